Source: an optimization exercise on an open RTL-to-GDS flow (aim: small area and a short achievable clock period). Production flows keep margins and buffers that such runs may drop.
RTL that was checked went through simulation tests only; none was proved equivalent to the original.
Order is by start time. A run may have started before the one above it ended, and the first run may already hold edits.
Some runs may be left out. An edit can pass the tests and still lose a function that they never use.
No functional check of the RTL was part of runs 2 to 5, 8, 10 to 15 and 21.
No activity file was given, so power comes from the tool's default toggle rates.

### design/flow/run.sh
#!/bin/bash
# synth_recipe.tcl (not shown) runs the flow's synth.tcl, then flattens the netlist and writes it again
# the make line also repeats each setting of config.mk as NAME=value (left out here)
make -C /OpenROAD-flow-scripts/flow DESIGN_CONFIG=/design/flow/config.mk WORK_HOME=/design/flow/orfs CLKGATE_MAP_FILE= SYNTH_SCRIPT=/design/flow/synth_recipe.tcl finish
### design/flow/config.mk
export PLATFORM = sky130hd
export DESIGN_NAME = fifo_generic
export DESIGN_NICKNAME = fifo_generic
export VERILOG_FILES = /design/flow/design.v
export SDC_FILE = /design/flow/constraint.sdc
export NUM_CORES = 4
export LEC_CHECK = 0
export CAP_MARGIN = 20
export CORE_MARGIN = 2
export CORE_UTILIZATION = 40
export PLACE_DENSITY = 0.6
export SETUP_SLACK_MARGIN = 1.0
export SLEW_MARGIN = 20
### design/flow/constraint.sdc
create_clock -name core_clock -period 2.8 [get_ports {clk}]
set_input_delay 0.5600 -clock core_clock [delete_from_list [all_inputs] [get_ports {clk}]]
set_output_delay 0.5600 -clock core_clock [all_outputs]
set_load 0.01 [all_outputs]
### design/flow/design.v
`timescale 1ns / 1ps
module fifo_generic #(
    parameter DataWidth = 32, 
    parameter int unsigned FifoDepth = 32  
    ) (
    input logic                    clk,
    input logic                    i_rst,
    input logic                    i_read,
    input logic                    i_write,
    input logic  [DataWidth - 1:0] i_write_data,
    output logic [DataWidth - 1:0] o_read_data,
    output logic                   o_full,
    output logic                   o_empty
    );
    localparam mem_addr_width = $clog2(FifoDepth);
    logic [DataWidth - 1:0] fifo_mem[0: FifoDepth - 1];  
    logic [mem_addr_width:0] write_ptr;
    logic [mem_addr_width:0] read_ptr;
    wire logic [mem_addr_width - 1:0] write_addr;  
    wire logic [mem_addr_width - 1:0] read_addr;  
    assign write_addr = write_ptr[mem_addr_width - 1:0];
    assign read_addr = read_ptr[mem_addr_width - 1:0];
    logic read_en;
    logic write_en;
    wire logic addr_equal;
    wire logic ptr_msb_equal;
    assign read_en = (i_read && !o_empty) ? 1'b1 : 1'b0;
    assign write_en = (i_write && !o_full) ? 1'b1 : 1'b0;
    always_ff @(posedge clk) begin
        if (i_rst == 1'b1) begin 
            read_ptr <= 0;  
        end else if (read_en) begin
            read_ptr <= read_ptr + 1'b1;
        end
    end
    always_ff @(posedge clk) begin
        if (read_en && !o_empty) begin
            o_read_data <= fifo_mem[read_addr];
        end
    end
    always_ff @(posedge clk) begin
        if (i_rst == 1'b1) begin
            write_ptr <= 0;  
        end else if (i_write && !o_full) begin
            write_ptr <= write_ptr + 1;
        end   
    end  
    always_ff @(posedge clk) begin
        if (write_en && !o_full) begin
            fifo_mem[write_addr] <= i_write_data;
        end 
    end 
    assign addr_equal = (write_addr == read_addr) ? 1'b1 : 1'b0;
    assign ptr_msb_equal = (write_ptr[mem_addr_width] == read_ptr[mem_addr_width]) ? 1'b1 : 1'b0;
    assign o_empty = (addr_equal && ptr_msb_equal) ? 1'b1 : 1'b0;  
    assign o_full = (addr_equal && !ptr_msb_equal) ? 1'b1 : 1'b0;  
endmodule
==> out/qor.csv, run 1 <==
stage,metric,value,unit
clock_network,Clock Tree Buf Depth,3,
final_layout,filler instances,7888,
clock_network,Skew-Pair Late Insertion Delay,670,ps
run,Max-Cap Viols,0,
yosys,library cells used by synthesis,41,
final_layout,register area,0.03199,sq mm
timing,Rel. slew slack,42.10,%
timing,Fmax,0.4231,GHz
timing,Final Hold Viols,0,
timing,RSZ-0062 raised after global routing,true,
timing,Least-Margin Pin Slew,868.5,ps
yosys,syn_nets,1960,
grt,Congestion Overflow GR,0,
floorplan,I/O pins,70,
worst_setup_path,Reg2Reg Depth,6,
clock_network,root buf cell,clkbuf_16,
detailed_routing,DR pass1 iterations,6,
detailed_routing,DR WL/cell,30.70,um
yosys,Post-synth EDFFs,1056,
yosys,largest cells by area after synthesis,"edfxtp_1 (77%), mux4_2 (8.8%), mux2i_1 (4.7%)",
timing,fin worst setup slack,436.7,ps
yosys,Yosys top cell area share,77.42,%
timing,post-route clock period utilization,84.40,%
placement,Buffers on Ports,69,
detailed_routing,Vias,21571,
clock_network,# hold bufs at CTS,0,
floorplan,chip height,324.0,um
detailed_routing,DRC,0,
timing,Setup Skew,22.55,ps
timing,worst hold slack,635.3,ps
power_and_ir_drop,Sequential Power Share,48.8,%
power_and_ir_drop,Pwr Density,705.8,mW/mm^2
grt,GRT Util Overall,20.98,%
yosys,number of synthesized register bits,1068,
clock_network,H-Tree Depth,3,
worst_setup_path,CP max FO,32,
yosys,largest area contributor in the netlist,edfxtp_1,
grt,vias in the first global route,21074,
placement,routability congestion estimate,0.7999,
placement,Final HPWL DP,63900,um
worst_setup_path,Crit. End Element,register,
power_and_ir_drop,Int Pwr,28240,uW
yosys,Avg Inst Size Synth,21.34,sq um
floorplan,FP Rows,117,
timing,Finish-stage setup viols,0,
floorplan,die area,0.1050,sq mm
grt,global-route wire length before repair,155100,um
detailed_routing,Post-DRT Antenna Nets,0,
power_and_ir_drop,sw frac,23.30,%
final_layout,Multi-input gate area,0.009648,sq mm
yosys,Post-Syn Area,0.04096,sq mm
detailed_routing,post-DR vias/cell,5.743,
worst_setup_path,WP data required,3300,ps
timing,post-layout min period,2363,ps
power_and_ir_drop,clock share of power,37.9,%
yosys,post-synthesis sequential area ratio,78.01,%
grt,initial antenna violation count,4,
detailed_routing,DRT iter0 DRCs,2684,
hold_path,Worst Hold Depth,2,
final_layout,n_diodes,0,
worst_setup_path,kind of critical path,reg2reg,
clock_network,TritonCTS clock tree,yes,
power_and_ir_drop,Leakage,0.01629,uW
power_and_ir_drop,combinational share of power,13.3,%
power_and_ir_drop,Sw Pwr,8581,uW
worst_setup_path,Startpoint Class,register,
clock_network,number of clock sinks,1068,
clock_network,Clock Pin Slew Worst Setup and Hold Paths,70,ps
grt,largest net degree at the start of global routing,44,
final_layout,Layout area overhead,27.38,%
yosys,Synth async-reset ratio,0,%
yosys,Main synth FF type,edfxtp_1,
floorplan,DIE WIDTH,324.0,um
floorplan,initial core utilization,40.31,%
yosys,warnings from Yosys,1,
detailed_routing,DRT Wirelength,115300,um
floorplan,core footprint,0.1016,sq mm
final_layout,fraction of layout cells with a size suffix above 1,37.06,%
power_and_ir_drop,VDD IR max,0.5372,mV
timing,"Slew Viols, Final",0,
hold_path,Hold Path Class,reg2reg,
placement,"worst slack, placed",-0.8340,ps
final_layout,Final nets,2348,
outcome,status,timing/DRC/antenna clean,
worst_setup_path,Worst Path Arrival,2870,ps
clock_network,total CTS buffers,102,
yosys,Post-Syn Instances,1919,
==> path summary, 6_finish.rpt <==
kind / from / end / slack, ps
worst max register to register: read_ptr[4] / o_read_data[1] / 440
worst min-delay path: read_ptr[5] / read_ptr[5] / 640
worst max-delay path: read_ptr[4] / o_read_data[1] / 440
worst min register to register: read_ptr[5] / read_ptr[5] / 640
==> cell usage in the layout, fill, tap and decap left out, drive strengths merged, types with 7 or more instances in the layout <==
master	instances
clkdlybuf4s50	35
a221oi	62
nor3	30
o221ai	32
mux2i	194
nand2	12
mux4	160
xnor2	10
nor2	49
clkinv	40
buf	333
a22oi	32
edfxtp	1056
inv	7
dfxtp	12
a211oi	30
bufinv	14
mux2	35
bufbuf	7
clkinvlp	7
o22ai	32
clkbuf	150
==> worst max-delay path, cell delays in order (launching register included) <==
cell and delay, ps:
dfxtp_4 370, buf_4 220, or3_1 390, buf_12 210, o221ai_1 710, a221oi_4 80, nor3_1 180
==> power groups by stage <==
stage               logic (uW)  registers (uW)  clock network, uW
finish                    4890           18000              14000
CTS                       4570           18000              14200
global route              5110           18000              14800
detailed placement        3770           18300                  0
global placement          3720           18300                  0
floorplan                 2200           18300                  0
==> cell families (layout without fill, tap and decap cells) <==
family	after synthesis	count (layout)	synth area share [%]
flops	1068	1068	78.01
mux	389	389	14.50
compound gates	202	202	4.152
buf+inv	124	593	1.549
simple gates	118	118	1.356
xor+xnor	13	13	0.2780
fa+ha+maj	5	5	0.1527
==> state kept, by name, summed over array words and instances, names as in the netlist <==
signal       cells
fifo_mem      1024
o_read_data     32
read_ptr         6
write_ptr        6
==> layout make-up <==
class | count | share of cell area, %
Clock inverter | 63 | 1.322
Clock buffer | 122 | 5.118
Sequential cell | 1068 | 61.31
Multi-Input combinational cell | 727 | 18.49
Tap cell | 1368 | 3.281
Inverter | 5 | 0.04317
Timing Repair Buffer | 403 | 10.43
==> metal layers <==
| metal | global-route usage (%) | part of all wire (%) | vias to the layer above |
|---|---|---|---|
| met1 | 29.86 | 41 | 11420 |
| met3 | 5.170 | 9.7 | 145 |
| li1 | - | - | 8914 |
| met5 | 0 | 0.011 | - |
| met2 | 32.54 | 47 | 1090 |
| met4 | 5.257 | 2.0 | 2 |
==> synth_stat cells (all sizes together), types with 2 or more instances <==
cell type and count:
a211oi 30, a21oi 5, a221oi 62, a22oi 32, a2bb2oi 2, a31oi 2, and2 2, and2b 2
and3 2, buf 69, clkbuf 50, dfxtp 12, edfxtp 1056, ha 5, inv 5, mux2 35
mux2i 194, mux4 160, nand2 12, nand2b 2, nand3 3, nand3b 3, nand4 2, nor2 49
nor2b 4, nor3 30, o221ai 32, o22ai 32, or2 2, or3 3, or3b 2, xnor2 10
xor2 3
==> repair_timing <==
item,CTS,global route
pin swaps,20,34
resized for setup,307,171
setup endpoints to repair,1128,1131
buffers inserted,50,67
cloned,13,31
==> through the flow <==
stage                     instances  TNS (ps)  power (uW)  util (%)  instance area (sq um)
after floorplan                1919         0       20450         -                  41250
after global placement         3410    -23.26       22050     44.27                  44970
after detailed placement       3410   -0.8340       22090     44.27                  44970
after CTS                      3658         0       36710     49.31                  50100
after global routing           3756         0       37860     51.35                  52170
final                          3756         0       36820     51.35                  52170
==> run 2: changes to the inputs <==
==> design/flow/design.v (replaced) <==
module fifo_generic #(
    parameter DataWidth = 32,
    parameter int unsigned FifoDepth = 32  
    ) (
    input logic                    clk,
    input logic                    i_rst,
    input logic                    i_read,
    input logic                    i_write,
    input logic  [DataWidth - 1:0] i_write_data,
    output logic [DataWidth - 1:0] o_read_data,
    output logic                   o_full,
    output logic                   o_empty
    );
    localparam AW = $clog2(FifoDepth);
    logic [DataWidth - 1:0] fifo_mem [0:FifoDepth - 1];
    logic [AW:0]            write_ptr;
    logic [AW:0]            read_ptr;
    logic [FifoDepth - 1:0] read_sel;    
    logic read_en, write_en;
    assign read_en  = i_read  & ~o_empty;
    assign write_en = i_write & ~o_full;
    logic [AW:0] count;
    assign count = write_ptr - read_ptr;
    logic almost_full, almost_empty;
    assign almost_full  = (count == FifoDepth - 1);
    assign almost_empty = (count == 1);
    always_ff @(posedge clk) begin
        if (i_rst) begin
            write_ptr <= '0;
            read_ptr  <= '0;
            read_sel  <= {{(FifoDepth - 1){1'b0}}, 1'b1};
            o_empty   <= 1'b1;
            o_full    <= 1'b0;
        end else begin
            if (write_en) write_ptr <= write_ptr + 1'b1;
            if (read_en) begin
                read_ptr <= read_ptr + 1'b1;
                read_sel <= {read_sel[FifoDepth - 2:0], read_sel[FifoDepth - 1]};
            end
            if (write_en & ~read_en) begin
                o_empty <= 1'b0;
                o_full  <= almost_full;
            end else if (read_en & ~write_en) begin
                o_full  <= 1'b0;
                o_empty <= almost_empty;
            end
        end
    end
    always_ff @(posedge clk) begin
        for (int i = 0; i < FifoDepth; i++) begin
            if (write_en && write_ptr[AW - 1:0] == i) fifo_mem[i] <= i_write_data;
        end
    end
    logic [DataWidth - 1:0] head;
    always_comb begin
        head = '0;
        for (int i = 0; i < FifoDepth; i++) begin
            head = head | (fifo_mem[i] & {DataWidth{read_sel[i]}});
        end
    end
    always_ff @(posedge clk) begin
        if (read_en) o_read_data <= head;
    end
endmodule
==> run 2 against run 1 <==
Compared with the run above:
- still clean on timing, DRC and antenna
- maximum frequency increased by 9.5%
- worst hold slack got worse by 150 ps
- global-route usage increased by 6.2 points
- worst setup slack improved by 210 ps
- critical path depth decreased by 3
- clock power about the same
- synthesized cell count increased by 12%
- count of clock-buffer cells in the layout increased by 17
- combinational power decreased by 71%
- utilization increased by 1.0 points
- total power decreased by 8.0%
==> out/qor.csv, run 2 <==
stage,metric,value,unit,change
outcome,status,timing/DRC/antenna clean,,
floorplan,I/O pins,70,,unchanged
yosys,combinational family with the most area after synthesis,compound AO/OA/AOI/OAI gates,,
worst_setup_path,Worst Path Arrival,2580,ps,-290 ps
floorplan,core footprint,0.09871,sq mm,-2.8%
yosys,largest area contributor in the netlist,edfxtp_1,,
power_and_ir_drop,VDD IR max,0.4983,mV,-7.2%
yosys,warnings from Yosys,2,,+1
grt,initial antenna violation count,3,,-1
timing,setup TNS,0,ps,unchanged
grt,GRT Util Overall,27.18,%,+6.2 points
final_layout,final instance area,0.05170,sq mm,-0.91%
worst_setup_path,reg2reg end,o_read_data[13],,
worst_setup_path,Startpoint Class,register,,
floorplan,FP Rows,115,,-1.7%
final_layout,Largest register FFs,1024,,unchanged
floorplan,chip height,320.0,um,-1.2%
power_and_ir_drop,combinational share of power,4.1,%,-9.2 points
power_and_ir_drop,Sw Pwr,7101,uW,-17%
final_layout,Final nets,2620,,+12%
power_and_ir_drop,Leakage,0.01628,uW,about the same
clock_network,number of clock sinks,1102,,+3.2%
final_layout,"commonest non-fill, non-tap cells in the layout","edfxtp_1 (1,056), a22oi_1 (349), a22oi_2 (163), buf_4 (141)",,
detailed_routing,DR pass1 iterations,6,,unchanged
timing,post-route clock period utilization,77.05,%,-7.3 points
yosys,Synth async-reset ratio,0,%,unchanged
run,Max-Cap Viols,0,,unchanged
yosys,Compound-Gate Fraction of Synth Area,10.33,%,+6.2 points
hold_path,Worst Hold Depth,2,,unchanged
power_and_ir_drop,Sequential Power Share,53.9,%,+5.1 points
yosys,library cells used by synthesis,36,,-12%
grt,global-route wire length before repair,193300,um,+25%
grt,vias in the first global route,23671,,+12%
detailed_routing,Post-DRT Antenna Nets,0,,unchanged
clock_network,Skew-Pair Late Insertion Delay,710,ps,+40 ps
yosys,Avg Inst Size Synth,18.57,sq um,-13%
hold_path,Worst Min Path Start,o_empty,,
power_and_ir_drop,sw frac,20.96,%,-2.3 points
detailed_routing,DRC,0,,unchanged
worst_setup_path,Reg2Reg Setup Slack,640,ps,+210 ps
grt,Congestion Overflow GR,0,,unchanged
yosys,Post-synth EDFFs,1056,,unchanged
timing,Rel. slew slack,54.77,%,+13 points
worst_setup_path,FF-to-FF Start,fifo_mem[11][13],,
yosys,Yosys top cell area share,79.39,%,+2.0 points
floorplan,initial core utilization,40.46,%,+0.15 points
final_layout,Non-Filler Instances,3948,,+5.1%
clock_network,Clock Tree Buf Depth,3,,unchanged
placement,Buffers on Ports,69,,unchanged
yosys,Adder-Cell Fraction of Synth Area,0.4574,%,+0.30 points
hold_path,Hold Path Class,reg2reg,,
final_layout,Util after Layout,52.37,%,+1.0 points
clock_network,root buf cell,clkbuf_16,,
yosys,post-synthesis xor/xnor area fraction,0.2851,%,+0.0071 points
timing,RSZ-0062 raised after global routing,true,,
timing,Final Hold Viols,0,,unchanged
yosys,Main synth FF type,edfxtp_1,,
power_and_ir_drop,Pwr Density,655.3,mW/mm^2,-7.2%
yosys,most frequent cell after synthesis,edfxtp_1,,
detailed_routing,Vias,25396,,+18%
yosys,syn_nets,2201,,+12%
yosys,post-synthesis sequential area ratio,81.70,%,+3.7 points
power_and_ir_drop,Int Pwr,26770,uW,-5.2%
clock_network,Clock Pin Slew Worst Setup and Hold Paths,60,ps,about the same
worst_setup_path,Crit. End Element,register,,
worst_setup_path,CP max FO,1,,-97%
power_and_ir_drop,clock share of power,41.9,%,+4.0 points
placement,Final HPWL DP,78010,um,+22%
timing,post-layout min period,2158,ps,-205.8 ps
detailed_routing,DR WL/cell,37.17,um,+21%
timing,Least-Margin Pin Slew,673.6,ps,-194.9 ps
worst_setup_path,WP data required,3220,ps,-80 ps
yosys,number of synthesized register bits,1102,,+3.2%
final_layout,top flop regs,"fifo_mem: 1024 flops, o_read_data: 32 flops, read_sel: 32 flops",,
clock_network,total CTS buffers,105,,+2.9%
floorplan,DIE WIDTH,320.0,um,-1.2%
detailed_routing,post-DR vias/cell,6.433,,+12%
final_layout,"most common cell after layout, fill and taps aside",edfxtp_1,,
grt,largest net degree at the start of global routing,50,,+14%
yosys,Post-Syn Area,0.03994,sq mm,-2.5%
worst_setup_path,Reg2Reg Depth,3,,-3
final_layout,Largest Register,fifo_mem,,
floorplan,die area,0.1024,sq mm,-2.4%
detailed_routing,DRT iter0 DRCs,4574,,+70%
yosys,simple-gate share of the synthesized area,4.185,%,+2.8 points
clock_network,TritonCTS clock tree,yes,,
timing,Finish-stage setup viols,0,,unchanged
final_layout,Layout area overhead,29.43,%,
yosys,largest cells by area after synthesis,"edfxtp_1 (79%), a22oi_1 (9.4%), dfxtp_1 (2.3%)",,
worst_setup_path,kind of critical path,reg2reg,,
placement,routability congestion estimate,0.8767,,+9.6%
placement,placed insts,3547,,+4.0%
timing,"Slew Viols, Final",0,,unchanged
yosys,Post-Syn Instances,2151,,+12%
detailed_routing,DRT Wirelength,146800,um,+27%
yosys,synth cell count leaders,"edfxtp_1 (1,056), a22oi_1 (502), nand4_1 (133), nand2_1 (76), buf_6 (73)",,
timing,Fmax,0.4635,GHz,+9.5%
yosys,post-synthesis mux area share,0.02506,%,-14 points
final_layout,fraction of layout cells with a size suffix above 1,32.54,%,-4.5 points
timing,Setup Skew,39.44,ps,+16.89 ps
placement,Placed Area,0.04371,sq mm,-2.8%
hold_path,Hold Path Sink,o_empty,,
clock_network,H-Tree Depth,3,,unchanged
==> run 2: worst max path at each step <==
stage / endpoint / cells after the start / from / slack (ps)
floorplan: o_empty / 9 / i_write / 640
global placement: o_empty / 9 / i_write / -0.4
detailed placement: fifo_mem[17][7] / 7 / i_write / 120
CTS: o_read_data[13] / 3 / fifo_mem[11][13] / 720
global route: o_read_data[13] / 4 / read_sel[6] / 670
finish: o_read_data[13] / 3 / fifo_mem[11][13] / 640
==> run 2: through the flow <==
step                      total power [uW]  worst slack, ps  hold slack (ps)
final                                33870            642.5            486.7
after global routing                 34560            670.2            511.9
after CTS                            33760            716.7            487.9
after detailed placement             19710            122.1            476.8
after global placement               19690          -0.3735            473.9
after floorplan                      18990            637.3            466.4
==> run 2: cells by family after synthesis <==
family | after synthesis
AO/OA/AOI/OAI | 555
XOR/XNOR | 13
adder cells (fa/ha/maj) | 14
buffers and inverters | 155
multiplexers | 1
flip-flops | 1102
AND/OR/NAND/NOR | 311
==> run 2: critical path, cell delays in order, from the launching register on <==
cell and delay, ps:
edfxtp_1 380, a22oi_2 380, nand4_1 440, or4_4 670
==> run 2: power groups by stage <==
stage               combinational (uW)  sequential [uW]  clock, uW
global route                      1440            18300      14800
global placement                  1050            18600          0
floorplan                          357            18600          0
CTS                               1270            18300      14200
finish                            1400            18300      14200
detailed placement                1060            18600          0
==> run 2: what timing repair did <==
action,4_1_cts,5_1_grt
gates resized for setup,449,118
pin swaps,98,71
hold buffers,0,0
buffers inserted,122,32
gates cloned,21,28
endpoints found under the setup margin,1079,819
==> run 2: cell type report <==
class,instances,area [sq um]
clock buffer,139,2839
inverter,9,37.54
multi-input combinational,894,7477
antenna,6,15.01
tap,1287,1610
sequential,1102,32750
timing repair buffer,458,6410
clock inverter,53,553.0
fill,7617,47010
==> run 2: metal layers <==
metal	GRT usage (%)	part of all wire, %	up-vias	routed length, um
met5	0	0.0089	-	13
met3	7.998	15	352	22560
met4	9.254	4.1	2	6051
met1	38.22	37	12940	54440
met2	40.45	43	2283	63700
li1	-	-	9819	-
==> run 3: changes to the inputs <==
==> design/flow/design.v (replaced) <==
module fifo_generic #(
    parameter DataWidth = 32,
    parameter int unsigned FifoDepth = 32  
    ) (
    input logic                    clk,
    input logic                    i_rst,
    input logic                    i_read,
    input logic                    i_write,
    input logic  [DataWidth - 1:0] i_write_data,
    output logic [DataWidth - 1:0] o_read_data,
    output logic                   o_full,
    output logic                   o_empty
    );
    localparam AW = $clog2(FifoDepth);
    logic [DataWidth - 1:0] fifo_mem [0:FifoDepth - 1];
    logic [AW - 1:0]        write_addr;
    logic [FifoDepth - 1:0] read_sel;    
    logic [AW:0]            count;       
    logic read_en, write_en;
    assign read_en  = i_read  & ~o_empty;
    assign write_en = i_write & ~o_full;
    always_ff @(posedge clk) begin
        if (i_rst) begin
            write_addr <= '0;
            read_sel   <= {{(FifoDepth - 1){1'b0}}, 1'b1};
            count      <= '0;
            o_empty    <= 1'b1;
            o_full     <= 1'b0;
        end else begin
            if (write_en) write_addr <= write_addr + 1'b1;
            if (read_en) read_sel <= {read_sel[FifoDepth - 2:0], read_sel[FifoDepth - 1]};
            if (write_en & ~read_en) begin
                count   <= count + 1'b1;
                o_empty <= 1'b0;
                o_full  <= (count == FifoDepth - 1);
            end else if (read_en & ~write_en) begin
                count   <= count - 1'b1;
                o_full  <= 1'b0;
                o_empty <= (count == 1);
            end
        end
    end
    logic [FifoDepth - 1:0] wsel, wkeep;
    always_comb begin
        for (int i = 0; i < FifoDepth; i++) begin
            wsel[i]  = i_write & ~o_full & (write_addr == i);
            wkeep[i] = ~i_write | count[AW] | (write_addr != i);
        end
    end
    always_ff @(posedge clk) begin
        for (int i = 0; i < FifoDepth; i++) begin
            fifo_mem[i] <= (i_write_data & {DataWidth{wsel[i]}})
                         | (fifo_mem[i] & {DataWidth{wkeep[i]}});
        end
    end
    logic [DataWidth - 1:0] head;
    always_comb begin
        head = '0;
        for (int i = 0; i < FifoDepth; i++) begin
            head = head | (fifo_mem[i] & {DataWidth{read_sel[i]}});
        end
    end
    always_ff @(posedge clk) begin
        if (read_en) o_read_data <= head;
    end
endmodule
==> run 3 against run 2 <==
Compared with the run above:
- flip-flop and latch count decreased by 1
- highest routed layer unchanged
- non-clock buffer count decreased by 29
- total power is 7.1% higher
- critical path depth rose by 1
- synthesized area hardly changed
- maximum frequency is 9.5% higher
- first-iteration DRC count up 18%
- count of clock-buffer cells in the layout grew 21
- synthesized cell count increased by 62%
- utilization shrank 2.5 points
- die area hardly changed
- sequential share of layout area shrank 18 points
==> out/qor.csv, run 3 <==
stage,metric,value,unit,change
outcome,status,timing/DRC/antenna clean,,
grt,Congestion Overflow GR,0,,unchanged
floorplan,chip height,320.1,um,about the same
detailed_routing,DR WL/cell,36.95,um,-0.59%
timing,RSZ-0062 raised after global routing,true,,
yosys,Main synth FF type,dfxtp_1,,
timing,Least-Margin Pin Slew,728.3,ps,+54.67 ps
timing,worst hold slack,478.2,ps,-8.409 ps
timing,Rel. slew slack,51.29,%,-3.5 points
final_layout,Util after Layout,49.87,%,-2.5 points
yosys,largest cells by area after synthesis,"dfxtp_1 (54%), a22o_1 (22%), a22oi_1 (9.6%)",,
yosys,warnings from Yosys,2,,unchanged
final_layout,fraction of layout cells with a size suffix above 1,22.97,%,-9.6 points
floorplan,FP Rows,115,,unchanged
final_layout,Largest register FFs,1024,,unchanged
timing,Final Hold Viols,0,,unchanged
clock_network,root buf cell,clkbuf_16,,
yosys,library cells used by synthesis,46,,+28%
final_layout,Final nets,3631,,+39%
timing,post-layout min period,1971,ps,-186.3 ps
floorplan,initial core utilization,40.49,%,about the same
final_layout,Layout area overhead,23.18,%,
clock_network,Skew-Pair Late Insertion Delay,700,ps,about the same
worst_setup_path,Crit. End Element,register,,
clock_network,Clock Tree Buf Depth,3,,unchanged
yosys,syn_nets,3536,,+61%
detailed_routing,DRC,0,,unchanged
placement,placed insts,4650,,+31%
worst_setup_path,kind of critical path,reg2reg,,
yosys,Yosys top cell area share,53.55,%,-26 points
final_layout,"commonest non-fill, non-tap cells in the layout","dfxtp_1 (1,032), a22o_1 (1,024), a22oi_1 (406), buf_4 (184), nand4_1 (133)",,
worst_setup_path,WP data required,3220,ps,about the same
power_and_ir_drop,Pwr Density,737.1,mW/mm^2,+12%
clock_network,# hold bufs at CTS,0,,unchanged
clock_network,H-Tree Depth,3,,unchanged
clock_network,Clock Pin Slew Worst Setup and Hold Paths,70,ps,about the same
detailed_routing,DRT iter0 DRCs,5382,,+18%
grt,largest net degree at the start of global routing,63,,+26%
grt,GRT Util Overall,34.00,%,+6.8 points
final_layout,Largest Register,fifo_mem,,
final_layout,n_diodes,0,,-6
clock_network,total CTS buffers,111,,+5.7%
run,Max-Cap Viols,0,,unchanged
detailed_routing,DRT Wirelength,183400,um,+25%
yosys,post-synthesis sequential area ratio,55.95,%,-26 points
floorplan,DIE WIDTH,320.1,um,about the same
timing,Fmax,0.5073,GHz,+9.5%
placement,Buffers on Ports,69,,unchanged
worst_setup_path,Reg2Reg Setup Slack,830,ps,+190 ps
yosys,Post-Syn Area,0.03996,sq mm,about the same
timing,post-route clock period utilization,70.40,%,-6.7 points
yosys,Post-Syn Instances,3490,,+62%
clock_network,TritonCTS clock tree,yes,,
timing,setup TNS,0,ps,unchanged
grt,vias in the first global route,32271,,+36%
floorplan,I/O pins,70,,unchanged
floorplan,core footprint,0.09871,sq mm,unchanged
yosys,number of synthesized register bits,1101,,-0.091%
yosys,Synth async-reset ratio,0,%,unchanged
yosys,Post-synth EDFFs,32,,-97%
power_and_ir_drop,Power Total,36290,uW,+7.1%
placement,Final HPWL DP,99790,um,+28%
worst_setup_path,Startpoint Class,register,,
yosys,most frequent cell after synthesis,dfxtp_1,,
grt,initial antenna violation count,6,,+3
final_layout,"most common cell after layout, fill and taps aside",dfxtp_1,,
yosys,Avg Inst Size Synth,11.45,sq um,-38%
worst_setup_path,Worst Path Arrival,2390,ps,-190 ps
detailed_routing,Post-DRT Antenna Nets,0,,unchanged
detailed_routing,post-DR vias/cell,7.057,,+9.7%
detailed_routing,DR pass1 iterations,6,,unchanged
final_layout,top flop regs,"fifo_mem: 1024 flops, o_read_data: 32 flops, read_sel: 32 flops",,
clock_network,number of clock sinks,1101,,-0.091%
placement,routability congestion estimate,0.8622,,-1.7%
detailed_routing,Vias,35015,,+38%
power_and_ir_drop,VDD IR max,0.5153,mV,+3.4%
final_layout,filler instances,8760,,+15%
timing,Setup Skew,26.19,ps,-13.25 ps
hold_path,Hold Path Class,reg2reg,,
timing,"Slew Viols, Final",0,,unchanged
yosys,largest area contributor in the netlist,dfxtp_1,,
grt,global-route wire length before repair,250200,um,+29%
floorplan,die area,0.1025,sq mm,about the same
timing,Finish-stage setup viols,0,,unchanged
worst_setup_path,CP max FO,6,,+5
yosys,synth cell count leaders,"dfxtp_1 (1,069), a22o_1 (1,024), a22oi_1 (512), clkbuf_1 (233), buf_2 (154)",,
final_layout,Non-Filler Instances,4962,,+26%
power_and_ir_drop,Leakage,0.01848,uW,+14%
[run 3: cell count changes in the layout (fill, tap and decap cells not counted), moves of 20 or more]
cell and delta:
buf_16 -25, a22oi_2 -57, a22o_1 +1024, buf_4 +43, a22oi_1 +57, edfxtp_1 -1024
clkinv_1 -20, clkbuf_8 +29, dfxtp_1 +1026
[run 3: cell families (layout without fill, tap and decap cells)]
| logic type | count (synthesis) | in the layout | share of synthesized area, % |
|---|---|---|---|
| AND/OR/NAND/NOR | 340 | 340 | 5.291 |
| XOR/XNOR | 8 | 8 | 0.1753 |
| flip-flops | 1101 | 1101 | 55.95 |
| buffers and inverters | 453 | 638 | 5.623 |
| multiplexers | 1 | 1 | 0.02505 |
| adder cells (fa/ha/maj) | 10 | 10 | 0.3131 |
| AO/OA/AOI/OAI | 1577 | 1577 | 32.62 |
[run 3: worst max-delay path, cell delays in order, from the launching register on]
cell and delay, ps:
dfxtp_4 410, buf_4 200, a22oi_1 180, nand4_1 250, or4_4 640
[run 3: cell type report]
cell class / count / area (sq um) / share of cell area [%]
flip-flops and latches: 1101 / 22480 / 45.67
clock buffers: 160 / 3378 / 6.863
multi-input cells: 1936 / 16280 / 33.08
repair buffers: 429 / 5047 / 10.25
clock inverters: 43 / 401.6 / 0.8159
inverters: 6 / 23.77 / 0.04829
well taps: 1287 / 1610 / 3.271
[run 3: repair_timing]
item,in CTS,in global routing
gates resized for setup,318,109
pin swaps,35,64
endpoints found under the setup margin,953,679
buffers inserted,69,29
endpoints found under the hold margin,0,0
gates cloned,2,9
[run 3: routing by layer]
layer	GRT usage, %	share of wire [%]	vias up
li1	-	-	13948
met1	45.75	38	17460
met2	49.26	41	2890
met3	10.16	14	709
met4	17.12	6.6	8
met5	0	0.030	-
[run 3: final timing paths]
kind,from,endpoint,cells past startpoint
setup / recovery,read_sel[4],o_read_data[25],4
hold / removal,fifo_mem[22][26],fifo_mem[22][26],1
hold reg to reg,fifo_mem[22][26],fifo_mem[22][26],1
setup reg to reg,read_sel[4],o_read_data[25],4
[run 3: stage by stage]
stage               cell area (sq um)  setup slack [ps]
finish                          49230             828.8
global route                    49230             850.4
CTS                             48260             914.5
detailed placement              43170             182.7
global placement                43170             131.4
floorplan                       40020             656.9
[run 3: power breakdown]
part / total (uW) / leakage (uW) / switching (uW) / internal [uW]
Combinational: 2940 / 0.00758 / 1370 / 1570
Sequential: 17900 / 0.00901 / 791 / 17100
Clock: 15500 / 0.00189 / 6560 / 8910
Total: 36300 / 0.0185 / 8710 / 27600
==> run 4: changes to the inputs <==
--- a/design/flow/config.mk
+++ b/design/flow/config.mk
@@ -8,6 +8,7 @@
 export CAP_MARGIN = 20
 export CORE_MARGIN = 2
-export CORE_UTILIZATION = 40
-export PLACE_DENSITY = 0.6
-export SETUP_SLACK_MARGIN = 1.0
+export CORE_UTILIZATION = 60
+export PLACE_DENSITY = 0.7
+export SETUP_SLACK_MARGIN = 1.2
 export SLEW_MARGIN = 20
+export TNS_END_PERCENT = 5
==> run 4 against run 3 <==
Compared with the run above:
- critical path depth up 1
- critical path type unchanged
- worst setup slack worse by 16 ps
- die area down 33%
- total power down 0.52%
- synthesized area unchanged
- final cell count down 8.2%
- routed wire length up 2.8%
- count of clock-buffer cells in the layout down 4
- clock skew down 0.55 ps
- register-to-register slack worse by 20 ps
- worst hold slack better by 2.6 ps
==> out/qor.csv, run 4 <==
stage,metric,value,unit,change
final_layout,Final nets,3638,,+0.19%
clock_network,number of clock sinks,1101,,unchanged
detailed_routing,DR pass1 iterations,12,,+6
grt,global-route wire length before repair,250800,um,+0.23%
worst_setup_path,Crit. End Element,register,,
worst_setup_path,Reg2Reg Setup Slack,810,ps,-20 ps
worst_setup_path,Critical Path Sink,o_read_data[16],,
worst_setup_path,CP max-delay cell,or4_1,,
outcome,status,timing/DRC/antenna clean,,
timing,Finish-stage setup viols,0,,unchanged
yosys,most frequent cell after synthesis,dfxtp_1,,
hold_path,Worst Hold Depth,1,,unchanged
timing,Least-Margin Pin Slew,616.7,ps,-111.6 ps
clock_network,Skew-Pair Late Insertion Delay,730,ps,+30 ps
floorplan,initial core utilization,60.68,%,+20 points
floorplan,chip height,262.1,um,-18%
detailed_routing,Vias,37513,,+7.1%
clock_network,Clock Pin Slew Worst Setup and Hold Paths,60,ps,about the same
grt,initial antenna violation count,12,,+6
power_and_ir_drop,Sw Pwr,8920,uW,+2.4%
yosys,warnings from Yosys,2,,unchanged
worst_setup_path,Startpoint Class,register,,
yosys,Main synth FF type,dfxtp_1,,
final_layout,"most common cell after layout, fill and taps aside",dfxtp_1,,
timing,RSZ-0062 raised after global routing,true,,
yosys,synth cell count leaders,"dfxtp_1 (1,069), a22o_1 (1,024), a22oi_1 (512), clkbuf_1 (233), buf_2 (154)",,
detailed_routing,DR WL/cell,41.37,um,+12%
power_and_ir_drop,sw frac,24.71,%,+0.70 points
worst_setup_path,"CP delay by family, top",simple AND/OR/NAND/NOR gates,,
worst_setup_path,WP data required,3240,ps,+20 ps
final_layout,Layout area overhead,21.58,%,
floorplan,I/O pins,70,,unchanged
worst_setup_path,Crit path buffers/inverters,2,,+1
timing,Fmax,0.5032,GHz,-0.81%
power_and_ir_drop,Power Total,36100,uW,-0.52%
worst_setup_path,Worst Path Arrival,2420,ps,+30 ps
grt,met3 usage,22.03,%,+12 points
worst_setup_path,kind of critical path,reg2reg,,
yosys,Post-synth EDFFs,32,,unchanged
worst_setup_path,Stages on worst setup path,5,,+1
grt,largest net degree at the start of global routing,46,,-27%
clock_network,# hold bufs at CTS,0,,unchanged
timing,Rel. slew slack,58.89,%,+7.6 points
grt,met2 GRT Util,70.47,%,+21 points
power_and_ir_drop,Int Pwr,27180,uW,-1.4%
detailed_routing,Post-DRT Antenna Nets,0,,unchanged
placement,routability congestion estimate,0.9415,,+9.2%
timing,Final Hold Viols,0,,unchanged
yosys,post-synthesis sequential area ratio,55.95,%,unchanged
timing,post-route clock period utilization,70.97,%,+0.57 points
yosys,Yosys top cell area share,53.55,%,unchanged
final_layout,filler instances,4374,,-50%
detailed_routing,DRT iter0 DRCs,7444,,+38%
final_layout,top flop regs,"fifo_mem: 1024 flops, o_read_data: 32 flops, read_sel: 32 flops",,
yosys,largest area contributor in the netlist,dfxtp_1,,
worst_setup_path,CP max FO,4,,-2
worst_setup_path,Reg2Reg Depth,5,,+1
floorplan,DIE WIDTH,262.1,um,-18%
timing,"Slew Viols, Final",0,,unchanged
hold_path,Hold Path Class,reg2reg,,
yosys,largest cells by area after synthesis,"dfxtp_1 (54%), a22o_1 (22%), a22oi_1 (9.6%)",,
yosys,library cells used by synthesis,46,,unchanged
floorplan,FP Rows,94,,-18%
clock_network,H-Tree Depth,3,,unchanged
worst_setup_path,Setup crit start,read_sel[1],,
detailed_routing,DRT Wirelength,188500,um,+2.8%
power_and_ir_drop,Pwr Density,743.0,mW/mm^2,+0.79%
worst_setup_path,max incr delay on CP,600,ps,-40 ps
floorplan,die area,0.06869,sq mm,-33%
grt,vias in the first global route,34550,,+7.1%
grt,GRT busiest layer,met2,,
grt,Congestion Overflow GR,0,,unchanged
clock_network,TritonCTS clock tree,yes,,
yosys,Post-Syn Area,0.03996,sq mm,unchanged
detailed_routing,DRC,0,,unchanged
run,Max-Cap Viols,0,,unchanged
timing,Setup Skew,25.65,ps,-0.5454 ps
final_layout,"commonest non-fill, non-tap cells in the layout","dfxtp_1 (1,029), a22o_1 (1,024), a22oi_1 (452), buf_4 (193), nand4_1 (133)",,
final_layout,Largest register FFs,1024,,unchanged
clock_network,Clock Tree Buf Depth,3,,unchanged
placement,Buffers on Ports,69,,unchanged
yosys,syn_nets,3536,,unchanged
power_and_ir_drop,Leakage,0.01852,uW,+0.23%
worst_setup_path,FF-to-FF Start,read_sel[1],,
power_and_ir_drop,VDD IR max,0.6630,mV,+29%
final_layout,Largest Register,fifo_mem,,
yosys,number of synthesized register bits,1101,,unchanged
floorplan,core footprint,0.06586,sq mm,-33%
power_and_ir_drop,Sequential Power Share,49.8,%,+0.5 points
timing,post-layout min period,1987,ps,+16.05 ps
power_and_ir_drop,combinational share of power,8.6,%,+0.5 points
yosys,Avg Inst Size Synth,11.45,sq um,unchanged
power_and_ir_drop,clock share of power,41.6,%,-1.0 points
yosys,Post-Syn Instances,3490,,unchanged
timing,setup TNS,0,ps,unchanged
worst_setup_path,cells along the critical path,buf_12 > buf_4 > a22oi_2 > nand4_1 > or4_1,,
clock_network,root buf cell,clkbuf_16,,
clock_network,total CTS buffers,107,,-3.6%
grt,met1 Use GR,63.11,%,+17 points
yosys,Synth async-reset ratio,0,%,unchanged
worst_setup_path,reg2reg end,o_read_data[16],,
placement,Final HPWL DP,95670,um,-4.1%
final_layout,fraction of layout cells with a size suffix above 1,21.37,%,-1.6 points
grt,GRT Util Overall,51.20,%,+17 points
detailed_routing,post-DR vias/cell,8.234,,+17%
-- run 4: cell counts after synthesis --
No cell type changed its count.
-- run 4: worst register-to-register path, stage by stage (launching register included) --
cell,delay (ps)
dfxtp_4,370
buf_12,160
buf_4,150
a22oi_2,210
nand4_1,220
or4_1,600
-- run 4: cells by family (layout without fill, tap and decap cells) --
kind of cell / count (synthesis) / after routing / share of synthesized area [%]
compound gates: 1577 / 1577 / 32.62
flops: 1101 / 1101 / 55.95
buf+inv: 453 / 645 / 5.623
simple gates: 340 / 341 / 5.291
fa+ha+maj: 10 / 10 / 0.3131
xor+xnor: 8 / 8 / 0.1753
mux: 1 / 1 / 0.02505
other cells: 0 / 9 / 0
-- run 4: stage by stage --
| step | worst slack, ps | std cells | utilization (%) | cell area (sq um) | hold slack, ps |
|---|---|---|---|---|---|
| CTS | 906.6 | 4483 | 71.88 | 47340 | 482.6 |
| finish | 812.7 | 4556 | 73.77 | 48590 | 480.8 |
| floorplan | 656.9 | 3490 | - | 40030 | 449.9 |
| global route | 834.8 | 4547 | 73.73 | 48560 | 490.3 |
| detailed placement | 94.83 | 4199 | 64.01 | 42160 | 456.1 |
| global placement | 105.8 | 4199 | 64.01 | 42160 | 456.0 |
-- run 4: timing repair --
item | CTS | global route
setup buffers | 74 | 47
cloned | 10 | 17
endpoints found under the hold margin | 0 | 0
pin swaps | 39 | 37
resized for setup | 279 | 123
setup endpoints to repair | 1093 | 1115
-- run 4: power by group through the flow --
stage	clock [uW]	combinational (uW)	sequential (uW)
finish	15000	3100	18000
global route	15500	3190	18100
CTS	14800	2730	17900
detailed placement	0	2620	18200
global placement	0	2540	18200
floorplan	0	1830	18000
-- run 4: how the worst min path moves through the flow --
stage	from	end	slack, ps
floorplan	fifo_mem[18][10]	fifo_mem[18][10]	450
global placement	read_sel[2]	read_sel[3]	460
detailed placement	read_sel[2]	read_sel[2]	460
CTS	fifo_mem[17][31]	fifo_mem[17][31]	480
global route	fifo_mem[25][3]	fifo_mem[25][3]	490
finish	fifo_mem[26][14]	fifo_mem[26][14]	480
-- run 4: per-layer routing --
layer | vias up | share of wire [%]
met5 | - | 0.11
met4 | 20 | 10
met3 | 1408 | 19
met2 | 4112 | 38
met1 | 17984 | 33
li1 | 13989 | -
-- run 4: cell type report --
class / instances / area, sq um / area share [%]
sequential: 1101 / 22490 / 46.29
multi-input combinational: 1937 / 16060 / 33.04
timing repair buffer: 439 / 5266 / 10.84
clock buffer: 156 / 3143 / 6.469
tap: 864 / 1081 / 2.225
clock inverter: 44 / 506.7 / 1.043
inverter: 6 / 22.52 / 0.04635
antenna: 9 / 22.52 / 0.04635
==> run 5: changes to the inputs <==
--- a/design/flow/design.v
+++ b/design/flow/design.v
@@ -1,2 +1,26 @@
+module fifo_or8 (input logic [7:0] d, input logic [7:0] s, output logic y);
+    assign y = |(d & s);
+endmodule
+module fifo_nor2 (input logic a, b, output logic y);
+    assign y = ~(a | b);
+endmodule
+module fifo_nand2 (input logic a, b, output logic y);
+    assign y = ~(a & b);
+endmodule
+module fifo_rdbit (
+    input  logic [31:0] d,
+    input  logic [31:0] s,
+    output logic        y
+    );
+    logic [3:0]  l2;
+    logic [1:0]  l3;
+    for (genvar k = 0; k < 4; k++) begin : g_l2
+        fifo_or8 u (.d(d[8*k +: 8]), .s(s[8*k +: 8]), .y(l2[k]));
+    end
+    for (genvar k = 0; k < 2; k++) begin : g_l3
+        fifo_nor2 u (.a(l2[2*k]), .b(l2[2*k+1]), .y(l3[k]));
+    end
+    fifo_nand2 u_l4 (.a(l3[0]), .b(l3[1]), .y(y));
+endmodule
 module fifo_generic #(
     parameter DataWidth = 32,
@@ -55,9 +79,10 @@
     end
     logic [DataWidth - 1:0] head;
-    always_comb begin
-        head = '0;
-        for (int i = 0; i < FifoDepth; i++) begin
-            head = head | (fifo_mem[i] & {DataWidth{read_sel[i]}});
+    for (genvar b = 0; b < DataWidth; b++) begin : g_rd
+        logic [FifoDepth - 1:0] col;
+        for (genvar i = 0; i < FifoDepth; i++) begin : g_col
+            assign col[i] = fifo_mem[i][b];
         end
+        fifo_rdbit u_bit (.d(col), .s(read_sel), .y(head[b]));
     end
     always_ff @(posedge clk) begin
--- a/design/flow/config.mk
+++ b/design/flow/config.mk
@@ -8,7 +8,7 @@
 export CAP_MARGIN = 20
 export CORE_MARGIN = 2
-export CORE_UTILIZATION = 60
-export PLACE_DENSITY = 0.7
-export SETUP_SLACK_MARGIN = 1.2
+export CORE_UTILIZATION = 40
+export PLACE_DENSITY = 0.6
+export SETUP_SLACK_MARGIN = 1.0
 export SLEW_MARGIN = 20
-export TNS_END_PERCENT = 5
+export SYNTH_HIERARCHICAL = 1
==> run 5 against run 4 <==
Compared with the run above:
- total power down 0.25%
- still clean
- global-route usage is 27 points lower
- highest routed layer unchanged
- largest cell class unchanged
- sequential power about the same
- largest power group unchanged
==> out/qor.csv, run 5 <==
stage,metric,value,unit,change
outcome,status,timing/DRC/antenna clean,,
detailed_routing,Vias,30548,,-19%
grt,initial antenna violation count,1,,-11
final_layout,fraction of layout cells with a size suffix above 1,13.48,%,-7.9 points
yosys,syn_nets,3489,,-1.3%
final_layout,Final nets,3515,,-3.4%
yosys,synth cell count leaders,"dfxtp_1 (1,069), a22o_1 (1,024), a22oi_1 (512), clkbuf_1 (198)",,
clock_network,Clock Pin Slew Worst Setup and Hold Paths,60,ps,about the same
power_and_ir_drop,VDD IR max,0.4243,mV,-36%
final_layout,top flop regs,"fifo_mem: 1024 flops, o_read_data: 32 flops, read_sel: 32 flops",,
clock_network,Clock Tree Buf Depth,3,,unchanged
detailed_routing,post-DR vias/cell,6.317,,-23%
yosys,Yosys top cell area share,54.91,%,+1.4 points
worst_setup_path,Worst Path Arrival,2240,ps,-180 ps
grt,GRT Util Overall,24.48,%,-27 points
clock_network,total CTS buffers,109,,+1.9%
yosys,warnings from Yosys,8,,+6
clock_network,root buf cell,clkbuf_16,,
timing,worst hold slack,453.3,ps,-27.46 ps
worst_setup_path,kind of critical path,reg2reg,,
clock_network,TritonCTS clock tree,yes,,
yosys,Post-Syn Area,0.03897,sq mm,-2.5%
timing,Rel. slew slack,58.44,%,-0.45 points
clock_network,Skew-Pair Late Insertion Delay,690,ps,-40 ps
worst_setup_path,Startpoint Class,register,,
detailed_routing,DRT iter0 DRCs,2906,,-61%
final_layout,Layout area overhead,18.06,%,
timing,Finish-stage setup viols,0,,unchanged
clock_network,H-Tree Depth,3,,unchanged
detailed_routing,DR pass1 iterations,5,,-7
floorplan,core footprint,0.09657,sq mm,+47%
floorplan,chip height,316.2,um,+21%
worst_setup_path,Crit. End Element,register,,
yosys,post-synthesis sequential area ratio,57.37,%,+1.4 points
detailed_routing,DR WL/cell,26.06,um,-37%
timing,post-layout min period,1821,ps,-166.0 ps
final_layout,"commonest non-fill, non-tap cells in the layout","dfxtp_1 (1,052), a22o_1 (1,024), a22oi_1 (511), nand4_1 (134), nand2_1 (128)",,
yosys,library cells used by synthesis,35,,-24%
yosys,number of synthesized register bits,1101,,unchanged
final_layout,n_diodes,0,,-9
placement,routability congestion estimate,0.8316,,-12%
worst_setup_path,WP data required,3220,ps,-20 ps
power_and_ir_drop,Pwr Density,782.5,mW/mm^2,+5.3%
floorplan,initial core utilization,40.36,%,-20 points
clock_network,number of clock sinks,1101,,unchanged
yosys,Avg Inst Size Synth,11.32,sq um,-1.1%
yosys,largest cells by area after synthesis,"dfxtp_1 (55%), a22o_1 (23%), a22oi_1 (9.9%)",,
timing,Final Hold Viols,0,,unchanged
timing,Fmax,0.5491,GHz,+9.1%
hold_path,Hold Path Class,reg2reg,,
placement,Buffers on Ports,69,,unchanged
yosys,Main synth FF type,dfxtp_1,,
detailed_routing,Post-DRT Antenna Nets,0,,unchanged
grt,largest net degree at the start of global routing,46,,unchanged
floorplan,I/O pins,70,,unchanged
placement,Final HPWL DP,72810,um,-24%
timing,Setup Skew,29.30,ps,+3.651 ps
grt,global-route wire length before repair,189500,um,-24%
final_layout,Largest Register,fifo_mem,,
yosys,Synth async-reset ratio,0,%,unchanged
yosys,Post-synth EDFFs,32,,unchanged
final_layout,filler instances,8618,,+97%
worst_setup_path,CP max FO,11,,+7
timing,post-route clock period utilization,65.05,%,-5.9 points
detailed_routing,DRT Wirelength,126000,um,-33%
final_layout,Largest register FFs,1024,,unchanged
detailed_routing,DRC,0,,unchanged
yosys,largest area contributor in the netlist,dfxtp_1,,
yosys,Post-Syn Instances,3443,,-1.3%
grt,vias in the first global route,29715,,-14%
timing,setup TNS,0,ps,unchanged
floorplan,FP Rows,114,,+21%
final_layout,register area,0.02241,sq mm,-0.36%
floorplan,DIE WIDTH,316.2,um,+21%
timing,"Slew Viols, Final",0,,unchanged
yosys,most frequent cell after synthesis,dfxtp_1,,
final_layout,Multi-input gate area,0.01577,sq mm,-1.8%
run,Max-Cap Viols,0,,unchanged
timing,RSZ-0062 raised after global routing,true,,
grt,Congestion Overflow GR,0,,unchanged
floorplan,die area,0.09995,sq mm,+46%
power_and_ir_drop,Leakage,0.01720,uW,-7.1%
final_layout,"most common cell after layout, fill and taps aside",dfxtp_1,,
timing,Least-Margin Pin Slew,622.5,ps,+5.846 ps
## run 5: changes by cell type after synthesis, moves of 32 or more
cell,change
buf_2,-63
buf_6,-36
clkbuf_1,-35
nand2_1,+56
nor2_1,+91
or4_1,-32
## run 5: final timing paths
| kind | startpoint | end | slack [ps] | depth (start not counted) |
|---|---|---|---|---|
| worst max-delay path | read_sel[5] | o_read_data[9] | 980 | 5 |
| worst min-delay path | read_sel[8] | read_sel[8] | 450 | 2 |
| worst max register to register | read_sel[5] | o_read_data[9] | 980 | 5 |
| worst min register to register | read_sel[8] | read_sel[8] | 450 | 2 |
## run 5: through the flow
stage	cells	worst slack (ps)	instance area (sq um)	utilization [%]	total power, uW
2_1_floorplan	3443	656.9	39030	-	19780
6_report	4836	978.7	46020	47.65	36010
5_1_grt	4836	962.3	46020	47.65	37220
3_5_place_dp	4629	268.7	41810	43.29	20850
3_3_place_gp	4629	256.2	41810	43.29	20790
4_1_cts	4832	873.1	45660	47.28	36080
## run 5: per-module statistics from Yosys (local to each module, per instance), a selection
module | flip-flops and latches | cells | times used | cell area [sq um]
fifo_nand2 | 0 | 1 | 32 | 3.754
fifo_or8 | 0 | 5 | 128 | 36.28
fifo_generic | 1101 | 2707 | 1 | 33970
fifo_nor2 | 0 | 1 | 64 | 3.754
## run 5: critical path, stage by stage, from the launching register on
cell and delay [ps]:
dfxtp_4 400, buf_4 210, a22oi_1 190, nand4_1 290, nor2_4 290, nand2_1 150
## run 5: logic make-up after synthesis
| group | count (synthesis) | share of synthesized area, % |
|---|---|---|
| AOI/OAI and AO/OA | 1577 | 33.44 |
| DFF | 1101 | 57.37 |
| and+or+nand+nor | 426 | 5.252 |
| buffers and inverters | 320 | 3.403 |
| adders and majority gates | 10 | 0.3210 |
| xor gates and xnor gates | 8 | 0.1798 |
| muxes | 1 | 0.02568 |
## run 5: metal layers
layer	track usage [%]	vias to the layer above	share of wire, %
li1	-	13711	-
met1	33.33	15361	44
met2	40.10	1242	47
met3	3.231	232	6.7
met4	8.272	2	2.6
met5	0	-	0.0071
## run 5: power breakdown
group / leakage (uW) / internal [uW] / total, uW / switching [uW]
Combinational: 0.00632 / 1360 / 2820 / 1450
Clock: 0.00188 / 9000 / 15400 / 6350
Sequential: 0.00899 / 17100 / 17800 / 724
Total: 0.0172 / 27500 / 36000 / 8530
## run 5: repair_timing
item / in CTS / in global routing
endpoints found under the setup margin: 1050 / 975
resized for setup: 197 / 86
pin swaps: 3 / 17
gates cloned: 1 / 2
setup buffers: 0 / 2
hold buffers: 0 / 0
## run 5: area by class of cell
cell class                 instances  area share, %
inverter                           6        0.04894
multi-input combinational       2022          34.27
clock buffer                     156          6.972
timing repair buffer             229          5.261
tap                             1276          3.470
sequential                      1101          48.70
clock inverter                    46          1.281
==> run 6: changes to the inputs <==
--- a/design/flow/design.v
+++ b/design/flow/design.v
@@ -38,28 +38,42 @@
     localparam AW = $clog2(FifoDepth);
     logic [DataWidth - 1:0] fifo_mem [0:FifoDepth - 1];
-    logic [AW - 1:0]        write_addr;
+    localparam LoN = 4;
+    localparam HiN = FifoDepth / LoN;
+    logic [LoN - 1:0]       wr_lo;
+    logic [HiN - 1:0]       wr_hi;
     logic [FifoDepth - 1:0] read_sel;    
     logic [AW:0]            count;       
+    logic not_empty, not_full;
     logic read_en, write_en;
-    assign read_en  = i_read  & ~o_empty;
-    assign write_en = i_write & ~o_full;
+    assign read_en  = i_read  & not_empty;
+    assign write_en = i_write & ~count[AW];
     always_ff @(posedge clk) begin
         if (i_rst) begin
-            write_addr <= '0;
+            wr_lo      <= {{(LoN - 1){1'b0}}, 1'b1};
+            wr_hi      <= {{(HiN - 1){1'b0}}, 1'b1};
             read_sel   <= {{(FifoDepth - 1){1'b0}}, 1'b1};
             count      <= '0;
+            not_empty  <= 1'b0;
+            not_full   <= 1'b1;
             o_empty    <= 1'b1;
             o_full     <= 1'b0;
         end else begin
-            if (write_en) write_addr <= write_addr + 1'b1;
+            if (write_en) begin
+                wr_lo <= {wr_lo[LoN - 2:0], wr_lo[LoN - 1]};
+                if (wr_lo[LoN - 1]) wr_hi <= {wr_hi[HiN - 2:0], wr_hi[HiN - 1]};
+            end
             if (read_en) read_sel <= {read_sel[FifoDepth - 2:0], read_sel[FifoDepth - 1]};
             if (write_en & ~read_en) begin
                 count   <= count + 1'b1;
-                o_empty <= 1'b0;
-                o_full  <= (count == FifoDepth - 1);
+                not_empty <= 1'b1;
+                o_empty   <= 1'b0;
+                not_full  <= (count != FifoDepth - 1);
+                o_full    <= (count == FifoDepth - 1);
             end else if (read_en & ~write_en) begin
                 count   <= count - 1'b1;
-                o_full  <= 1'b0;
-                o_empty <= (count == 1);
+                not_full  <= 1'b1;
+                o_full    <= 1'b0;
+                not_empty <= (count != 1);
+                o_empty   <= (count == 1);
             end
         end
@@ -68,6 +82,6 @@
     always_comb begin
         for (int i = 0; i < FifoDepth; i++) begin
-            wsel[i]  = i_write & ~o_full & (write_addr == i);
-            wkeep[i] = ~i_write | count[AW] | (write_addr != i);
+            wsel[i]  = i_write & ~count[AW] & wr_lo[i % LoN] & wr_hi[i / LoN];
+            wkeep[i] = ~(i_write & not_full & wr_lo[i % LoN] & wr_hi[i / LoN]);
         end
     end
@@ -86,6 +100,9 @@
         fifo_rdbit u_bit (.d(col), .s(read_sel), .y(head[b]));
     end
+    logic read_keep;
+    assign read_keep = ~i_read | (count == 0);
     always_ff @(posedge clk) begin
-        if (read_en) o_read_data <= head;
+        o_read_data <= (head & {DataWidth{read_en}})
+                     | (o_read_data & {DataWidth{read_keep}});
     end
 endmodule
--- a/design/flow/config.mk
+++ b/design/flow/config.mk
@@ -8,7 +8,10 @@
 export CAP_MARGIN = 20
 export CORE_MARGIN = 2
-export CORE_UTILIZATION = 40
-export PLACE_DENSITY = 0.6
-export SETUP_SLACK_MARGIN = 1.0
+export CORE_UTILIZATION = 50
+export CTS_CLUSTER_DIAMETER = 80
+export CTS_CLUSTER_SIZE = 25
+export PLACE_DENSITY = 0.65
+export SETUP_SLACK_MARGIN = 1.25
 export SLEW_MARGIN = 20
 export SYNTH_HIERARCHICAL = 1
+export TNS_END_PERCENT = 10
==> run 6 against run 5 <==
Compared with the run above:
- still clean on timing, DRC and antenna
- clock power shrank 45%
- synthesized cell count grew 1.4%
- sequential power is essentially flat
- first-iteration DRC count grew 43%
- routed wire length grew 13%
- utilization grew 11 points
- non-clock buffer count grew 121
- critical path type unchanged
- largest cell class unchanged
==> out/qor.csv, run 6 <==
stage,metric,value,unit,change
yosys,Post-synth EDFFs,0,,-100%
floorplan,FP Rows,102,,-11%
power_and_ir_drop,Pwr Density,675.1,mW/mm^2,-14%
grt,global-route wire length before repair,209700,um,+11%
timing,fin worst setup slack,951.0,ps,-27.67 ps
yosys,Synth async-reset ratio,0,%,unchanged
yosys,warnings from Yosys,8,,unchanged
worst_setup_path,kind of critical path,reg2reg,,
timing,Final Hold Viols,0,,unchanged
final_layout,Multi-input gate area,0.01626,sq mm,+3.1%
clock_network,root buf cell,clkbuf_16,,
placement,routability congestion estimate,0.8353,,+0.44%
clock_network,TritonCTS clock tree,yes,,
yosys,Main synth FF type,dfxtp_1,,
worst_setup_path,Crit. End Element,register,,
floorplan,I/O pins,70,,unchanged
detailed_routing,DRT Wirelength,143000,um,+13%
timing,Rel. slew slack,49.43,%,-9.0 points
clock_network,# hold bufs at CTS,0,,unchanged
final_layout,register area,0.02239,sq mm,about the same
grt,GRT Util Overall,33.83,%,+9.3 points
clock_network,Clock Tree Buf Depth,3,,unchanged
detailed_routing,Vias,33183,,+8.6%
worst_setup_path,WP data required,3340,ps,+120 ps
grt,vias in the first global route,32298,,+8.7%
final_layout,Largest register FFs,1024,,unchanged
worst_setup_path,CP max FO,7,,-4
yosys,syn_nets,3531,,+1.2%
placement,Final HPWL DP,77660,um,+6.7%
final_layout,Util after Layout,58.78,%,+11 points
yosys,number of synthesized register bits,1110,,+0.82%
yosys,Yosys top cell area share,56.70,%,+1.8 points
grt,Congestion Overflow GR,0,,unchanged
floorplan,chip height,284.0,um,-10%
final_layout,n_diodes,0,,unchanged
placement,"worst slack, placed",210.2,ps,-58.49 ps
detailed_routing,DRT iter0 DRCs,4153,,+43%
yosys,Avg Inst Size Synth,11.23,sq um,-0.80%
final_layout,fraction of layout cells with a size suffix above 1,17.59,%,+4.1 points
yosys,Post-Syn Area,0.03919,sq mm,+0.56%
final_layout,Largest Register,fifo_mem,,
detailed_routing,DRC,0,,unchanged
timing,post-layout min period,1849,ps,+27.67 ps
run,Max-Cap Viols,0,,unchanged
yosys,most frequent cell after synthesis,dfxtp_1,,
clock_network,number of clock sinks,1110,,+0.82%
final_layout,top flop regs,"fifo_mem: 1024 flops, o_read_data: 32 flops, read_sel: 32 flops",,
clock_network,Skew-Pair Late Insertion Delay,660,ps,-30 ps
floorplan,core footprint,0.07747,sq mm,-20%
timing,Setup Skew,22.78,ps,-6.521 ps
power_and_ir_drop,Leakage,0.01696,uW,-1.4%
timing,RSZ-0062 raised after global routing,true,,
detailed_routing,Post-DRT Antenna Nets,0,,unchanged
timing,Fmax,0.5408,GHz,-1.5%
floorplan,initial core utilization,50.59,%,+10 points
worst_setup_path,Worst Path Arrival,2390,ps,+150 ps
yosys,largest area contributor in the netlist,dfxtp_1,,
placement,Buffers on Ports,69,,unchanged
yosys,library cells used by synthesis,39,,+11%
final_layout,filler instances,6244,,-28%
final_layout,Layout area overhead,16.19,%,
detailed_routing,DR WL/cell,31.02,um,+19%
timing,Least-Margin Pin Slew,758.6,ps,+136.1 ps
yosys,Post-Syn Instances,3490,,+1.4%
yosys,post-synthesis sequential area ratio,56.70,%,-0.67 points
hold_path,Hold Path Class,in2reg,,
detailed_routing,post-DR vias/cell,7.196,,+14%
yosys,synth cell count leaders,"dfxtp_1 (1,110), a22o_1 (1,056), a22oi_1 (512), clkbuf_1 (182), nand4_1 (134)",,
floorplan,DIE WIDTH,284.0,um,-10%
outcome,status,timing/DRC/antenna clean,,
final_layout,"most common cell after layout, fill and taps aside",a22o_1,,
final_layout,"commonest non-fill, non-tap cells in the layout","a22o_1 (1,056), dfxtp_1 (1,039), a22oi_1 (421), buf_4 (154), nand4_1 (134)",,
grt,initial antenna violation count,0,,-1
clock_network,Clock Pin Slew Worst Setup and Hold Paths,110,ps,+50 ps
worst_setup_path,Startpoint Class,register,,
floorplan,die area,0.08064,sq mm,-19%
timing,setup TNS,0,ps,unchanged
grt,largest net degree at the start of global routing,65,,+41%
power_and_ir_drop,VDD IR max,0.5427,mV,+28%
timing,"Slew Viols, Final",0,,unchanged
detailed_routing,DR pass1 iterations,6,,+1
clock_network,H-Tree Depth,2,,-1
timing,post-route clock period utilization,66.03,%,+0.99 points
yosys,largest cells by area after synthesis,"dfxtp_1 (57%), a22o_1 (24%), a22oi_1 (9.8%)",,
timing,Finish-stage setup viols,0,,unchanged
clock_network,total CTS buffers,51,,-53%
final_layout,Final nets,3601,,+2.4%
[run 6: cell types whose count changed after synthesis, moves of 11 or more]
cell	change
a22o_1	+32
nor2_2	-11
buf_2	+37
nor2_1	-13
clkbuf_1	-16
a21oi_1	+11
and3_1	+13
dfxtp_1	+41
edfxtp_1	-32
[run 6: cell type report]
class,count,area share [%]
Clock inverter,5,0.09617
Sequential cell,1110,49.17
Timing Repair Buffer,350,9.123
Multi-Input combinational cell,2042,35.70
Clock buffer,59,3.006
Inverter,5,0.04671
Tap cell,1040,2.858
[run 6: layer usage]
layer | vias up | track usage, % | wire [um]
li1 | 13888 | - | -
met1 | 16621 | 43.80 | 55810
met2 | 2161 | 52.19 | 62710
met3 | 513 | 7.564 | 15390
met4 | 0 | 19.22 | 9116
met5 | - | 0 | 0
[run 6: path summary, 6_finish.rpt]
check	start	endpoint	slack (ps)	cells past startpoint
setup / recovery	read_sel[3]	o_read_data[9]	950	7
hold / removal	i_rst	count[0]	460	2
setup reg to reg	read_sel[3]	o_read_data[9]	950	7
hold reg to reg	not_empty	not_empty	470	2
[run 6: Yosys stat by module, one instance, submodules excluded, a selection]
module,flops+latches,area [sq um],times used,cells inside
fifo_generic,1110,34190,1,2754
fifo_or8,0,36.28,128,5
fifo_nand2,0,3.754,32,1
fifo_nor2,0,3.754,64,1
[run 6: logic make-up (layout without fill, tap and decap cells)]
family | Yosys count | after routing | synth area share [%]
compound gates | 1621 | 1621 | 34.13
xor+xnor | 5 | 5 | 0.1118
fa+ha+maj | 5 | 5 | 0.1596
buf+inv | 338 | 419 | 3.774
flops | 1110 | 1110 | 56.70
mux | 1 | 1 | 0.02554
simple gates | 410 | 410 | 5.098
[run 6: timing repair]
action                                   CTS  global route
endpoints found under the setup margin  1132          1044
setup buffers                             95             1
pin swaps                                132            16
gates cloned                              11             5
resized for setup                        480            32
[run 6: stage by stage]
step                area, sq um  std cells  total power, uW  hold slack [ps]
floorplan                 39290       3490            20140            435.2
global placement          41590       4435            21680            447.1
detailed placement        41590       4435            21810            450.7
finish                    45530       4611            30740            455.5
global route              45530       4611            31690            460.4
CTS                       45290       4605            30620            428.2
[run 6: worst max-delay path, cell delays in order (launching register included)]
cell and delay, ps:
dfxtp_4 430, buf_12 170, buf_4 140, a22oi_2 140, nand4_1 300, nor2_4 270, nand2_2 90, a22o_1 200
[run 6: report_power, final]
group	internal, uW	switching [uW]
clock	3490	5040
combinational	2110	2200
sequential	17100	846
total	22700	8090
==> run 7: changes to the inputs <==
==> design/flow/flow/run.sh (new file) <==
#!/bin/bash
set -e
cp standard.sh standard.sh.txt
echo 'export BUFFER_PORTS_ARGS = -buffer_cell sky130_fd_sc_hd__buf_4' >> config.mk
bash standard.sh > standard.log 2>&1
==> design/flow/standard.sh (new file) <==
#!/bin/bash
# synth_recipe.tcl (not shown) runs the flow's synth.tcl, then flattens the netlist and writes it again
# the make line also repeats each setting of config.mk as NAME=value (left out here)
make -C /OpenROAD-flow-scripts/flow DESIGN_CONFIG=/design/flow/config.mk WORK_HOME=/design/flow/orfs CLKGATE_MAP_FILE= SYNTH_SCRIPT=/design/flow/synth_recipe.tcl "${@:-finish}"
--- a/design/flow/config.mk
+++ b/design/flow/config.mk
@@ -12,6 +12,6 @@
 export CTS_CLUSTER_SIZE = 25
 export PLACE_DENSITY = 0.65
-export SETUP_SLACK_MARGIN = 1.25
+export SETUP_SLACK_MARGIN = 1.0
 export SLEW_MARGIN = 20
 export SYNTH_HIERARCHICAL = 1
-export TNS_END_PERCENT = 10
+export BUFFER_PORTS_ARGS = -buffer_cell sky130_fd_sc_hd__buf_4
removed: design/flow/run.sh
==> run 7 against run 6 <==
Compared with the run above:
- clock skew up 3.2 ps
- die area unchanged
- critical endpoint is now o_read_data[0]
- largest power group unchanged
- total power down 0.54%
==> out/qor.csv, run 7 <==
stage,metric,value,unit,change
final_layout,Layout area overhead,10.21,%,
worst_setup_path,Crit. End Element,register,,
grt,global-route wire length before repair,199600,um,-4.8%
power_and_ir_drop,Pwr Density,707.9,mW/mm^2,+4.9%
clock_network,total CTS buffers,52,,+2.0%
timing,RSZ-0062 raised after global routing,true,,
placement,Final HPWL DP,75990,um,-2.1%
yosys,Post-synth EDFFs,0,,unchanged
detailed_routing,post-DR vias/cell,7.035,,-2.2%
grt,Congestion Overflow GR,0,,unchanged
worst_setup_path,cells along the critical path,buf_12 > buf_8 > a22oi_2 > nand4_1 > nor2_4 > nand2_1 > a22o_1,,
grt,largest net degree at the start of global routing,65,,unchanged
timing,Fmax,0.5301,GHz,-2.0%
floorplan,I/O pins,70,,unchanged
yosys,largest cells by area after synthesis,"dfxtp_1 (57%), a22o_1 (24%), a22oi_1 (9.8%)",,
hold_path,Worst Min Path Start,i_write,,
timing,post-route clock period utilization,67.37,%,+1.3 points
yosys,warnings from Yosys,8,,unchanged
timing,worst hold slack,427.0,ps,-28.51 ps
detailed_routing,met1 WL,54780,um,-1.8%
timing,"Slew Viols, Final",0,,unchanged
clock_network,Skew-Pair Late Insertion Delay,660,ps,about the same
yosys,Main synth FF type,dfxtp_1,,
power_and_ir_drop,VDD IR max,0.3685,mV,-32%
worst_setup_path,WP data required,3350,ps,about the same
clock_network,TritonCTS clock tree,yes,,
floorplan,initial core utilization,50.59,%,unchanged
yosys,most frequent cell after synthesis,dfxtp_1,,
detailed_routing,DR top layer,met4,,
yosys,syn_nets,3531,,unchanged
floorplan,FP Rows,102,,unchanged
floorplan,chip height,284.0,um,unchanged
grt,vias in the first global route,30939,,-4.2%
yosys,Yosys top cell area share,56.70,%,unchanged
final_layout,Util after Layout,55.75,%,-3.0 points
final_layout,Largest Register,fifo_mem,,
yosys,Avg Inst Size Synth,11.23,sq um,unchanged
detailed_routing,DR pass1 iterations,6,,unchanged
power_and_ir_drop,Power Total,30570,uW,-0.54%
clock_network,root buf cell,clkbuf_16,,
yosys,number of synthesized register bits,1110,,unchanged
placement,Buffers on Ports,69,,unchanged
timing,Final Hold Viols,0,,unchanged
final_layout,n_diodes,0,,unchanged
detailed_routing,Post-DRT Antenna Nets,0,,unchanged
detailed_routing,DRT Wirelength,135400,um,-5.3%
timing,post-layout min period,1886,ps,+37.49 ps
final_layout,"most common cell after layout, fill and taps aside",dfxtp_1,,
power_and_ir_drop,Leakage,0.01615,uW,-4.7%
final_layout,top flop regs,"fifo_mem: 1024 flops, o_read_data: 32 flops, read_sel: 32 flops",,
floorplan,core footprint,0.07747,sq mm,unchanged
worst_setup_path,kind of critical path,reg2reg,,
placement,routability congestion estimate,0.8420,,+0.80%
yosys,synth cell count leaders,"dfxtp_1 (1,110), a22o_1 (1,056), a22oi_1 (512), clkbuf_1 (182), nand4_1 (134)",,
yosys,Post-Syn Area,0.03919,sq mm,unchanged
final_layout,Largest register FFs,1024,,unchanged
yosys,Post-Syn Instances,3490,,unchanged
timing,Finish-stage setup viols,0,,unchanged
clock_network,H-Tree Depth,2,,unchanged
run,Max-Cap Viols,0,,unchanged
yosys,largest area contributor in the netlist,dfxtp_1,,
detailed_routing,met2 wire len,60500,um,-3.5%
final_layout,"commonest non-fill, non-tap cells in the layout","dfxtp_1 (1,082), a22o_1 (1,056), a22oi_1 (482), buf_4 (187), nand4_1 (134)",,
yosys,post-synthesis sequential area ratio,56.70,%,unchanged
worst_setup_path,Setup crit start,read_sel[0],,
detailed_routing,DRT iter0 DRCs,3804,,-8.4%
floorplan,die area,0.08064,sq mm,unchanged
grt,initial antenna violation count,0,,unchanged
floorplan,DIE WIDTH,284.0,um,unchanged
clock_network,Clock Pin Slew Worst Setup and Hold Paths,100,ps,about the same
hold_path,Hold Path Class,in2reg,,
timing,Least-Margin Pin Slew,960.3,ps,+201.7 ps
yosys,Synth async-reset ratio,0,%,unchanged
worst_setup_path,CP max-delay cell,dfxtp_2,,
detailed_routing,Vias,31678,,-4.5%
final_layout,fraction of layout cells with a size suffix above 1,12.56,%,-5.0 points
worst_setup_path,max incr delay on CP,340,ps,-90 ps
detailed_routing,DRC,0,,unchanged
final_layout,filler instances,6608,,+5.8%
timing,setup TNS,0,ps,unchanged
timing,Setup Skew,25.95,ps,+3.175 ps
final_layout,Final nets,3486,,-3.2%
worst_setup_path,Startpoint Class,register,,
worst_setup_path,FF-to-FF Start,read_sel[0],,
clock_network,# hold bufs at CTS,0,,unchanged
timing,Rel. slew slack,35.98,%,-13 points
detailed_routing,DR WL/cell,30.08,um,-3.0%
worst_setup_path,Worst Path Arrival,2430,ps,+40 ps
grt,GRT Util Overall,32.27,%,-1.6 points
clock_network,Clock Tree Buf Depth,3,,unchanged
yosys,library cells used by synthesis,39,,unchanged
worst_setup_path,CP max FO,24,,+17
detailed_routing,DR WL met3,11840,um,-23%
outcome,status,timing/DRC/antenna clean,,
clock_network,number of clock sinks,1110,,unchanged
run 7: cell counts after synthesis:
No cell type changed its count.
run 7: cells by family after synthesis:
| logic type | count (synthesis) | synth area share (%) |
|---|---|---|
| buf+inv | 338 | 3.774 |
| mux | 1 | 0.02554 |
| simple gates | 410 | 5.098 |
| xor+xnor | 5 | 0.1118 |
| flops | 1110 | 56.70 |
| fa+ha+maj | 5 | 0.1596 |
| compound gates | 1621 | 34.13 |
run 7: repair_timing:
action / in CTS / in global routing
setup buffers: 19 / 20
pin swaps: 34 / 44
endpoints found under the setup margin: 107 / 293
resized for setup: 112 / 68
run 7: final cells by class:
cell class	instances	area, sq um	share of cell area [%]
clock buffers	59	1349	3.123
clock inverters	13	198.9	0.4606
multi-input cells	2042	15920	36.86
inverters	5	28.78	0.06663
flip-flops and latches	1110	22300	51.64
well taps	1040	1301	3.013
repair buffers	234	2091	4.841
run 7: metal layers:
layer  vias up  track usage [%]
met5         -                0
met4         0            18.72
met3       300            5.265
met2      1673            50.43
met1     16060            42.32
li1      13645                -
run 7: report_power, final:
part           internal (uW)  switching (uW)
clock                   3850            5120
sequential             17000             750
combinational           1710            2130
run 7: through the flow:
step | cell area [sq um] | std cells | worst slack (ps)
finish | 43190 | 4503 | 913.6
detailed placement | 40650 | 4392 | 554.1
global placement | 40640 | 4392 | 511.8
floorplan | 39230 | 3490 | 639.0
CTS | 42710 | 4483 | 940.4
global route | 43190 | 4503 | 923.1
run 7: worst paths after layout:
check,to,slack (ps),cells past startpoint
worst min-delay path,wr_lo[2],430,5
worst min register to register,not_empty,470,2
worst max register to register,o_read_data[0],910,7
worst max-delay path,o_read_data[0],910,7
run 7: critical path, delay by kind of cell (launching register included):
kind | cells | cell delay [ps]
AO/OA/AOI/OAI | 2 | 380
buffers and inverters | 2 | 320
flip-flops | 1 | 340
AND/OR/NAND/NOR | 3 | 700
run 7: per-module statistics from Yosys (local to each module, per instance), a selection:
module,times used,cells inside
fifo_generic,1,2754
fifo_nand2,32,1
fifo_nor2,64,1
fifo_or8,128,5
==> run 8: changes to the inputs <==
--- a/design/flow/design.v
+++ b/design/flow/design.v
@@ -1,25 +1,29 @@
-module fifo_or8 (input logic [7:0] d, input logic [7:0] s, output logic y);
+module fifo_or4 (input logic [3:0] d, input logic [3:0] s, output logic y);
     assign y = |(d & s);
+endmodule
+module fifo_nand2 (input logic a, b, output logic y);
+    assign y = ~(a & b);
 endmodule
 module fifo_nor2 (input logic a, b, output logic y);
     assign y = ~(a | b);
 endmodule
-module fifo_nand2 (input logic a, b, output logic y);
-    assign y = ~(a & b);
-endmodule
 module fifo_rdbit (
     input  logic [31:0] d,
     input  logic [31:0] s,
-    output logic        y
+    output logic        y_n
     );
-    logic [3:0]  l2;
-    logic [1:0]  l3;
-    for (genvar k = 0; k < 4; k++) begin : g_l2
-        fifo_or8 u (.d(d[8*k +: 8]), .s(s[8*k +: 8]), .y(l2[k]));
+    logic [7:0]  l2;    
+    logic [3:0]  l3;    
+    logic [1:0]  l4;    
+    for (genvar k = 0; k < 8; k++) begin : g_l2
+        fifo_or4 u (.d(d[4*k +: 4]), .s(s[4*k +: 4]), .y(l2[k]));
     end
-    for (genvar k = 0; k < 2; k++) begin : g_l3
+    for (genvar k = 0; k < 4; k++) begin : g_l3
         fifo_nor2 u (.a(l2[2*k]), .b(l2[2*k+1]), .y(l3[k]));
     end
-    fifo_nand2 u_l4 (.a(l3[0]), .b(l3[1]), .y(y));
+    for (genvar k = 0; k < 2; k++) begin : g_l4
+        fifo_nand2 u (.a(l3[2*k]), .b(l3[2*k+1]), .y(l4[k]));
+    end
+    fifo_nor2 u_l5 (.a(l4[0]), .b(l4[1]), .y(y_n));
 endmodule
 module fifo_generic #(
@@ -92,5 +96,5 @@
         end
     end
-    logic [DataWidth - 1:0] head;
+    logic [DataWidth - 1:0] head_n;
     for (genvar b = 0; b < DataWidth; b++) begin : g_rd
         logic [FifoDepth - 1:0] col;
@@ -98,10 +102,10 @@
             assign col[i] = fifo_mem[i][b];
         end
-        fifo_rdbit u_bit (.d(col), .s(read_sel), .y(head[b]));
+        fifo_rdbit u_bit (.d(col), .s(read_sel), .y_n(head_n[b]));
     end
     logic read_keep;
     assign read_keep = ~i_read | (count == 0);
     always_ff @(posedge clk) begin
-        o_read_data <= (head & {DataWidth{read_en}})
+        o_read_data <= (~head_n & {DataWidth{read_en}})
                      | (o_read_data & {DataWidth{read_keep}});
     end
==> run 8 against run 7 <==
Compared with the run above:
- die area is 1.7% higher
- utilization decreased by 0.91 points
- synthesized area increased by 1.7%
- global-route usage shrank 1.1 points
- first-iteration DRC count shrank 6.2%
- total power down 1.6%
- worst hold slack got worse by 3.6 ps
- routed wire length decreased by 2.9%
==> out/qor.csv, run 8 <==
stage,metric,value,unit,change
detailed_routing,DRT iter0 DRCs,3569,,-6.2%
yosys,Main synth FF type,dfxtp_1,,
timing,Rel. slew slack,49.85,%,+14 points
yosys,warnings from Yosys,8,,unchanged
placement,Final HPWL DP,75250,um,-0.98%
detailed_routing,Vias,31611,,-0.21%
worst_setup_path,Worst Path Arrival,2380,ps,-50 ps
yosys,syn_nets,3820,,+8.2%
final_layout,Largest register FFs,1024,,unchanged
yosys,Synth async-reset ratio,0,%,unchanged
clock_network,TritonCTS clock tree,yes,,
hold_path,Hold Path Class,in2reg,,
clock_network,root buf cell,clkbuf_16,,
grt,largest net degree at the start of global routing,65,,unchanged
timing,fin worst setup slack,925.3,ps,+11.74 ps
detailed_routing,Post-DRT Antenna Nets,0,,unchanged
placement,"worst slack, placed",571.5,ps,+17.40 ps
detailed_routing,post-DR vias/cell,6.621,,-5.9%
yosys,largest cells by area after synthesis,"dfxtp_1 (56%), a22o_1 (23%), a22oi_1 (9.6%)",,
yosys,Post-Syn Area,0.03985,sq mm,+1.7%
timing,"Slew Viols, Final",0,,unchanged
final_layout,Layout area overhead,8.716,%,
floorplan,die area,0.08198,sq mm,+1.7%
yosys,Post-Syn Instances,3779,,+8.3%
worst_setup_path,Startpoint Class,register,,
timing,Finish-stage setup viols,0,,unchanged
worst_setup_path,kind of critical path,reg2reg,,
clock_network,Skew-Pair Late Insertion Delay,650,ps,about the same
outcome,status,timing/DRC/antenna clean,,
timing,post-route clock period utilization,66.95,%,-0.42 points
worst_setup_path,Crit. End Element,register,,
worst_setup_path,CP max FO,6,,-75%
clock_network,H-Tree Depth,2,,unchanged
placement,routability congestion estimate,0.8692,,+3.2%
final_layout,"most common cell after layout, fill and taps aside",dfxtp_1,,
timing,RSZ-0062 raised after global routing,true,,
power_and_ir_drop,Leakage,0.01746,uW,+8.1%
final_layout,final instance area,0.04333,sq mm,+0.31%
power_and_ir_drop,Pwr Density,694.1,mW/mm^2,-2.0%
power_and_ir_drop,VDD IR max,0.4662,mV,+27%
clock_network,# hold bufs at CTS,0,,unchanged
clock_network,total CTS buffers,51,,-1.9%
detailed_routing,DR pass1 iterations,6,,unchanged
floorplan,DIE WIDTH,286.3,um,+0.83%
timing,Final Hold Viols,0,,unchanged
grt,GRT Util Overall,31.14,%,-1.1 points
clock_network,number of clock sinks,1110,,unchanged
final_layout,Util after Layout,54.84,%,-0.91 points
detailed_routing,DRT Wirelength,131500,um,-2.9%
worst_setup_path,WP data required,3310,ps,-40 ps
final_layout,filler instances,6998,,+5.9%
floorplan,FP Rows,103,,+0.98%
yosys,library cells used by synthesis,37,,-5.1%
placement,Buffers on Ports,69,,unchanged
grt,initial antenna violation count,2,,+2
final_layout,Non-Filler Instances,4774,,+6.0%
final_layout,Largest Register,fifo_mem,,
clock_network,Clock Pin Slew Worst Setup and Hold Paths,100,ps,about the same
detailed_routing,DR WL/cell,27.55,um,-8.4%
yosys,most frequent cell after synthesis,dfxtp_1,,
final_layout,n_diodes,0,,unchanged
timing,setup TNS,0,ps,unchanged
yosys,post-synthesis sequential area ratio,55.76,%,-0.94 points
placement,placed insts,4703,,+7.1%
grt,global-route wire length before repair,195700,um,-2.0%
final_layout,fraction of layout cells with a size suffix above 1,10.74,%,-1.8 points
placement,Placed Area,0.04143,sq mm,+1.9%
yosys,Yosys top cell area share,55.76,%,-0.94 points
grt,vias in the first global route,29854,,-3.5%
timing,Fmax,0.5334,GHz,+0.63%
yosys,number of synthesized register bits,1110,,unchanged
floorplan,chip height,286.3,um,+0.83%
detailed_routing,DRC,0,,unchanged
yosys,Avg Inst Size Synth,10.55,sq um,-6.1%
floorplan,I/O pins,70,,unchanged
final_layout,top flop regs,"fifo_mem: 1024 flops, o_read_data: 32 flops, read_sel: 32 flops",,
yosys,largest area contributor in the netlist,dfxtp_1,,
timing,post-layout min period,1875,ps,-11.74 ps
timing,Least-Margin Pin Slew,752.2,ps,-208.1 ps
yosys,Post-synth EDFFs,0,,unchanged
floorplan,core footprint,0.07900,sq mm,+2.0%
run,Max-Cap Viols,0,,unchanged
final_layout,"commonest non-fill, non-tap cells in the layout","dfxtp_1 (1,092), a22o_1 (1,024), a22oi_1 (511), nand2_1 (440), buf_4 (199)",,
floorplan,initial core utilization,50.45,%,-0.15 points
worst_setup_path,Reg2Reg Setup Slack,930,ps,about the same
clock_network,Clock Tree Buf Depth,3,,unchanged
final_layout,Final nets,3755,,+7.7%
timing,Setup Skew,22.91,ps,-3.040 ps
yosys,synth cell count leaders,"dfxtp_1 (1,110), a22o_1 (1,024), a22oi_1 (512), nand2_1 (452), nor2_1 (193)",,
grt,Congestion Overflow GR,0,,unchanged
-- run 8: worst max-delay path, stage by stage (launching register included) --
cell      delay [ps]
dfxtp_4          400
nand2b_4         150
inv_4             50
ha_4             180
or4_4            420
a221oi_2         310
xnor2_1          160
nor2_1            60
-- run 8: cell families after synthesis --
kind of cell / count (synthesis) / synth area share (%)
XOR/XNOR: 5 / 0.1099
AO/OA/AOI/OAI: 1622 / 33.31
adder cells (fa/ha/maj): 5 / 0.1570
multiplexers: 1 / 0.02512
buffers and inverters: 339 / 3.733
AND/OR/NAND/NOR: 697 / 6.910
flip-flops: 1110 / 55.76
-- run 8: what timing repair did --
item,4_1_cts,5_1_grt
hold endpoints to repair,0,0
pin swaps,2,9
setup endpoints to repair,635,587
resized for setup,80,55
buffers inserted,3,5
-- run 8: area by class of cell --
class	instances	area, sq um	area share [%]
well taps	1050	1314	3.032
multi-input cells	2330	16540	38.18
inverters	5	21.27	0.04909
repair buffers	216	1755	4.052
clock inverters	6	71.32	0.1646
flip-flops and latches	1110	22260	51.38
clock buffers	57	1361	3.142
-- run 8: worst paths after layout --
path | from | end | cells after the start
max | count[5] | count[5] | 7
min | i_rst | count[1] | 2
max reg2reg | count[5] | count[5] | 7
min reg2reg | o_read_data[30] | o_read_data[30] | 2
-- run 8: through the flow --
| step | power (uW) | hold slack [ps] |
|---|---|---|
| after detailed placement | 21640 | 443.4 |
| after floorplan | 20090 | 435.2 |
| after CTS | 30090 | 409.2 |
| final | 30070 | 423.5 |
| after global routing | 31140 | 445.9 |
| after global placement | 21580 | 440.8 |
-- run 8: routing by layer --
| layer | track usage (%) | share of wire, % | up-vias |
|---|---|---|---|
| li1 | - | - | 14201 |
| met1 | 43.72 | 44 | 15874 |
| met2 | 47.96 | 44 | 1323 |
| met3 | 4.404 | 7.4 | 213 |
| met4 | 13.46 | 4.5 | 0 |
| met5 | 0 | 0 | - |
-- run 8: per-module statistics from Yosys (local to each module, per instance), a selection --
module	flops+latches	times used	area, sq um	cells inside
fifo_nand2	0	64	3.754	1
fifo_or4	0	256	18.77	3
fifo_nor2	0	160	3.754	1
fifo_generic	1110	1	34210	2787
-- run 8: report_power, final --
| group | internal [uW] | switching (uW) | total, uW |
|---|---|---|---|
| Clock | 3580 | 5030 | 8610 |
| Combinational | 1600 | 2090 | 3700 |
| Sequential | 17000 | 750 | 17800 |
| Total | 22200 | 7870 | 30100 |
==> run 9: changes to the inputs <==
--- a/design/flow/design.v
+++ b/design/flow/design.v
@@ -1,29 +1,25 @@
-module fifo_or4 (input logic [3:0] d, input logic [3:0] s, output logic y);
+module fifo_or8 (input logic [7:0] d, input logic [7:0] s, output logic y);
     assign y = |(d & s);
+endmodule
+module fifo_nor2 (input logic a, b, output logic y);
+    assign y = ~(a | b);
 endmodule
 module fifo_nand2 (input logic a, b, output logic y);
     assign y = ~(a & b);
 endmodule
-module fifo_nor2 (input logic a, b, output logic y);
-    assign y = ~(a | b);
-endmodule
 module fifo_rdbit (
     input  logic [31:0] d,
     input  logic [31:0] s,
-    output logic        y_n
+    output logic        y
     );
-    logic [7:0]  l2;    
-    logic [3:0]  l3;    
-    logic [1:0]  l4;    
-    for (genvar k = 0; k < 8; k++) begin : g_l2
-        fifo_or4 u (.d(d[4*k +: 4]), .s(s[4*k +: 4]), .y(l2[k]));
+    logic [3:0]  l2;
+    logic [1:0]  l3;
+    for (genvar k = 0; k < 4; k++) begin : g_l2
+        fifo_or8 u (.d(d[8*k +: 8]), .s(s[8*k +: 8]), .y(l2[k]));
     end
-    for (genvar k = 0; k < 4; k++) begin : g_l3
+    for (genvar k = 0; k < 2; k++) begin : g_l3
         fifo_nor2 u (.a(l2[2*k]), .b(l2[2*k+1]), .y(l3[k]));
     end
-    for (genvar k = 0; k < 2; k++) begin : g_l4
-        fifo_nand2 u (.a(l3[2*k]), .b(l3[2*k+1]), .y(l4[k]));
-    end
-    fifo_nor2 u_l5 (.a(l4[0]), .b(l4[1]), .y(y_n));
+    fifo_nand2 u_l4 (.a(l3[0]), .b(l3[1]), .y(y));
 endmodule
 module fifo_generic #(
@@ -96,5 +92,5 @@
         end
     end
-    logic [DataWidth - 1:0] head_n;
+    logic [DataWidth - 1:0] head;
     for (genvar b = 0; b < DataWidth; b++) begin : g_rd
         logic [FifoDepth - 1:0] col;
@@ -102,10 +98,10 @@
             assign col[i] = fifo_mem[i][b];
         end
-        fifo_rdbit u_bit (.d(col), .s(read_sel), .y_n(head_n[b]));
+        fifo_rdbit u_bit (.d(col), .s(read_sel), .y(head[b]));
     end
     logic read_keep;
     assign read_keep = ~i_read | (count == 0);
     always_ff @(posedge clk) begin
-        o_read_data <= (~head_n & {DataWidth{read_en}})
+        o_read_data <= (head & {DataWidth{read_en}})
                      | (o_read_data & {DataWidth{read_keep}});
     end
==> design/flow/run.sh (new file) <==
#!/bin/bash
# synth_recipe.tcl (not shown) runs the flow's synth.tcl, then flattens the netlist and writes it again
# the make line also repeats each setting of config.mk as NAME=value (left out here)
make -C /OpenROAD-flow-scripts/flow DESIGN_CONFIG=/design/flow/config.mk WORK_HOME=/design/flow/orfs CLKGATE_MAP_FILE= SYNTH_SCRIPT=/design/flow/synth_recipe.tcl finish
--- a/design/flow/config.mk
+++ b/design/flow/config.mk
@@ -15,3 +15,2 @@
 export SLEW_MARGIN = 20
 export SYNTH_HIERARCHICAL = 1
-export BUFFER_PORTS_ARGS = -buffer_cell sky130_fd_sc_hd__buf_4
removed: design/flow/flow/run.sh
removed: design/flow/standard.sh
==> run 9 against run 8 <==
Compared with the run above:
- still clean
- critical endpoint is now o_read_data[1]
- die area decreased by 1.6%
- highest routed layer is now met5
- worst hold slack got worse by 65 ps
- via count increased by 2.5%
- first-iteration DRC count grew 13%
- count of clock-buffer cells in the layout decreased by 3
- critical path type unchanged
==> out/qor.csv, run 9 <==
stage,metric,value,unit,change
run,Max-Cap Viols,0,,unchanged
power_and_ir_drop,Pwr Density,692.5,mW/mm^2,-0.23%
detailed_routing,DRT iter0 DRCs,4039,,+13%
clock_network,Clock Pin Slew Worst Setup and Hold Paths,100,ps,about the same
yosys,Synth async-reset ratio,0,%,unchanged
final_layout,Largest Register,fifo_mem,,
yosys,Post-synth EDFFs,0,,unchanged
yosys,post-synthesis sequential area ratio,56.70,%,+0.94 points
floorplan,initial core utilization,50.59,%,+0.15 points
grt,global-route wire length before repair,205500,um,+5.0%
clock_network,number of clock sinks,1110,,unchanged
detailed_routing,DR WL/cell,30.95,um,+12%
timing,Fmax,0.5307,GHz,-0.51%
timing,Final Hold Viols,0,,unchanged
clock_network,total CTS buffers,51,,unchanged
grt,largest net degree at the start of global routing,65,,unchanged
yosys,largest cells by area after synthesis,"dfxtp_1 (57%), a22o_1 (24%), a22oi_1 (9.8%)",,
worst_setup_path,Worst Path Arrival,2430,ps,+50 ps
final_layout,filler instances,6504,,-7.1%
worst_setup_path,max incr delay on CP,420,ps,about the same
floorplan,die area,0.08064,sq mm,-1.6%
power_and_ir_drop,Leakage,0.01626,uW,-6.9%
detailed_routing,Post-DRT Antenna Nets,0,,unchanged
placement,Buffers on Ports,69,,unchanged
final_layout,fraction of layout cells with a size suffix above 1,12.37,%,+1.6 points
timing,Finish-stage setup viols,0,,unchanged
worst_setup_path,CP max FO,8,,+2
yosys,Avg Inst Size Synth,11.23,sq um,+6.5%
clock_network,Skew-Pair Late Insertion Delay,660,ps,about the same
final_layout,Layout area overhead,11.26,%,
yosys,library cells used by synthesis,39,,+5.4%
timing,post-layout min period,1884,ps,+9.533 ps
placement,routability congestion estimate,0.8486,,-2.4%
yosys,largest area contributor in the netlist,dfxtp_1,,
worst_setup_path,Crit. End Element,register,,
timing,setup TNS,0,ps,unchanged
grt,initial antenna violation count,5,,+3
placement,Final HPWL DP,78610,um,+4.5%
clock_network,# hold bufs at CTS,0,,unchanged
worst_setup_path,Startpoint Class,register,,
power_and_ir_drop,VDD IR max,0.5055,mV,+8.4%
yosys,Post-Syn Area,0.03919,sq mm,-1.7%
final_layout,Non-Filler Instances,4524,,-5.2%
timing,RSZ-0062 raised after global routing,true,,
yosys,number of synthesized register bits,1110,,unchanged
detailed_routing,DRT Wirelength,140000,um,+6.4%
worst_setup_path,Reg2Reg Depth,6,,-1
clock_network,Clock Tree Buf Depth,3,,unchanged
grt,vias in the first global route,31679,,+6.1%
hold_path,Hold Path Class,in2reg,,
worst_setup_path,CP max-delay cell,dfxtp_4,,
detailed_routing,post-DR vias/cell,7.159,,+8.1%
worst_setup_path,Reg2Reg Setup Slack,920,ps,about the same
yosys,syn_nets,3531,,-7.6%
clock_network,TritonCTS clock tree,yes,,
clock_network,H-Tree Depth,2,,unchanged
detailed_routing,DR pass1 iterations,5,,-1
yosys,Main synth FF type,dfxtp_1,,
final_layout,Final nets,3515,,-6.4%
timing,post-route clock period utilization,67.29,%,+0.34 points
yosys,warnings from Yosys,8,,unchanged
detailed_routing,Vias,32388,,+2.5%
hold_path,Worst Hold Depth,2,,unchanged
final_layout,"most common cell after layout, fill and taps aside",a22o_1,,
final_layout,n_diodes,0,,unchanged
floorplan,core footprint,0.07747,sq mm,-1.9%
yosys,most frequent cell after synthesis,dfxtp_1,,
floorplan,DIE WIDTH,284.0,um,-0.82%
placement,placed insts,4426,,-5.9%
floorplan,I/O pins,70,,unchanged
yosys,Yosys top cell area share,56.70,%,+0.94 points
outcome,status,timing/DRC/antenna clean,,
final_layout,Largest register FFs,1024,,unchanged
final_layout,top flop regs,"fifo_mem: 1024 flops, o_read_data: 32 flops, read_sel: 32 flops",,
grt,GRT Util Overall,33.17,%,+2.0 points
final_layout,Multi-input gate area,0.01578,sq mm,-4.6%
grt,Congestion Overflow GR,0,,unchanged
floorplan,chip height,284.0,um,-0.82%
timing,Setup Skew,28.25,ps,+5.337 ps
final_layout,register area,0.02235,sq mm,+0.42%
worst_setup_path,WP data required,3350,ps,+40 ps
final_layout,"commonest non-fill, non-tap cells in the layout","a22o_1 (1,056), dfxtp_1 (1,050), a22oi_1 (503), nand4_1 (134), buf_4 (133)",,
timing,Rel. slew slack,39.31,%,-11 points
timing,"Slew Viols, Final",0,,unchanged
clock_network,root buf cell,clkbuf_16,,
timing,Least-Margin Pin Slew,910.4,ps,+158.2 ps
yosys,Post-Syn Instances,3490,,-7.6%
detailed_routing,DRC,0,,unchanged
worst_setup_path,cells along the critical path,buf_12 > a22oi_1 > nand4_1 > nor2_4 > nand2_1 > a22o_1,,
worst_setup_path,kind of critical path,reg2reg,,
yosys,synth cell count leaders,"dfxtp_1 (1,110), a22o_1 (1,056), a22oi_1 (512), clkbuf_1 (182), nand4_1 (134)",,
floorplan,FP Rows,102,,-0.97%
==> run 9: worst paths after layout <==
check | start | to
hold / removal | i_rst | read_sel[2]
setup reg to reg | read_sel[3] | o_read_data[1]
hold reg to reg | o_empty | o_empty
setup / recovery | read_sel[3] | o_read_data[1]
==> run 9: cells by family (layout without fill, tap and decap cells) <==
family          after synthesis  after routing  synth area share [%]
compound gates             1621           1621                 34.13
flops                      1110           1110                 56.70
simple gates                410            410                 5.098
buf+inv                     338            332                 3.774
fa+ha+maj                     5              5                0.1596
xor+xnor                      5              5                0.1118
mux                           1              1               0.02554
==> run 9: where the power goes <==
group | switching (uW) | internal [uW] | total, uW
sequential | 766 | 17000 | 17800
clock | 5070 | 3450 | 8520
combinational | 2140 | 1730 | 3870
==> run 9: through the flow <==
stage / worst slack [ps] / hold WS [ps] / utilization (%) / total power (uW) / area [sq um]
2_1_floorplan: 639.0 / 435.2 / - / 20130 / 39230
3_3_place_gp: 180.8 / 448.6 / 53.60 / 21700 / 41520
6_report: 915.8 / 358.9 / 56.29 / 30200 / 43600
5_1_grt: 945.2 / 336.9 / 56.29 / 31140 / 43600
4_1_cts: 983.6 / 328.6 / 55.76 / 30060 / 43200
3_5_place_dp: 182.4 / 462.8 / 53.60 / 21860 / 41520
==> run 9: layout make-up <==
class | instances | share of cell area, %
clock inverters | 9 | 0.2267
well taps | 1040 | 2.984
clock buffers | 54 | 2.976
repair buffers | 264 | 6.304
flip-flops and latches | 1110 | 51.27
multi-input cells | 2042 | 36.20
inverters | 5 | 0.04878
==> run 9: critical path: cells and delay by family (launching register included) <==
family          cells  cell delay, ps
simple gates        3             800
compound gates      2             400
buf+inv             1             160
flops               1             420
==> run 9: repair_timing <==
| action | in CTS | in global routing |
|---|---|---|
| endpoints found under the setup margin | 483 | 436 |
| cloned | 0 | 1 |
| pin swaps | 13 | 35 |
| buffers inserted | 6 | 28 |
| resized for setup | 203 | 76 |
==> run 9: layer usage <==
metal	track usage (%)	wire length [um]	part of all wire, %
met3	7.741	15400	11
met2	51.10	62390	45
met4	16.59	6989	5.0
met1	43.68	55210	39
met5	0	13	0.0093
==> run 9: per-module statistics from Yosys, one instance, submodules excluded, a selection <==
module | cells | flip-flops and latches
fifo_generic | 2754 | 1110
fifo_or8 | 5 | 0
fifo_nand2 | 1 | 0
fifo_nor2 | 1 | 0
==> run 10: changes to the inputs <==
--- a/design/flow/design.v
+++ b/design/flow/design.v
@@ -1,25 +1,29 @@
-module fifo_or8 (input logic [7:0] d, input logic [7:0] s, output logic y);
+module fifo_or4 (input logic [3:0] d, input logic [3:0] s, output logic y);
     assign y = |(d & s);
+endmodule
+module fifo_nand2 (input logic a, b, output logic y);
+    assign y = ~(a & b);
 endmodule
 module fifo_nor2 (input logic a, b, output logic y);
     assign y = ~(a | b);
 endmodule
-module fifo_nand2 (input logic a, b, output logic y);
-    assign y = ~(a & b);
-endmodule
 module fifo_rdbit (
     input  logic [31:0] d,
     input  logic [31:0] s,
-    output logic        y
+    output logic        y_n
     );
-    logic [3:0]  l2;
-    logic [1:0]  l3;
-    for (genvar k = 0; k < 4; k++) begin : g_l2
-        fifo_or8 u (.d(d[8*k +: 8]), .s(s[8*k +: 8]), .y(l2[k]));
+    logic [7:0]  l2;    
+    logic [3:0]  l3;    
+    logic [1:0]  l4;    
+    for (genvar k = 0; k < 8; k++) begin : g_l2
+        fifo_or4 u (.d(d[4*k +: 4]), .s(s[4*k +: 4]), .y(l2[k]));
     end
-    for (genvar k = 0; k < 2; k++) begin : g_l3
+    for (genvar k = 0; k < 4; k++) begin : g_l3
         fifo_nor2 u (.a(l2[2*k]), .b(l2[2*k+1]), .y(l3[k]));
     end
-    fifo_nand2 u_l4 (.a(l3[0]), .b(l3[1]), .y(y));
+    for (genvar k = 0; k < 2; k++) begin : g_l4
+        fifo_nand2 u (.a(l3[2*k]), .b(l3[2*k+1]), .y(l4[k]));
+    end
+    fifo_nor2 u_l5 (.a(l4[0]), .b(l4[1]), .y(y_n));
 endmodule
 module fifo_generic #(
@@ -42,9 +46,12 @@
     logic [LoN - 1:0]       wr_lo;
     logic [HiN - 1:0]       wr_hi;
-    logic [FifoDepth - 1:0] read_sel;    
+    logic [FifoDepth - 1:0] read_sel;
+    logic [FifoDepth - 1:0] read_sel_b;
     logic [AW:0]            count;       
     logic not_empty, not_full;
     logic read_en, write_en;
     assign read_en  = i_read  & not_empty;
+    logic read_en_b;
+    assign read_en_b = i_read & (count != 0);
     assign write_en = i_write & ~count[AW];
     always_ff @(posedge clk) begin
@@ -53,4 +60,5 @@
             wr_hi      <= {{(HiN - 1){1'b0}}, 1'b1};
             read_sel   <= {{(FifoDepth - 1){1'b0}}, 1'b1};
+            read_sel_b <= {{(FifoDepth - 1){1'b0}}, 1'b1};
             count      <= '0;
             not_empty  <= 1'b0;
@@ -64,4 +72,5 @@
             end
             if (read_en) read_sel <= {read_sel[FifoDepth - 2:0], read_sel[FifoDepth - 1]};
+            if (read_en_b) read_sel_b <= {read_sel_b[FifoDepth - 2:0], read_sel_b[FifoDepth - 1]};
             if (write_en & ~read_en) begin
                 count   <= count + 1'b1;
@@ -92,5 +101,5 @@
         end
     end
-    logic [DataWidth - 1:0] head;
+    logic [DataWidth - 1:0] head_n;
     for (genvar b = 0; b < DataWidth; b++) begin : g_rd
         logic [FifoDepth - 1:0] col;
@@ -98,10 +107,10 @@
             assign col[i] = fifo_mem[i][b];
         end
-        fifo_rdbit u_bit (.d(col), .s(read_sel), .y(head[b]));
+        fifo_rdbit u_bit (.d(col), .s(b < DataWidth / 2 ? read_sel : read_sel_b), .y_n(head_n[b]));
     end
     logic read_keep;
     assign read_keep = ~i_read | (count == 0);
     always_ff @(posedge clk) begin
-        o_read_data <= (head & {DataWidth{read_en}})
+        o_read_data <= (~head_n & {DataWidth{read_en}})
                      | (o_read_data & {DataWidth{read_keep}});
     end
==> design/flow/flow/run.sh (new file) <==
#!/bin/bash
set -e
cp standard.sh standard.sh.txt
echo 'export BUFFER_PORTS_ARGS = -buffer_cell sky130_fd_sc_hd__buf_4' >> config.mk
bash standard.sh > standard.log 2>&1
==> design/flow/standard.sh (new file) <==
#!/bin/bash
# synth_recipe.tcl (not shown) runs the flow's synth.tcl, then flattens the netlist and writes it again
# the make line also repeats each setting of config.mk as NAME=value (left out here)
make -C /OpenROAD-flow-scripts/flow DESIGN_CONFIG=/design/flow/config.mk WORK_HOME=/design/flow/orfs CLKGATE_MAP_FILE= SYNTH_SCRIPT=/design/flow/synth_recipe.tcl "${@:-finish}"
--- a/design/flow/config.mk
+++ b/design/flow/config.mk
@@ -15,2 +15,3 @@
 export SLEW_MARGIN = 20
 export SYNTH_HIERARCHICAL = 1
+export BUFFER_PORTS_ARGS = -buffer_cell sky130_fd_sc_hd__buf_4
removed: design/flow/run.sh
==> run 10 against run 9 <==
Compared with the run above:
- worst hold slack lost 31 ps
- maximum frequency increased by 4.1%
- total power rose by 4.4%
- global-route usage fell by 3.5 points
- synthesized cell count increased by 12%
- non-clock buffer count fell by 86
- clock power increased by 3.4%
- sequential share of layout area grew 1.0 points
==> out/qor.csv, run 10 <==
stage,metric,value,unit,change
worst_setup_path,Worst Path Arrival,2390,ps,-40 ps
floorplan,FP Rows,104,,+2.0%
placement,Buffers on Ports,69,,unchanged
final_layout,"most common cell after layout, fill and taps aside",dfxtp_1,,
yosys,warnings from Yosys,8,,unchanged
clock_network,root buf cell,clkbuf_16,,
floorplan,core footprint,0.08081,sq mm,+4.3%
detailed_routing,DR WL/cell,26.79,um,-13%
placement,Final HPWL DP,74280,um,-5.5%
yosys,synth cell count leaders,"dfxtp_1 (1,142), a22o_1 (1,024), nand2_1 (516), a22oi_1 (512), clkbuf_1 (243)",,
worst_setup_path,Reg2Reg Depth,6,,unchanged
worst_setup_path,"CP delay by family, top",flip-flops,,
detailed_routing,DR pass1 iterations,5,,unchanged
clock_network,total CTS buffers,52,,+2.0%
timing,setup TNS,0,ps,unchanged
final_layout,Multi-input gate area,0.01673,sq mm,+6.0%
yosys,most frequent cell after synthesis,dfxtp_1,,
clock_network,Clock Tree Buf Depth,3,,unchanged
worst_setup_path,FF-to-FF Start,read_sel[21],,
yosys,syn_nets,3961,,+12%
clock_network,Skew-Pair Late Insertion Delay,670,ps,about the same
timing,post-layout min period,1811,ps,-73.58 ps
worst_setup_path,Stages on worst setup path,6,,unchanged
worst_setup_path,Crit. End Element,register,,
final_layout,n_diodes,0,,unchanged
timing,Rel. slew slack,35.87,%,-3.4 points
floorplan,DIE WIDTH,290.0,um,+2.1%
timing,Least-Margin Pin Slew,962.0,ps,+51.60 ps
detailed_routing,DRT Wirelength,130600,um,-6.7%
grt,GRT Util Overall,29.68,%,-3.5 points
worst_setup_path,cells along the critical path,a22oi_1 > nand2_1 > nor2_1 > nand2_1 > nor2_1 > o21ai_0,,
floorplan,initial core utilization,50.63,%,about the same
floorplan,chip height,290.0,um,+2.1%
yosys,Post-synth EDFFs,0,,unchanged
worst_setup_path,Startpoint Class,register,,
yosys,Synth async-reset ratio,0,%,unchanged
worst_setup_path,Critical Path Sink,o_read_data[15],,
worst_setup_path,Setup crit start,read_sel[21],,
detailed_routing,Vias,32175,,-0.66%
grt,initial antenna violation count,0,,-5
worst_setup_path,reg2reg end,o_read_data[15],,
placement,placed insts,4796,,+8.4%
worst_setup_path,WP data required,3380,ps,+30 ps
final_layout,Layout area overhead,7.307,%,
worst_setup_path,kind of critical path,reg2reg,,
clock_network,number of clock sinks,1142,,+2.9%
worst_setup_path,Reg2Reg Setup Slack,990,ps,+70 ps
power_and_ir_drop,VDD IR max,0.4680,mV,-7.4%
final_layout,register area,0.02295,sq mm,+2.6%
timing,RSZ-0062 raised after global routing,true,,
power_and_ir_drop,Pwr Density,718.4,mW/mm^2,+3.7%
yosys,largest area contributor in the netlist,dfxtp_1,,
grt,vias in the first global route,30178,,-4.7%
yosys,number of synthesized register bits,1142,,+2.9%
final_layout,Final nets,3847,,+9.4%
floorplan,die area,0.08412,sq mm,+4.3%
final_layout,filler instances,7117,,+9.4%
yosys,post-synthesis sequential area ratio,55.88,%,-0.82 points
timing,"Slew Viols, Final",0,,unchanged
yosys,Post-Syn Instances,3920,,+12%
grt,largest net degree at the start of global routing,65,,unchanged
worst_setup_path,Crit path buffers/inverters,0,,-1
worst_setup_path,max incr delay on CP,820,ps,+400 ps
run,Max-Cap Viols,0,,unchanged
yosys,largest cells by area after synthesis,"dfxtp_1 (56%), a22o_1 (22%), a22oi_1 (9.4%)",,
worst_setup_path,CP max FO,18,,+10
clock_network,Clock Pin Slew Worst Setup and Hold Paths,90,ps,about the same
yosys,Main synth FF type,dfxtp_1,,
yosys,Avg Inst Size Synth,10.44,sq um,-7.1%
final_layout,Largest register FFs,1024,,unchanged
final_layout,Util after Layout,54.32,%,-2.0 points
detailed_routing,DRC,0,,unchanged
clock_network,TritonCTS clock tree,yes,,
timing,post-route clock period utilization,64.67,%,-2.6 points
final_layout,Non-Filler Instances,4875,,+7.8%
yosys,Yosys top cell area share,55.88,%,-0.82 points
power_and_ir_drop,Leakage,0.01751,uW,+7.7%
floorplan,I/O pins,70,,unchanged
final_layout,Largest Register,fifo_mem,,
timing,Final Hold Viols,0,,unchanged
grt,Congestion Overflow GR,0,,unchanged
detailed_routing,Post-DRT Antenna Nets,0,,unchanged
placement,routability congestion estimate,0.8103,,-4.5%
timing,Setup Skew,26.17,ps,-2.084 ps
final_layout,fraction of layout cells with a size suffix above 1,9.305,%,-3.1 points
hold_path,Hold Path Class,in2reg,,
grt,global-route wire length before repair,194400,um,-5.4%
final_layout,"commonest non-fill, non-tap cells in the layout","dfxtp_1 (1,077), a22o_1 (1,024), nand2_1 (509), a22oi_1 (509), nor2_1 (170)",,
timing,worst hold slack,328.0,ps,-30.86 ps
yosys,Post-Syn Area,0.04091,sq mm,+4.4%
yosys,library cells used by synthesis,38,,-2.6%
clock_network,H-Tree Depth,2,,unchanged
detailed_routing,DRT iter0 DRCs,3507,,-13%
worst_setup_path,CP max-delay cell,dfxtp_1,,
timing,Finish-stage setup viols,0,,unchanged
detailed_routing,post-DR vias/cell,6.600,,-7.8%
outcome,status,timing/DRC/antenna clean,,
timing,Fmax,0.5523,GHz,+4.1%
-- run 10: cell types whose count changed after synthesis, sizes merged, moves of 31 or more --
cell / change
a21oi: +31
a22o: -32
buf: -45
clkbuf: +59
dfxtp: +32
nand2: +383
nand4: -128
nor2: +96
o21ai: +32
-- run 10: how the worst min path moves through the flow --
stage | start | to | slack, ps | cells after the start
after floorplan | not_empty | not_empty | 440 | 2
after global placement | o_read_data[18] | o_read_data[18] | 440 | 2
after detailed placement | o_read_data[13] | o_read_data[13] | 440 | 2
after CTS | i_rst | count[0] | 310 | 2
after global routing | i_rst | count[0] | 330 | 2
final | i_rst | count[0] | 330 | 2
-- run 10: timing repair --
| action | 4_1_cts | 5_1_grt |
|---|---|---|
| endpoints found under the hold margin | 0 | 0 |
| gates cloned | 0 | 1 |
| gates resized for setup | 42 | 65 |
| pin swaps | 0 | 5 |
| hold buffers | 0 | 0 |
| setup buffers | 3 | 12 |
| endpoints found under the setup margin | 605 | 696 |
-- run 10: metrics by stage --
stage               area [sq um]  power [uW]  setup slack, ps
floorplan                  40970       20950            461.1
global route               43900       32620            898.4
CTS                        43650       31290             1003
global placement           42110       22610            566.4
finish                     43900       31540            989.3
detailed placement         42110       22680            557.0
-- run 10: power breakdown --
group / internal [uW] / switching, uW / total [uW]
registers: 17500 / 817 / 18300
clock network: 3620 / 5200 / 8810
logic: 1840 / 2570 / 4400
-- run 10: routing by layer --
metal	GRT usage (%)	routed length (um)	up-vias
li1	-	-	14541
met1	43.44	58960	16086
met2	45.66	58010	1362
met3	3.577	9758	186
met4	9.400	3895	0
met5	0	0	-
-- run 10: kinds of logic after synthesis --
kind of cell	share of synthesized area [%]
compound gates	32.88
xor+xnor	0.1071
simple gates	7.356
flops	55.88
fa+ha+maj	0.1529
mux	0.02447
buf+inv	3.597
-- run 10: Yosys stat by module, one instance, submodules excluded, excerpt --
module | flip-flops and latches | cell area [sq um]
fifo_nand2 | 0 | 3.754
fifo_generic | 1142 | 35260
fifo_nor2 | 0 | 3.754
fifo_or4 | 0 | 18.77
-- run 10: layout make-up --
| cell class | count | share of cell area, % |
|---|---|---|
| clock buffers | 54 | 3.030 |
| inverters | 5 | 0.04845 |
| well taps | 1060 | 3.021 |
| clock inverters | 9 | 0.2565 |
| flip-flops and latches | 1142 | 52.27 |
| repair buffers | 178 | 3.266 |
| multi-input cells | 2427 | 38.11 |
==> run 11: changes to the inputs <==
--- a/design/flow/design.v
+++ b/design/flow/design.v
@@ -40,5 +40,4 @@
     output logic                   o_empty
     );
-    localparam AW = $clog2(FifoDepth);
     logic [DataWidth - 1:0] fifo_mem [0:FifoDepth - 1];
     localparam LoN = 4;
@@ -46,13 +45,25 @@
     logic [LoN - 1:0]       wr_lo;
     logic [HiN - 1:0]       wr_hi;
+    logic [FifoDepth - 1:0] wr_sel;      
+    always_comb begin
+        for (int i = 0; i < FifoDepth; i++) wr_sel[i] = wr_lo[i % LoN] & wr_hi[i / LoN];
+    end
     logic [FifoDepth - 1:0] read_sel;
     logic [FifoDepth - 1:0] read_sel_b;
-    logic [AW:0]            count;       
-    logic not_empty, not_full;
-    logic read_en, write_en;
-    assign read_en  = i_read  & not_empty;
-    logic read_en_b;
-    assign read_en_b = i_read & (count != 0);
-    assign write_en = i_write & ~count[AW];
+    logic not_empty, not_full, empty_b, full_b;
+    logic read_en, write_en, read_en_b, write_en_b;
+    assign read_en    = i_read  & not_empty;
+    assign write_en   = i_write & not_full;
+    assign read_en_b  = i_read  & ~empty_b;
+    assign write_en_b = i_write & ~full_b;
+    logic one_left, one_free;
+    always_comb begin
+        one_left = 1'b0;
+        one_free = 1'b0;
+        for (int i = 0; i < FifoDepth; i++) begin
+            one_left = one_left | (read_sel[i] & wr_sel[(i + 1) % FifoDepth]);
+            one_free = one_free | (wr_sel[i] & read_sel[(i + 1) % FifoDepth]);
+        end
+    end
     always_ff @(posedge clk) begin
         if (i_rst) begin
@@ -61,9 +72,10 @@
             read_sel   <= {{(FifoDepth - 1){1'b0}}, 1'b1};
             read_sel_b <= {{(FifoDepth - 1){1'b0}}, 1'b1};
-            count      <= '0;
             not_empty  <= 1'b0;
             not_full   <= 1'b1;
             o_empty    <= 1'b1;
             o_full     <= 1'b0;
+            empty_b    <= 1'b1;
+            full_b     <= 1'b0;
         end else begin
             if (write_en) begin
@@ -74,15 +86,20 @@
             if (read_en_b) read_sel_b <= {read_sel_b[FifoDepth - 2:0], read_sel_b[FifoDepth - 1]};
             if (write_en & ~read_en) begin
-                count   <= count + 1'b1;
                 not_empty <= 1'b1;
                 o_empty   <= 1'b0;
-                not_full  <= (count != FifoDepth - 1);
-                o_full    <= (count == FifoDepth - 1);
+                not_full  <= ~one_free;
+                o_full    <= one_free;
             end else if (read_en & ~write_en) begin
-                count   <= count - 1'b1;
                 not_full  <= 1'b1;
                 o_full    <= 1'b0;
-                not_empty <= (count != 1);
-                o_empty   <= (count == 1);
+                not_empty <= ~one_left;
+                o_empty   <= one_left;
+            end
+            if (write_en_b & ~read_en_b) begin
+                empty_b <= 1'b0;
+                full_b  <= one_free;
+            end else if (read_en_b & ~write_en_b) begin
+                full_b  <= 1'b0;
+                empty_b <= one_left;
             end
         end
@@ -91,6 +108,6 @@
     always_comb begin
         for (int i = 0; i < FifoDepth; i++) begin
-            wsel[i]  = i_write & ~count[AW] & wr_lo[i % LoN] & wr_hi[i / LoN];
-            wkeep[i] = ~(i_write & not_full & wr_lo[i % LoN] & wr_hi[i / LoN]);
+            wsel[i]  = i_write & ~full_b & wr_sel[i];
+            wkeep[i] = ~(i_write & not_full & wr_sel[i]);
         end
     end
@@ -110,5 +127,5 @@
     end
     logic read_keep;
-    assign read_keep = ~i_read | (count == 0);
+    assign read_keep = ~i_read | empty_b;
     always_ff @(posedge clk) begin
         o_read_data <= (~head_n & {DataWidth{read_en}})
==> run 11 against run 10 <==
Compared with the run above:
- count of clock-buffer cells in the layout rose by 6
- worst hold slack got worse by 46 ps
- routed wire length rose by 0.80%
- total power fell by 10%
- flip-flop and latch count fell by 4
- register-to-register slack improved by 20 ps
- global-route usage rose by 0.49 points
- synthesized area rose by 0.33%
- via count rose by 0.80%
- first-iteration DRC count rose by 2.7%
- synthesized cell count rose by 0.89%
- critical path type unchanged
- critical endpoint is now o_read_data[6]
- largest power group unchanged
- highest routed layer unchanged
==> out/qor.csv, run 11 <==
stage,metric,value,unit,change
outcome,status,timing/DRC/antenna clean,,
clock_network,Clock Tree Buf Depth,3,,unchanged
grt,initial antenna violation count,0,,unchanged
yosys,Post-Syn Instances,3955,,+0.89%
hold_path,Hold Path Class,in2reg,,
detailed_routing,DR pass1 iterations,5,,unchanged
detailed_routing,DR WL/cell,26.76,um,-0.12%
timing,"Slew Viols, Final",0,,unchanged
floorplan,FP Rows,105,,+0.96%
clock_network,TritonCTS clock tree,yes,,
timing,Fmax,0.5583,GHz,+1.1%
yosys,largest cells by area after synthesis,"dfxtp_1 (56%), a22o_1 (22%), a22oi_1 (9.6%)",,
final_layout,n_diodes,0,,unchanged
final_layout,final instance area,0.04462,sq mm,+1.7%
timing,Least-Margin Pin Slew,787.5,ps,-174.5 ps
detailed_routing,Post-DRT Antenna Nets,0,,unchanged
run,Max-Cap Viols,0,,unchanged
floorplan,DIE WIDTH,290.5,um,+0.16%
clock_network,number of clock sinks,1138,,-0.35%
yosys,number of synthesized register bits,1138,,-0.35%
detailed_routing,Vias,32432,,+0.80%
yosys,Avg Inst Size Synth,10.38,sq um,-0.55%
worst_setup_path,Crit. End Element,register,,
worst_setup_path,WP data required,3350,ps,-30 ps
grt,Congestion Overflow GR,0,,unchanged
final_layout,filler instances,7211,,+1.3%
worst_setup_path,Startpoint Class,register,,
final_layout,"commonest non-fill, non-tap cells in the layout","dfxtp_1 (1,072), a22o_1 (1,038), a22oi_1 (522), nand2_1 (521), buf_4 (160)",,
timing,post-route clock period utilization,63.97,%,-0.70 points
power_and_ir_drop,Leakage,0.01792,uW,+2.3%
clock_network,Skew-Pair Late Insertion Delay,660,ps,about the same
worst_setup_path,kind of critical path,reg2reg,,
timing,setup TNS,0,ps,unchanged
timing,Setup Skew,25.42,ps,-0.7422 ps
final_layout,Layout area overhead,8.715,%,
placement,Final HPWL DP,76120,um,+2.5%
yosys,Post-synth EDFFs,0,,unchanged
yosys,syn_nets,3993,,+0.81%
detailed_routing,DRT Wirelength,131700,um,+0.80%
yosys,post-synthesis sequential area ratio,55.50,%,-0.38 points
yosys,largest area contributor in the netlist,dfxtp_1,,
placement,Placed Area,0.04263,sq mm,+1.2%
final_layout,Util after Layout,54.61,%,+0.28 points
grt,global-route wire length before repair,198000,um,+1.9%
floorplan,core footprint,0.08172,sq mm,+1.1%
yosys,library cells used by synthesis,34,,-11%
final_layout,fraction of layout cells with a size suffix above 1,9.377,%,+0.071 points
placement,Buffers on Ports,69,,unchanged
clock_network,H-Tree Depth,2,,unchanged
detailed_routing,DRC,0,,unchanged
timing,Finish-stage setup viols,0,,unchanged
clock_network,root buf cell,clkbuf_16,,
yosys,Main synth FF type,dfxtp_1,,
final_layout,Final nets,3872,,+0.65%
final_layout,"most common cell after layout, fill and taps aside",dfxtp_1,,
grt,GRT Util Overall,30.18,%,+0.49 points
detailed_routing,DRT iter0 DRCs,3602,,+2.7%
final_layout,Largest register FFs,1024,,unchanged
floorplan,initial core utilization,50.23,%,-0.40 points
yosys,Post-Syn Area,0.04105,sq mm,+0.33%
placement,routability congestion estimate,0.8546,,+5.5%
yosys,synth cell count leaders,"dfxtp_1 (1,138), a22o_1 (1,040), a22oi_1 (526), nand2_1 (526), clkbuf_1 (253)",,
yosys,Synth async-reset ratio,0,%,unchanged
clock_network,total CTS buffers,54,,+3.8%
power_and_ir_drop,VDD IR max,0.5342,mV,+14%
timing,post-layout min period,1791,ps,-19.53 ps
yosys,most frequent cell after synthesis,dfxtp_1,,
worst_setup_path,CP max FO,20,,+2
grt,vias in the first global route,30623,,+1.5%
floorplan,chip height,290.5,um,+0.16%
floorplan,die area,0.08440,sq mm,+0.33%
floorplan,I/O pins,70,,unchanged
timing,Rel. slew slack,47.43,%,+12 points
yosys,Yosys top cell area share,55.50,%,-0.38 points
timing,Final Hold Viols,0,,unchanged
yosys,warnings from Yosys,8,,unchanged
final_layout,Largest Register,fifo_mem,,
grt,largest net degree at the start of global routing,65,,unchanged
detailed_routing,post-DR vias/cell,6.592,,-0.12%
timing,RSZ-0062 raised after global routing,true,,
power_and_ir_drop,Power Total,28260,uW,-10%
clock_network,Clock Pin Slew Worst Setup and Hold Paths,100,ps,about the same
worst_setup_path,Worst Path Arrival,2340,ps,-50 ps
power_and_ir_drop,Pwr Density,633.3,mW/mm^2,-12%
-- run 11: changes by cell type in the layout (fill, tap and decap cells not counted), sizes merged, moves of 4 or more --
cell and change:
buf +19, and3 +23, clkinv +4, dfxtp -4
nand3 -5, a22oi +14, a22o +17, clkbuf +7
a221o +4, nand2b -5, nand2 +10, nor2 -30
nand4 -4
-- run 11: worst paths after layout --
| check | from | endpoint | slack (ps) | depth (start not counted) |
|---|---|---|---|---|
| worst max-delay path | read_sel[14] | o_read_data[6] | 1010 | 6 |
| worst min-delay path | i_rst | wr_lo[2] | 280 | 2 |
| worst max register to register | read_sel[14] | o_read_data[6] | 1010 | 6 |
| worst min register to register | o_read_data[29] | o_read_data[29] | 450 | 2 |
-- run 11: kinds of logic (layout without fill, tap and decap cells) --
| group | Yosys count | after routing | synth area share, % |
|---|---|---|---|
| AO/OA/AOI/OAI | 1688 | 1688 | 33.47 |
| flip-flops | 1138 | 1138 | 55.50 |
| AND/OR/NAND/NOR | 747 | 747 | 7.221 |
| buffers and inverters | 380 | 275 | 3.743 |
| adder cells (fa/ha/maj) | 2 | 2 | 0.06096 |
-- run 11: cell type report --
cell class	count	area [sq um]	area share, %
Clock buffer	60	1394	3.124
Clock inverter	12	187.7	0.4206
Inverter	5	18.77	0.04206
Multi-Input combinational cell	2437	16840	37.73
Sequential cell	1138	22920	51.36
Tap cell	1070	1339	3.000
Timing Repair Buffer	198	1929	4.324
-- run 11: worst max-delay path: stages (launching register included) --
cell and delay (ps):
dfxtp_2 480, a22oi_1 390, nand2_1 100, nor2_1 230, nand2_1 150, nor2_1 220, o21ai_1 100
-- run 11: per-stage QoR --
stage / std cells / hold slack [ps] / worst slack, ps
after floorplan: 3955 / 439.1 / 864.1
after global placement: 4827 / 442.7 / 773.0
after detailed placement: 4827 / 443.1 / 744.0
after CTS: 4905 / 248.4 / 1001
after global routing: 4920 / 266.9 / 924.9
final: 4920 / 282.5 / 1009
-- run 11: routing by layer --
layer  vias to the layer above  GRT usage (%)  routed length [um]
li1                      14704              -                   -
met1                     16242          44.03               59010
met2                      1294          46.58               59020
met3                       192          3.816                9604
met4                         0          9.289                4029
met5                         -              0                   0
-- run 11: what timing repair did --
action                                  in CTS  in global routing
gates resized for setup                     54                 60
endpoints found under the setup margin     541                356
setup buffers                                6                 14
pin swaps                                    5                  9
hold buffers                                 0                  0
cloned                                       0                  1
-- run 11: where the power goes --
group / switching [uW] / leakage [uW] / internal (uW)
Combinational: 1110 / 0.00789 / 794
Clock: 5330 / 0.000771 / 3810
Sequential: 398 / 0.00925 / 16800
-- run 11: modules after synthesis (local to each module, per instance), a selection --
| module | area (sq um) | flops+latches |
|---|---|---|
| fifo_nand2 | 3.754 | 0 |
| fifo_nor2 | 3.754 | 0 |
| fifo_or4 | 18.77 | 0 |
| fifo_generic | 35400 | 1138 |
==> run 12: changes to the inputs <==
--- a/design/flow/config.mk
+++ b/design/flow/config.mk
@@ -12,6 +12,7 @@
 export CTS_CLUSTER_SIZE = 25
 export PLACE_DENSITY = 0.65
-export SETUP_SLACK_MARGIN = 1.0
+export SETUP_SLACK_MARGIN = 1.2
 export SLEW_MARGIN = 20
 export SYNTH_HIERARCHICAL = 1
+export TNS_END_PERCENT = 20
 export BUFFER_PORTS_ARGS = -buffer_cell sky130_fd_sc_hd__buf_4
==> run 12 against run 11 <==
Compared with the run above:
- utilization rose by 0.77 points
- synthesized area did not move
- worst hold slack improved by 80 ps
- maximum frequency rose by 3.9%
- sequential power barely moved
- total power fell by 0.84%
- via count rose by 1.4%
- critical path type unchanged
- clock skew rose by 2.1 ps
- die area did not move
- non-clock buffer count rose by 52
- synthesized cell count did not move
- register-to-register slack improved by 70 ps
- still clean on timing, DRC and antenna
==> out/qor.csv, run 12 <==
stage,metric,value,unit,change
detailed_routing,post-DR vias/cell,6.621,,+0.44%
worst_setup_path,CP max FO,9,,-55%
yosys,Post-Syn Area,0.04105,sq mm,unchanged
power_and_ir_drop,VDD IR max,0.4055,mV,-24%
yosys,Avg Inst Size Synth,10.38,sq um,unchanged
yosys,warnings from Yosys,8,,unchanged
grt,vias in the first global route,31010,,+1.3%
timing,post-layout min period,1725,ps,-66.51 ps
clock_network,total CTS buffers,53,,-1.9%
grt,Congestion Overflow GR,0,,unchanged
yosys,post-synthesis sequential area ratio,55.50,%,unchanged
worst_setup_path,Crit. End Element,register,,
grt,met2 GRT Util,46.81,%,+0.23 points
hold_path,Worst Hold Depth,2,,unchanged
final_layout,Layout area overhead,10.25,%,
power_and_ir_drop,Power Total,28020,uW,-0.84%
clock_network,number of clock sinks,1138,,unchanged
floorplan,initial core utilization,50.23,%,unchanged
power_and_ir_drop,Leakage,0.01821,uW,+1.6%
yosys,Yosys top cell area share,55.50,%,unchanged
floorplan,FP Rows,105,,unchanged
hold_path,Hold Path Class,in2reg,,
timing,Setup Skew,27.57,ps,+2.147 ps
yosys,Synth async-reset ratio,0,%,unchanged
clock_network,Skew-Pair Late Insertion Delay,660,ps,about the same
worst_setup_path,FF-to-FF Start,wr_lo[2],,
clock_network,H-Tree Depth,2,,unchanged
final_layout,"commonest non-fill, non-tap cells in the layout","a22o_1 (1,039), dfxtp_1 (1,038), a22oi_1 (515), nand2_1 (505), buf_4 (172)",,
yosys,library cells used by synthesis,34,,unchanged
final_layout,Largest register FFs,1024,,unchanged
grt,met3 usage,3.870,%,+0.054 points
detailed_routing,Vias,32894,,+1.4%
floorplan,DIE WIDTH,290.5,um,unchanged
timing,RSZ-0062 raised after global routing,true,,
yosys,largest area contributor in the netlist,dfxtp_1,,
yosys,Main synth FF type,dfxtp_1,,
worst_setup_path,Reg2Reg Depth,6,,unchanged
final_layout,fraction of layout cells with a size suffix above 1,13.21,%,+3.8 points
grt,initial antenna violation count,1,,+1
worst_setup_path,Startpoint Class,register,,
clock_network,Clock Tree Buf Depth,3,,unchanged
floorplan,chip height,290.5,um,unchanged
worst_setup_path,Reg2Reg Setup Slack,1080,ps,+70 ps
grt,GRT busiest layer,met2,,
hold_path,Hold Path Sink,full_b,,
timing,Fmax,0.5798,GHz,+3.9%
yosys,Post-Syn Instances,3955,,unchanged
grt,GRT Util Overall,30.39,%,+0.21 points
final_layout,Largest Register,fifo_mem,,
final_layout,final instance area,0.04525,sq mm,+1.4%
final_layout,Non-Filler Instances,4968,,+0.98%
worst_setup_path,Worst Path Arrival,2270,ps,-70 ps
outcome,status,timing/DRC/antenna clean,,
yosys,syn_nets,3993,,unchanged
placement,Buffers on Ports,69,,unchanged
hold_path,Worst Min Path Start,i_rst,,
timing,Least-Margin Pin Slew,602.8,ps,-184.7 ps
clock_network,Clock Pin Slew Worst Setup and Hold Paths,100,ps,about the same
clock_network,TritonCTS clock tree,yes,,
yosys,number of synthesized register bits,1138,,unchanged
placement,Placed Area,0.04251,sq mm,-0.28%
timing,worst hold slack,362.5,ps,+80.01 ps
worst_setup_path,kind of critical path,reg2reg,,
grt,global-route wire length before repair,199900,um,+0.92%
placement,routability congestion estimate,0.8821,,+3.2%
timing,Final Hold Viols,0,,unchanged
grt,met1 Use GR,43.89,%,-0.13 points
clock_network,root buf cell,clkbuf_16,,
floorplan,die area,0.08440,sq mm,unchanged
final_layout,"most common cell after layout, fill and taps aside",a22o_1,,
detailed_routing,DRT iter0 DRCs,3463,,-3.9%
timing,post-route clock period utilization,61.59,%,-2.4 points
timing,"Slew Viols, Final",0,,unchanged
yosys,largest cells by area after synthesis,"dfxtp_1 (56%), a22o_1 (22%), a22oi_1 (9.6%)",,
yosys,most frequent cell after synthesis,dfxtp_1,,
detailed_routing,DR WL/cell,26.78,um,about the same
placement,Final HPWL DP,78000,um,+2.5%
grt,largest net degree at the start of global routing,52,,-20%
detailed_routing,DRT Wirelength,133100,um,+1.1%
floorplan,I/O pins,70,,unchanged
detailed_routing,Post-DRT Antenna Nets,0,,unchanged
final_layout,n_diodes,0,,unchanged
worst_setup_path,reg2reg end,o_empty,,
yosys,synth cell count leaders,"dfxtp_1 (1,138), a22o_1 (1,040), a22oi_1 (526), nand2_1 (526), clkbuf_1 (253)",,
worst_setup_path,WP data required,3340,ps,about the same
final_layout,Final nets,3925,,+1.4%
timing,Rel. slew slack,59.81,%,+12 points
timing,Finish-stage setup viols,0,,unchanged
final_layout,filler instances,7200,,-0.15%
power_and_ir_drop,Pwr Density,619.3,mW/mm^2,-2.2%
timing,setup TNS,0,ps,unchanged
detailed_routing,DR pass1 iterations,5,,unchanged
floorplan,core footprint,0.08172,sq mm,unchanged
detailed_routing,DRC,0,,unchanged
placement,placed insts,4852,,+0.52%
run,Max-Cap Viols,0,,unchanged
yosys,Post-synth EDFFs,0,,unchanged
## run 12: cell counts after synthesis
No cell type changed its count.
## run 12: Yosys stat by module (local to each module, per instance), excerpt
module        flip-flops and latches  cells inside  times used  cell area (sq um)
fifo_nand2                         0             1          64              3.754
fifo_or4                           0             3         256              18.77
fifo_generic                    1138          2963           1              35400
fifo_nor2                          0             1         160              3.754
## run 12: timing repair
item                       in CTS  in global routing
pin swaps                       9                 20
gates cloned                    1                  2
resized for setup             145                178
buffers inserted               32                 15
setup endpoints to repair    1090                996
hold buffers                    0                  0
hold endpoints to repair        0                  0
## run 12: report_power, final
group	leakage [uW]	total, uW	internal (uW)	switching (uW)
Combinational	0.00825	2090	925	1170
Clock	0.000694	8700	3480	5220
Sequential	0.00927	17200	16800	406
Total	0.0182	28000	21200	6790
## run 12: worst max path at each step
stage,startpoint,endpoint,slack [ps],cells after the start
floorplan,i_read,full_b,860,8
global placement,i_write,fifo_mem[8][31],680,5
detailed placement,i_write,fifo_mem[23][31],660,5
CTS,o_empty,o_empty,1070,1
global route,wr_lo[1],empty_b,1030,6
finish,wr_lo[2],o_empty,1080,6
## run 12: per-stage QoR
stage | utilization (%) | worst slack (ps)
6_report | 55.38 | 1075
4_1_cts | 54.50 | 1071
3_3_place_gp | 52.02 | 682.8
2_1_floorplan | - | 864.1
5_1_grt | 55.38 | 1028
3_5_place_dp | 52.02 | 659.7
## run 12: area by class of cell
cell class	count	area (sq um)	share of cell area [%]
sequential	1138	23000	50.84
clock inverter	8	72.57	0.1604
timing repair buffer	250	2300	5.082
inverter	5	18.77	0.04147
tap	1070	1339	2.958
multi-input combinational	2439	17170	37.95
clock buffer	58	1345	2.972
## run 12: per-layer routing
metal | vias up | wire (um)
li1 | 14795 | -
met1 | 16373 | 58740
met2 | 1470 | 59290
met3 | 254 | 10350
met4 | 2 | 4654
met5 | - | 13
## run 12: worst max-delay path, stage by stage, from the launching register on
cell	delay, ps
dfxtp_2	340
buf_12	130
a22o_1	210
a22oi_1	150
nand4_1	200
a2111oi_4	460
o31ai_1	120
## run 12: cells by family after synthesis
group                      share of synthesized area [%]
adders and majority gates                        0.06096
buffers and inverters                              3.743
DFF                                                55.50
AOI/OAI and AO/OA                                  33.47
and+or+nand+nor                                    7.221
==> run 13: changes to the inputs <==
--- a/design/flow/design.v
+++ b/design/flow/design.v
@@ -43,12 +43,13 @@
     localparam LoN = 4;
     localparam HiN = FifoDepth / LoN;
-    logic [LoN - 1:0]       wr_lo;
-    logic [HiN - 1:0]       wr_hi;
-    logic [FifoDepth - 1:0] wr_sel;      
+    logic [LoN - 1:0]       wr_lo, rd_lo;
+    logic [HiN - 1:0]       wr_hi, rd_hi;
+    logic [FifoDepth - 1:0] wr_sel, rd_sel;
     always_comb begin
-        for (int i = 0; i < FifoDepth; i++) wr_sel[i] = wr_lo[i % LoN] & wr_hi[i / LoN];
+        for (int i = 0; i < FifoDepth; i++) begin
+            wr_sel[i] = wr_lo[i % LoN] & wr_hi[i / LoN];
+            rd_sel[i] = rd_lo[i % LoN] & rd_hi[i / LoN];
+        end
     end
-    logic [FifoDepth - 1:0] read_sel;
-    logic [FifoDepth - 1:0] read_sel_b;
     logic not_empty, not_full, empty_b, full_b;
     logic read_en, write_en, read_en_b, write_en_b;
@@ -57,19 +58,32 @@
     assign read_en_b  = i_read  & ~empty_b;
     assign write_en_b = i_write & ~full_b;
+    logic rw_lo_next, rw_hi_same, rw_hi_next;    
+    logic wr_lo_next, wr_hi_same, wr_hi_next;    
+    always_comb begin
+        rw_lo_next = 1'b0;
+        wr_lo_next = 1'b0;
+        for (int k = 0; k < LoN; k++) begin
+            rw_lo_next = rw_lo_next | (rd_lo[k] & wr_lo[(k + 1) % LoN]);
+            wr_lo_next = wr_lo_next | (wr_lo[k] & rd_lo[(k + 1) % LoN]);
+        end
+        rw_hi_same = 1'b0;
+        rw_hi_next = 1'b0;
+        wr_hi_next = 1'b0;
+        for (int j = 0; j < HiN; j++) begin
+            rw_hi_same = rw_hi_same | (rd_hi[j] & wr_hi[j]);
+            rw_hi_next = rw_hi_next | (rd_hi[j] & wr_hi[(j + 1) % HiN]);
+            wr_hi_next = wr_hi_next | (wr_hi[j] & rd_hi[(j + 1) % HiN]);
+        end
+        wr_hi_same = rw_hi_same;
+    end
     logic one_left, one_free;
-    always_comb begin
-        one_left = 1'b0;
-        one_free = 1'b0;
-        for (int i = 0; i < FifoDepth; i++) begin
-            one_left = one_left | (read_sel[i] & wr_sel[(i + 1) % FifoDepth]);
-            one_free = one_free | (wr_sel[i] & read_sel[(i + 1) % FifoDepth]);
-        end
-    end
+    assign one_left = rw_lo_next & (rd_lo[LoN - 1] ? rw_hi_next : rw_hi_same);
+    assign one_free = wr_lo_next & (wr_lo[LoN - 1] ? wr_hi_next : wr_hi_same);
     always_ff @(posedge clk) begin
         if (i_rst) begin
             wr_lo      <= {{(LoN - 1){1'b0}}, 1'b1};
             wr_hi      <= {{(HiN - 1){1'b0}}, 1'b1};
-            read_sel   <= {{(FifoDepth - 1){1'b0}}, 1'b1};
-            read_sel_b <= {{(FifoDepth - 1){1'b0}}, 1'b1};
+            rd_lo      <= {{(LoN - 1){1'b0}}, 1'b1};
+            rd_hi      <= {{(HiN - 1){1'b0}}, 1'b1};
             not_empty  <= 1'b0;
             not_full   <= 1'b1;
@@ -83,6 +97,8 @@
                 if (wr_lo[LoN - 1]) wr_hi <= {wr_hi[HiN - 2:0], wr_hi[HiN - 1]};
             end
-            if (read_en) read_sel <= {read_sel[FifoDepth - 2:0], read_sel[FifoDepth - 1]};
-            if (read_en_b) read_sel_b <= {read_sel_b[FifoDepth - 2:0], read_sel_b[FifoDepth - 1]};
+            if (read_en) begin
+                rd_lo <= {rd_lo[LoN - 2:0], rd_lo[LoN - 1]};
+                if (rd_lo[LoN - 1]) rd_hi <= {rd_hi[HiN - 2:0], rd_hi[HiN - 1]};
+            end
             if (write_en & ~read_en) begin
                 not_empty <= 1'b1;
@@ -124,5 +140,5 @@
             assign col[i] = fifo_mem[i][b];
         end
-        fifo_rdbit u_bit (.d(col), .s(b < DataWidth / 2 ? read_sel : read_sel_b), .y_n(head_n[b]));
+        fifo_rdbit u_bit (.d(col), .s(rd_sel), .y_n(head_n[b]));
     end
     logic read_keep;
==> run 13 against run 12 <==
Compared with the run above:
- global-route usage up 6.2 points
- die area decreased by 3.1%
- non-clock buffer count is 23 higher
- maximum frequency is 7.8% lower
- worst setup slack lost 150 ps
- routed wire length is 19% higher
- still clean on timing, DRC and antenna
==> out/qor.csv, run 13 <==
stage,metric,value,unit,change
detailed_routing,DR WL/cell,32.68,um,+22%
yosys,library cells used by synthesis,34,,unchanged
detailed_routing,DRT iter0 DRCs,4444,,+28%
placement,placed insts,4580,,-5.6%
timing,Finish-stage setup viols,0,,unchanged
grt,Congestion Overflow GR,0,,unchanged
yosys,largest area contributor in the netlist,dfxtp_1,,
run,Max-Cap Viols,0,,unchanged
yosys,post-synthesis sequential area ratio,54.68,%,-0.83 points
yosys,Post-Syn Area,0.03976,sq mm,-3.1%
worst_setup_path,CP max FO,8,,-1
yosys,synth cell count leaders,"dfxtp_1 (1,086), a22o_1 (1,026), a22oi_1 (520), nand2_1 (417), nor2_1 (163)",,
clock_network,root buf cell,clkbuf_16,,
yosys,Synth async-reset ratio,0,%,unchanged
yosys,Post-synth EDFFs,0,,unchanged
grt,vias in the first global route,32490,,+4.8%
power_and_ir_drop,VDD IR max,0.4723,mV,+16%
timing,Least-Margin Pin Slew,674.6,ps,+71.75 ps
clock_network,total CTS buffers,50,,-5.7%
outcome,status,timing/DRC/antenna clean,,
hold_path,Hold Path Class,in2reg,,
power_and_ir_drop,Leakage,0.01831,uW,+0.56%
floorplan,I/O pins,70,,unchanged
timing,post-route clock period utilization,66.78,%,+5.2 points
timing,setup TNS,0,ps,unchanged
final_layout,"commonest non-fill, non-tap cells in the layout","dfxtp_1 (1,048), a22o_1 (1,026), a22oi_1 (408), nand2_1 (340), buf_4 (164)",,
final_layout,fraction of layout cells with a size suffix above 1,20.57,%,+7.4 points
yosys,Main synth FF type,dfxtp_1,,
detailed_routing,DR pass1 iterations,10,,+5
clock_network,H-Tree Depth,2,,unchanged
worst_setup_path,Startpoint Class,register,,
clock_network,Clock Pin Slew Worst Setup and Hold Paths,100,ps,about the same
yosys,largest cells by area after synthesis,"dfxtp_1 (55%), a22o_1 (23%), a22oi_1 (9.8%)",,
detailed_routing,DRC,0,,unchanged
timing,worst hold slack,277.3,ps,-85.18 ps
detailed_routing,Vias,34265,,+4.2%
worst_setup_path,kind of critical path,reg2reg,,
floorplan,chip height,286.0,um,-1.6%
clock_network,Skew-Pair Late Insertion Delay,660,ps,about the same
floorplan,DIE WIDTH,286.0,um,-1.6%
yosys,most frequent cell after synthesis,dfxtp_1,,
final_layout,"most common cell after layout, fill and taps aside",dfxtp_1,,
placement,"worst slack, placed",235.3,ps,-424.4 ps
final_layout,Layout area overhead,14.77,%,
timing,Rel. slew slack,55.03,%,-4.8 points
yosys,Yosys top cell area share,54.68,%,-0.83 points
clock_network,# hold bufs at CTS,0,,unchanged
final_layout,Largest Register,fifo_mem,,
worst_setup_path,Crit. End Element,register,,
timing,RSZ-0062 raised after global routing,true,,
grt,largest net degree at the start of global routing,34,,-35%
grt,global-route wire length before repair,224100,um,+12%
timing,Setup Skew,30.45,ps,+2.880 ps
grt,initial antenna violation count,4,,+3
yosys,warnings from Yosys,8,,unchanged
final_layout,Final nets,3801,,-3.2%
placement,routability congestion estimate,0.9064,,+2.8%
timing,post-layout min period,1870,ps,+145.2 ps
floorplan,die area,0.08180,sq mm,-3.1%
clock_network,TritonCTS clock tree,yes,,
detailed_routing,DRT Wirelength,157800,um,+19%
final_layout,top flop regs,"fifo_mem: 1024 flops, o_read_data: 32 flops",,
clock_network,number of clock sinks,1086,,-4.6%
timing,fin worst setup slack,930.2,ps,-145.2 ps
timing,"Slew Viols, Final",0,,unchanged
final_layout,Largest register FFs,1024,,unchanged
clock_network,Clock Tree Buf Depth,3,,unchanged
timing,Final Hold Viols,0,,unchanged
final_layout,filler instances,6599,,-8.3%
final_layout,Non-Filler Instances,4829,,-2.8%
floorplan,core footprint,0.07887,sq mm,-3.5%
placement,Buffers on Ports,69,,unchanged
timing,Fmax,0.5348,GHz,-7.8%
floorplan,FP Rows,103,,-1.9%
worst_setup_path,Worst Path Arrival,2390,ps,+120 ps
power_and_ir_drop,Power Total,27570,uW,-1.6%
grt,GRT Util Overall,36.56,%,+6.2 points
floorplan,initial core utilization,50.42,%,+0.19 points
worst_setup_path,WP data required,3320,ps,-20 ps
detailed_routing,post-DR vias/cell,7.096,,+7.2%
power_and_ir_drop,Pwr Density,604.2,mW/mm^2,-2.4%
detailed_routing,Post-DRT Antenna Nets,0,,unchanged
yosys,number of synthesized register bits,1086,,-4.6%
yosys,syn_nets,3772,,-5.5%
yosys,Post-Syn Instances,3734,,-5.6%
placement,Final HPWL DP,77660,um,-0.44%
yosys,Avg Inst Size Synth,10.65,sq um,+2.6%
run 13: changes by cell type after synthesis, moves of 31 or more:
cell and change:
dfxtp_1 -52, nand2_1 -109, clkbuf_1 -99, a21oi_1 -50
buf_6 +58, and2_1 +31
run 13: cell families (layout without fill, tap and decap cells):
family                     after synthesis  in the layout  synth area share (%)
AOI/OAI and AO/OA                     1618           1618                 33.45
adders and majority gates                2              2               0.06292
buffers and inverters                  366            344                 5.044
DFF                                   1086           1086                 54.68
other                                    0              1                     0
and+or+nand+nor                        662            728                 6.765
run 13: per-module statistics from Yosys (local to each module, per instance), excerpt:
module        cells inside  flops+latches
fifo_generic          2742           1086
fifo_nand2               1              0
fifo_nor2                1              0
fifo_or4                 3              0
run 13: path summary, 6_finish.rpt:
kind,start,to,slack (ps),depth (start not counted)
max,rd_lo[2],o_read_data[18],930,8
max reg2reg,rd_lo[2],o_read_data[18],930,8
min reg2reg,o_read_data[13],o_read_data[13],480,2
min,i_rst,wr_lo[3],280,2
run 13: power by group:
part	leakage (uW)	internal [uW]	switching (uW)
registers	0.00881	16100	568
clock network	0.000703	3600	5020
logic	0.00879	958	1290
run 13: metrics by stage:
step	util [%]	area, sq um
after floorplan	-	39890
after global placement	51.18	40370
after detailed placement	51.18	40370
after CTS	56.51	44570
after global routing	57.86	45640
final	57.86	45640
run 13: layout make-up:
type / count / area, sq um / area share, %
Clock inverter: 4 / 62.56 / 0.1371
Clock buffer: 63 / 1384 / 3.032
Timing Repair Buffer: 273 / 2793 / 6.119
Tap cell: 1050 / 1314 / 2.879
Multi-Input combinational cell: 2348 / 18220 / 39.91
Sequential cell: 1086 / 21850 / 47.88
Antenna cell: 1 / 2.502 / 0.005483
Inverter: 4 / 15.01 / 0.03290
run 13: repair_timing:
action | 4_1_cts | 5_1_grt
pin swaps | 132 | 114
setup endpoints to repair | 1094 | 1086
gates resized for setup | 467 | 203
cloned | 52 | 15
buffers inserted | 95 | 19
run 13: layer usage:
| layer | vias to the layer above | GRT usage, % | wire length [um] |
|---|---|---|---|
| met1 | 17086 | 47.38 | 59810 |
| met5 | - | 0 | 11 |
| met4 | 2 | 26.40 | 12980 |
| li1 | 14323 | - | - |
| met3 | 562 | 8.493 | 18330 |
| met2 | 2292 | 53.49 | 66700 |
run 13: critical path, cell delays in order (launching register included):
cell and delay [ps]:
dfxtp_4 410, buf_8 170, and2_2 310, a22oi_1 220, nand2_1 110, nor2_4 200, nand2_4 120, nor2_4 120
o21ai_0 90
==> run 14: changes to the inputs <==
--- a/design/flow/config.mk
+++ b/design/flow/config.mk
@@ -12,7 +12,6 @@
 export CTS_CLUSTER_SIZE = 25
 export PLACE_DENSITY = 0.65
-export SETUP_SLACK_MARGIN = 1.2
+export SETUP_SLACK_MARGIN = 1.0
 export SLEW_MARGIN = 20
 export SYNTH_HIERARCHICAL = 1
-export TNS_END_PERCENT = 20
 export BUFFER_PORTS_ARGS = -buffer_cell sky130_fd_sc_hd__buf_4
==> run 14 against run 13 <==
Compared with the run above:
- still clean
- worst hold slack worse by 42 ps
- synthesized cell count unchanged
- clock skew up 2.2 ps
- routed wire length down 10%
- register-to-register slack worse by 70 ps
- total power down 0.60%
- critical path type unchanged
- critical endpoint is now o_read_data[14]
- largest power group unchanged
==> out/qor.csv, run 14 <==
stage,metric,value,unit,change
grt,met2 GRT Util,51.25,%,-2.2 points
timing,Setup Skew,32.61,ps,+2.163 ps
timing,worst hold slack,235.3,ps,-42.01 ps
yosys,Post-Syn Instances,3734,,unchanged
run,Max-Cap Viols,0,,unchanged
timing,Fmax,0.5162,GHz,-3.5%
outcome,status,timing/DRC/antenna clean,,
clock_network,Clock Tree Buf Depth,3,,unchanged
power_and_ir_drop,VDD IR max,0.4710,mV,-0.27%
yosys,post-synthesis sequential area ratio,54.68,%,unchanged
grt,vias in the first global route,31505,,-3.0%
detailed_routing,DRC,0,,unchanged
floorplan,die area,0.08180,sq mm,unchanged
placement,Placed Area,0.04085,sq mm,+1.2%
detailed_routing,Vias,32562,,-5.0%
worst_setup_path,Crit. End Element,register,,
grt,met1 Use GR,42.87,%,-4.5 points
detailed_routing,post-DR vias/cell,6.928,,-2.4%
grt,met3 usage,5.989,%,-2.5 points
worst_setup_path,Worst path most repeated cell,nand2_1,,
worst_setup_path,"CP delay by family, top",simple AND/OR/NAND/NOR gates,,
grt,Congestion Overflow GR,0,,unchanged
clock_network,total CTS buffers,51,,+2.0%
worst_setup_path,cells along the critical path,buf_4 > and2_4 > clkbuf_16 > a22oi_1 > nand2_1 > nor2_2 > nand2_1 > nor2_4 > o21ai_0,,
clock_network,# hold bufs at CTS,0,,unchanged
floorplan,initial core utilization,50.42,%,unchanged
final_layout,filler instances,6750,,+2.3%
yosys,Avg Inst Size Synth,10.65,sq um,unchanged
yosys,Post-synth EDFFs,0,,unchanged
final_layout,"commonest non-fill, non-tap cells in the layout","dfxtp_1 (1,057), a22o_1 (1,026), a22oi_1 (453), nand2_1 (347), buf_4 (155)",,
yosys,library cells used by synthesis,34,,unchanged
power_and_ir_drop,Pwr Density,622.7,mW/mm^2,+3.1%
final_layout,Layout area overhead,10.68,%,
timing,post-layout min period,1937,ps,+67.28 ps
grt,GRT busiest layer,met2,,
yosys,largest cells by area after synthesis,"dfxtp_1 (55%), a22o_1 (23%), a22oi_1 (9.8%)",,
placement,routability congestion estimate,0.8902,,-1.8%
detailed_routing,DRT Wirelength,141900,um,-10%
final_layout,Final nets,3673,,-3.4%
placement,"worst slack, placed",215.4,ps,-19.91 ps
grt,largest net degree at the start of global routing,37,,+8.8%
yosys,syn_nets,3772,,unchanged
final_layout,register area,0.02182,sq mm,-0.13%
worst_setup_path,Startpoint Class,register,,
timing,Rel. slew slack,48.94,%,-6.1 points
worst_setup_path,kind of critical path,reg2reg,,
floorplan,DIE WIDTH,286.0,um,unchanged
final_layout,Largest register FFs,1024,,unchanged
clock_network,root buf cell,clkbuf_16,,
yosys,largest area contributor in the netlist,dfxtp_1,,
worst_setup_path,CP max-delay cell,dfxtp_4,,
detailed_routing,DR pass1 iterations,7,,-3
grt,global-route wire length before repair,206400,um,-7.9%
clock_network,TritonCTS clock tree,yes,,
final_layout,top flop regs,"fifo_mem: 1024 flops, o_read_data: 32 flops",,
clock_network,Clock Pin Slew Worst Setup and Hold Paths,100,ps,about the same
clock_network,number of clock sinks,1086,,unchanged
final_layout,Util after Layout,55.80,%,-2.1 points
worst_setup_path,Worst Path Arrival,2440,ps,+50 ps
hold_path,Hold Path Class,in2reg,,
floorplan,FP Rows,103,,unchanged
worst_setup_path,CP max FO,8,,unchanged
yosys,synth cell count leaders,"dfxtp_1 (1,086), a22o_1 (1,026), a22oi_1 (520), nand2_1 (417), nor2_1 (163)",,
detailed_routing,DR WL/cell,30.19,um,-7.6%
grt,initial antenna violation count,1,,-3
placement,Buffers on Ports,69,,unchanged
worst_setup_path,WP data required,3300,ps,-20 ps
timing,"Slew Viols, Final",0,,unchanged
yosys,most frequent cell after synthesis,dfxtp_1,,
clock_network,Skew-Pair Late Insertion Delay,660,ps,about the same
detailed_routing,DRT iter0 DRCs,3784,,-15%
final_layout,Largest Register,fifo_mem,,
yosys,warnings from Yosys,8,,unchanged
timing,setup TNS,0,ps,unchanged
placement,Final HPWL DP,79890,um,+2.9%
floorplan,chip height,286.0,um,unchanged
power_and_ir_drop,Leakage,0.01759,uW,-3.9%
yosys,Main synth FF type,dfxtp_1,,
final_layout,final instance area,0.04401,sq mm,-3.6%
yosys,Post-Syn Area,0.03976,sq mm,unchanged
yosys,Yosys top cell area share,54.68,%,unchanged
floorplan,core footprint,0.07887,sq mm,unchanged
timing,Least-Margin Pin Slew,765.9,ps,+91.28 ps
worst_setup_path,Crit path buffers/inverters,2,,+1
timing,Final Hold Viols,0,,unchanged
timing,Finish-stage setup viols,0,,unchanged
floorplan,I/O pins,70,,unchanged
detailed_routing,Post-DRT Antenna Nets,0,,unchanged
final_layout,fraction of layout cells with a size suffix above 1,14.99,%,-5.6 points
yosys,Synth async-reset ratio,0,%,unchanged
final_layout,Multi-input gate area,0.01719,sq mm,-5.6%
grt,GRT Util Overall,33.13,%,-3.4 points
clock_network,H-Tree Depth,2,,unchanged
timing,RSZ-0062 raised after global routing,true,,
timing,post-route clock period utilization,69.18,%,+2.4 points
final_layout,"most common cell after layout, fill and taps aside",dfxtp_1,,
worst_setup_path,max incr delay on CP,380,ps,-30 ps
yosys,number of synthesized register bits,1086,,unchanged
timing,fin worst setup slack,862.9,ps,-67.28 ps
run 14: power breakdown:
part	switching [uW]	leakage [uW]	internal, uW	total [uW]
clock	5010	0.000726	3620	8630
sequential	566	0.00881	16100	16700
combinational	1240	0.00805	855	2090
run 14: tightest hold or removal path, delay by kind of cell:
family / cells / cell delay (ps)
AO/OA/AOI/OAI: 1 / 50
AND/OR/NAND/NOR: 1 / 90
buffers and inverters: 1 / 150
run 14: kinds of logic after synthesis:
group | synth area share [%]
flops | 54.68
fa+ha+maj | 0.06292
compound gates | 33.45
buf+inv | 5.044
simple gates | 6.765
run 14: metal layers:
metal  vias up  part of all wire [%]
li1      13971                     -
met1     16469                    40
met2      1780                    44
met3       342                   8.9
met4         0                   6.8
met5         -                     0
run 14: worst paths after layout:
check | from | end | slack (ps) | cells past startpoint
min | i_read | rd_lo[1] | 240 | 3
max reg2reg | rd_lo[2] | o_read_data[14] | 860 | 9
min reg2reg | o_read_data[12] | o_read_data[12] | 480 | 2
max | rd_lo[2] | o_read_data[14] | 860 | 9
run 14: per-module statistics from Yosys, one instance, submodules excluded, a selection:
module        flip-flops and latches  cell area [sq um]  copies in the design
fifo_nor2                          0              3.754                   160
fifo_or4                           0              18.77                   256
fifo_nand2                         0              3.754                    64
fifo_generic                    1086              34120                     1
run 14: final cells by class:
class	count	area share [%]
Tap cell	1050	2.985
Clock inverter	9	0.2388
Clock buffer	57	3.116
Antenna cell	2	0.01137
Sequential cell	1086	49.59
Multi-Input combinational cell	2282	39.06
Timing Repair Buffer	210	4.970
Inverter	4	0.03412
run 14: repair_timing:
| item | 4_1_cts | 5_1_grt |
|---|---|---|
| pin swaps | 21 | 111 |
| gates resized for setup | 228 | 184 |
| cloned | 1 | 6 |
| endpoints found under the setup margin | 637 | 251 |
| buffers inserted | 5 | 10 |
run 14: metrics by stage:
stage                     total power (uW)  cells
after floorplan                      17780   3734
after global placement               18790   4610
after detailed placement             18860   4610
after CTS                            27350   4682
after global routing                 28190   4699
final                                27410   4700
==> run 15: changes to the inputs <==
--- a/design/flow/design.v
+++ b/design/flow/design.v
@@ -1,29 +1,28 @@
-module fifo_or4 (input logic [3:0] d, input logic [3:0] s, output logic y);
+module fifo_or8 (input logic [7:0] d, input logic [7:0] s, output logic y);
     assign y = |(d & s);
+endmodule
+module fifo_nor2 (input logic a, b, output logic y);
+    assign y = ~(a | b);
 endmodule
 module fifo_nand2 (input logic a, b, output logic y);
     assign y = ~(a & b);
 endmodule
-module fifo_nor2 (input logic a, b, output logic y);
-    assign y = ~(a | b);
-endmodule
 module fifo_rdbit (
     input  logic [31:0] d,
     input  logic [31:0] s,
-    output logic        y_n
+    output logic        y
     );
-    logic [7:0]  l2;    
-    logic [3:0]  l3;    
-    logic [1:0]  l4;    
-    for (genvar k = 0; k < 8; k++) begin : g_l2
-        fifo_or4 u (.d(d[4*k +: 4]), .s(s[4*k +: 4]), .y(l2[k]));
+    logic [3:0]  l2;
+    logic [1:0]  l3;
+    for (genvar k = 0; k < 4; k++) begin : g_l2
+        fifo_or8 u (.d(d[8*k +: 8]), .s(s[8*k +: 8]), .y(l2[k]));
     end
-    for (genvar k = 0; k < 4; k++) begin : g_l3
+    for (genvar k = 0; k < 2; k++) begin : g_l3
         fifo_nor2 u (.a(l2[2*k]), .b(l2[2*k+1]), .y(l3[k]));
     end
-    for (genvar k = 0; k < 2; k++) begin : g_l4
-        fifo_nand2 u (.a(l3[2*k]), .b(l3[2*k+1]), .y(l4[k]));
-    end
-    fifo_nor2 u_l5 (.a(l4[0]), .b(l4[1]), .y(y_n));
+    fifo_nand2 u_l4 (.a(l3[0]), .b(l3[1]), .y(y));
+endmodule
+module fifo_and2 (input logic a, b, output logic y);
+    assign y = a & b;
 endmodule
 module fifo_generic #(
@@ -43,13 +42,10 @@
     localparam LoN = 4;
     localparam HiN = FifoDepth / LoN;
-    logic [LoN - 1:0]       wr_lo, rd_lo;
-    logic [HiN - 1:0]       wr_hi, rd_hi;
-    logic [FifoDepth - 1:0] wr_sel, rd_sel;
-    always_comb begin
-        for (int i = 0; i < FifoDepth; i++) begin
-            wr_sel[i] = wr_lo[i % LoN] & wr_hi[i / LoN];
-            rd_sel[i] = rd_lo[i % LoN] & rd_hi[i / LoN];
-        end
-    end
+    logic [LoN - 1:0]       wr_lo;
+    logic [HiN - 1:0]       wr_hi;
+    logic [FifoDepth - 1:0] read_sel;
+    logic [FifoDepth - 1:0] read_sel_b;
+    logic [LoN - 1:0]       rd_lo;
+    logic [HiN - 1:0]       rd_hi;
     logic not_empty, not_full, empty_b, full_b;
     logic read_en, write_en, read_en_b, write_en_b;
@@ -86,4 +82,6 @@
             rd_lo      <= {{(LoN - 1){1'b0}}, 1'b1};
             rd_hi      <= {{(HiN - 1){1'b0}}, 1'b1};
+            read_sel   <= {{(FifoDepth - 1){1'b0}}, 1'b1};
+            read_sel_b <= {{(FifoDepth - 1){1'b0}}, 1'b1};
             not_empty  <= 1'b0;
             not_full   <= 1'b1;
@@ -100,5 +98,7 @@
                 rd_lo <= {rd_lo[LoN - 2:0], rd_lo[LoN - 1]};
                 if (rd_lo[LoN - 1]) rd_hi <= {rd_hi[HiN - 2:0], rd_hi[HiN - 1]};
+                read_sel <= {read_sel[FifoDepth - 2:0], read_sel[FifoDepth - 1]};
             end
+            if (read_en_b) read_sel_b <= {read_sel_b[FifoDepth - 2:0], read_sel_b[FifoDepth - 1]};
             if (write_en & ~read_en) begin
                 not_empty <= 1'b1;
@@ -121,10 +121,11 @@
         end
     end
+    logic [LoN - 1:0]       wlo_sel, wlo_hold_n;
     logic [FifoDepth - 1:0] wsel, wkeep;
-    always_comb begin
-        for (int i = 0; i < FifoDepth; i++) begin
-            wsel[i]  = i_write & ~full_b & wr_sel[i];
-            wkeep[i] = ~(i_write & not_full & wr_sel[i]);
-        end
+    assign wlo_sel    = {LoN{i_write & ~full_b}} & wr_lo;
+    assign wlo_hold_n = {LoN{i_write & not_full}} & wr_lo;
+    for (genvar i = 0; i < FifoDepth; i++) begin : g_we
+        fifo_and2  u_sel  (.a(wlo_sel[i % LoN]),    .b(wr_hi[i / LoN]), .y(wsel[i]));
+        fifo_nand2 u_keep (.a(wlo_hold_n[i % LoN]), .b(wr_hi[i / LoN]), .y(wkeep[i]));
     end
     always_ff @(posedge clk) begin
@@ -134,5 +135,5 @@
         end
     end
-    logic [DataWidth - 1:0] head_n;
+    logic [DataWidth - 1:0] head;
     for (genvar b = 0; b < DataWidth; b++) begin : g_rd
         logic [FifoDepth - 1:0] col;
@@ -140,10 +141,10 @@
             assign col[i] = fifo_mem[i][b];
         end
-        fifo_rdbit u_bit (.d(col), .s(rd_sel), .y_n(head_n[b]));
+        fifo_rdbit u_bit (.d(col), .s(b < DataWidth / 2 ? read_sel : read_sel_b), .y(head[b]));
     end
     logic read_keep;
     assign read_keep = ~i_read | empty_b;
     always_ff @(posedge clk) begin
-        o_read_data <= (~head_n & {DataWidth{read_en}})
+        o_read_data <= (head & {DataWidth{read_en}})
                      | (o_read_data & {DataWidth{read_keep}});
     end
--- a/design/flow/config.mk
+++ b/design/flow/config.mk
@@ -12,6 +12,7 @@
 export CTS_CLUSTER_SIZE = 25
 export PLACE_DENSITY = 0.65
-export SETUP_SLACK_MARGIN = 1.0
+export SETUP_SLACK_MARGIN = 1.2
 export SLEW_MARGIN = 20
 export SYNTH_HIERARCHICAL = 1
+export TNS_END_PERCENT = 20
 export BUFFER_PORTS_ARGS = -buffer_cell sky130_fd_sc_hd__buf_4
==> run 15 against run 14 <==
Compared with the run above:
- non-clock buffer count shrank 36
- global-route usage fell by 1.7 points
- clock power rose by 5.7%
- synthesized area rose by 1.4%
- utilization decreased by 0.86 points
==> out/qor.csv, run 15 <==
stage,metric,value,unit,change
worst_setup_path,CP max FO,18,,+10
power_and_ir_drop,Power Total,28550,uW,+4.2%
clock_network,Clock Pin Slew Worst Setup and Hold Paths,90,ps,about the same
yosys,post-synthesis sequential area ratio,57.11,%,+2.4 points
timing,post-route clock period utilization,62.78,%,-6.4 points
grt,GRT Util Overall,31.39,%,-1.7 points
floorplan,core footprint,0.08016,sq mm,+1.6%
timing,Least-Margin Pin Slew,829.2,ps,+63.36 ps
yosys,Synth async-reset ratio,0,%,unchanged
final_layout,fraction of layout cells with a size suffix above 1,11.41,%,-3.6 points
clock_network,TritonCTS clock tree,yes,,
floorplan,chip height,287.9,um,+0.67%
final_layout,register area,0.02320,sq mm,+6.3%
timing,RSZ-0062 raised after global routing,true,,
yosys,post-synthesis mux area share,0,%,unchanged
worst_setup_path,kind of critical path,reg2reg,,
power_and_ir_drop,Pwr Density,648.4,mW/mm^2,+4.1%
worst_setup_path,Worst Path Arrival,2300,ps,-140 ps
power_and_ir_drop,combinational share of power,7.0,%,-0.6 points
power_and_ir_drop,VDD IR max,0.4502,mV,-4.4%
timing,setup TNS,0,ps,unchanged
yosys,Post-Syn Area,0.04031,sq mm,+1.4%
yosys,synth cell count leaders,"dfxtp_1 (1,150), a22o_1 (1,058), a22oi_1 (520), clkbuf_1 (306), nand2_1 (235)",,
detailed_routing,DR top layer,met5,,
final_layout,Largest register FFs,1024,,unchanged
timing,"Slew Viols, Final",0,,unchanged
power_and_ir_drop,sw frac,24.04,%,-0.81 points
yosys,Post-synth EDFFs,0,,unchanged
power_and_ir_drop,Sequential Power Share,61.1,%,+0.2 points
clock_network,Clock Tree Buf Depth,3,,unchanged
final_layout,Multi-input gate area,0.01640,sq mm,-4.6%
grt,largest net degree at the start of global routing,66,,+78%
floorplan,die area,0.08291,sq mm,+1.4%
timing,Setup Skew,32.34,ps,-0.2787 ps
worst_setup_path,Crit. End Element,register,,
timing,Rel. slew slack,44.72,%,-4.2 points
yosys,simple-gate share of the synthesized area,5.649,%,-1.1 points
power_and_ir_drop,Sw Pwr,6864,uW,+0.81%
power_and_ir_drop,Leakage,0.01630,uW,-7.3%
power_and_ir_drop,clock share of power,31.9,%,+0.4 points
worst_setup_path,Startpoint Class,register,,
detailed_routing,DR pass1 iterations,8,,+1
yosys,largest area contributor in the netlist,dfxtp_1,,
floorplan,FP Rows,104,,+0.97%
detailed_routing,DR WL/cell,29.07,um,-3.7%
worst_setup_path,Reg2Reg Setup Slack,1040,ps,+180 ps
yosys,Post-Syn Instances,3643,,-2.4%
detailed_routing,DRC,0,,unchanged
final_layout,Final nets,3591,,-2.2%
worst_setup_path,reg2reg end,o_read_data[17],,
timing,Finish-stage setup viols,0,,unchanged
yosys,Adder-Cell Fraction of Synth Area,0.06208,%,-0.00085 points
detailed_routing,met1 WL,57400,um,+1.6%
floorplan,DIE WIDTH,287.9,um,+0.67%
worst_setup_path,Reg2Reg Depth,5,,-4
clock_network,Skew-Pair Late Insertion Delay,650,ps,about the same
final_layout,n_diodes,0,,-2
outcome,status,timing/DRC/antenna clean,,
final_layout,Largest Register,fifo_mem,,
yosys,Avg Inst Size Synth,11.07,sq um,+3.9%
hold_path,Hold Path Class,in2reg,,
yosys,syn_nets,3681,,-2.4%
grt,Congestion Overflow GR,0,,unchanged
final_layout,"commonest non-fill, non-tap cells in the layout","dfxtp_1 (1,069), a22o_1 (1,058), a22oi_1 (484), nand2_1 (235), buf_4 (133)",,
hold_path,Worst Min Path Start,i_write,,
placement,Final HPWL DP,79350,um,-0.67%
detailed_routing,Vias,32754,,+0.59%
detailed_routing,DR WL met3,13660,um,+7.9%
yosys,number of synthesized register bits,1150,,+5.9%
yosys,library cells used by synthesis,33,,-2.9%
timing,post-layout min period,1758,ps,-179.4 ps
floorplan,initial core utilization,50.29,%,-0.13 points
floorplan,I/O pins,70,,unchanged
yosys,largest cells by area after synthesis,"dfxtp_1 (57%), a22o_1 (23%), a22oi_1 (9.7%)",,
final_layout,Layout area overhead,9.244,%,
clock_network,H-Tree Depth,2,,unchanged
yosys,warnings from Yosys,8,,unchanged
power_and_ir_drop,Int Pwr,21690,uW,+5.3%
detailed_routing,DRT iter0 DRCs,3842,,+1.5%
worst_setup_path,FF-to-FF Start,read_sel_b[23],,
hold_path,Hold Path Sink,wr_lo[0],,
detailed_routing,met2 wire len,59050,um,-6.5%
worst_setup_path,WP data required,3340,ps,+40 ps
clock_network,total CTS buffers,54,,+5.9%
yosys,combinational family with the most area after synthesis,compound AO/OA/AOI/OAI gates,,
placement,Buffers on Ports,69,,unchanged
clock_network,number of clock sinks,1150,,+5.9%
timing,Fmax,0.5689,GHz,+10%
yosys,Yosys top cell area share,57.11,%,+2.4 points
final_layout,"most common cell after layout, fill and taps aside",dfxtp_1,,
final_layout,filler instances,6860,,+1.6%
timing,Final Hold Viols,0,,unchanged
yosys,Compound-Gate Fraction of Synth Area,34.07,%,+0.62 points
clock_network,root buf cell,clkbuf_16,,
hold_path,Worst Hold Depth,3,,unchanged
placement,routability congestion estimate,0.8467,,-4.9%
grt,vias in the first global route,31535,,+0.095%
detailed_routing,Post-DRT Antenna Nets,0,,unchanged
yosys,Main synth FF type,dfxtp_1,,
run,Max-Cap Viols,0,,unchanged
detailed_routing,post-DR vias/cell,7.079,,+2.2%
detailed_routing,DRT Wirelength,134500,um,-5.2%
yosys,post-synthesis xor/xnor area fraction,0,%,unchanged
grt,initial antenna violation count,3,,+2
yosys,most frequent cell after synthesis,dfxtp_1,,
clock_network,# hold bufs at CTS,0,,unchanged
grt,global-route wire length before repair,200900,um,-2.7%
[run 15: layout make-up]
| type | count | area share [%] |
|---|---|---|
| inverter | 7 | 0.07387 |
| multi-input combinational | 2166 | 37.24 |
| tap | 1060 | 3.012 |
| sequential | 1150 | 52.69 |
| clock inverter | 8 | 0.2444 |
| timing repair buffer | 174 | 3.444 |
| clock buffer | 62 | 3.304 |
[run 15: worst max-delay path by stage]
stage / slack (ps) / end / from / cells past startpoint
2_1_floorplan: 1070 / not_full / i_read / 7
3_3_place_gp: 620 / fifo_mem[30][31] / i_write / 6
3_5_place_dp: 560 / fifo_mem[30][26] / i_write / 6
4_1_cts: 1070 / o_read_data[14] / o_read_data[14] / 1
5_1_grt: 1040 / o_read_data[26] / read_sel_b[3] / 7
6_report: 1040 / o_read_data[17] / read_sel_b[23] / 5
[run 15: metrics by stage]
step / cell area (sq um) / hold WS (ps) / std cells / worst slack (ps) / utilization, %
after floorplan: 40540 / 439.1 / 3643 / 1066 / -
after CTS: 43860 / 283.5 / 4619 / 1070 / 54.72
after detailed placement: 41650 / 455.0 / 4536 / 556.1 / 51.96
after global routing: 44040 / 330.1 / 4627 / 1036 / 54.94
after global placement: 41650 / 452.9 / 4536 / 616.0 / 51.96
final: 44040 / 327.9 / 4627 / 1042 / 54.94
[run 15: logic make-up after synthesis]
kind of cell	count (synthesis)
fa+ha+maj	2
buf+inv	328
compound gates	1679
flops	1150
simple gates	484
[run 15: routing by layer]
layer / global-route usage (%) / up-vias
met3: 6.173 / 287
li1: - / 14103
met1: 44.38 / 16475
met4: 10.85 / 6
met5: 0 / -
met2: 47.88 / 1883
[run 15: modules after synthesis (local to each module, per instance), excerpt]
module / copies in the design / cell area (sq um)
fifo_and2: 32 / 6.256
fifo_generic: 1 / 34980
fifo_nand2: 64 / 3.754
fifo_nor2: 64 / 3.754
fifo_or8: 128 / 36.28
[run 15: worst max-delay path, cell delays in order (launching register included)]
cell     delay (ps)
dfxtp_2         470
a22oi_1         250
nand4_1         310
nor2_4          270
nand2_1         120
a22o_1          210
[run 15: timing repair]
action,CTS,global route
setup buffers,12,8
pin swaps,36,29
gates cloned,1,0
gates resized for setup,205,36
setup endpoints to repair,1065,1097
[run 15: power groups by stage]
| stage | Combinational [uW] | Clock, uW | Sequential (uW) |
|---|---|---|---|
| after floorplan | 1050 | 0 | 17700 |
| after global placement | 1830 | 0 | 17800 |
| after detailed placement | 1880 | 0 | 17800 |
| after CTS | 1940 | 9170 | 17400 |
| after global routing | 2110 | 9750 | 17500 |
| final | 1990 | 9120 | 17400 |
==> run 16: changes to the inputs <==
--- a/design/flow/design.v
+++ b/design/flow/design.v
@@ -1,28 +1,32 @@
-module fifo_or8 (input logic [7:0] d, input logic [7:0] s, output logic y);
+module fifo_or4 (input logic [3:0] d, input logic [3:0] s, output logic y);
     assign y = |(d & s);
+endmodule
+module fifo_nand2 (input logic a, b, output logic y);
+    assign y = ~(a & b);
+endmodule
+module fifo_and2 (input logic a, b, output logic y);
+    assign y = a & b;
 endmodule
 module fifo_nor2 (input logic a, b, output logic y);
     assign y = ~(a | b);
 endmodule
-module fifo_nand2 (input logic a, b, output logic y);
-    assign y = ~(a & b);
-endmodule
 module fifo_rdbit (
     input  logic [31:0] d,
     input  logic [31:0] s,
-    output logic        y
+    output logic        y_n
     );
-    logic [3:0]  l2;
-    logic [1:0]  l3;
-    for (genvar k = 0; k < 4; k++) begin : g_l2
-        fifo_or8 u (.d(d[8*k +: 8]), .s(s[8*k +: 8]), .y(l2[k]));
+    logic [7:0]  l2;    
+    logic [3:0]  l3;    
+    logic [1:0]  l4;    
+    for (genvar k = 0; k < 8; k++) begin : g_l2
+        fifo_or4 u (.d(d[4*k +: 4]), .s(s[4*k +: 4]), .y(l2[k]));
     end
-    for (genvar k = 0; k < 2; k++) begin : g_l3
+    for (genvar k = 0; k < 4; k++) begin : g_l3
         fifo_nor2 u (.a(l2[2*k]), .b(l2[2*k+1]), .y(l3[k]));
     end
-    fifo_nand2 u_l4 (.a(l3[0]), .b(l3[1]), .y(y));
-endmodule
-module fifo_and2 (input logic a, b, output logic y);
-    assign y = a & b;
+    for (genvar k = 0; k < 2; k++) begin : g_l4
+        fifo_nand2 u (.a(l3[2*k]), .b(l3[2*k+1]), .y(l4[k]));
+    end
+    fifo_nor2 u_l5 (.a(l4[0]), .b(l4[1]), .y(y_n));
 endmodule
 module fifo_generic #(
@@ -135,5 +139,5 @@
         end
     end
-    logic [DataWidth - 1:0] head;
+    logic [DataWidth - 1:0] head_n;
     for (genvar b = 0; b < DataWidth; b++) begin : g_rd
         logic [FifoDepth - 1:0] col;
@@ -141,10 +145,10 @@
             assign col[i] = fifo_mem[i][b];
         end
-        fifo_rdbit u_bit (.d(col), .s(b < DataWidth / 2 ? read_sel : read_sel_b), .y(head[b]));
+        fifo_rdbit u_bit (.d(col), .s(b < DataWidth / 2 ? read_sel : read_sel_b), .y_n(head_n[b]));
     end
     logic read_keep;
     assign read_keep = ~i_read | empty_b;
     always_ff @(posedge clk) begin
-        o_read_data <= (head & {DataWidth{read_en}})
+        o_read_data <= (~head_n & {DataWidth{read_en}})
                      | (o_read_data & {DataWidth{read_keep}});
     end
==> run 16 against run 15 <==
Compared with the run above:
- global-route usage decreased by 2.0 points
- combinational power decreased by 5%
- via count decreased by 0.80%
- critical path type is now reg2out
==> out/qor.csv, run 16 <==
stage,metric,value,unit,change
floorplan,initial core utilization,50.68,%,+0.39 points
final_layout,Largest register FFs,1024,,unchanged
yosys,warnings from Yosys,8,,unchanged
worst_setup_path,Startpoint Class,register,,
clock_network,H-Tree Depth,2,,unchanged
yosys,syn_nets,3969,,+7.8%
yosys,Main synth FF type,dfxtp_1,,
worst_setup_path,FF-to-FF Start,wr_hi[4],,
timing,Rel. slew slack,60.22,%,+16 points
placement,Final HPWL DP,75950,um,-4.3%
grt,global-route wire length before repair,194300,um,-3.3%
yosys,post-synthesis sequential area ratio,56.22,%,-0.90 points
worst_setup_path,CP max FO,2,,-16
floorplan,core footprint,0.08081,sq mm,+0.81%
timing,post-route clock period utilization,61.27,%,-1.5 points
worst_setup_path,max incr delay on CP,370,ps,-100 ps
yosys,number of synthesized register bits,1150,,unchanged
floorplan,DIE WIDTH,290.2,um,+0.78%
worst_setup_path,cells along the critical path,buf_4,,
clock_network,number of clock sinks,1150,,unchanged
grt,GRT Util Overall,29.36,%,-2.0 points
yosys,library cells used by synthesis,33,,unchanged
detailed_routing,DRT Wirelength,129500,um,-3.7%
hold_path,Hold Path Class,in2reg,,
timing,Finish-stage setup viols,0,,unchanged
yosys,Post-Syn Area,0.04095,sq mm,+1.6%
final_layout,Layout area overhead,8.374,%,
worst_setup_path,Worst Path Arrival,1160,ps,-1140 ps
worst_setup_path,kind of critical path,reg2out,,
outcome,status,timing/DRC/antenna clean,,
power_and_ir_drop,Leakage,0.01773,uW,+8.7%
detailed_routing,DR WL/cell,26.40,um,-9.2%
final_layout,fraction of layout cells with a size suffix above 1,9.358,%,-2.1 points
worst_setup_path,CP max-delay cell,dfxtp_1,,
power_and_ir_drop,Pwr Density,632.5,mW/mm^2,-2.5%
yosys,Post-synth EDFFs,0,,unchanged
clock_network,Clock Tree Buf Depth,3,,unchanged
timing,RSZ-0062 raised after global routing,true,,
grt,vias in the first global route,30139,,-4.4%
placement,routability congestion estimate,0.8122,,-4.1%
worst_setup_path,Crit path buffers/inverters,1,,+1
worst_setup_path,Reg2Reg Depth,4,,-1
yosys,synth cell count leaders,"dfxtp_1 (1,150), a22o_1 (1,026), nand2_1 (556), a22oi_1 (520), clkbuf_1 (307)",,
detailed_routing,DR pass1 iterations,6,,-2
hold_path,Worst Min Path Start,i_rst,,
yosys,Yosys top cell area share,56.22,%,-0.90 points
floorplan,chip height,290.2,um,+0.78%
floorplan,FP Rows,104,,unchanged
final_layout,Largest Register,fifo_mem,,
floorplan,die area,0.08421,sq mm,+1.6%
timing,Fmax,0.5829,GHz,+2.5%
power_and_ir_drop,Sequential Power Share,62.0,%,+0.9 points
yosys,Synth async-reset ratio,0,%,unchanged
hold_path,Worst Hold Depth,2,,-1
hold_path,Hold Path Sink,read_sel[31],,
final_layout,"commonest non-fill, non-tap cells in the layout","dfxtp_1 (1,077), a22o_1 (1,026), nand2_1 (549), a22oi_1 (517), nor2_1 (145)",,
power_and_ir_drop,Sw Pwr,6708,uW,-2.3%
timing,Setup Skew,16.54,ps,-15.79 ps
grt,largest net degree at the start of global routing,53,,-20%
timing,Final Hold Viols,0,,unchanged
yosys,Avg Inst Size Synth,10.42,sq um,-5.8%
placement,Buffers on Ports,69,,unchanged
detailed_routing,post-DR vias/cell,6.621,,-6.5%
timing,"Slew Viols, Final",0,,unchanged
worst_setup_path,Crit. End Element,primary output,,
run,Max-Cap Viols,0,,unchanged
power_and_ir_drop,clock share of power,31.3,%,-0.6 points
final_layout,Final nets,3872,,+7.8%
worst_setup_path,WP data required,2240,ps,-1100 ps
worst_setup_path,"CP delay by family, top",flip-flops,,
power_and_ir_drop,VDD IR max,0.4327,mV,-3.9%
detailed_routing,Post-DRT Antenna Nets,0,,unchanged
yosys,largest area contributor in the netlist,dfxtp_1,,
power_and_ir_drop,sw frac,23.90,%,-0.14 points
timing,worst hold slack,321.0,ps,-6.971 ps
clock_network,# hold bufs at CTS,0,,unchanged
clock_network,Skew-Pair Late Insertion Delay,650,ps,about the same
worst_setup_path,Reg2Reg Setup Slack,1090,ps,+50 ps
clock_network,postcts setup bufs,0,,-12
power_and_ir_drop,Power Total,28070,uW,-1.7%
yosys,Post-Syn Instances,3931,,+7.9%
grt,Congestion Overflow GR,0,,unchanged
power_and_ir_drop,combinational share of power,6.8,%,-0.2 points
final_layout,n_diodes,0,,unchanged
detailed_routing,DRC,0,,unchanged
clock_network,root buf cell,clkbuf_16,,
yosys,largest cells by area after synthesis,"dfxtp_1 (56%), a22o_1 (22%), a22oi_1 (9.5%)",,
worst_setup_path,Setup crit start,o_read_data[31],,
detailed_routing,Vias,32491,,-0.80%
power_and_ir_drop,Int Pwr,21360,uW,-1.5%
clock_network,TritonCTS clock tree,yes,,
detailed_routing,DRT iter0 DRCs,3916,,+1.9%
clock_network,total CTS buffers,53,,-1.9%
final_layout,"most common cell after layout, fill and taps aside",dfxtp_1,,
floorplan,I/O pins,70,,unchanged
clock_network,Clock Pin Slew Worst Setup and Hold Paths,100,ps,about the same
grt,initial antenna violation count,0,,-3
yosys,most frequent cell after synthesis,dfxtp_1,,
worst_setup_path,reg2reg end,not_full,,
timing,Least-Margin Pin Slew,596.7,ps,-232.6 ps
timing,post-layout min period,1715,ps,-42.25 ps
timing,setup TNS,0,ps,unchanged
## run 16: how the worst max path moves through the flow
stage | endpoint | slack, ps | cells after the start
after floorplan | not_full | 960 | 8
after global placement | fifo_mem[2][5] | 610 | 6
after detailed placement | fifo_mem[2][10] | 540 | 6
after CTS | o_full | 1070 | 1
after global routing | o_read_data[20] | 1050 | 1
final | o_read_data[31] | 1080 | 1
## run 16: power groups by stage
stage               Clock (uW)  Combinational, uW  Sequential, uW
floorplan                    0               1020           17700
finish                    8780               1900           17400
global placement             0               1820           17800
CTS                       8920               1860           17400
detailed placement           0               1860           17800
global route              9460               2020           17500
## run 16: layer usage
metal  GRT usage [%]  share of wire (%)  vias to the layer above
li1                -                  -                    14660
met1           44.43                 46                    16190
met2           43.92                 44                     1480
met3           4.153                8.2                      161
met4           7.203                2.2                        0
met5               0                  0                        -
## run 16: area by class of cell
type / count / area, sq um
Inverter: 7 / 33.78
Clock buffer: 62 / 1410
Sequential cell: 1150 / 23170
Tap cell: 1060 / 1326
Timing Repair Buffer: 167 / 1528
Multi-Input combinational cell: 2455 / 16870
Fill cell: 7063 / 36420
Clock inverter: 6 / 48.80
## run 16: Yosys stat by module (local to each module, per instance), excerpt
module,area [sq um],flip-flops and latches
fifo_generic,34990,1150
fifo_or4,18.77,0
fifo_and2,6.256,0
fifo_nand2,3.754,0
fifo_nor2,3.754,0
## run 16: logic make-up (layout without fill, tap and decap cells)
group / Yosys count / count (layout) / synth area share, %
AND/OR/NAND/NOR: 772 / 774 / 7.412
AO/OA/AOI/OAI: 1679 / 1679 / 33.24
buffers and inverters: 328 / 242 / 3.067
flip-flops: 1150 / 1150 / 56.22
adder cells (fa/ha/maj): 2 / 2 / 0.06109
## run 16: timing repair
action / CTS / global route
cloned: 0 / 2
endpoints found under the setup margin: 1087 / 1083
gates resized for setup: 90 / 100
## run 16: per-stage QoR
step           setup WS, ps  cells  cell area, sq um  util [%]
2_1_floorplan         960.9   3931             41100         -
3_3_place_gp          608.4   4837             42480     52.57
3_5_place_dp          545.0   4837             42480     52.57
4_1_cts                1072   4905             44120     54.60
5_1_grt                1054   4907             44380     54.92
6_report               1085   4907             44380     54.92
==> run 17: changes to the inputs <==
--- a/design/flow/config.mk
+++ b/design/flow/config.mk
@@ -11,5 +11,5 @@
 export CTS_CLUSTER_DIAMETER = 80
 export CTS_CLUSTER_SIZE = 25
-export PLACE_DENSITY = 0.65
+export PLACE_DENSITY = 0.8
 export SETUP_SLACK_MARGIN = 1.2
 export SLEW_MARGIN = 20
==> run 17 against run 16 <==
Compared with the run above:
- combinational power grew 3%
- sequential power is essentially flat
- routed wire length shrank 6.0%
- flip-flop and latch count is the same
- non-clock buffer count is the same
- final cell count shrank 0.20%
- critical path depth is the same
- critical path type unchanged
- largest cell class unchanged
==> out/qor.csv, run 17 <==
stage,metric,value,unit,change
timing,setup TNS,0,ps,unchanged
yosys,Main synth FF type,dfxtp_1,,
timing,Finish-stage setup viols,0,,unchanged
worst_setup_path,Worst Path Arrival,1160,ps,about the same
final_layout,Largest Register,fifo_mem,,
detailed_routing,DRT Wirelength,121800,um,-6.0%
hold_path,Hold Path Class,in2reg,,
worst_setup_path,Crit path buffers/inverters,1,,unchanged
yosys,Avg Inst Size Synth,10.42,sq um,unchanged
final_layout,"most common cell after layout, fill and taps aside",dfxtp_1,,
clock_network,number of clock sinks,1150,,unchanged
timing,post-route clock period utilization,61.57,%,+0.30 points
worst_setup_path,CP max-delay cell,dfxtp_4,,
grt,global-route wire length before repair,187800,um,-3.4%
outcome,status,timing/DRC/antenna clean,,
placement,routability congestion estimate,0.8635,,+6.3%
clock_network,H-Tree Depth,2,,unchanged
worst_setup_path,Crit. End Element,primary output,,
worst_setup_path,CP max FO,2,,unchanged
clock_network,postcts setup bufs,0,,unchanged
run,Max-Cap Viols,0,,unchanged
final_layout,fraction of layout cells with a size suffix above 1,8.705,%,-0.65 points
yosys,largest cells by area after synthesis,"dfxtp_1 (56%), a22o_1 (22%), a22oi_1 (9.5%)",,
floorplan,initial core utilization,50.68,%,unchanged
yosys,number of synthesized register bits,1150,,unchanged
placement,Final HPWL DP,74380,um,-2.1%
worst_setup_path,kind of critical path,reg2out,,
power_and_ir_drop,Leakage,0.01764,uW,-0.46%
yosys,Synth async-reset ratio,0,%,unchanged
yosys,Yosys top cell area share,56.22,%,unchanged
power_and_ir_drop,clock share of power,30.8,%,-0.5 points
timing,RSZ-0062 raised after global routing,true,,
placement,Buffers on Ports,69,,unchanged
yosys,largest area contributor in the netlist,dfxtp_1,,
detailed_routing,Vias,33030,,+1.7%
worst_setup_path,"CP delay by family, top",flip-flops,,
clock_network,Clock Tree Buf Depth,3,,unchanged
power_and_ir_drop,VDD IR max,0.5062,mV,+17%
power_and_ir_drop,Pwr Density,633.1,mW/mm^2,+0.11%
clock_network,total CTS buffers,52,,-1.9%
grt,vias in the first global route,31251,,+3.7%
timing,post-layout min period,1724,ps,+8.380 ps
yosys,syn_nets,3969,,unchanged
worst_setup_path,Reg2Reg Depth,4,,unchanged
floorplan,DIE WIDTH,290.2,um,unchanged
detailed_routing,DRC,0,,unchanged
timing,Rel. slew slack,58.87,%,-1.4 points
floorplan,I/O pins,70,,unchanged
detailed_routing,DRT iter0 DRCs,4367,,+12%
worst_setup_path,Reg2Reg Setup Slack,1110,ps,+20 ps
hold_path,Worst Min Path Start,i_write,,
grt,GRT Util Overall,27.70,%,-1.7 points
floorplan,core footprint,0.08081,sq mm,unchanged
power_and_ir_drop,Power Total,27940,uW,-0.48%
timing,Final Hold Viols,0,,unchanged
yosys,warnings from Yosys,8,,unchanged
timing,Least-Margin Pin Slew,617.0,ps,+20.31 ps
timing,worst hold slack,291.5,ps,-29.48 ps
clock_network,# hold bufs at CTS,0,,unchanged
worst_setup_path,WP data required,2240,ps,about the same
detailed_routing,DR WL/cell,24.87,um,-5.8%
timing,Setup Skew,23.90,ps,+7.358 ps
floorplan,die area,0.08421,sq mm,unchanged
power_and_ir_drop,sw frac,23.85,%,-0.047 points
final_layout,n_diodes,0,,unchanged
clock_network,root buf cell,clkbuf_16,,
power_and_ir_drop,Sequential Power Share,62.3,%,+0.3 points
detailed_routing,post-DR vias/cell,6.745,,+1.9%
yosys,Post-Syn Instances,3931,,unchanged
yosys,synth cell count leaders,"dfxtp_1 (1,150), a22o_1 (1,026), nand2_1 (556), a22oi_1 (520), clkbuf_1 (307)",,
final_layout,Layout area overhead,7.742,%,
floorplan,chip height,290.2,um,unchanged
yosys,Post-Syn Area,0.04095,sq mm,unchanged
worst_setup_path,reg2reg end,not_full,,
power_and_ir_drop,combinational share of power,7.0,%,+0.2 points
final_layout,"commonest non-fill, non-tap cells in the layout","dfxtp_1 (1,082), a22o_1 (1,026), nand2_1 (555), a22oi_1 (518), nor2_1 (149)",,
floorplan,FP Rows,104,,unchanged
final_layout,Largest register FFs,1024,,unchanged
clock_network,Clock Pin Slew Worst Setup and Hold Paths,100,ps,about the same
final_layout,Final nets,3869,,-0.077%
worst_setup_path,Startpoint Class,register,,
power_and_ir_drop,Sw Pwr,6663,uW,-0.68%
worst_setup_path,FF-to-FF Start,wr_hi[4],,
power_and_ir_drop,Int Pwr,21270,uW,-0.42%
yosys,post-synthesis sequential area ratio,56.22,%,unchanged
detailed_routing,DR pass1 iterations,6,,unchanged
hold_path,Hold Path Sink,wr_lo[0],,
yosys,library cells used by synthesis,33,,unchanged
worst_setup_path,cells along the critical path,buf_6,,
yosys,Post-synth EDFFs,0,,unchanged
clock_network,TritonCTS clock tree,yes,,
grt,largest net degree at the start of global routing,65,,+23%
timing,Fmax,0.5801,GHz,-0.49%
grt,initial antenna violation count,1,,+1
detailed_routing,Post-DRT Antenna Nets,0,,unchanged
worst_setup_path,max incr delay on CP,410,ps,+40 ps
clock_network,Skew-Pair Late Insertion Delay,660,ps,about the same
timing,"Slew Viols, Final",0,,unchanged
grt,Congestion Overflow GR,0,,unchanged
yosys,most frequent cell after synthesis,dfxtp_1,,
hold_path,Worst Hold Depth,3,,+1
==> run 17: cell counts after synthesis <==
Identical to the previous run, type by type.
==> run 17: layout make-up <==
cell class,count,area (sq um)
Fill cell,6776,36680
Sequential cell,1150,23130
Multi-Input combinational cell,2453,16820
Timing Repair Buffer,167,1396
Clock buffer,56,1368
Tap cell,1060,1326
Clock inverter,4,42.54
Inverter,7,33.78
==> run 17: worst max path at each step <==
stage | from | to | cells after the start
after floorplan | i_read | not_full | 8
final | o_full | o_full | 1
after global routing | o_full | o_full | 1
after global placement | i_write | fifo_mem[30][10] | 6
after detailed placement | i_write | fifo_mem[25][30] | 6
after CTS | o_full | o_full | 1
==> run 17: kinds of logic after synthesis <==
logic type	synth area share [%]
adder cells (fa/ha/maj)	0.06109
AO/OA/AOI/OAI	33.24
buffers and inverters	3.067
flip-flops	56.22
AND/OR/NAND/NOR	7.412
==> run 17: metrics by stage <==
stage | setup WS (ps) | instances | util (%) | area [sq um]
finish | 1076 | 4897 | 54.60 | 44120
CTS | 1061 | 4897 | 54.41 | 43970
global route | 1055 | 4897 | 54.60 | 44120
floorplan | 960.9 | 3931 | - | 41100
detailed placement | 686.1 | 4837 | 52.44 | 42380
global placement | 746.1 | 4837 | 52.44 | 42380
==> run 17: per-module statistics from Yosys (local to each module, per instance), a selection <==
module | area [sq um] | cells inside | copies in the design
fifo_generic | 34990 | 2875 | 1
fifo_nand2 | 3.754 | 1 | 96
fifo_and2 | 6.256 | 1 | 32
fifo_or4 | 18.77 | 3 | 256
fifo_nor2 | 3.754 | 1 | 160
==> run 17: layer usage <==
metal	vias to the layer above	share of wire (%)	track usage [%]
li1	14620	-	-
met1	16172	41	38.08
met2	1948	45	43.06
met3	288	10	5.545
met4	2	4.0	10.40
met5	-	0.0099	0
==> run 17: timing repair <==
item                       in CTS  in global routing
setup endpoints to repair     948               1036
gates cloned                    0                  0
hold endpoints to repair        0                  0
resized for setup              93                 55
==> run 17: power by group through the flow <==
stage / sequential [uW] / combinational [uW] / clock [uW]
final: 17400 / 1950 / 8590
after global routing: 17500 / 2060 / 9210
after CTS: 17400 / 1900 / 8640
after detailed placement: 17800 / 1880 / 0
after global placement: 17700 / 1830 / 0
after floorplan: 17700 / 1020 / 0
==> run 18: changes to the inputs <==
--- a/design/flow/config.mk
+++ b/design/flow/config.mk
@@ -12,5 +12,5 @@
 export CTS_CLUSTER_SIZE = 25
 export PLACE_DENSITY = 0.8
-export SETUP_SLACK_MARGIN = 1.2
+export SETUP_SLACK_MARGIN = 1.1
 export SLEW_MARGIN = 20
 export SYNTH_HIERARCHICAL = 1
==> run 18 against run 17 <==
Compared with the run above:
- register-to-register slack worse by 60 ps
- sequential share of layout area rose by 0.20 points
- clock skew down 2.8 ps
- maximum frequency is 1.8% lower
- first-iteration DRC count is 0.96% higher
- critical endpoint unchanged
- largest cell class unchanged
==> out/qor.csv, run 18 <==
stage,metric,value,unit,change
outcome,status,timing/DRC/antenna clean,,
floorplan,I/O pins,70,,unchanged
final_layout,filler instances,6779,,+0.044%
yosys,post-synthesis sequential area ratio,56.22,%,unchanged
timing,Final Hold Viols,0,,unchanged
detailed_routing,DRT Wirelength,121900,um,about the same
yosys,syn_nets,3969,,unchanged
final_layout,Final nets,3852,,-0.44%
worst_setup_path,Crit path buffers/inverters,1,,unchanged
timing,Fmax,0.5695,GHz,-1.8%
timing,post-layout min period,1756,ps,+32.12 ps
timing,post-route clock period utilization,62.71,%,+1.1 points
detailed_routing,post-DR vias/cell,6.762,,+0.25%
detailed_routing,DRT iter0 DRCs,4409,,+0.96%
worst_setup_path,CP max FO,2,,unchanged
worst_setup_path,Reg2Reg Depth,6,,+2
floorplan,FP Rows,104,,unchanged
worst_setup_path,Worst Path Arrival,1200,ps,+40 ps
grt,global-route wire length before repair,187900,um,about the same
yosys,Synth async-reset ratio,0,%,unchanged
floorplan,die area,0.08421,sq mm,unchanged
yosys,Avg Inst Size Synth,10.42,sq um,unchanged
placement,Placed Area,0.04225,sq mm,-0.29%
detailed_routing,Post-DRT Antenna Nets,0,,unchanged
yosys,library cells used by synthesis,33,,unchanged
timing,worst hold slack,304.9,ps,+13.39 ps
final_layout,Largest Register,fifo_mem,,
yosys,Post-Syn Area,0.04095,sq mm,unchanged
timing,Rel. slew slack,51.91,%,-7.0 points
run,Max-Cap Viols,0,,unchanged
hold_path,Hold Path Sink,wr_lo[0],,
timing,fin worst setup slack,1044,ps,-32.12 ps
power_and_ir_drop,Pwr Density,633.0,mW/mm^2,about the same
timing,Least-Margin Pin Slew,720.4,ps,+103.4 ps
grt,GRT Util Overall,27.74,%,+0.048 points
worst_setup_path,cells along the critical path,buf_4,,
grt,vias in the first global route,31536,,+0.91%
clock_network,TritonCTS clock tree,yes,,
worst_setup_path,reg2reg end,o_read_data[14],,
hold_path,Worst Min Path Start,i_write,,
floorplan,core footprint,0.08081,sq mm,unchanged
final_layout,Util after Layout,54.36,%,-0.24 points
yosys,most frequent cell after synthesis,dfxtp_1,,
clock_network,Clock Pin Slew Worst Setup and Hold Paths,100,ps,about the same
clock_network,# hold bufs at CTS,0,,unchanged
worst_setup_path,"CP delay by family, top",flip-flops,,
yosys,largest cells by area after synthesis,"dfxtp_1 (56%), a22o_1 (22%), a22oi_1 (9.5%)",,
yosys,Yosys top cell area share,56.22,%,unchanged
worst_setup_path,CP max-delay cell,dfxtp_2,,
worst_setup_path,Startpoint Class,register,,
final_layout,final instance area,0.04393,sq mm,-0.45%
worst_setup_path,Stages on worst setup path,1,,unchanged
worst_setup_path,Crit. End Element,primary output,,
grt,largest net degree at the start of global routing,52,,-20%
power_and_ir_drop,VDD IR max,0.6298,mV,+24%
yosys,number of synthesized register bits,1150,,unchanged
worst_setup_path,Reg2Reg Setup Slack,1050,ps,-60 ps
placement,Final HPWL DP,72580,um,-2.4%
floorplan,initial core utilization,50.68,%,unchanged
clock_network,root buf cell,clkbuf_16,,
grt,Congestion Overflow GR,0,,unchanged
detailed_routing,DR WL/cell,24.99,um,+0.46%
timing,"Slew Viols, Final",0,,unchanged
timing,Setup Skew,21.07,ps,-2.831 ps
yosys,synth cell count leaders,"dfxtp_1 (1,150), a22o_1 (1,026), nand2_1 (556), a22oi_1 (520), clkbuf_1 (307)",,
yosys,Post-synth EDFFs,0,,unchanged
grt,initial antenna violation count,1,,unchanged
detailed_routing,DRC,0,,unchanged
yosys,largest area contributor in the netlist,dfxtp_1,,
clock_network,total CTS buffers,52,,unchanged
final_layout,n_diodes,0,,unchanged
final_layout,"most common cell after layout, fill and taps aside",dfxtp_1,,
floorplan,chip height,290.2,um,unchanged
timing,RSZ-0062 raised after global routing,true,,
worst_setup_path,WP data required,2240,ps,about the same
yosys,Main synth FF type,dfxtp_1,,
placement,routability congestion estimate,0.8510,,-1.4%
final_layout,"commonest non-fill, non-tap cells in the layout","dfxtp_1 (1,081), a22o_1 (1,026), nand2_1 (555), a22oi_1 (516), nor2_1 (152)",,
clock_network,Clock Tree Buf Depth,3,,unchanged
floorplan,DIE WIDTH,290.2,um,unchanged
placement,"worst slack, placed",594.5,ps,-91.53 ps
final_layout,Largest register FFs,1024,,unchanged
clock_network,number of clock sinks,1150,,unchanged
final_layout,fraction of layout cells with a size suffix above 1,8.117,%,-0.59 points
timing,setup TNS,0,ps,unchanged
worst_setup_path,FF-to-FF Start,read_sel[4],,
placement,Buffers on Ports,69,,unchanged
hold_path,Hold Path Class,in2reg,,
timing,Finish-stage setup viols,0,,unchanged
detailed_routing,DR pass1 iterations,6,,unchanged
clock_network,H-Tree Depth,2,,unchanged
final_layout,Layout area overhead,7.262,%,
clock_network,postcts setup bufs,0,,unchanged
yosys,warnings from Yosys,8,,unchanged
worst_setup_path,max incr delay on CP,400,ps,about the same
hold_path,Worst Hold Depth,3,,unchanged
detailed_routing,Vias,32990,,-0.12%
worst_setup_path,kind of critical path,reg2out,,
yosys,Post-Syn Instances,3931,,unchanged
clock_network,Skew-Pair Late Insertion Delay,650,ps,about the same
power_and_ir_drop,Leakage,0.01753,uW,-0.65%
==> run 18: logic make-up (layout without fill, tap and decap cells) <==
family / after synthesis / in the layout / share of synthesized area (%)
buffers and inverters: 328 / 216 / 3.067
flip-flops: 1150 / 1150 / 56.22
AND/OR/NAND/NOR: 772 / 772 / 7.412
adder cells (fa/ha/maj): 2 / 2 / 0.06109
AO/OA/AOI/OAI: 1679 / 1679 / 33.24
==> run 18: what timing repair did <==
action | CTS | global route
endpoints found under the setup margin | 976 | 993
pin swaps | 0 | 0
endpoints found under the hold margin | 0 | 0
resized for setup | 60 | 70
==> run 18: cell type report <==
cell class	count	area (sq um)	area share, %
clock buffers	54	1340	3.051
clock inverters	5	46.29	0.1054
inverters	7	33.78	0.07691
multi-input cells	2453	16780	38.21
flip-flops and latches	1150	23120	52.62
well taps	1060	1326	3.019
repair buffers	150	1281	2.917
==> run 18: routing by layer <==
metal / track usage (%) / routed length [um] / vias to the layer above
met5: 0 / 10 / -
met1: 38.64 / 50190 / 16148
met3: 4.764 / 12700 / 277
met4: 12.11 / 5480 / 2
met2: 42.41 / 53540 / 1986
li1: - / - / 14577
==> run 18: per-stage QoR <==
stage                     power, uW  instances
after floorplan               18750       3931
after global placement        19520       4820
after detailed placement      19580       4820
after CTS                     27780       4879
after global routing          28570       4879
final                         27810       4879
==> run 18: Yosys stat by module (local to each module, per instance), a selection <==
module	cell area, sq um	cells	copies in the design
fifo_or4	18.77	3	256
fifo_nand2	3.754	1	96
fifo_generic	34990	2875	1
fifo_and2	6.256	1	32
fifo_nor2	3.754	1	160
==> run 18: worst max-delay path by stage <==
stage                        from          endpoint
final                      o_full            o_full
after global placement    i_write   fifo_mem[22][2]
after global routing       full_b  fifo_mem[23][31]
after floorplan            i_read          not_full
after CTS                  o_full            o_full
after detailed placement  i_write  fifo_mem[12][12]
==> run 18: power by group <==
group,leakage (uW),internal [uW],switching (uW)
Clock,0.000681,3450,5070
Sequential,0.00935,17000,398
Combinational,0.00750,760,1120
==> run 18: worst register-to-register path, stage by stage (launching register included) <==
cell and delay, ps:
dfxtp_2 450, a22oi_1 270, nand2_1 80, nor2_1 260, nand2_1 230, nor2_1 240, o21ai_0 120
==> run 19: changes to the inputs <==
--- a/design/flow/config.mk
+++ b/design/flow/config.mk
@@ -9,6 +9,6 @@
 export CORE_MARGIN = 2
 export CORE_UTILIZATION = 50
-export CTS_CLUSTER_DIAMETER = 80
-export CTS_CLUSTER_SIZE = 25
+export CTS_CLUSTER_DIAMETER = 90
+export CTS_CLUSTER_SIZE = 30
 export PLACE_DENSITY = 0.8
 export SETUP_SLACK_MARGIN = 1.1
==> run 19 against run 18 <==
Compared with the run above:
- die area unchanged
- synthesized cell count unchanged
- critical path type unchanged
- clock power fell by 8.0%
- critical path depth is the same
- via count shrank 0.34%
- worst hold slack gained 20 ps
- still clean on timing, DRC and antenna
- non-clock buffer count unchanged
- worst setup slack better by 18 ps
==> out/qor.csv, run 19 <==
stage,metric,value,unit,change
detailed_routing,DRT Wirelength,121300,um,-0.51%
final_layout,Final nets,3844,,-0.21%
placement,routability congestion estimate,0.8510,,unchanged
yosys,Post-Syn Instances,3931,,unchanged
clock_network,number of clock sinks,1150,,unchanged
clock_network,root buf cell,clkbuf_16,,
detailed_routing,Vias,32877,,-0.34%
worst_setup_path,CP max FO,2,,unchanged
grt,global-route wire length before repair,186800,um,-0.61%
worst_setup_path,CP max-delay cell,dfxtp_2,,
floorplan,FP Rows,104,,unchanged
detailed_routing,post-DR vias/cell,6.755,,about the same
worst_setup_path,cells along the critical path,buf_4,,
clock_network,total CTS buffers,44,,-15%
placement,Buffers on Ports,69,,unchanged
power_and_ir_drop,Leakage,0.01741,uW,-0.69%
floorplan,DIE WIDTH,290.2,um,unchanged
power_and_ir_drop,Pwr Density,621.2,mW/mm^2,-1.9%
worst_setup_path,WP data required,2240,ps,about the same
final_layout,Largest Register,fifo_mem,,
yosys,Post-synth EDFFs,0,,unchanged
clock_network,Clock Tree Buf Depth,3,,unchanged
grt,GRT Util Overall,27.61,%,-0.13 points
timing,setup TNS,0,ps,unchanged
yosys,warnings from Yosys,8,,unchanged
timing,Rel. slew slack,49.25,%,-2.7 points
floorplan,die area,0.08421,sq mm,unchanged
grt,vias in the first global route,31208,,-1.0%
clock_network,Skew-Pair Late Insertion Delay,630,ps,-20 ps
placement,Final HPWL DP,72580,um,unchanged
detailed_routing,DRT iter0 DRCs,4275,,-3.0%
final_layout,Layout area overhead,6.608,%,
hold_path,Hold Path Class,in2reg,,
floorplan,chip height,290.2,um,unchanged
timing,post-route clock period utilization,62.08,%,-0.63 points
worst_setup_path,max incr delay on CP,400,ps,about the same
final_layout,"commonest non-fill, non-tap cells in the layout","dfxtp_1 (1,084), a22o_1 (1,026), nand2_1 (554), a22oi_1 (518), nor2_1 (155)",,
worst_setup_path,Crit path buffers/inverters,1,,unchanged
power_and_ir_drop,VDD IR max,0.4384,mV,-30%
grt,Congestion Overflow GR,0,,unchanged
yosys,largest area contributor in the netlist,dfxtp_1,,
final_layout,filler instances,6853,,+1.1%
grt,largest net degree at the start of global routing,52,,unchanged
timing,RSZ-0062 raised after global routing,true,,
grt,initial antenna violation count,1,,unchanged
worst_setup_path,Crit. End Element,primary output,,
timing,Finish-stage setup viols,0,,unchanged
yosys,number of synthesized register bits,1150,,unchanged
timing,worst hold slack,325.1,ps,+20.19 ps
yosys,largest cells by area after synthesis,"dfxtp_1 (56%), a22o_1 (22%), a22oi_1 (9.5%)",,
yosys,Main synth FF type,dfxtp_1,,
timing,"Slew Viols, Final",0,,unchanged
detailed_routing,Post-DRT Antenna Nets,0,,unchanged
worst_setup_path,kind of critical path,reg2out,,
yosys,Post-Syn Area,0.04095,sq mm,unchanged
yosys,syn_nets,3969,,unchanged
floorplan,I/O pins,70,,unchanged
final_layout,"most common cell after layout, fill and taps aside",dfxtp_1,,
clock_network,TritonCTS clock tree,yes,,
worst_setup_path,Worst Path Arrival,1180,ps,-20 ps
yosys,Synth async-reset ratio,0,%,unchanged
final_layout,Largest register FFs,1024,,unchanged
timing,post-layout min period,1738,ps,-17.75 ps
run,Max-Cap Viols,0,,unchanged
timing,Final Hold Viols,0,,unchanged
detailed_routing,DR WL/cell,24.92,um,-0.26%
worst_setup_path,"CP delay by family, top",flip-flops,,
yosys,Avg Inst Size Synth,10.42,sq um,unchanged
yosys,most frequent cell after synthesis,dfxtp_1,,
timing,Least-Margin Pin Slew,760.2,ps,+39.78 ps
worst_setup_path,Startpoint Class,register,,
clock_network,Clock Pin Slew Worst Setup and Hold Paths,110,ps,about the same
timing,Setup Skew,28.94,ps,+7.865 ps
yosys,post-synthesis sequential area ratio,56.22,%,unchanged
yosys,synth cell count leaders,"dfxtp_1 (1,150), a22o_1 (1,026), nand2_1 (556), a22oi_1 (520), clkbuf_1 (307)",,
clock_network,# hold bufs at CTS,0,,unchanged
floorplan,initial core utilization,50.68,%,unchanged
outcome,status,timing/DRC/antenna clean,,
floorplan,core footprint,0.08081,sq mm,unchanged
detailed_routing,DR pass1 iterations,6,,unchanged
yosys,Yosys top cell area share,56.22,%,unchanged
yosys,library cells used by synthesis,33,,unchanged
final_layout,fraction of layout cells with a size suffix above 1,7.646,%,-0.47 points
detailed_routing,DRC,0,,unchanged
timing,Fmax,0.5753,GHz,+1.0%
clock_network,H-Tree Depth,2,,unchanged
==> run 19: per-module statistics from Yosys, one instance, submodules excluded, excerpt <==
module,times used,cells,flops+latches
fifo_generic,1,2875,1150
fifo_or4,256,3,0
fifo_and2,32,1,0
fifo_nand2,96,1,0
fifo_nor2,160,1,0
==> run 19: path summary, 6_finish.rpt <==
check | slack (ps) | depth (start not counted) | to | startpoint
max | 1060 | 1 | o_full | o_full
min | 330 | 3 | wr_lo[0] | i_write
max reg2reg | 1110 | 6 | o_read_data[14] | read_sel[4]
min reg2reg | 470 | 2 | o_read_data[19] | o_read_data[19]
==> run 19: cells by family (layout without fill, tap and decap cells) <==
kind of cell	Yosys count	in the layout	synth area share (%)
AO/OA/AOI/OAI	1679	1679	33.24
adder cells (fa/ha/maj)	2	2	0.06109
buffers and inverters	328	203	3.067
flip-flops	1150	1150	56.22
other	0	1	0
AND/OR/NAND/NOR	772	772	7.412
==> run 19: power by group <==
group / switching, uW / internal, uW
combinational: 1110 / 758
clock: 4910 / 2930
sequential: 395 / 17000
total: 6420 / 20700
==> run 19: cell type report <==
cell class / count / area, sq um / share of cell area, %
Sequential cell: 1150 / 23110 / 52.93
Inverter: 7 / 33.78 / 0.07738
Clock buffer: 45 / 1126 / 2.579
Tap cell: 1060 / 1326 / 3.038
Multi-Input combinational cell: 2453 / 16770 / 38.41
Timing Repair Buffer: 150 / 1271 / 2.912
Antenna cell: 1 / 2.502 / 0.005732
Clock inverter: 1 / 20.02 / 0.04585
==> run 19: timing repair <==
| item | 4_1_cts | 5_1_grt |
|---|---|---|
| setup endpoints to repair | 953 | 939 |
| resized for setup | 66 | 54 |
| gates cloned | 0 | 0 |
| setup buffers | 0 | 0 |
==> run 19: metal layers <==
layer,GRT usage (%),vias to the layer above,wire (um)
met2,42.25,1823,53250
met4,11.79,0,5366
met5,0,-,0
met3,4.428,286,11660
li1,-,14564,-
met1,38.72,16204,51020
==> run 19: per-stage QoR <==
stage | cell area (sq um) | power (uW) | cells | worst slack, ps | utilization, %
global route | 43660 | 27890 | 4866 | 1013 | 54.03
CTS | 43550 | 27100 | 4866 | 1035 | 53.89
detailed placement | 42250 | 19580 | 4820 | 594.5 | 52.29
global placement | 42250 | 19520 | 4820 | 662.1 | 52.29
floorplan | 41030 | 18750 | 3931 | 960.9 | -
finish | 43660 | 27120 | 4867 | 1062 | 54.03
==> run 20: changes to the inputs <==
==> design/flow/flow/run.sh (replaced) <==
#!/bin/bash
set -e
echo 'export BUFFER_PORTS_ARGS = -buffer_cell sky130_fd_sc_hd__buf_4' >> config.mk
bash standard.sh > standard.log 2>&1
==> run 20 against run 19 <==
Compared with the run above:
- utilization is the same
- largest cell class unchanged
- final cell count stayed put
- worst hold slack unchanged
- still clean on timing, DRC and antenna
- synthesized area stayed put
==> out/qor.csv, run 20 <==
stage,metric,value,unit,change
outcome,status,timing/DRC/antenna clean,,
final_layout,fraction of layout cells with a size suffix above 1,7.646,%,unchanged
timing,post-layout min period,1738,ps,unchanged
detailed_routing,DR WL/cell,24.92,um,unchanged
yosys,Post-Syn Area,0.04095,sq mm,unchanged
yosys,warnings from Yosys,8,,unchanged
timing,Least-Margin Pin Slew,760.2,ps,unchanged
clock_network,number of clock sinks,1150,,unchanged
worst_setup_path,Stages on worst setup path,1,,unchanged
worst_setup_path,kind of critical path,reg2out,,
timing,Finish-stage setup viols,0,,unchanged
timing,post-route clock period utilization,62.08,%,unchanged
timing,Rel. slew slack,49.25,%,unchanged
yosys,largest cells by area after synthesis,"dfxtp_1 (56%), a22o_1 (22%), a22oi_1 (9.5%)",,
clock_network,H-Tree Depth,2,,unchanged
timing,setup TNS,0,ps,unchanged
placement,Buffers on Ports,69,,unchanged
clock_network,postcts setup bufs,0,,unchanged
worst_setup_path,Crit. End Element,primary output,,
final_layout,Largest Register,fifo_mem,,
worst_setup_path,max incr delay on CP,400,ps,about the same
yosys,Synth async-reset ratio,0,%,unchanged
grt,largest net degree at the start of global routing,52,,unchanged
grt,Congestion Overflow GR,0,,unchanged
power_and_ir_drop,Power Total,27120,uW,unchanged
worst_setup_path,cells along the critical path,buf_4,,
yosys,number of synthesized register bits,1150,,unchanged
timing,Setup Skew,28.94,ps,unchanged
grt,initial antenna violation count,1,,unchanged
worst_setup_path,Worst Path Arrival,1180,ps,about the same
yosys,synth cell count leaders,"dfxtp_1 (1,150), a22o_1 (1,026), nand2_1 (556), a22oi_1 (520), clkbuf_1 (307)",,
floorplan,DIE WIDTH,290.2,um,unchanged
power_and_ir_drop,VDD IR max,0.4384,mV,unchanged
final_layout,Final nets,3844,,unchanged
yosys,library cells used by synthesis,33,,unchanged
placement,routability congestion estimate,0.8510,,unchanged
timing,RSZ-0062 raised after global routing,true,,
yosys,Post-Syn Instances,3931,,unchanged
clock_network,Clock Tree Buf Depth,3,,unchanged
grt,GRT Util Overall,27.61,%,unchanged
hold_path,Worst Hold Depth,3,,unchanged
clock_network,Clock Pin Slew Worst Setup and Hold Paths,110,ps,about the same
floorplan,FP Rows,104,,unchanged
detailed_routing,DRT Wirelength,121300,um,unchanged
detailed_routing,Vias,32877,,unchanged
yosys,most frequent cell after synthesis,dfxtp_1,,
worst_setup_path,CP max-delay cell,dfxtp_2,,
placement,Final HPWL DP,72580,um,unchanged
grt,global-route wire length before repair,186800,um,unchanged
detailed_routing,DRT iter0 DRCs,4275,,unchanged
worst_setup_path,"CP delay by family, top",flip-flops,,
yosys,Yosys top cell area share,56.22,%,unchanged
final_layout,Layout area overhead,6.608,%,unchanged
yosys,post-synthesis sequential area ratio,56.22,%,unchanged
worst_setup_path,CP max FO,2,,unchanged
detailed_routing,DR pass1 iterations,6,,unchanged
floorplan,initial core utilization,50.68,%,unchanged
clock_network,root buf cell,clkbuf_16,,
clock_network,TritonCTS clock tree,yes,,
power_and_ir_drop,Pwr Density,621.2,mW/mm^2,unchanged
yosys,Avg Inst Size Synth,10.42,sq um,unchanged
timing,Final Hold Viols,0,,unchanged
floorplan,core footprint,0.08081,sq mm,unchanged
floorplan,chip height,290.2,um,unchanged
timing,"Slew Viols, Final",0,,unchanged
detailed_routing,Post-DRT Antenna Nets,0,,unchanged
final_layout,Largest register FFs,1024,,unchanged
worst_setup_path,Crit path buffers/inverters,1,,unchanged
power_and_ir_drop,Leakage,0.01741,uW,unchanged
clock_network,total CTS buffers,44,,unchanged
timing,Fmax,0.5753,GHz,unchanged
yosys,syn_nets,3969,,unchanged
run,Max-Cap Viols,0,,unchanged
clock_network,Skew-Pair Late Insertion Delay,630,ps,about the same
yosys,Main synth FF type,dfxtp_1,,
worst_setup_path,WP data required,2240,ps,about the same
floorplan,die area,0.08421,sq mm,unchanged
yosys,Post-synth EDFFs,0,,unchanged
final_layout,"commonest non-fill, non-tap cells in the layout","dfxtp_1 (1,084), a22o_1 (1,026), nand2_1 (554), a22oi_1 (518), nor2_1 (155)",,
floorplan,I/O pins,70,,unchanged
yosys,largest area contributor in the netlist,dfxtp_1,,
detailed_routing,DRC,0,,unchanged
grt,vias in the first global route,31208,,unchanged
detailed_routing,post-DR vias/cell,6.755,,unchanged
final_layout,filler instances,6853,,unchanged
final_layout,"most common cell after layout, fill and taps aside",dfxtp_1,,
hold_path,Hold Path Class,in2reg,,
worst_setup_path,Startpoint Class,register,,
worst_setup_path,Reg2Reg Depth,6,,unchanged
[run 20: cell counts after synthesis]
No cell type changed its count.
[run 20: path summary, 6_finish.rpt]
path / to / slack (ps) / startpoint
worst max register to register: o_read_data[14] / 1110 / read_sel[4]
worst min-delay path: wr_lo[0] / 330 / i_write
worst min register to register: o_read_data[19] / 470 / o_read_data[19]
worst max-delay path: o_full / 1060 / o_full
[run 20: timing repair]
item | CTS | global route
endpoints found under the setup margin | 953 | 939
gates resized for setup | 66 | 54
hold buffers | 0 | 0
[run 20: area by class of cell]
type | count | area (sq um) | share of cell area (%)
Clock inverter | 1 | 20.02 | 0.04585
Tap cell | 1060 | 1326 | 3.038
Inverter | 7 | 33.78 | 0.07738
Timing Repair Buffer | 150 | 1271 | 2.912
Multi-Input combinational cell | 2453 | 16770 | 38.41
Antenna cell | 1 | 2.502 | 0.005732
Sequential cell | 1150 | 23110 | 52.93
Clock buffer | 45 | 1126 | 2.579
[run 20: kinds of logic (layout without fill, tap and decap cells)]
| family | after synthesis | after routing | share of synthesized area (%) |
|---|---|---|---|
| DFF | 1150 | 1150 | 56.22 |
| AOI/OAI and AO/OA | 1679 | 1679 | 33.24 |
| buffers and inverters | 328 | 203 | 3.067 |
| and+or+nand+nor | 772 | 772 | 7.412 |
| other | 0 | 1 | 0 |
| adders and majority gates | 2 | 2 | 0.06109 |
[run 20: modules after synthesis (local to each module, per instance), excerpt]
module,cells,area [sq um]
fifo_nand2,1,3.754
fifo_nor2,1,3.754
fifo_generic,2875,34990
fifo_and2,1,6.256
fifo_or4,3,18.77
[run 20: power by group]
group / switching (uW) / leakage (uW) / internal, uW / total [uW]
Combinational: 1110 / 0.00750 / 758 / 1870
Clock: 4910 / 0.000564 / 2930 / 7840
Sequential: 395 / 0.00934 / 17000 / 17400
[run 20: metal layers]
metal / vias up / track usage (%) / share of wire [%]
li1: 14564 / - / -
met1: 16204 / 38.72 / 42
met2: 1823 / 42.25 / 44
met3: 286 / 4.428 / 9.6
met4: 0 / 11.79 / 4.4
met5: - / 0 / 0
[run 20: through the flow]
stage	setup slack, ps	instances	hold slack, ps	cell area (sq um)	utilization (%)
finish	1062	4867	325.1	43660	54.03
global route	1013	4866	327.5	43660	54.03
CTS	1035	4866	351.9	43550	53.89
detailed placement	594.5	4820	446.9	42250	52.29
global placement	662.1	4820	439.2	42250	52.29
floorplan	960.9	3931	439.1	41030	-
==> run 21: changes to the inputs <==
--- a/design/flow/design.v
+++ b/design/flow/design.v
@@ -105,4 +105,6 @@
             end
             if (read_en_b) read_sel_b <= {read_sel_b[FifoDepth - 2:0], read_sel_b[FifoDepth - 1]};
+            o_empty <= ~not_empty;
+            o_full  <= ~not_full;
             if (write_en & ~read_en) begin
                 not_empty <= 1'b1;
==> run 21 against run 20 <==
Compared with the run above:
- combinational power is essentially flat
- largest power group unchanged
- sequential power about the same
- flip-flop and latch count unchanged
- count of clock-buffer cells in the layout stayed put
- still clean
- worst hold slack improved by 6.0 ps
- non-clock buffer count is 2 lower
- sequential share of layout area shrank 0.17 points
- synthesized cell count grew 0.10%
- worst setup slack better by 21 ps
- clock power grew 2%
- die area hardly changed
==> out/qor.csv, run 21 <==
stage,metric,value,unit,change
timing,post-route clock period utilization,61.33,%,-0.75 points
detailed_routing,DRT Wirelength,123900,um,+2.1%
timing,"Slew Viols, Final",0,,unchanged
placement,"worst slack, placed",575.6,ps,-18.91 ps
timing,post-layout min period,1717,ps,-21.01 ps
worst_setup_path,Crit path buffers/inverters,1,,unchanged
clock_network,Clock Tree Buf Depth,3,,unchanged
clock_network,TritonCTS clock tree,yes,,
floorplan,core footprint,0.08081,sq mm,unchanged
grt,vias in the first global route,30904,,-0.97%
power_and_ir_drop,Leakage,0.01752,uW,+0.65%
detailed_routing,DR pass1 iterations,6,,unchanged
yosys,Yosys top cell area share,56.20,%,about the same
grt,GRT Util Overall,28.17,%,+0.56 points
final_layout,Largest Register,fifo_mem,,
yosys,Post-synth EDFFs,0,,unchanged
floorplan,chip height,290.2,um,about the same
floorplan,FP Rows,104,,unchanged
timing,Finish-stage setup viols,0,,unchanged
detailed_routing,DR WL/cell,25.43,um,+2.1%
power_and_ir_drop,VDD IR max,0.4663,mV,+6.4%
floorplan,initial core utilization,50.70,%,about the same
timing,setup TNS,0,ps,unchanged
final_layout,n_diodes,0,,-1
final_layout,Largest register FFs,1024,,unchanged
yosys,Post-Syn Instances,3935,,+0.10%
worst_setup_path,Crit. End Element,primary output,,
clock_network,Skew-Pair Late Insertion Delay,640,ps,about the same
timing,Least-Margin Pin Slew,928.2,ps,+168.0 ps
yosys,warnings from Yosys,8,,unchanged
hold_path,Hold Path Class,in2reg,,
yosys,synth cell count leaders,"dfxtp_1 (1,150), a22o_1 (1,028), nand2_1 (559), a22oi_1 (518), clkbuf_1 (310)",,
worst_setup_path,Reg2Reg Setup Slack,1100,ps,about the same
outcome,status,timing/DRC/antenna clean,,
yosys,most frequent cell after synthesis,dfxtp_1,,
run,Max-Cap Viols,0,,unchanged
worst_setup_path,WP data required,2240,ps,about the same
yosys,Avg Inst Size Synth,10.41,sq um,about the same
yosys,Post-Syn Area,0.04097,sq mm,about the same
placement,Final HPWL DP,72820,um,+0.34%
yosys,largest cells by area after synthesis,"dfxtp_1 (56%), a22o_1 (22%), a22oi_1 (9.5%)",,
clock_network,Clock Pin Slew Worst Setup and Hold Paths,110,ps,about the same
yosys,number of synthesized register bits,1150,,unchanged
floorplan,DIE WIDTH,290.2,um,about the same
placement,Buffers on Ports,69,,unchanged
yosys,Main synth FF type,dfxtp_1,,
yosys,largest area contributor in the netlist,dfxtp_1,,
final_layout,Final nets,3848,,+0.10%
detailed_routing,Vias,32989,,+0.34%
worst_setup_path,Worst Path Arrival,1160,ps,-20 ps
worst_setup_path,Startpoint Class,register,,
clock_network,number of clock sinks,1150,,unchanged
final_layout,"most common cell after layout, fill and taps aside",dfxtp_1,,
clock_network,# hold bufs at CTS,0,,unchanged
grt,Congestion Overflow GR,0,,unchanged
grt,largest net degree at the start of global routing,69,,+33%
timing,Setup Skew,19.71,ps,-9.226 ps
timing,RSZ-0062 raised after global routing,true,,
power_and_ir_drop,Pwr Density,620.3,mW/mm^2,-0.16%
grt,initial antenna violation count,0,,-1
timing,Final Hold Viols,0,,unchanged
yosys,syn_nets,3974,,+0.13%
yosys,library cells used by synthesis,31,,-6.1%
final_layout,fraction of layout cells with a size suffix above 1,7.977,%,+0.33 points
detailed_routing,DRC,0,,unchanged
floorplan,die area,0.08424,sq mm,about the same
power_and_ir_drop,Power Total,27210,uW,+0.31%
worst_setup_path,cells along the critical path,buf_4,,
timing,Rel. slew slack,38.12,%,-11 points
clock_network,total CTS buffers,44,,unchanged
yosys,post-synthesis sequential area ratio,56.20,%,about the same
timing,Fmax,0.5823,GHz,+1.2%
detailed_routing,post-DR vias/cell,6.773,,+0.26%
detailed_routing,Post-DRT Antenna Nets,0,,unchanged
worst_setup_path,CP max FO,2,,unchanged
yosys,Synth async-reset ratio,0,%,unchanged
clock_network,postcts setup bufs,0,,unchanged
placement,routability congestion estimate,0.9000,,+5.8%
clock_network,H-Tree Depth,2,,unchanged
worst_setup_path,kind of critical path,reg2out,,
clock_network,root buf cell,clkbuf_16,,
worst_setup_path,CP max-delay cell,dfxtp_2,,
timing,fin worst setup slack,1083,ps,+21.01 ps
final_layout,Layout area overhead,7.076,%,
worst_setup_path,"CP delay by family, top",flip-flops,,
grt,global-route wire length before repair,188900,um,+1.1%
worst_setup_path,max incr delay on CP,390,ps,about the same
detailed_routing,DRT iter0 DRCs,4348,,+1.7%
floorplan,I/O pins,70,,unchanged
final_layout,"commonest non-fill, non-tap cells in the layout","dfxtp_1 (1,077), a22o_1 (1,028), nand2_1 (551), a22oi_1 (518), nor2_1 (157)",,
[run 21: kinds of logic after synthesis]
logic type                 Yosys count  share of synthesized area (%)
buffers and inverters              327                          3.036
AOI/OAI and AO/OA                 1677                          33.22
DFF                               1150                          56.20
and+or+nand+nor                    778                          7.452
adders and majority gates            3                        0.09164
[run 21: Yosys stat by module, one instance, submodules excluded, a selection]
module        cells  times used
fifo_and2         1          32
fifo_nor2         1         160
fifo_or4          3         256
fifo_nand2        1          96
fifo_generic   2879           1
[run 21: layer usage]
metal / wire, um / global-route usage, % / vias to the layer above
li1: - / - / 14568
met1: 50110 / 38.79 / 16142
met2: 55150 / 43.29 / 2011
met3: 13020 / 4.917 / 268
met4: 5610 / 12.82 / 0
met5: 0 / 0 / -
[run 21: worst paths after layout]
path / start / endpoint / depth (start not counted)
worst min-delay path: i_write / wr_lo[0] / 4
worst max register to register: read_sel[17] / o_read_data[8] / 6
worst min register to register: o_read_data[12] / o_read_data[12] / 2
worst max-delay path: o_read_data[15] / o_read_data[15] / 1
[run 21: what timing repair did]
item / in CTS / in global routing
endpoints found under the setup margin: 906 / 986
cloned: 0 / 1
gates resized for setup: 82 / 65
pin swaps: 0 / 1
[run 21: cell type report]
| type | instances | area [sq um] |
|---|---|---|
| inverters | 6 | 27.53 |
| repair buffers | 148 | 1405 |
| flip-flops and latches | 1150 | 23140 |
| multi-input cells | 2458 | 16780 |
| fillers | 6855 | 36940 |
| well taps | 1060 | 1326 |
| repair inverters | 1 | 5.005 |
| clock buffers | 45 | 1126 |
| clock inverters | 3 | 50.05 |
[run 21: stage by stage]
step           std cells  area, sq um  utilization, %  hold slack (ps)
6_report            4871        43870           54.28            331.1
5_1_grt             4871        43870           54.28            351.3
4_1_cts             4870        43730           54.12            365.9
3_5_place_dp        4822        42380           52.45            445.0
3_3_place_gp        4822        42380           52.45            440.6
2_1_floorplan       3935        41010               -            436.9
[run 21: power by group]
group,switching [uW],leakage [uW],total (uW),internal [uW]
clock network,4930,0.000579,7960,3020
registers,399,0.00935,17400,17000
logic,1100,0.00759,1850,753
==> run 22: changes to the inputs <==
--- a/design/flow/design.v
+++ b/design/flow/design.v
@@ -105,6 +105,4 @@
             end
             if (read_en_b) read_sel_b <= {read_sel_b[FifoDepth - 2:0], read_sel_b[FifoDepth - 1]};
-            o_empty <= ~not_empty;
-            o_full  <= ~not_full;
             if (write_en & ~read_en) begin
                 not_empty <= 1'b1;
--- a/design/flow/config.mk
+++ b/design/flow/config.mk
@@ -12,7 +12,7 @@
 export CTS_CLUSTER_SIZE = 30
 export PLACE_DENSITY = 0.8
-export SETUP_SLACK_MARGIN = 1.1
+export SETUP_SLACK_MARGIN = 1.3
 export SLEW_MARGIN = 20
 export SYNTH_HIERARCHICAL = 1
-export TNS_END_PERCENT = 20
+export TNS_END_PERCENT = 5
 export BUFFER_PORTS_ARGS = -buffer_cell sky130_fd_sc_hd__buf_4
==> run 22 against run 21 <==
Compared with the run above:
- total power rose by 0.63%
- final area rose by 0.70%
- first-iteration DRC count fell by 0.92%
- utilization rose by 0.38 points
- sequential share of layout area fell by 0.33 points
- register-to-register slack barely moved
- global-route usage fell by 0.63 points
- non-clock buffer count rose by 14
- flip-flop and latch count did not move
- via count rose by 0.29%
- critical path depth did not move
- largest cell class unchanged
==> out/qor.csv, run 22 <==
stage,metric,value,unit,change
outcome,status,timing/DRC/antenna clean,,
timing,Setup Skew,32.77,ps,+13.06 ps
yosys,number of synthesized register bits,1150,,unchanged
clock_network,TritonCTS clock tree,yes,,
grt,GRT Util Overall,27.55,%,-0.63 points
yosys,post-synthesis sequential area ratio,56.22,%,about the same
clock_network,root buf cell,clkbuf_16,,
timing,"Slew Viols, Final",0,,unchanged
floorplan,initial core utilization,50.68,%,about the same
final_layout,n_diodes,0,,unchanged
yosys,most frequent cell after synthesis,dfxtp_1,,
detailed_routing,DRC,0,,unchanged
final_layout,register area,0.02316,sq mm,about the same
power_and_ir_drop,Leakage,0.01759,uW,+0.40%
floorplan,FP Rows,104,,unchanged
clock_network,total CTS buffers,44,,unchanged
grt,initial antenna violation count,1,,+1
detailed_routing,DR WL/cell,24.96,um,-1.9%
final_layout,"most common cell after layout, fill and taps aside",dfxtp_1,,
detailed_routing,DR pass1 iterations,6,,unchanged
grt,global-route wire length before repair,186900,um,-1.1%
worst_setup_path,cells along the critical path,buf_6,,
grt,vias in the first global route,31150,,+0.80%
yosys,syn_nets,3969,,-0.13%
worst_setup_path,Startpoint Class,register,,
timing,RSZ-0062 raised after global routing,true,,
worst_setup_path,CP max-delay cell,dfxtp_4,,
worst_setup_path,"CP delay by family, top",flip-flops,,
yosys,Yosys top cell area share,56.22,%,about the same
worst_setup_path,Setup crit start,o_full,,
final_layout,"commonest non-fill, non-tap cells in the layout","dfxtp_1 (1,080), a22o_1 (1,026), nand2_1 (536), a22oi_1 (509), buf_4 (133)",,
worst_setup_path,FF-to-FF Start,read_sel[0],,
final_layout,Layout area overhead,7.861,%,
detailed_routing,DRT iter0 DRCs,4308,,-0.92%
yosys,Synth async-reset ratio,0,%,unchanged
yosys,Main synth FF type,dfxtp_1,,
worst_setup_path,max incr delay on CP,410,ps,+20 ps
worst_setup_path,reg2reg end,o_read_data[8],,
final_layout,fraction of layout cells with a size suffix above 1,9.893,%,+1.9 points
timing,setup TNS,0,ps,unchanged
run,Max-Cap Viols,0,,unchanged
final_layout,Multi-input gate area,0.01707,sq mm,+1.7%
timing,post-route clock period utilization,62.21,%,+0.89 points
final_layout,final instance area,0.04417,sq mm,+0.70%
yosys,Post-Syn Instances,3931,,-0.10%
timing,Rel. slew slack,61.22,%,+23 points
clock_network,number of clock sinks,1150,,unchanged
timing,Fmax,0.5740,GHz,-1.4%
yosys,Post-Syn Area,0.04095,sq mm,about the same
floorplan,chip height,290.2,um,about the same
yosys,Avg Inst Size Synth,10.42,sq um,about the same
floorplan,core footprint,0.08081,sq mm,unchanged
worst_setup_path,WP data required,2240,ps,about the same
hold_path,Worst Min Path Start,i_rst,,
final_layout,filler instances,6812,,-0.63%
worst_setup_path,Crit. End Element,primary output,,
power_and_ir_drop,Pwr Density,619.9,mW/mm^2,about the same
clock_network,Clock Pin Slew Worst Setup and Hold Paths,120,ps,about the same
yosys,largest cells by area after synthesis,"dfxtp_1 (56%), a22o_1 (22%), a22oi_1 (9.5%)",,
placement,Final HPWL DP,73570,um,+1.0%
detailed_routing,Vias,33085,,+0.29%
worst_setup_path,Reg2Reg Setup Slack,1110,ps,about the same
timing,Final Hold Viols,0,,unchanged
worst_setup_path,Worst Path Arrival,1180,ps,+20 ps
timing,post-layout min period,1742,ps,+24.83 ps
floorplan,DIE WIDTH,290.2,um,about the same
detailed_routing,post-DR vias/cell,6.778,,about the same
placement,routability congestion estimate,0.8713,,-3.2%
yosys,Post-synth EDFFs,0,,unchanged
hold_path,Hold Path Sink,wr_lo[2],,
detailed_routing,DRT Wirelength,121800,um,-1.7%
yosys,library cells used by synthesis,33,,+6.5%
final_layout,Util after Layout,54.66,%,+0.38 points
timing,Finish-stage setup viols,0,,unchanged
worst_setup_path,CP max FO,2,,unchanged
timing,Least-Margin Pin Slew,581.7,ps,-346.6 ps
clock_network,Clock Tree Buf Depth,3,,unchanged
final_layout,Largest register FFs,1024,,unchanged
yosys,synth cell count leaders,"dfxtp_1 (1,150), a22o_1 (1,026), nand2_1 (556), a22oi_1 (520), clkbuf_1 (307)",,
detailed_routing,Post-DRT Antenna Nets,0,,unchanged
hold_path,Worst Hold Depth,2,,-2
placement,Buffers on Ports,69,,unchanged
yosys,largest area contributor in the netlist,dfxtp_1,,
hold_path,Hold Path Class,in2reg,,
grt,largest net degree at the start of global routing,60,,-13%
worst_setup_path,Reg2Reg Depth,7,,+1
clock_network,H-Tree Depth,2,,unchanged
clock_network,Skew-Pair Late Insertion Delay,650,ps,about the same
final_layout,Largest Register,fifo_mem,,
floorplan,die area,0.08421,sq mm,about the same
clock_network,# hold bufs at CTS,0,,unchanged
worst_setup_path,Crit path buffers/inverters,1,,unchanged
worst_setup_path,kind of critical path,reg2out,,
power_and_ir_drop,VDD IR max,0.4915,mV,+5.4%
final_layout,Final nets,3856,,+0.21%
yosys,warnings from Yosys,8,,unchanged
floorplan,I/O pins,70,,unchanged
placement,Placed Area,0.04233,sq mm,-0.12%
grt,Congestion Overflow GR,0,,unchanged
run 22: changes by cell type in the layout (fill, tap and decap cells not counted), moves of 4 or more:
| cell | change |
|---|---|
| a22oi_2 | +11 |
| and2_4 | +6 |
| dfxtp_4 | +8 |
| nor2_1 | -40 |
| nor2_2 | +20 |
| a22oi_1 | -9 |
| buf_12 | -7 |
| nand2_1 | -15 |
| buf_4 | +25 |
| nand2_2 | +10 |
| nor3_1 | -4 |
| nor2_4 | +17 |
| dfxtp_2 | -11 |
run 22: what timing repair did:
| action | in CTS | in global routing |
|---|---|---|
| setup endpoints to repair | 1050 | 1135 |
| buffers inserted | 3 | 2 |
| resized for setup | 186 | 51 |
| pin swaps | 13 | 1 |
| cloned | 0 | 1 |
| hold endpoints to repair | 0 | 0 |
run 22: kinds of logic (layout without fill, tap and decap cells):
kind of cell             Yosys count  in the layout  synth area share, %
adder cells (fa/ha/maj)            2              2              0.06109
AND/OR/NAND/NOR                  772            772                7.412
AO/OA/AOI/OAI                   1679           1679                33.24
buffers and inverters            328            218                3.067
flip-flops                      1150           1150                56.22
run 22: worst max-delay path by stage:
stage	end	slack, ps	cells after the start
after floorplan	not_full	960	8
after global routing	o_full	1060	1
after global placement	fifo_mem[6][30]	830	6
after CTS	o_full	1060	1
final	o_full	1060	1
after detailed placement	fifo_mem[22][3]	760	6
run 22: modules after synthesis (local to each module, per instance), a selection:
module        flip-flops and latches  cells  times used  area (sq um)
fifo_nand2                         0      1          96         3.754
fifo_or4                           0      3         256         18.77
fifo_nor2                          0      1         160         3.754
fifo_and2                          0      1          32         6.256
fifo_generic                    1150   2875           1         34990
run 22: final cells by class:
cell class / instances / area share, %
repair buffers: 162 / 3.195
clock buffers: 45 / 2.549
well taps: 1060 / 3.002
inverters: 7 / 0.07648
multi-input cells: 2453 / 38.65
flip-flops and latches: 1150 / 52.43
clock inverters: 4 / 0.09631
run 22: through the flow:
step / cells / hold slack (ps) / setup slack [ps] / power [uW]
2_1_floorplan: 3931 / 440.1 / 960.9 / 18760
3_3_place_gp: 4826 / 436.7 / 830.4 / 19570
3_5_place_dp: 4826 / 443.5 / 755.5 / 19640
4_1_cts: 4878 / 357.4 / 1059 / 27330
5_1_grt: 4881 / 387.2 / 1056 / 28110
6_report: 4881 / 394.0 / 1058 / 27380
run 22: routing by layer:
metal	track usage [%]	part of all wire, %	up-vias
li1	-	-	14599
met1	38.77	41	16287
met2	43.10	45	1951
met3	4.428	10	246
met4	9.261	3.3	2
met5	0	0.0099	-
run 22: where the power goes:
group / internal (uW) / total [uW] / switching (uW)
combinational: 820 / 2040 / 1220
sequential: 17000 / 17400 / 402
clock: 2950 / 7940 / 4990
==> run 23: changes to the inputs <==
--- a/design/flow/config.mk
+++ b/design/flow/config.mk
@@ -11,8 +11,8 @@
 export CTS_CLUSTER_DIAMETER = 90
 export CTS_CLUSTER_SIZE = 30
-export PLACE_DENSITY = 0.8
-export SETUP_SLACK_MARGIN = 1.3
+export PLACE_DENSITY = 0.9
+export SETUP_SLACK_MARGIN = 1.1
 export SLEW_MARGIN = 20
 export SYNTH_HIERARCHICAL = 1
-export TNS_END_PERCENT = 5
+export TNS_END_PERCENT = 20
 export BUFFER_PORTS_ARGS = -buffer_cell sky130_fd_sc_hd__buf_4
==> run 23 against run 22 <==
Compared with the run above:
- highest routed layer unchanged
- register-to-register slack got worse by 50 ps
- combinational power fell by 6%
- critical path depth rose by 4
- die area did not move
- still clean on timing, DRC and antenna
- largest power group unchanged
- utilization fell by 0.49 points
==> out/qor.csv, run 23 <==
stage,metric,value,unit,change
outcome,status,timing/DRC/antenna clean,,
timing,Least-Margin Pin Slew,541.4,ps,-40.23 ps
worst_setup_path,reg2reg end,fifo_mem[26][3],,
worst_setup_path,"CP delay by family, top",simple AND/OR/NAND/NOR gates,,
worst_setup_path,Crit. End Element,register,,
floorplan,I/O pins,70,,unchanged
detailed_routing,post-DR vias/cell,6.917,,+2.0%
yosys,number of synthesized register bits,1150,,unchanged
final_layout,Non-Filler Instances,4876,,-0.10%
final_layout,Largest Register,fifo_mem,,
final_layout,"most common cell after layout, fill and taps aside",dfxtp_1,,
power_and_ir_drop,combinational share of power,7.0,%,-0.4 points
power_and_ir_drop,Leakage,0.01747,uW,-0.66%
clock_network,root buf cell,clkbuf_16,,
yosys,Post-Syn Area,0.04095,sq mm,unchanged
worst_setup_path,Worst Path Arrival,2320,ps,+1140 ps
timing,"Slew Viols, Final",0,,unchanged
yosys,Avg Inst Size Synth,10.42,sq um,unchanged
final_layout,Util after Layout,54.17,%,-0.49 points
timing,Setup Skew,24.96,ps,-7.810 ps
grt,vias in the first global route,31987,,+2.7%
final_layout,n_diodes,0,,unchanged
final_layout,Layout area overhead,6.890,%,
run,Max-Cap Viols,0,,unchanged
clock_network,Clock Pin Slew Worst Setup and Hold Paths,110,ps,about the same
final_layout,filler instances,6557,,-3.7%
worst_setup_path,Startpoint Class,register,,
power_and_ir_drop,Int Pwr,20730,uW,-0.16%
timing,Rel. slew slack,63.90,%,+2.7 points
placement,routability congestion estimate,0.8774,,+0.70%
placement,Buffers on Ports,69,,unchanged
final_layout,"commonest non-fill, non-tap cells in the layout","dfxtp_1 (1,083), a22o_1 (1,026), nand2_1 (554), a22oi_1 (516), nor2_1 (147)",,
worst_setup_path,CP max-delay cell,buf_4,,
detailed_routing,Post-DRT Antenna Nets,0,,unchanged
detailed_routing,DR pass1 iterations,8,,+2
clock_network,total CTS buffers,44,,unchanged
worst_setup_path,max incr delay on CP,400,ps,about the same
detailed_routing,Vias,33725,,+1.9%
hold_path,Worst Hold Depth,3,,+1
worst_setup_path,Crit path buffers/inverters,1,,unchanged
hold_path,Hold Path Sink,wr_lo[0],,
yosys,Post-synth EDFFs,0,,unchanged
detailed_routing,DRT Wirelength,122000,um,+0.15%
yosys,post-synthesis sequential area ratio,56.22,%,unchanged
floorplan,initial core utilization,50.68,%,unchanged
grt,Congestion Overflow GR,0,,unchanged
yosys,largest cells by area after synthesis,"dfxtp_1 (56%), a22o_1 (22%), a22oi_1 (9.5%)",,
grt,largest net degree at the start of global routing,53,,-12%
timing,Final Hold Viols,0,,unchanged
timing,post-layout min period,1744,ps,+2.220 ps
final_layout,Largest register FFs,1024,,unchanged
final_layout,Final nets,3853,,-0.078%
power_and_ir_drop,sw frac,23.67,%,-0.49 points
yosys,syn_nets,3969,,unchanged
timing,Fmax,0.5733,GHz,-0.13%
yosys,warnings from Yosys,8,,unchanged
final_layout,fraction of layout cells with a size suffix above 1,8.229,%,-1.7 points
floorplan,FP Rows,104,,unchanged
floorplan,die area,0.08421,sq mm,unchanged
detailed_routing,DRT iter0 DRCs,4874,,+13%
timing,post-route clock period utilization,62.29,%,+0.079 points
yosys,synth cell count leaders,"dfxtp_1 (1,150), a22o_1 (1,026), nand2_1 (556), a22oi_1 (520), clkbuf_1 (307)",,
clock_network,Skew-Pair Late Insertion Delay,630,ps,-20 ps
placement,placed insts,4829,,+0.062%
yosys,largest area contributor in the netlist,dfxtp_1,,
detailed_routing,DR WL/cell,25.02,um,+0.25%
final_layout,Multi-input gate area,0.01681,sq mm,-1.5%
timing,setup TNS,0,ps,unchanged
power_and_ir_drop,VDD IR max,0.4605,mV,-6.3%
worst_setup_path,cells along the critical path,nor2b_2 > and2_2 > and2_1 > buf_4 > a22o_1,,
worst_setup_path,kind of critical path,reg2reg,,
yosys,Synth async-reset ratio,0,%,unchanged
yosys,most frequent cell after synthesis,dfxtp_1,,
power_and_ir_drop,Sw Pwr,6429,uW,-2.8%
timing,RSZ-0062 raised after global routing,true,,
yosys,library cells used by synthesis,33,,unchanged
hold_path,Hold Path Class,in2reg,,
final_layout,register area,0.02312,sq mm,-0.17%
worst_setup_path,FF-to-FF Start,full_b,,
power_and_ir_drop,Sequential Power Share,64.1,%,+0.6 points
grt,global-route wire length before repair,186600,um,-0.18%
final_layout,final instance area,0.04377,sq mm,-0.90%
worst_setup_path,Reg2Reg Depth,5,,-2
placement,Placed Area,0.04234,sq mm,about the same
clock_network,H-Tree Depth,2,,unchanged
power_and_ir_drop,clock share of power,28.9,%,about the same
yosys,Post-Syn Instances,3931,,unchanged
clock_network,number of clock sinks,1150,,unchanged
worst_setup_path,WP data required,3370,ps,+1130 ps
grt,GRT Util Overall,27.42,%,-0.12 points
hold_path,Worst Min Path Start,i_write,,
floorplan,core footprint,0.08081,sq mm,unchanged
timing,Finish-stage setup viols,0,,unchanged
yosys,Yosys top cell area share,56.22,%,unchanged
yosys,Main synth FF type,dfxtp_1,,
placement,Final HPWL DP,73290,um,-0.37%
clock_network,TritonCTS clock tree,yes,,
floorplan,DIE WIDTH,290.2,um,unchanged
clock_network,Clock Tree Buf Depth,3,,unchanged
grt,initial antenna violation count,2,,+1
worst_setup_path,Reg2Reg Setup Slack,1060,ps,-50 ps
worst_setup_path,CP max FO,32,,+30
worst_setup_path,Setup crit start,full_b,,
power_and_ir_drop,Pwr Density,620.5,mW/mm^2,+0.11%
detailed_routing,DRC,0,,unchanged
floorplan,chip height,290.2,um,unchanged
[run 23: cell type report]
cell class | instances | area share, %
Inverter | 7 | 0.07717
Tap cell | 1060 | 3.030
Sequential cell | 1150 | 52.82
Timing Repair Buffer | 159 | 3.021
Clock buffer | 46 | 2.604
Multi-Input combinational cell | 2453 | 38.40
Clock inverter | 1 | 0.04573
[run 23: power groups by stage]
stage | registers [uW] | clock network (uW) | logic (uW)
2_1_floorplan | 17700 | 0 | 1020
3_3_place_gp | 17700 | 0 | 1770
3_5_place_dp | 17800 | 0 | 1830
4_1_cts | 17400 | 7830 | 1840
5_1_grt | 17500 | 8350 | 2010
6_report | 17400 | 7840 | 1910
[run 23: Yosys stat by module, one instance, submodules excluded, excerpt]
module        cell area, sq um  cells
fifo_and2                6.256      1
fifo_nand2               3.754      1
fifo_nor2                3.754      1
fifo_or4                 18.77      3
fifo_generic             34990   2875
[run 23: worst max path at each step]
| stage | endpoint | slack [ps] | cells past startpoint |
|---|---|---|---|
| 2_1_floorplan | not_full | 960 | 8 |
| 3_3_place_gp | fifo_mem[18][10] | 620 | 6 |
| 3_5_place_dp | fifo_mem[30][29] | 560 | 6 |
| 4_1_cts | o_read_data[3] | 1030 | 6 |
| 5_1_grt | fifo_mem[26][11] | 1040 | 5 |
| 6_report | fifo_mem[26][3] | 1060 | 5 |
[run 23: stage by stage]
step	hold WS, ps	worst slack, ps	total power, uW
final	322.8	1056	27160
after global routing	328.9	1036	27840
after CTS	312.4	1029	27070
after detailed placement	446.2	559.5	19590
after global placement	438.2	624.0	19500
after floorplan	439.1	960.9	18750
[run 23: routing by layer]
metal	global-route usage [%]	part of all wire, %	routed length (um)
met1	36.99	39	47540
met4	13.31	4.9	6013
met2	42.43	45	54560
met5	0	0.019	23
met3	5.078	11	13850
[run 23: kinds of logic (layout without fill, tap and decap cells)]
logic type                 Yosys count  in the layout  share of synthesized area (%)
adders and majority gates            2              2                        0.06109
AOI/OAI and AO/OA                 1679           1679                          33.24
buffers and inverters              328            213                          3.067
DFF                               1150           1150                          56.22
and+or+nand+nor                    772            772                          7.412
[run 23: worst reg2reg max path, stage by stage, from the launching register on]
cell and delay, ps:
dfxtp_1 340, nor2b_2 240, and2_2 310, and2_1 150
buf_4 400, a22o_1 240
[run 23: repair_timing]
item,in CTS,in global routing
setup endpoints to repair,1005,775
hold buffers,0,0
buffers inserted,0,0
resized for setup,44,85

[separate check: timing with driven ports]
The results above use ideal ports. As a check the final layouts listed here were re-extracted and re-timed, cells and wires unchanged.
Step 1: set_driving_cell puts a clkbuf_16 on clk and a buf_2 on each other input, an assumption about the parent block.
Step 2 times the ports against the registers' clock, not the clock port: input delays grow and output delays shrink by t, the midpoint of the rising clock arrivals with the driver on.
Slacks: ideal / step 1 / step 2; pairs: ideal / step 1.
| run | t, ns | slack for setup (ns) | worst setup path after step 2 | clock arrival spread, ns | worst slew at a driven data input, ns |
|---|---|---|---|---|---|
| run 1 | 0.728 | 0.437 / 0.415 / 0.152 | input to register | 0.026 / 0.027 | 0.07 |
| run 2 | 0.760 | 0.642 / 0.642 / 0.408 | input to register | 0.041 / 0.041 | 0.07 |
| run 3 | 0.766 | 0.829 / 0.829 / 0.388 | input to register | 0.027 / 0.027 | 0.03 |
| run 4 | 0.782 | 0.813 / 0.813 / 0.379 | input to register | 0.034 / 0.035 | 0.04 |
| run 5 | 0.748 | 0.979 / 0.968 / 0.351 | input to register | 0.029 / 0.029 | 0.04 |
| run 6 | 0.718 | 0.951 / 0.951 / 0.470 | input to register | 0.024 / 0.024 | 0.04 |
| run 7 | 0.714 | 0.914 / 0.914 / 0.587 | input to register | 0.031 / 0.031 | 0.08 |
| run 8 | 0.706 | 0.925 / 0.925 / 0.487 | input to register | 0.025 / 0.025 | 0.13 |
| run 9 | 0.706 | 0.916 / 0.916 / 0.504 | input to register | 0.031 / 0.031 | 0.04 |
| run 10 | 0.715 | 0.989 / 0.989 / 0.518 | input to register | 0.028 / 0.028 | 0.06 |
| run 11 | 0.715 | 1.009 / 0.964 / 0.758 | input to register | 0.028 / 0.028 | 0.06 |
| run 12 | 0.717 | 1.075 / 1.023 / 0.818 | input to register | 0.031 / 0.032 | 0.06 |
| run 13 | 0.712 | 0.930 / 0.930 / 0.619 | input to register | 0.033 / 0.033 | 0.08 |
| run 14 | 0.706 | 0.863 / 0.863 / 0.721 | input to register | 0.037 / 0.038 | 0.05 |
| run 15 | 0.714 | 1.042 / 1.007 / 0.690 | input to register | 0.038 / 0.038 | 0.15 |
| run 16 | 0.704 | 1.085 / 1.020 / 0.715 | input to register | 0.020 / 0.020 | 0.10 |
| run 17 | 0.715 | 1.076 / 1.007 / 0.702 | input to register | 0.026 / 0.026 | 0.13 |
| run 18 | 0.714 | 1.044 / 0.977 / 0.590 | input to register | 0.027 / 0.027 | 0.13 |
| run 19 | 0.691 | 1.062 / 0.992 / 0.672 | input to register | 0.035 / 0.035 | 0.12 |
| run 20 | 0.691 | 1.062 / 0.992 / 0.672 | input to register | 0.035 / 0.035 | 0.12 |
| run 21 | 0.697 | 1.083 / 1.016 / 0.698 | input to register | 0.023 / 0.024 | 0.06 |
| run 22 | 0.707 | 1.058 / 0.989 / 0.621 | input to register | 0.035 / 0.036 | 0.13 |
| run 23 | 0.692 | 1.056 / 1.024 / 0.579 | input to register | 0.039 / 0.039 | 0.11 |
After both steps every run listed still meets setup and hold. The setup slack of run 5, which loses most, moves by -0.011 ns with the drivers and by -0.628 ns with both steps.
